From an optimization exercise on the open Yosys and OpenROAD flow, aimed at small area and a short achievable clock period; shortcuts taken in it are not production practice. Only simulation tests tie the RTL to the original design; equivalence was not proved. The runs stand in the order in which they began. Some may have run side by side, so a run need not build on the results above it, and the first need not be the original design. The series may have gaps, and a smaller design here may also do less where the tests do not look.

### design/flow/run.sh
#!/bin/bash
# synth_recipe.tcl (not shown) runs the flow's synth.tcl, then flattens the netlist and writes it again
# the make line also repeats each setting of config.mk as NAME=value (left out here)
make -C /OpenROAD-flow-scripts/flow DESIGN_CONFIG=/design/flow/config.mk WORK_HOME=/design/flow/orfs CLKGATE_MAP_FILE= SYNTH_SCRIPT=/design/flow/synth_recipe.tcl finish
### design/flow/config.mk
export PLATFORM = sky130hd
export DESIGN_NAME = DYN_MMU
export DESIGN_NICKNAME = DYN_MMU
export VERILOG_FILES = /design/flow/design.v
export SDC_FILE = /design/flow/constraint.sdc
export NUM_CORES = 4
export LEC_CHECK = 0
export CAP_MARGIN = 20
export CORE_MARGIN = 2
export CORE_UTILIZATION = 40
export SLEW_MARGIN = 20
### design/flow/constraint.sdc
create_clock -name core_clock -period 6.5 [get_ports {clk}]
set_input_delay 1.3000 -clock core_clock [delete_from_list [all_inputs] [get_ports {clk}]]
set_output_delay 1.3000 -clock core_clock [all_outputs]
set_load 0.01 [all_outputs]
### design/flow/design.v
`timescale 1ns / 1ps
module MAC#(parameter size = 256, bit_width=8, acc_width_curr=32, acc_width_next=32)(
    clk,
	 control,
	 acc_in,		 
	 acc_out,	 
	 data_in,	 
	 wt_path_in,		 
	 data_out,	
	 wt_path_out		 
	 );
	input clk;
	input control;
	input signed [acc_width_curr-1:0] acc_in;
	input signed [bit_width-1:0] data_in;
	input signed [bit_width-1:0] wt_path_in;				
	output reg signed [acc_width_next-1:0] acc_out;
	output reg signed [bit_width-1:0] data_out;
	output reg signed [bit_width-1:0] wt_path_out;		
	reg signed [bit_width-1:0] wt_in;							
	wire signed [acc_width_next-1:0]acc_out_temp;
	wire signed [2*bit_width-1:0] multi_temp;
	multi  #(.bit_width(bit_width)) multipl(data_in, wt_in, multi_temp);
    assign acc_out_temp = acc_in + multi_temp;
	always@(posedge clk)begin
	if(control)begin
	wt_path_out<=wt_path_in;				
	end
	else if(~control) wt_in<=wt_path_out;
	end
	always@(posedge clk)
	begin
	if(~control) begin
	data_out <= data_in;
	acc_out <= acc_out_temp;
	end
	end
endmodule
module multi #(parameter bit_width=8) (input signed [bit_width-1: 0] a,
		input signed [bit_width-1: 0] b,
		output reg signed [2*bit_width-1:0] c);
always@ (*) begin
c = a*b;
end 
endmodule
`timescale 1ns / 1ps
module MAC_chain#(parameter size=4, bit_width=8 ,acc_width_curr=32, acc_width_next=32)(
	clk,
	control,
	data,
	weight,
	acc_in,
	data_out,
	weight_out,
    acc_out
    );
	input clk;
	input control;
	input signed [bit_width-1:0] data;
	input signed [bit_width-1:0] weight;
	input signed [acc_width_curr*size-1:0] acc_in;
	output reg signed [bit_width-1:0] data_out;
	output reg signed [bit_width-1:0] weight_out;
	output reg signed [acc_width_next*size-1:0] acc_out;
	integer m,n;
	wire [acc_width_next-1:0] acc_out_temp[0:size-1];
	always@* begin
	for(m=0;m<size;m=m+1)begin
	for(n=0;n<acc_width_next;n=n+1)begin
	acc_out[m*acc_width_next+n]=acc_out_temp[m][n];
	end
	end
	end
	reg [bit_width-1:0] temp_first_wt;
	wire [bit_width-1:0]temp_data[size+1:0];		 
	wire [bit_width-1:0]temp_wt[size+1:0];
	assign temp_data[0]=data;
	assign temp_wt[0]=temp_first_wt;
    always@(*)begin
	data_out=temp_data[size];
	end
    always@(*)begin
	weight_out=temp_wt[size];
	end
	always@(*)begin
	if(control) temp_first_wt=weight; 
	else temp_first_wt= 0;
	end
	generate 
	genvar i;
    for(i=0;i<size;i=i+1)
		begin:mac
		MAC #(.size(size), .bit_width(bit_width),.acc_width_curr(acc_width_curr),.acc_width_next(acc_width_next)) mac(
		.clk(clk),
		.control(control),
		.acc_in(acc_in[i*acc_width_curr+acc_width_curr-1:i*acc_width_curr]),
		.acc_out(acc_out_temp[i]),
		.data_in(temp_data[i]),
		.wt_path_in(temp_wt[i]),
		.data_out(temp_data[i+1]),
		.wt_path_out(temp_wt[i+1]));
		end
	endgenerate
endmodule
`timescale 1ns / 1ps
module MMU #(parameter depth=16, bit_width=16, acc_width=64, size=16)
(
	clk,
	control,
	data_arr,  
	wt_arr,
	acc_in, 
	data_arr_out,
	wt_arr_out,
	acc_out   
    );
input clk;
input control;
input  [(bit_width*depth)-1:0] data_arr;
input  [(bit_width*depth)-1:0] wt_arr;
input [acc_width*size-1 : 0] acc_in;  
output wire [(bit_width*depth)-1:0] data_arr_out;   
output wire [(bit_width*depth)-1:0] wt_arr_out;
output reg [acc_width*size-1 : 0] acc_out;
	generate 
	genvar i;
	for(i=0;i<depth+1;i=i+1)
	begin:temp_acc
	wire [acc_width*size-1:0] test;
	end
	endgenerate
	assign temp_acc[0].test=acc_in;
	always@(*)begin
	acc_out=temp_acc[depth].test;
	end
	generate 
	for(i=0;i<depth;i=i+1)
		begin:chain	
		MAC_chain #(.size(size),.bit_width(bit_width),.acc_width_curr(acc_width),.acc_width_next(acc_width)) chain(
			.clk(clk),
			.control(control),
			.data(data_arr[(depth-1-i)*bit_width+bit_width-1 : (depth-1-i)*bit_width]),
			.weight(wt_arr[(depth-1-i)*bit_width+bit_width-1 : (depth-1-i)*bit_width]),
			.acc_in(temp_acc[i].test),
			.data_out(data_arr_out[(depth-1-i)*bit_width+bit_width-1 : (depth-1-i)*bit_width]),
			.weight_out(wt_arr_out[(depth-1-i)*bit_width+bit_width-1 : (depth-1-i)*bit_width]),
			.acc_out(temp_acc[i+1].test));
		end
	endgenerate
endmodule
`timescale 1ns / 1ps
module MMU_chain #(parameter depth=128, bit_width=8, acc_width=24, size=128, mmu_block=16)
(
	clk,
	control,
	data_arr_alt,
	data_arr_sle_s,
	acc_arr_sle_d,
	wt_arr,
	acc_in,
	wt_arr_out,
	data_arr_out,
	acc_out
    );
localparam s_len = size / mmu_block;
input clk;
input  control;
input  [bit_width*mmu_block*s_len-1:0] data_arr_alt;
input  [s_len-1:0] data_arr_sle_s;
input  [s_len-1:0] acc_arr_sle_d;
input  [bit_width*mmu_block-1:0] wt_arr;
input [acc_width*mmu_block*s_len-1 : 0] acc_in;
output reg [bit_width*mmu_block-1:0] wt_arr_out;
output reg [bit_width*mmu_block-1:0] data_arr_out;
output reg [acc_width*mmu_block*s_len-1 : 0] acc_out;
wire [acc_width*mmu_block-1:0] acc_out_temp [0: s_len-1];
reg [bit_width*mmu_block-1:0] data_arr_temp [0: s_len-1];
integer m,n;
always@* begin
	for(m=0;m<s_len;m=m+1)begin
	for(n=0;n<acc_width*mmu_block;n=n+1)begin
		acc_out[m*acc_width*mmu_block+n]=acc_out_temp[m][n];
	end
	end
	end
always@* begin
	for(m=0;m<s_len;m=m+1)begin
	for(n=0;n<bit_width*mmu_block;n=n+1)begin
		data_arr_temp[m][n] = data_arr_alt[m*bit_width*mmu_block+n];
	end
	end
	end
	reg [bit_width*mmu_block-1:0] temp_first_wt;
	wire [bit_width*mmu_block-1:0] temp_data [s_len:0];		 
	wire [bit_width*mmu_block-1:0] temp_data2 [s_len:0];
	wire [bit_width*mmu_block-1:0] temp_wt[s_len:0];
	wire [acc_width*mmu_block-1:0] acc_in2 [s_len-1:0];
	assign temp_wt[0]=temp_first_wt;
	always@(*)begin
	if(control) temp_first_wt=wt_arr; 
	else temp_first_wt= 0;
	end
	assign temp_data[0]=0;
    always@(*)begin
	data_arr_out = temp_data[s_len];
	wt_arr_out = temp_wt[s_len];
	end
	generate 
	genvar i;
    for(i=0;i<s_len;i=i+1)
		begin:mmu
		assign temp_data2[i] = (data_arr_sle_s[i])? data_arr_temp[i]: temp_data[i];
		assign acc_in2[i] = (acc_arr_sle_d[i])? 0: acc_in[i*acc_width*mmu_block+acc_width*mmu_block-1:i*acc_width*mmu_block];
        MMU #(.depth(mmu_block), .bit_width(bit_width),.acc_width(acc_width),.size(mmu_block)) mmu (
		.clk(clk),
		.control(control),
		.data_arr(temp_data2[i]),   
		.wt_arr(temp_wt[i]),
		.acc_in(acc_in2[i]),
		.data_arr_out(temp_data[i+1]),
		.wt_arr_out(temp_wt[i+1]),
		.acc_out(acc_out_temp[i])
		);
		end
	endgenerate
endmodule
`timescale 1ns / 1ps
module DYN_MMU #(parameter depth=6, bit_width=8, acc_width=24, size=6, mmu_block=3)
(
	clk,
	control,
	wt_arr,
	data_arr_alt,  
	acc_sle_d,
	data_sle_s,
	wt_arr_out,
	data_arr_out,
	acc_in,
	acc_out   
    );
localparam d_len  = depth / mmu_block;
localparam s_len = size / mmu_block;
input clk;
input control;
input  [(bit_width*mmu_block*d_len)-1:0] wt_arr;
input  [bit_width*mmu_block*s_len*d_len-1:0] data_arr_alt;
input  [d_len*s_len-1:0] acc_sle_d;
input [s_len*d_len-1:0] data_sle_s;
input [acc_width*mmu_block*s_len-1:0] acc_in;
output wire [(bit_width*mmu_block*d_len)-1:0] wt_arr_out;
output wire [(bit_width*mmu_block*d_len)-1:0] data_arr_out;
output reg [acc_width*mmu_block*s_len-1 : 0] acc_out;	
	generate 
	genvar i;
	for(i=0;i<d_len+1;i=i+1)
	begin:temp_acc
	wire [acc_width*mmu_block*s_len-1:0] test;
	wire [acc_width*mmu_block*s_len-1:0] test2;
	end
	endgenerate
assign temp_acc[0].test=acc_in;
always@(*)begin
	acc_out=temp_acc[d_len].test;
	end
	generate 
	for(i=0;i<d_len;i=i+1)
		begin:mmu_chain	
		MMU_chain #(.depth(depth),.bit_width(bit_width),.acc_width(acc_width),.size(size), .mmu_block(mmu_block)) mmu_chain(
			.clk(clk),
			.control(control),
			.data_arr_alt(data_arr_alt[(d_len-1-i)*bit_width*mmu_block*s_len+bit_width*mmu_block*s_len-1 : (d_len-1-i)*bit_width*mmu_block*s_len]),
			.data_arr_sle_s (data_sle_s[(d_len-i)*s_len-1:(d_len-i-1)*s_len]),
			.acc_arr_sle_d (acc_sle_d[(d_len-i)*s_len-1:(d_len-i-1)*s_len]),
			.wt_arr(wt_arr[(d_len-1-i)*bit_width*mmu_block+bit_width*mmu_block-1 : (d_len-1-i)*bit_width*mmu_block]),
			.wt_arr_out(wt_arr_out[(d_len-1-i)*bit_width*mmu_block+bit_width*mmu_block-1 : (d_len-1-i)*bit_width*mmu_block]),
			.data_arr_out(data_arr_out[(d_len-1-i)*bit_width*mmu_block+bit_width*mmu_block-1 : (d_len-1-i)*bit_width*mmu_block]),
			.acc_in(temp_acc[i].test),
			.acc_out(temp_acc[i+1].test));
	end
	endgenerate
endmodule
==> reports/qor.yml, run 1 <==
crit_start: "data_arr_alt[95]"
cts-root-buf: "clkbuf_16"
synthCells: 17100
vias: 123000
fillCellCount: 46100
met3_length_um: 15700
clk_latency_ps: 930
die_y_um: 714
cts_tree: "built"
drtPass1Iterations: 5
clock_path_buffers: 4
drt_iter0_drc: 5778
fp.dieW_um: 714
worst_setup_path_start_kind: "primary input"
ys_warn_count: 8
synth_edf_count: 1728
setup_viol_count_final: 0
netlist.top_cell.by_area: "fa_1"
clock-sinks: 1728
wl_per_cell_um: 17.5
cts_inserted_buffers: 220
synth_fp_nets: 23100
grt_pass1_wl_um: 740000
slew_headroom: 0.377
drive_gt1_frac: 0.0889
drc: 0
run_status: "finished clean"
gr-total-overflow: 0
setup_tns_ps: 0
hold_path_class: "reg2reg"
skew_ps: 76.4
antenna_found_initial: 48
synth_area_leaders: "fa_1 37%, edfxtp_1 26%, ha_1 12%"
dp_cells: 25400
io_pins: 538
avgSynthCellArea_sq_um: 11.8
critPathKind: "in2reg"
critPathMaxFanout: 7
ys_seq_area_frac: 0.257
cts_hold_buf: 0
netlist_area_sq_um: 202000
cap_violations: 0
fin_util: 0.462
m1WireLength_um: 202000
routed.top_layer: "met5"
min_period_ps: 6330
max_freq_ghz: 0.158
critPathArrivalTime_ps: 6970
min_path_cells: 0
track_usage: 0.183
start_util: 0.402
maxSlewViolCount: 0
fin_crit_sh: 0.974
core_sq_um: 502000
yosys.area.top_type_share: 0.372
syn_to_final_growth_pct: 15.0
synth_ff_type: "edfxtp_1"
grt_pass1_vias: 135000
synth_cell_types: 84
r2r_cells: 16
wl_met2_um: 223000
dieArea_sq_um: 510000
row_count: 260
clkTransAtPathRegs_ps: 70
netlist_top_cells_count: "3744 x fa_1, 3428 x inv_1, 1944 x ha_1"
reg2reg_slack_ps: 350
final_area_sq_um: 232000
gp_congestion: 0.873
viasPerCell: 4.77
place_hpwl_um: 386000
synth_most_common_cell: "fa_1"
grt_max_degree: 153
ys_seq_elements: 1728
htree_num_levels: 4
routed_wl_um: 451000
async_reset_ff_frac: 0
cp.required_ps: 7140
fin_cells: 25800
crit_path_end_kind: "register"
antenna_left: 0
place_area_sq_um: 224000
nNetsFinal: 24900
rsz0062_at_grt: "false"
io_buffers: 537
tightestPinTransition_ps: 935
finalHoldViolCount: 0
## cell usage in the layout (no fill, tap or decap), types with 18 or more instances in the layout
cell type,n
o211ai_1,27
xor2_1,153
o21ai_0,187
buf_12,27
a211oi_1,55
clkinvlp_4,20
o21a_1,101
a21oi_1,414
nand2b_1,176
nand3_1,111
ha_1,1944
nand2_1,988
a21boi_0,18
nor3_1,139
a21o_1,137
inv_1,3427
and3_1,269
clkinv_4,24
or2_2,31
o21bai_1,64
clkinv_2,31
edfxtp_1,1728
bufinv_16,28
clkbuf_1,27
a31oi_1,32
nor2b_1,471
buf_4,1169
mux2_2,61
nor2_1,508
clkbuf_16,222
and2_1,1075
clkdlybuf4s50_1,528
xnor2_1,692
clkinv_1,47
fa_1,3744
or3_1,55
## stage by stage
| stage | hold WS [ps] | setup slack, ps |
|---|---|---|
| 6_report | 407 | 168 |
| 5_1_grt | 428 | 2.72 |
| 3_3_place_gp | 431 | -863 |
| 3_5_place_dp | 432 | -878 |
| 2_1_floorplan | 421 | -16660 |
| 4_1_cts | 400 | 134 |
## kinds of logic (layout without fill, tap and decap cells)
logic type | after synthesis | count (layout) | synth area share
DFF | 1728 | 1728 | 0.257
AOI/OAI and AO/OA | 1281 | 1281 | 0.0420
adders and majority gates | 5688 | 5688 | 0.492
buffers and inverters | 3565 | 5581 | 0.0664
xor gates and xnor gates | 845 | 845 | 0.0367
and+or+nand+nor | 3886 | 3886 | 0.101
muxes | 77 | 77 | 0.00421
other | 0 | 14 | 0
## final cells by class
cell class / count / area [sq um] / area share
tap: 6681 / 8360 / 0.0361
timing repair buffer: 1733 / 14700 / 0.0633
clock inverter: 160 / 1820 / 0.00783
clock buffer: 249 / 5660 / 0.0244
sequential: 1728 / 51900 / 0.224
inverter: 3439 / 12900 / 0.0557
antenna: 14 / 35.0 / 0.000151
multi-input combinational: 11800 / 136000 / 0.589
## critical path, cell delays in order
cell	delay [ps]
clkdlybuf4s50_1	470
mux2_4	350
and2_1	210
buf_12	150
fa_1	540
fa_1	450
fa_1	560
fa_1	420
ha_1	290
ha_1	290
a2111o_1	440
or3_1	300
and3_1	220
a2111oi_4	390
nor3_2	110
nor3_2	220
nor3_1	110
xor2_1	160
## worst min-delay path by stage
stage	startpoint	to	slack [ps]
after floorplan	register	register	420
after detailed placement	register	register	430
after CTS	register	register	400
after global routing	register	register	430
final	register	register	410
after global placement	register	register	430
## repair_timing
item | CTS | global route
gates resized for setup | 0 | 24
setup endpoints to repair | 0 | 21
setup buffers | 0 | 3
## registers in the layout, summed over array words and instances, names as in the netlist
signal                                                       count
mmu_chain.mmu_chain.mmu.mmu.chain.chain.mac.mac.wt_path_out    288
mmu_chain.mmu_chain.mmu.mmu.chain.chain.mac.mac.wt_in          288
mmu_chain.mmu_chain.mmu.mmu.chain.chain.mac.mac.acc_out        864
mmu_chain.mmu_chain.mmu.mmu.chain.chain.mac.mac.data_out       288
## metal layers
metal / track usage / vias up
li1: - / 57900
met1: 0.244 / 62800
met2: 0.321 / 1720
met3: 0.0188 / 453
met4: 0.0408 / 14
met5: 0 / -
Power of run 1 is not shown: default switching activity piles up to over one toggle a cycle in this logic, so the estimate is an artifact.
==> run 2, diff against run 1 <==
==> design/flow/design.v (replaced) <==
module macar_c(input [7:0] x, input [7:0] y, input [23:0] c, output [23:0] s);
wire p1;
wire p2;
wire p3;
wire p4;
wire p5;
wire p6;
wire p7;
wire p8;
wire p9;
wire p10;
wire p11;
wire p12;
wire p13;
wire p14;
wire p15;
wire p16;
wire p17;
wire p18;
wire p19;
wire p20;
wire p21;
wire p22;
wire p23;
wire p24;
wire p25;
wire p26;
wire p27;
wire p28;
wire p29;
wire p30;
wire p31;
wire p32;
wire p33;
wire p34;
wire p35;
wire p36;
wire p37;
wire p38;
wire p39;
wire p40;
wire p41;
wire p42;
wire p43;
wire p44;
wire p45;
wire p46;
wire p47;
wire p48;
wire p49;
wire p50;
wire p51;
wire p52;
wire p53;
wire p54;
wire p55;
wire p56;
wire p57;
wire p58;
wire p59;
wire p60;
wire p61;
wire p62;
wire p63;
wire p64;
wire s65;
wire k66;
wire s67;
wire k68;
wire s69;
wire k70;
wire s71;
wire k72;
wire s73;
wire k74;
wire s75;
wire k76;
wire s77;
wire k78;
wire s79;
wire k80;
wire s81;
wire k82;
wire s83;
wire k84;
wire s85;
wire k86;
wire s87;
wire k88;
wire s89;
wire k90;
wire s91;
wire k92;
wire s93;
wire k94;
wire s95;
wire k96;
wire s97;
wire k98;
wire s99;
wire k100;
wire s101;
wire k102;
wire s103;
wire k104;
wire s105;
wire k106;
wire s107;
wire k108;
wire s109;
wire k110;
wire s111;
wire k112;
wire s113;
wire k114;
wire s115;
wire k116;
wire s117;
wire k118;
wire s119;
wire k120;
wire s121;
wire k122;
wire s123;
wire k124;
wire s125;
wire k126;
wire s127;
wire k128;
wire s129;
wire k130;
wire s131;
wire k132;
wire s133;
wire k134;
wire s135;
wire k136;
wire s137;
wire k138;
wire s139;
wire k140;
wire s141;
wire k142;
wire s143;
wire k144;
wire s145;
wire k146;
wire s147;
wire k148;
wire s149;
wire k150;
wire s151;
wire k152;
wire s153;
wire k154;
wire s155;
wire k156;
wire s157;
wire k158;
wire s159;
wire k160;
wire s161;
wire k162;
wire s163;
wire k164;
wire s165;
wire k166;
wire s167;
wire k168;
wire s169;
wire k170;
wire s171;
wire k172;
wire s173;
wire k174;
wire s175;
wire k176;
wire s177;
wire k178;
wire s179;
wire k180;
wire s181;
wire k182;
wire s183;
wire k184;
wire s185;
wire k186;
wire s187;
wire k188;
wire s189;
wire k190;
wire s191;
wire k192;
wire s193;
wire k194;
assign p1 = x[0] & y[0];
assign p2 = x[0] & y[1];
assign p3 = x[0] & y[2];
assign p4 = x[0] & y[3];
assign p5 = x[0] & y[4];
assign p6 = x[0] & y[5];
assign p7 = x[0] & y[6];
assign p8 = ~(x[0] & y[7]);
assign p9 = x[1] & y[0];
assign p10 = x[1] & y[1];
assign p11 = x[1] & y[2];
assign p12 = x[1] & y[3];
assign p13 = x[1] & y[4];
assign p14 = x[1] & y[5];
assign p15 = x[1] & y[6];
assign p16 = ~(x[1] & y[7]);
assign p17 = x[2] & y[0];
assign p18 = x[2] & y[1];
assign p19 = x[2] & y[2];
assign p20 = x[2] & y[3];
assign p21 = x[2] & y[4];
assign p22 = x[2] & y[5];
assign p23 = x[2] & y[6];
assign p24 = ~(x[2] & y[7]);
assign p25 = x[3] & y[0];
assign p26 = x[3] & y[1];
assign p27 = x[3] & y[2];
assign p28 = x[3] & y[3];
assign p29 = x[3] & y[4];
assign p30 = x[3] & y[5];
assign p31 = x[3] & y[6];
assign p32 = ~(x[3] & y[7]);
assign p33 = x[4] & y[0];
assign p34 = x[4] & y[1];
assign p35 = x[4] & y[2];
assign p36 = x[4] & y[3];
assign p37 = x[4] & y[4];
assign p38 = x[4] & y[5];
assign p39 = x[4] & y[6];
assign p40 = ~(x[4] & y[7]);
assign p41 = x[5] & y[0];
assign p42 = x[5] & y[1];
assign p43 = x[5] & y[2];
assign p44 = x[5] & y[3];
assign p45 = x[5] & y[4];
assign p46 = x[5] & y[5];
assign p47 = x[5] & y[6];
assign p48 = ~(x[5] & y[7]);
assign p49 = x[6] & y[0];
assign p50 = x[6] & y[1];
assign p51 = x[6] & y[2];
assign p52 = x[6] & y[3];
assign p53 = x[6] & y[4];
assign p54 = x[6] & y[5];
assign p55 = x[6] & y[6];
assign p56 = ~(x[6] & y[7]);
assign p57 = ~(x[7] & y[0]);
assign p58 = ~(x[7] & y[1]);
assign p59 = ~(x[7] & y[2]);
assign p60 = ~(x[7] & y[3]);
assign p61 = ~(x[7] & y[4]);
assign p62 = ~(x[7] & y[5]);
assign p63 = ~(x[7] & y[6]);
assign p64 = x[7] & y[7];
assign s65 = p2 ^ p9 ^ c[1];
assign k66 = (p2 & p9) | (p2 & c[1]) | (p9 & c[1]);
assign s67 = p3 ^ p10 ^ p17;
assign k68 = (p3 & p10) | (p3 & p17) | (p10 & p17);
assign s69 = s67 ^ c[2] ^ k66;
assign k70 = (s67 & c[2]) | (s67 & k66) | (c[2] & k66);
assign s71 = p4 ^ p11 ^ p18;
assign k72 = (p4 & p11) | (p4 & p18) | (p11 & p18);
assign s73 = p25 ^ k68 ^ s71;
assign k74 = (p25 & k68) | (p25 & s71) | (k68 & s71);
assign s75 = s73 ^ c[3] ^ k70;
assign k76 = (s73 & c[3]) | (s73 & k70) | (c[3] & k70);
assign s77 = p5 ^ p12 ^ p19;
assign k78 = (p5 & p12) | (p5 & p19) | (p12 & p19);
assign s79 = p26 ^ p33 ^ k72;
assign k80 = (p26 & p33) | (p26 & k72) | (p33 & k72);
assign s81 = s77 ^ s79 ^ k74;
assign k82 = (s77 & s79) | (s77 & k74) | (s79 & k74);
assign s83 = c[4] ^ s81 ^ k76;
assign k84 = (c[4] & s81) | (c[4] & k76) | (s81 & k76);
assign s85 = p6 ^ p13 ^ p20;
assign k86 = (p6 & p13) | (p6 & p20) | (p13 & p20);
assign s87 = p27 ^ p34 ^ p41;
assign k88 = (p27 & p34) | (p27 & p41) | (p34 & p41);
assign s89 = k78 ^ s85 ^ s87;
assign k90 = (k78 & s85) | (k78 & s87) | (s85 & s87);
assign s91 = k80 ^ s89 ^ k82;
assign k92 = (k80 & s89) | (k80 & k82) | (s89 & k82);
assign s93 = c[5] ^ s91 ^ k84;
assign k94 = (c[5] & s91) | (c[5] & k84) | (s91 & k84);
assign s95 = p7 ^ p14 ^ p21;
assign k96 = (p7 & p14) | (p7 & p21) | (p14 & p21);
assign s97 = p28 ^ p35 ^ p42;
assign k98 = (p28 & p35) | (p28 & p42) | (p35 & p42);
assign s99 = p49 ^ k86 ^ k88;
assign k100 = (p49 & k86) | (p49 & k88) | (k86 & k88);
assign s101 = s95 ^ s97 ^ s99;
assign k102 = (s95 & s97) | (s95 & s99) | (s97 & s99);
assign s103 = k90 ^ c[6] ^ s101;
assign k104 = (k90 & c[6]) | (k90 & s101) | (c[6] & s101);
assign s105 = k92 ^ s103 ^ k94;
assign k106 = (k92 & s103) | (k92 & k94) | (s103 & k94);
assign s107 = p8 ^ p15 ^ p22;
assign k108 = (p8 & p15) | (p8 & p22) | (p15 & p22);
assign s109 = p29 ^ p36 ^ p43;
assign k110 = (p29 & p36) | (p29 & p43) | (p36 & p43);
assign s111 = p50 ^ p57 ^ k96;
assign k112 = (p50 & p57) | (p50 & k96) | (p57 & k96);
assign s113 = k98 ^ s107 ^ s109;
assign k114 = (k98 & s107) | (k98 & s109) | (s107 & s109);
assign s115 = k100 ^ s111 ^ s113;
assign k116 = (k100 & s111) | (k100 & s113) | (s111 & s113);
assign s117 = k102 ^ c[7] ^ s115;
assign k118 = (k102 & c[7]) | (k102 & s115) | (c[7] & s115);
assign s119 = k104 ^ s117 ^ k106;
assign k120 = (k104 & s117) | (k104 & k106) | (s117 & k106);
assign s121 = 1'b1 ^ p16 ^ p23;
assign k122 = (1'b1 & p16) | (1'b1 & p23) | (p16 & p23);
assign s123 = p30 ^ p37 ^ p44;
assign k124 = (p30 & p37) | (p30 & p44) | (p37 & p44);
assign s125 = p51 ^ p58 ^ k108;
assign k126 = (p51 & p58) | (p51 & k108) | (p58 & k108);
assign s127 = k110 ^ s121 ^ s123;
assign k128 = (k110 & s121) | (k110 & s123) | (s121 & s123);
assign s129 = k112 ^ s125 ^ k114;
assign k130 = (k112 & s125) | (k112 & k114) | (s125 & k114);
assign s131 = s127 ^ c[8] ^ k116;
assign k132 = (s127 & c[8]) | (s127 & k116) | (c[8] & k116);
assign s133 = s129 ^ k118 ^ s131;
assign k134 = (s129 & k118) | (s129 & s131) | (k118 & s131);
assign s135 = p24 ^ p31 ^ p38;
assign k136 = (p24 & p31) | (p24 & p38) | (p31 & p38);
assign s137 = p45 ^ p52 ^ p59;
assign k138 = (p45 & p52) | (p45 & p59) | (p52 & p59);
assign s139 = k122 ^ k124 ^ s135;
assign k140 = (k122 & k124) | (k122 & s135) | (k124 & s135);
assign s141 = s137 ^ k126 ^ k128;
assign k142 = (s137 & k126) | (s137 & k128) | (k126 & k128);
assign s143 = s139 ^ k130 ^ c[9];
assign k144 = (s139 & k130) | (s139 & c[9]) | (k130 & c[9]);
assign s145 = s141 ^ k132 ^ s143;
assign k146 = (s141 & k132) | (s141 & s143) | (k132 & s143);
assign s147 = p32 ^ p39 ^ p46;
assign k148 = (p32 & p39) | (p32 & p46) | (p39 & p46);
assign s149 = p53 ^ p60 ^ k136;
assign k150 = (p53 & p60) | (p53 & k136) | (p60 & k136);
assign s151 = k138 ^ s147 ^ s149;
assign k152 = (k138 & s147) | (k138 & s149) | (s147 & s149);
assign s153 = k140 ^ k142 ^ c[10];
assign k154 = (k140 & k142) | (k140 & c[10]) | (k142 & c[10]);
assign s155 = s151 ^ k144 ^ s153;
assign k156 = (s151 & k144) | (s151 & s153) | (k144 & s153);
assign s157 = p40 ^ p47 ^ p54;
assign k158 = (p40 & p47) | (p40 & p54) | (p47 & p54);
assign s159 = p61 ^ k148 ^ s157;
assign k160 = (p61 & k148) | (p61 & s157) | (k148 & s157);
assign s161 = k150 ^ s159 ^ k152;
assign k162 = (k150 & s159) | (k150 & k152) | (s159 & k152);
assign s163 = c[11] ^ k154 ^ s161;
assign k164 = (c[11] & k154) | (c[11] & s161) | (k154 & s161);
assign s165 = p48 ^ p55 ^ p62;
assign k166 = (p48 & p55) | (p48 & p62) | (p55 & p62);
assign s167 = k158 ^ s165 ^ k160;
assign k168 = (k158 & s165) | (k158 & k160) | (s165 & k160);
assign s169 = c[12] ^ s167 ^ k162;
assign k170 = (c[12] & s167) | (c[12] & k162) | (s167 & k162);
assign s171 = p56 ^ p63 ^ k166;
assign k172 = (p56 & p63) | (p56 & k166) | (p63 & k166);
assign s173 = s171 ^ k168 ^ c[13];
assign k174 = (s171 & k168) | (s171 & c[13]) | (k168 & c[13]);
assign s175 = p64 ^ k172 ^ c[14];
assign k176 = (p64 & k172) | (p64 & c[14]) | (k172 & c[14]);
assign s177 = 1'b1 ^ c[15] ^ k176;
assign k178 = (1'b1 & c[15]) | (1'b1 & k176) | (c[15] & k176);
assign s179 = 1'b1 ^ c[16] ^ k178;
assign k180 = (1'b1 & c[16]) | (1'b1 & k178) | (c[16] & k178);
assign s181 = 1'b1 ^ c[17] ^ k180;
assign k182 = (1'b1 & c[17]) | (1'b1 & k180) | (c[17] & k180);
assign s183 = 1'b1 ^ c[18] ^ k182;
assign k184 = (1'b1 & c[18]) | (1'b1 & k182) | (c[18] & k182);
assign s185 = 1'b1 ^ c[19] ^ k184;
assign k186 = (1'b1 & c[19]) | (1'b1 & k184) | (c[19] & k184);
assign s187 = 1'b1 ^ c[20] ^ k186;
assign k188 = (1'b1 & c[20]) | (1'b1 & k186) | (c[20] & k186);
assign s189 = 1'b1 ^ c[21] ^ k188;
assign k190 = (1'b1 & c[21]) | (1'b1 & k188) | (c[21] & k188);
assign s191 = 1'b1 ^ c[22] ^ k190;
assign k192 = (1'b1 & c[22]) | (1'b1 & k190) | (c[22] & k190);
assign s193 = 1'b1 ^ c[23] ^ k192;
assign k194 = (1'b1 & c[23]) | (1'b1 & k192) | (c[23] & k192);
wire [23:0] r0 = {s193, s191, s189, s187, s185, s183, s181, s179, s177, k174, k170, k164, k156, k146, k134, k120, s119, s105, s93, s83, s75, s69, s65, p1};
wire [23:0] r1 = {1'b0, 1'b0, 1'b0, 1'b0, 1'b0, 1'b0, 1'b0, 1'b0, 1'b0, s175, s173, s169, s163, s155, s145, s133, 1'b0, 1'b0, 1'b0, 1'b0, 1'b0, 1'b0, 1'b0, c[0]};
assign s = r0 + r1;
endmodule
module MAC_c (
  input clk,
  input control,
  input [23:0] ain,
  input [7:0] din,
  input [7:0] wpin,
  output reg [23:0] a,
  output reg [7:0] d,
  output reg [7:0] wpath
);
  reg [7:0] w;
  wire [23:0] s;
  macar_c u_ar (.x(din), .y(w), .c(ain), .s(s));
  always @(posedge clk) begin
    if (control) wpath <= wpin;
    else begin
      w <= wpath;
      d <= din;
      a <= s;
    end
  end
endmodule
module macar_n(input [7:0] x, input [7:0] y, input [23:0] c, output [23:0] s);
wire p1;
wire p2;
wire p3;
wire p4;
wire p5;
wire p6;
wire p7;
wire p8;
wire p9;
wire p10;
wire p11;
wire p12;
wire p13;
wire p14;
wire p15;
wire p16;
wire p17;
wire p18;
wire p19;
wire p20;
wire p21;
wire p22;
wire p23;
wire p24;
wire p25;
wire p26;
wire p27;
wire p28;
wire p29;
wire p30;
wire p31;
wire p32;
wire p33;
wire p34;
wire p35;
wire p36;
wire p37;
wire p38;
wire p39;
wire p40;
wire p41;
wire p42;
wire p43;
wire p44;
wire p45;
wire p46;
wire p47;
wire p48;
wire p49;
wire p50;
wire p51;
wire p52;
wire p53;
wire p54;
wire p55;
wire p56;
wire p57;
wire p58;
wire p59;
wire p60;
wire p61;
wire p62;
wire p63;
wire p64;
wire s65;
wire k66;
wire s67;
wire k68;
wire s69;
wire k70;
wire s71;
wire k72;
wire s73;
wire k74;
wire s75;
wire k76;
wire s77;
wire k78;
wire s79;
wire k80;
wire s81;
wire k82;
wire s83;
wire k84;
wire s85;
wire k86;
wire s87;
wire k88;
wire s89;
wire k90;
wire s91;
wire k92;
wire s93;
wire k94;
wire s95;
wire k96;
wire s97;
wire k98;
wire s99;
wire k100;
wire s101;
wire k102;
wire s103;
wire k104;
wire s105;
wire k106;
wire s107;
wire k108;
wire s109;
wire k110;
wire s111;
wire k112;
wire s113;
wire k114;
wire s115;
wire k116;
wire s117;
wire k118;
wire s119;
wire k120;
wire s121;
wire k122;
wire s123;
wire k124;
wire s125;
wire k126;
wire s127;
wire k128;
wire s129;
wire k130;
wire s131;
wire k132;
wire s133;
wire k134;
wire s135;
wire k136;
wire s137;
wire k138;
wire s139;
wire k140;
wire s141;
wire k142;
wire s143;
wire k144;
wire s145;
wire k146;
wire s147;
wire k148;
wire s149;
wire k150;
wire s151;
wire k152;
wire s153;
wire k154;
wire s155;
wire k156;
wire s157;
wire k158;
wire s159;
wire k160;
wire s161;
wire k162;
wire s163;
wire k164;
wire s165;
wire k166;
wire s167;
wire k168;
wire s169;
wire k170;
wire s171;
wire k172;
wire s173;
wire k174;
wire s175;
wire k176;
wire s177;
wire k178;
wire s179;
wire k180;
wire s181;
wire k182;
wire s183;
wire k184;
wire s185;
wire k186;
wire s187;
wire k188;
wire s189;
wire k190;
wire s191;
wire k192;
wire s193;
wire k194;
assign p1 = x[0] & y[0];
assign p2 = x[0] & y[1];
assign p3 = x[0] & y[2];
assign p4 = x[0] & y[3];
assign p5 = x[0] & y[4];
assign p6 = x[0] & y[5];
assign p7 = x[0] & y[6];
assign p8 = ~(x[0] & y[7]);
assign p9 = x[1] & y[0];
assign p10 = x[1] & y[1];
assign p11 = x[1] & y[2];
assign p12 = x[1] & y[3];
assign p13 = x[1] & y[4];
assign p14 = x[1] & y[5];
assign p15 = x[1] & y[6];
assign p16 = ~(x[1] & y[7]);
assign p17 = x[2] & y[0];
assign p18 = x[2] & y[1];
assign p19 = x[2] & y[2];
assign p20 = x[2] & y[3];
assign p21 = x[2] & y[4];
assign p22 = x[2] & y[5];
assign p23 = x[2] & y[6];
assign p24 = ~(x[2] & y[7]);
assign p25 = x[3] & y[0];
assign p26 = x[3] & y[1];
assign p27 = x[3] & y[2];
assign p28 = x[3] & y[3];
assign p29 = x[3] & y[4];
assign p30 = x[3] & y[5];
assign p31 = x[3] & y[6];
assign p32 = ~(x[3] & y[7]);
assign p33 = x[4] & y[0];
assign p34 = x[4] & y[1];
assign p35 = x[4] & y[2];
assign p36 = x[4] & y[3];
assign p37 = x[4] & y[4];
assign p38 = x[4] & y[5];
assign p39 = x[4] & y[6];
assign p40 = ~(x[4] & y[7]);
assign p41 = x[5] & y[0];
assign p42 = x[5] & y[1];
assign p43 = x[5] & y[2];
assign p44 = x[5] & y[3];
assign p45 = x[5] & y[4];
assign p46 = x[5] & y[5];
assign p47 = x[5] & y[6];
assign p48 = ~(x[5] & y[7]);
assign p49 = x[6] & y[0];
assign p50 = x[6] & y[1];
assign p51 = x[6] & y[2];
assign p52 = x[6] & y[3];
assign p53 = x[6] & y[4];
assign p54 = x[6] & y[5];
assign p55 = x[6] & y[6];
assign p56 = ~(x[6] & y[7]);
assign p57 = ~(x[7] & y[0]);
assign p58 = ~(x[7] & y[1]);
assign p59 = ~(x[7] & y[2]);
assign p60 = ~(x[7] & y[3]);
assign p61 = ~(x[7] & y[4]);
assign p62 = ~(x[7] & y[5]);
assign p63 = ~(x[7] & y[6]);
assign p64 = x[7] & y[7];
assign s65 = c[1] ^ p2 ^ p9;
assign k66 = (c[1] & p2) | (c[1] & p9) | (p2 & p9);
assign s67 = c[2] ^ p3 ^ p10;
assign k68 = (c[2] & p3) | (c[2] & p10) | (p3 & p10);
assign s69 = p17 ^ k66 ^ s67;
assign k70 = (p17 & k66) | (p17 & s67) | (k66 & s67);
assign s71 = c[3] ^ p4 ^ p11;
assign k72 = (c[3] & p4) | (c[3] & p11) | (p4 & p11);
assign s73 = p18 ^ p25 ^ k68;
assign k74 = (p18 & p25) | (p18 & k68) | (p25 & k68);
assign s75 = s71 ^ s73 ^ k70;
assign k76 = (s71 & s73) | (s71 & k70) | (s73 & k70);
assign s77 = c[4] ^ p5 ^ p12;
assign k78 = (c[4] & p5) | (c[4] & p12) | (p5 & p12);
assign s79 = p19 ^ p26 ^ p33;
assign k80 = (p19 & p26) | (p19 & p33) | (p26 & p33);
assign s81 = k72 ^ s77 ^ s79;
assign k82 = (k72 & s77) | (k72 & s79) | (s77 & s79);
assign s83 = k74 ^ s81 ^ k76;
assign k84 = (k74 & s81) | (k74 & k76) | (s81 & k76);
assign s85 = c[5] ^ p6 ^ p13;
assign k86 = (c[5] & p6) | (c[5] & p13) | (p6 & p13);
assign s87 = p20 ^ p27 ^ p34;
assign k88 = (p20 & p27) | (p20 & p34) | (p27 & p34);
assign s89 = p41 ^ k78 ^ k80;
assign k90 = (p41 & k78) | (p41 & k80) | (k78 & k80);
assign s91 = s85 ^ s87 ^ s89;
assign k92 = (s85 & s87) | (s85 & s89) | (s87 & s89);
assign s93 = k82 ^ s91 ^ k84;
assign k94 = (k82 & s91) | (k82 & k84) | (s91 & k84);
assign s95 = c[6] ^ p7 ^ p14;
assign k96 = (c[6] & p7) | (c[6] & p14) | (p7 & p14);
assign s97 = p21 ^ p28 ^ p35;
assign k98 = (p21 & p28) | (p21 & p35) | (p28 & p35);
assign s99 = p42 ^ p49 ^ k86;
assign k100 = (p42 & p49) | (p42 & k86) | (p49 & k86);
assign s101 = k88 ^ s95 ^ s97;
assign k102 = (k88 & s95) | (k88 & s97) | (s95 & s97);
assign s103 = k90 ^ s99 ^ s101;
assign k104 = (k90 & s99) | (k90 & s101) | (s99 & s101);
assign s105 = k92 ^ s103 ^ k94;
assign k106 = (k92 & s103) | (k92 & k94) | (s103 & k94);
assign s107 = c[7] ^ p8 ^ p15;
assign k108 = (c[7] & p8) | (c[7] & p15) | (p8 & p15);
assign s109 = p22 ^ p29 ^ p36;
assign k110 = (p22 & p29) | (p22 & p36) | (p29 & p36);
assign s111 = p43 ^ p50 ^ p57;
assign k112 = (p43 & p50) | (p43 & p57) | (p50 & p57);
assign s113 = k96 ^ k98 ^ s107;
assign k114 = (k96 & k98) | (k96 & s107) | (k98 & s107);
assign s115 = s109 ^ s111 ^ k100;
assign k116 = (s109 & s111) | (s109 & k100) | (s111 & k100);
assign s117 = k102 ^ s113 ^ s115;
assign k118 = (k102 & s113) | (k102 & s115) | (s113 & s115);
assign s119 = k104 ^ s117 ^ k106;
assign k120 = (k104 & s117) | (k104 & k106) | (s117 & k106);
assign s121 = 1'b1 ^ c[8] ^ p16;
assign k122 = (1'b1 & c[8]) | (1'b1 & p16) | (c[8] & p16);
assign s123 = p23 ^ p30 ^ p37;
assign k124 = (p23 & p30) | (p23 & p37) | (p30 & p37);
assign s125 = p44 ^ p51 ^ p58;
assign k126 = (p44 & p51) | (p44 & p58) | (p51 & p58);
assign s127 = k108 ^ k110 ^ k112;
assign k128 = (k108 & k110) | (k108 & k112) | (k110 & k112);
assign s129 = s121 ^ s123 ^ s125;
assign k130 = (s121 & s123) | (s121 & s125) | (s123 & s125);
assign s131 = s127 ^ k114 ^ s129;
assign k132 = (s127 & k114) | (s127 & s129) | (k114 & s129);
assign s133 = k116 ^ s131 ^ k118;
assign k134 = (k116 & s131) | (k116 & k118) | (s131 & k118);
assign s135 = c[9] ^ p24 ^ p31;
assign k136 = (c[9] & p24) | (c[9] & p31) | (p24 & p31);
assign s137 = p38 ^ p45 ^ p52;
assign k138 = (p38 & p45) | (p38 & p52) | (p45 & p52);
assign s139 = p59 ^ k122 ^ k124;
assign k140 = (p59 & k122) | (p59 & k124) | (k122 & k124);
assign s141 = k126 ^ s135 ^ s137;
assign k142 = (k126 & s135) | (k126 & s137) | (s135 & s137);
assign s143 = k128 ^ s139 ^ k130;
assign k144 = (k128 & s139) | (k128 & k130) | (s139 & k130);
assign s145 = s141 ^ k132 ^ s143;
assign k146 = (s141 & k132) | (s141 & s143) | (k132 & s143);
assign s147 = c[10] ^ p32 ^ p39;
assign k148 = (c[10] & p32) | (c[10] & p39) | (p32 & p39);
assign s149 = p46 ^ p53 ^ p60;
assign k150 = (p46 & p53) | (p46 & p60) | (p53 & p60);
assign s151 = k136 ^ k138 ^ s147;
assign k152 = (k136 & k138) | (k136 & s147) | (k138 & s147);
assign s153 = s149 ^ k140 ^ k142;
assign k154 = (s149 & k140) | (s149 & k142) | (k140 & k142);
assign s155 = s151 ^ k144 ^ s153;
assign k156 = (s151 & k144) | (s151 & s153) | (k144 & s153);
assign s157 = c[11] ^ p40 ^ p47;
assign k158 = (c[11] & p40) | (c[11] & p47) | (p40 & p47);
assign s159 = p54 ^ p61 ^ k148;
assign k160 = (p54 & p61) | (p54 & k148) | (p61 & k148);
assign s161 = k150 ^ s157 ^ s159;
assign k162 = (k150 & s157) | (k150 & s159) | (s157 & s159);
assign s163 = k152 ^ k154 ^ s161;
assign k164 = (k152 & k154) | (k152 & s161) | (k154 & s161);
assign s165 = c[12] ^ p48 ^ p55;
assign k166 = (c[12] & p48) | (c[12] & p55) | (p48 & p55);
assign s167 = p62 ^ k158 ^ s165;
assign k168 = (p62 & k158) | (p62 & s165) | (k158 & s165);
assign s169 = k160 ^ s167 ^ k162;
assign k170 = (k160 & s167) | (k160 & k162) | (s167 & k162);
assign s171 = c[13] ^ p56 ^ p63;
assign k172 = (c[13] & p56) | (c[13] & p63) | (p56 & p63);
assign s173 = k166 ^ s171 ^ k168;
assign k174 = (k166 & s171) | (k166 & k168) | (s171 & k168);
assign s175 = c[14] ^ p64 ^ k172;
assign k176 = (c[14] & p64) | (c[14] & k172) | (p64 & k172);
assign s177 = 1'b1 ^ c[15] ^ k176;
assign k178 = (1'b1 & c[15]) | (1'b1 & k176) | (c[15] & k176);
assign s179 = 1'b1 ^ c[16] ^ k178;
assign k180 = (1'b1 & c[16]) | (1'b1 & k178) | (c[16] & k178);
assign s181 = 1'b1 ^ c[17] ^ k180;
assign k182 = (1'b1 & c[17]) | (1'b1 & k180) | (c[17] & k180);
assign s183 = 1'b1 ^ c[18] ^ k182;
assign k184 = (1'b1 & c[18]) | (1'b1 & k182) | (c[18] & k182);
assign s185 = 1'b1 ^ c[19] ^ k184;
assign k186 = (1'b1 & c[19]) | (1'b1 & k184) | (c[19] & k184);
assign s187 = 1'b1 ^ c[20] ^ k186;
assign k188 = (1'b1 & c[20]) | (1'b1 & k186) | (c[20] & k186);
assign s189 = 1'b1 ^ c[21] ^ k188;
assign k190 = (1'b1 & c[21]) | (1'b1 & k188) | (c[21] & k188);
assign s191 = 1'b1 ^ c[22] ^ k190;
assign k192 = (1'b1 & c[22]) | (1'b1 & k190) | (c[22] & k190);
assign s193 = 1'b1 ^ c[23] ^ k192;
assign k194 = (1'b1 & c[23]) | (1'b1 & k192) | (c[23] & k192);
wire [23:0] r0 = {s193, s191, s189, s187, s185, s183, s181, s179, s177, k174, k170, k164, k156, k146, k134, k120, s119, s105, s93, s83, s75, s69, s65, p1};
wire [23:0] r1 = {1'b0, 1'b0, 1'b0, 1'b0, 1'b0, 1'b0, 1'b0, 1'b0, 1'b0, s175, s173, s169, s163, s155, s145, s133, 1'b0, 1'b0, 1'b0, 1'b0, 1'b0, 1'b0, 1'b0, c[0]};
assign s = r0 + r1;
endmodule
module MAC_n (
  input clk,
  input control,
  input [23:0] ain,
  input [7:0] din,
  input [7:0] wpin,
  output reg [23:0] a,
  output reg [7:0] d,
  output reg [7:0] wpath
);
  reg [7:0] w;
  wire [23:0] s;
  macar_n u_ar (.x(din), .y(w), .c(ain), .s(s));
  always @(posedge clk) begin
    if (control) wpath <= wpin;
    else begin
      w <= wpath;
      d <= din;
      a <= s;
    end
  end
endmodule
module macar_x(input [7:0] x, input [7:0] y, input [23:0] c, output [23:0] s);
wire p1;
wire p2;
wire p3;
wire p4;
wire p5;
wire p6;
wire p7;
wire p8;
wire p9;
wire p10;
wire p11;
wire p12;
wire p13;
wire p14;
wire p15;
wire p16;
wire p17;
wire p18;
wire p19;
wire p20;
wire p21;
wire p22;
wire p23;
wire p24;
wire p25;
wire p26;
wire p27;
wire p28;
wire p29;
wire p30;
wire p31;
wire p32;
wire p33;
wire p34;
wire p35;
wire p36;
wire p37;
wire p38;
wire p39;
wire p40;
wire p41;
wire p42;
wire p43;
wire p44;
wire p45;
wire p46;
wire p47;
wire p48;
wire p49;
wire p50;
wire p51;
wire p52;
wire p53;
wire p54;
wire p55;
wire p56;
wire p57;
wire p58;
wire p59;
wire p60;
wire p61;
wire p62;
wire p63;
wire p64;
wire s65;
wire k66;
wire s67;
wire k68;
wire s69;
wire k70;
wire s71;
wire k72;
wire s73;
wire k74;
wire s75;
wire k76;
wire s77;
wire k78;
wire s79;
wire k80;
wire s81;
wire k82;
wire s83;
wire k84;
wire s85;
wire k86;
wire s87;
wire k88;
wire s89;
wire k90;
wire s91;
wire k92;
wire s93;
wire k94;
wire s95;
wire k96;
wire s97;
wire k98;
wire s99;
wire k100;
wire s101;
wire k102;
wire s103;
wire k104;
wire s105;
wire k106;
wire s107;
wire k108;
wire s109;
wire k110;
wire s111;
wire k112;
wire s113;
wire k114;
wire s115;
wire k116;
wire s117;
wire k118;
wire s119;
wire k120;
wire s121;
wire k122;
wire s123;
wire k124;
wire s125;
wire k126;
wire s127;
wire k128;
wire s129;
wire k130;
wire s131;
wire k132;
wire s133;
wire k134;
wire s135;
wire k136;
wire s137;
wire k138;
wire s139;
wire k140;
wire s141;
wire k142;
wire s143;
wire k144;
wire s145;
wire k146;
wire s147;
wire k148;
wire s149;
wire k150;
wire s151;
wire k152;
wire s153;
wire k154;
wire s155;
wire k156;
wire s157;
wire k158;
wire s159;
wire k160;
wire s161;
wire k162;
wire s163;
wire k164;
wire s165;
wire k166;
wire s167;
wire k168;
wire s169;
wire k170;
wire s171;
wire k172;
wire s173;
wire k174;
wire s175;
wire k176;
wire s177;
wire k178;
wire s179;
wire k180;
wire s181;
wire k182;
wire s183;
wire k184;
wire s185;
wire k186;
wire s187;
wire k188;
wire s189;
wire k190;
wire s191;
wire k192;
wire s193;
wire k194;
assign p1 = x[0] & y[0];
assign p2 = x[0] & y[1];
assign p3 = x[0] & y[2];
assign p4 = x[0] & y[3];
assign p5 = x[0] & y[4];
assign p6 = x[0] & y[5];
assign p7 = x[0] & y[6];
assign p8 = ~(x[0] & y[7]);
assign p9 = x[1] & y[0];
assign p10 = x[1] & y[1];
assign p11 = x[1] & y[2];
assign p12 = x[1] & y[3];
assign p13 = x[1] & y[4];
assign p14 = x[1] & y[5];
assign p15 = x[1] & y[6];
assign p16 = ~(x[1] & y[7]);
assign p17 = x[2] & y[0];
assign p18 = x[2] & y[1];
assign p19 = x[2] & y[2];
assign p20 = x[2] & y[3];
assign p21 = x[2] & y[4];
assign p22 = x[2] & y[5];
assign p23 = x[2] & y[6];
assign p24 = ~(x[2] & y[7]);
assign p25 = x[3] & y[0];
assign p26 = x[3] & y[1];
assign p27 = x[3] & y[2];
assign p28 = x[3] & y[3];
assign p29 = x[3] & y[4];
assign p30 = x[3] & y[5];
assign p31 = x[3] & y[6];
assign p32 = ~(x[3] & y[7]);
assign p33 = x[4] & y[0];
assign p34 = x[4] & y[1];
assign p35 = x[4] & y[2];
assign p36 = x[4] & y[3];
assign p37 = x[4] & y[4];
assign p38 = x[4] & y[5];
assign p39 = x[4] & y[6];
assign p40 = ~(x[4] & y[7]);
assign p41 = x[5] & y[0];
assign p42 = x[5] & y[1];
assign p43 = x[5] & y[2];
assign p44 = x[5] & y[3];
assign p45 = x[5] & y[4];
assign p46 = x[5] & y[5];
assign p47 = x[5] & y[6];
assign p48 = ~(x[5] & y[7]);
assign p49 = x[6] & y[0];
assign p50 = x[6] & y[1];
assign p51 = x[6] & y[2];
assign p52 = x[6] & y[3];
assign p53 = x[6] & y[4];
assign p54 = x[6] & y[5];
assign p55 = x[6] & y[6];
assign p56 = ~(x[6] & y[7]);
assign p57 = ~(x[7] & y[0]);
assign p58 = ~(x[7] & y[1]);
assign p59 = ~(x[7] & y[2]);
assign p60 = ~(x[7] & y[3]);
assign p61 = ~(x[7] & y[4]);
assign p62 = ~(x[7] & y[5]);
assign p63 = ~(x[7] & y[6]);
assign p64 = x[7] & y[7];
assign s65 = c[1] ^ p2 ^ p9;
assign k66 = (c[1] & p2) | (c[1] & p9) | (p2 & p9);
assign s67 = c[2] ^ p3 ^ p10;
assign k68 = (c[2] & p3) | (c[2] & p10) | (p3 & p10);
assign s69 = p17 ^ k66 ^ s67;
assign k70 = (p17 & k66) | (p17 & s67) | (k66 & s67);
assign s71 = c[3] ^ p4 ^ p11;
assign k72 = (c[3] & p4) | (c[3] & p11) | (p4 & p11);
assign s73 = p18 ^ p25 ^ k68;
assign k74 = (p18 & p25) | (p18 & k68) | (p25 & k68);
assign s75 = s71 ^ k70 ^ s73;
assign k76 = (s71 & k70) | (s71 & s73) | (k70 & s73);
assign s77 = c[4] ^ p5 ^ p12;
assign k78 = (c[4] & p5) | (c[4] & p12) | (p5 & p12);
assign s79 = p19 ^ p26 ^ p33;
assign k80 = (p19 & p26) | (p19 & p33) | (p26 & p33);
assign s81 = k72 ^ s77 ^ s79;
assign k82 = (k72 & s77) | (k72 & s79) | (s77 & s79);
assign s83 = k74 ^ s81 ^ k76;
assign k84 = (k74 & s81) | (k74 & k76) | (s81 & k76);
assign s85 = c[5] ^ p6 ^ p13;
assign k86 = (c[5] & p6) | (c[5] & p13) | (p6 & p13);
assign s87 = p20 ^ p27 ^ p34;
assign k88 = (p20 & p27) | (p20 & p34) | (p27 & p34);
assign s89 = p41 ^ k78 ^ k80;
assign k90 = (p41 & k78) | (p41 & k80) | (k78 & k80);
assign s91 = s85 ^ s87 ^ k82;
assign k92 = (s85 & s87) | (s85 & k82) | (s87 & k82);
assign s93 = s89 ^ s91 ^ k84;
assign k94 = (s89 & s91) | (s89 & k84) | (s91 & k84);
assign s95 = c[6] ^ p7 ^ p14;
assign k96 = (c[6] & p7) | (c[6] & p14) | (p7 & p14);
assign s97 = p21 ^ p28 ^ p35;
assign k98 = (p21 & p28) | (p21 & p35) | (p28 & p35);
assign s99 = p42 ^ p49 ^ k86;
assign k100 = (p42 & p49) | (p42 & k86) | (p49 & k86);
assign s101 = k88 ^ s95 ^ s97;
assign k102 = (k88 & s95) | (k88 & s97) | (s95 & s97);
assign s103 = k90 ^ s99 ^ s101;
assign k104 = (k90 & s99) | (k90 & s101) | (s99 & s101);
assign s105 = k92 ^ s103 ^ k94;
assign k106 = (k92 & s103) | (k92 & k94) | (s103 & k94);
assign s107 = c[7] ^ p8 ^ p15;
assign k108 = (c[7] & p8) | (c[7] & p15) | (p8 & p15);
assign s109 = p22 ^ p29 ^ p36;
assign k110 = (p22 & p29) | (p22 & p36) | (p29 & p36);
assign s111 = p43 ^ p50 ^ p57;
assign k112 = (p43 & p50) | (p43 & p57) | (p50 & p57);
assign s113 = k96 ^ k98 ^ s107;
assign k114 = (k96 & k98) | (k96 & s107) | (k98 & s107);
assign s115 = s109 ^ s111 ^ k100;
assign k116 = (s109 & s111) | (s109 & k100) | (s111 & k100);
assign s117 = k102 ^ s113 ^ s115;
assign k118 = (k102 & s113) | (k102 & s115) | (s113 & s115);
assign s119 = k104 ^ s117 ^ k106;
assign k120 = (k104 & s117) | (k104 & k106) | (s117 & k106);
assign s121 = 1'b1 ^ c[8] ^ p16;
assign k122 = (1'b1 & c[8]) | (1'b1 & p16) | (c[8] & p16);
assign s123 = p23 ^ p30 ^ p37;
assign k124 = (p23 & p30) | (p23 & p37) | (p30 & p37);
assign s125 = p44 ^ p51 ^ p58;
assign k126 = (p44 & p51) | (p44 & p58) | (p51 & p58);
assign s127 = k108 ^ k110 ^ k112;
assign k128 = (k108 & k110) | (k108 & k112) | (k110 & k112);
assign s129 = s121 ^ s123 ^ s125;
assign k130 = (s121 & s123) | (s121 & s125) | (s123 & s125);
assign s131 = k114 ^ s127 ^ s129;
assign k132 = (k114 & s127) | (k114 & s129) | (s127 & s129);
assign s133 = k116 ^ s131 ^ k118;
assign k134 = (k116 & s131) | (k116 & k118) | (s131 & k118);
assign s135 = c[9] ^ p24 ^ p31;
assign k136 = (c[9] & p24) | (c[9] & p31) | (p24 & p31);
assign s137 = p38 ^ p45 ^ p52;
assign k138 = (p38 & p45) | (p38 & p52) | (p45 & p52);
assign s139 = p59 ^ k122 ^ k124;
assign k140 = (p59 & k122) | (p59 & k124) | (k122 & k124);
assign s141 = k126 ^ s135 ^ s137;
assign k142 = (k126 & s135) | (k126 & s137) | (s135 & s137);
assign s143 = k128 ^ k130 ^ s139;
assign k144 = (k128 & k130) | (k128 & s139) | (k130 & s139);
assign s145 = s141 ^ k132 ^ s143;
assign k146 = (s141 & k132) | (s141 & s143) | (k132 & s143);
assign s147 = c[10] ^ p32 ^ p39;
assign k148 = (c[10] & p32) | (c[10] & p39) | (p32 & p39);
assign s149 = p46 ^ p53 ^ p60;
assign k150 = (p46 & p53) | (p46 & p60) | (p53 & p60);
assign s151 = k136 ^ k138 ^ s147;
assign k152 = (k136 & k138) | (k136 & s147) | (k138 & s147);
assign s153 = s149 ^ k140 ^ k142;
assign k154 = (s149 & k140) | (s149 & k142) | (k140 & k142);
assign s155 = s151 ^ k144 ^ s153;
assign k156 = (s151 & k144) | (s151 & s153) | (k144 & s153);
assign s157 = c[11] ^ p40 ^ p47;
assign k158 = (c[11] & p40) | (c[11] & p47) | (p40 & p47);
assign s159 = p54 ^ p61 ^ k148;
assign k160 = (p54 & p61) | (p54 & k148) | (p61 & k148);
assign s161 = k150 ^ s157 ^ k152;
assign k162 = (k150 & s157) | (k150 & k152) | (s157 & k152);
assign s163 = s159 ^ k154 ^ s161;
assign k164 = (s159 & k154) | (s159 & s161) | (k154 & s161);
assign s165 = c[12] ^ p48 ^ p55;
assign k166 = (c[12] & p48) | (c[12] & p55) | (p48 & p55);
assign s167 = p62 ^ k158 ^ s165;
assign k168 = (p62 & k158) | (p62 & s165) | (k158 & s165);
assign s169 = k160 ^ s167 ^ k162;
assign k170 = (k160 & s167) | (k160 & k162) | (s167 & k162);
assign s171 = c[13] ^ p56 ^ p63;
assign k172 = (c[13] & p56) | (c[13] & p63) | (p56 & p63);
assign s173 = k166 ^ s171 ^ k168;
assign k174 = (k166 & s171) | (k166 & k168) | (s171 & k168);
assign s175 = c[14] ^ p64 ^ k172;
assign k176 = (c[14] & p64) | (c[14] & k172) | (p64 & k172);
assign s177 = 1'b1 ^ c[15] ^ k176;
assign k178 = (1'b1 & c[15]) | (1'b1 & k176) | (c[15] & k176);
assign s179 = 1'b1 ^ c[16] ^ k178;
assign k180 = (1'b1 & c[16]) | (1'b1 & k178) | (c[16] & k178);
assign s181 = 1'b1 ^ c[17] ^ k180;
assign k182 = (1'b1 & c[17]) | (1'b1 & k180) | (c[17] & k180);
assign s183 = 1'b1 ^ c[18] ^ k182;
assign k184 = (1'b1 & c[18]) | (1'b1 & k182) | (c[18] & k182);
assign s185 = 1'b1 ^ c[19] ^ k184;
assign k186 = (1'b1 & c[19]) | (1'b1 & k184) | (c[19] & k184);
assign s187 = 1'b1 ^ c[20] ^ k186;
assign k188 = (1'b1 & c[20]) | (1'b1 & k186) | (c[20] & k186);
assign s189 = 1'b1 ^ c[21] ^ k188;
assign k190 = (1'b1 & c[21]) | (1'b1 & k188) | (c[21] & k188);
assign s191 = 1'b1 ^ c[22] ^ k190;
assign k192 = (1'b1 & c[22]) | (1'b1 & k190) | (c[22] & k190);
assign s193 = 1'b1 ^ c[23] ^ k192;
assign k194 = (1'b1 & c[23]) | (1'b1 & k192) | (c[23] & k192);
wire [23:0] r0 = {s193, s191, s189, s187, s185, s183, s181, s179, s177, k174, k170, k164, k156, k146, k134, k120, s119, s105, s93, s83, s75, s69, s65, p1};
wire [23:0] r1 = {1'b0, 1'b0, 1'b0, 1'b0, 1'b0, 1'b0, 1'b0, 1'b0, 1'b0, s175, s173, s169, s163, s155, s145, s133, 1'b0, 1'b0, 1'b0, 1'b0, 1'b0, 1'b0, 1'b0, c[0]};
assign s = r0 + r1;
endmodule
module MAC_x (
  input clk,
  input control,
  input [23:0] ain,
  input [7:0] din,
  input [7:0] wpin,
  output reg [23:0] a,
  output reg [7:0] d,
  output reg [7:0] wpath
);
  reg [7:0] w;
  wire [23:0] s;
  macar_x u_ar (.x(din), .y(w), .c(ain), .s(s));
  always @(posedge clk) begin
    if (control) wpath <= wpin;
    else begin
      w <= wpath;
      d <= din;
      a <= s;
    end
  end
endmodule
module macar_xc(input [7:0] x, input [7:0] y, input [23:0] c, output [23:0] s);
wire p1;
wire p2;
wire p3;
wire p4;
wire p5;
wire p6;
wire p7;
wire p8;
wire p9;
wire p10;
wire p11;
wire p12;
wire p13;
wire p14;
wire p15;
wire p16;
wire p17;
wire p18;
wire p19;
wire p20;
wire p21;
wire p22;
wire p23;
wire p24;
wire p25;
wire p26;
wire p27;
wire p28;
wire p29;
wire p30;
wire p31;
wire p32;
wire p33;
wire p34;
wire p35;
wire p36;
wire p37;
wire p38;
wire p39;
wire p40;
wire p41;
wire p42;
wire p43;
wire p44;
wire p45;
wire p46;
wire p47;
wire p48;
wire p49;
wire p50;
wire p51;
wire p52;
wire p53;
wire p54;
wire p55;
wire p56;
wire p57;
wire p58;
wire p59;
wire p60;
wire p61;
wire p62;
wire p63;
wire p64;
wire s65;
wire k66;
wire s67;
wire k68;
wire s69;
wire k70;
wire s71;
wire k72;
wire s73;
wire k74;
wire s75;
wire k76;
wire s77;
wire k78;
wire s79;
wire k80;
wire s81;
wire k82;
wire s83;
wire k84;
wire s85;
wire k86;
wire s87;
wire k88;
wire s89;
wire k90;
wire s91;
wire k92;
wire s93;
wire k94;
wire s95;
wire k96;
wire s97;
wire k98;
wire s99;
wire k100;
wire s101;
wire k102;
wire s103;
wire k104;
wire s105;
wire k106;
wire s107;
wire k108;
wire s109;
wire k110;
wire s111;
wire k112;
wire s113;
wire k114;
wire s115;
wire k116;
wire s117;
wire k118;
wire s119;
wire k120;
wire s121;
wire k122;
wire s123;
wire k124;
wire s125;
wire k126;
wire s127;
wire k128;
wire s129;
wire k130;
wire s131;
wire k132;
wire s133;
wire k134;
wire s135;
wire k136;
wire s137;
wire k138;
wire s139;
wire k140;
wire s141;
wire k142;
wire s143;
wire k144;
wire s145;
wire k146;
wire s147;
wire k148;
wire s149;
wire k150;
wire s151;
wire k152;
wire s153;
wire k154;
wire s155;
wire k156;
wire s157;
wire k158;
wire s159;
wire k160;
wire s161;
wire k162;
wire s163;
wire k164;
wire s165;
wire k166;
wire s167;
wire k168;
wire s169;
wire k170;
wire s171;
wire k172;
wire s173;
wire k174;
wire s175;
wire k176;
wire s177;
wire k178;
wire s179;
wire k180;
wire s181;
wire k182;
wire s183;
wire k184;
wire s185;
wire k186;
wire s187;
wire k188;
wire s189;
wire k190;
wire s191;
wire k192;
wire s193;
wire k194;
assign p1 = x[0] & y[0];
assign p2 = x[0] & y[1];
assign p3 = x[0] & y[2];
assign p4 = x[0] & y[3];
assign p5 = x[0] & y[4];
assign p6 = x[0] & y[5];
assign p7 = x[0] & y[6];
assign p8 = ~(x[0] & y[7]);
assign p9 = x[1] & y[0];
assign p10 = x[1] & y[1];
assign p11 = x[1] & y[2];
assign p12 = x[1] & y[3];
assign p13 = x[1] & y[4];
assign p14 = x[1] & y[5];
assign p15 = x[1] & y[6];
assign p16 = ~(x[1] & y[7]);
assign p17 = x[2] & y[0];
assign p18 = x[2] & y[1];
assign p19 = x[2] & y[2];
assign p20 = x[2] & y[3];
assign p21 = x[2] & y[4];
assign p22 = x[2] & y[5];
assign p23 = x[2] & y[6];
assign p24 = ~(x[2] & y[7]);
assign p25 = x[3] & y[0];
assign p26 = x[3] & y[1];
assign p27 = x[3] & y[2];
assign p28 = x[3] & y[3];
assign p29 = x[3] & y[4];
assign p30 = x[3] & y[5];
assign p31 = x[3] & y[6];
assign p32 = ~(x[3] & y[7]);
assign p33 = x[4] & y[0];
assign p34 = x[4] & y[1];
assign p35 = x[4] & y[2];
assign p36 = x[4] & y[3];
assign p37 = x[4] & y[4];
assign p38 = x[4] & y[5];
assign p39 = x[4] & y[6];
assign p40 = ~(x[4] & y[7]);
assign p41 = x[5] & y[0];
assign p42 = x[5] & y[1];
assign p43 = x[5] & y[2];
assign p44 = x[5] & y[3];
assign p45 = x[5] & y[4];
assign p46 = x[5] & y[5];
assign p47 = x[5] & y[6];
assign p48 = ~(x[5] & y[7]);
assign p49 = x[6] & y[0];
assign p50 = x[6] & y[1];
assign p51 = x[6] & y[2];
assign p52 = x[6] & y[3];
assign p53 = x[6] & y[4];
assign p54 = x[6] & y[5];
assign p55 = x[6] & y[6];
assign p56 = ~(x[6] & y[7]);
assign p57 = ~(x[7] & y[0]);
assign p58 = ~(x[7] & y[1]);
assign p59 = ~(x[7] & y[2]);
assign p60 = ~(x[7] & y[3]);
assign p61 = ~(x[7] & y[4]);
assign p62 = ~(x[7] & y[5]);
assign p63 = ~(x[7] & y[6]);
assign p64 = x[7] & y[7];
assign s65 = c[1] ^ p2 ^ p9;
assign k66 = (c[1] & p2) | (c[1] & p9) | (p2 & p9);
assign s67 = c[2] ^ p3 ^ p10;
assign k68 = (c[2] & p3) | (c[2] & p10) | (p3 & p10);
assign s69 = p17 ^ k66 ^ s67;
assign k70 = (p17 & k66) | (p17 & s67) | (k66 & s67);
assign s71 = c[3] ^ p4 ^ p11;
assign k72 = (c[3] & p4) | (c[3] & p11) | (p4 & p11);
assign s73 = p18 ^ p25 ^ k68;
assign k74 = (p18 & p25) | (p18 & k68) | (p25 & k68);
assign s75 = s71 ^ k70 ^ s73;
assign k76 = (s71 & k70) | (s71 & s73) | (k70 & s73);
assign s77 = c[4] ^ p5 ^ p12;
assign k78 = (c[4] & p5) | (c[4] & p12) | (p5 & p12);
assign s79 = p19 ^ p26 ^ p33;
assign k80 = (p19 & p26) | (p19 & p33) | (p26 & p33);
assign s81 = k72 ^ s77 ^ s79;
assign k82 = (k72 & s77) | (k72 & s79) | (s77 & s79);
assign s83 = k74 ^ s81 ^ k76;
assign k84 = (k74 & s81) | (k74 & k76) | (s81 & k76);
assign s85 = c[5] ^ p6 ^ p13;
assign k86 = (c[5] & p6) | (c[5] & p13) | (p6 & p13);
assign s87 = p20 ^ p27 ^ p34;
assign k88 = (p20 & p27) | (p20 & p34) | (p27 & p34);
assign s89 = p41 ^ k78 ^ k80;
assign k90 = (p41 & k78) | (p41 & k80) | (k78 & k80);
assign s91 = s85 ^ s87 ^ k82;
assign k92 = (s85 & s87) | (s85 & k82) | (s87 & k82);
assign s93 = s89 ^ s91 ^ k84;
assign k94 = (s89 & s91) | (s89 & k84) | (s91 & k84);
assign s95 = c[6] ^ p7 ^ p14;
assign k96 = (c[6] & p7) | (c[6] & p14) | (p7 & p14);
assign s97 = p21 ^ p28 ^ p35;
assign k98 = (p21 & p28) | (p21 & p35) | (p28 & p35);
assign s99 = p42 ^ p49 ^ k86;
assign k100 = (p42 & p49) | (p42 & k86) | (p49 & k86);
assign s101 = k88 ^ s95 ^ s97;
assign k102 = (k88 & s95) | (k88 & s97) | (s95 & s97);
assign s103 = k90 ^ s99 ^ s101;
assign k104 = (k90 & s99) | (k90 & s101) | (s99 & s101);
assign s105 = k92 ^ s103 ^ k94;
assign k106 = (k92 & s103) | (k92 & k94) | (s103 & k94);
assign s107 = c[7] ^ p8 ^ p15;
assign k108 = (c[7] & p8) | (c[7] & p15) | (p8 & p15);
assign s109 = p22 ^ p29 ^ p36;
assign k110 = (p22 & p29) | (p22 & p36) | (p29 & p36);
assign s111 = p43 ^ p50 ^ p57;
assign k112 = (p43 & p50) | (p43 & p57) | (p50 & p57);
assign s113 = k96 ^ k98 ^ s107;
assign k114 = (k96 & k98) | (k96 & s107) | (k98 & s107);
assign s115 = s109 ^ s111 ^ k100;
assign k116 = (s109 & s111) | (s109 & k100) | (s111 & k100);
assign s117 = k102 ^ s113 ^ s115;
assign k118 = (k102 & s113) | (k102 & s115) | (s113 & s115);
assign s119 = k104 ^ s117 ^ k106;
assign k120 = (k104 & s117) | (k104 & k106) | (s117 & k106);
assign s121 = 1'b1 ^ c[8] ^ p16;
assign k122 = (1'b1 & c[8]) | (1'b1 & p16) | (c[8] & p16);
assign s123 = p23 ^ p30 ^ p37;
assign k124 = (p23 & p30) | (p23 & p37) | (p30 & p37);
assign s125 = p44 ^ p51 ^ p58;
assign k126 = (p44 & p51) | (p44 & p58) | (p51 & p58);
assign s127 = k108 ^ k110 ^ k112;
assign k128 = (k108 & k110) | (k108 & k112) | (k110 & k112);
assign s129 = s121 ^ s123 ^ s125;
assign k130 = (s121 & s123) | (s121 & s125) | (s123 & s125);
assign s131 = k114 ^ s127 ^ s129;
assign k132 = (k114 & s127) | (k114 & s129) | (s127 & s129);
assign s133 = k116 ^ s131 ^ k118;
assign k134 = (k116 & s131) | (k116 & k118) | (s131 & k118);
assign s135 = c[9] ^ p24 ^ p31;
assign k136 = (c[9] & p24) | (c[9] & p31) | (p24 & p31);
assign s137 = p38 ^ p45 ^ p52;
assign k138 = (p38 & p45) | (p38 & p52) | (p45 & p52);
assign s139 = p59 ^ k122 ^ k124;
assign k140 = (p59 & k122) | (p59 & k124) | (k122 & k124);
assign s141 = k126 ^ s135 ^ s137;
assign k142 = (k126 & s135) | (k126 & s137) | (s135 & s137);
assign s143 = k128 ^ k130 ^ s139;
assign k144 = (k128 & k130) | (k128 & s139) | (k130 & s139);
assign s145 = s141 ^ k132 ^ s143;
assign k146 = (s141 & k132) | (s141 & s143) | (k132 & s143);
assign s147 = c[10] ^ p32 ^ p39;
assign k148 = (c[10] & p32) | (c[10] & p39) | (p32 & p39);
assign s149 = p46 ^ p53 ^ p60;
assign k150 = (p46 & p53) | (p46 & p60) | (p53 & p60);
assign s151 = k136 ^ k138 ^ s147;
assign k152 = (k136 & k138) | (k136 & s147) | (k138 & s147);
assign s153 = s149 ^ k140 ^ k142;
assign k154 = (s149 & k140) | (s149 & k142) | (k140 & k142);
assign s155 = s151 ^ k144 ^ s153;
assign k156 = (s151 & k144) | (s151 & s153) | (k144 & s153);
assign s157 = c[11] ^ p40 ^ p47;
assign k158 = (c[11] & p40) | (c[11] & p47) | (p40 & p47);
assign s159 = p54 ^ p61 ^ k148;
assign k160 = (p54 & p61) | (p54 & k148) | (p61 & k148);
assign s161 = k150 ^ s157 ^ k152;
assign k162 = (k150 & s157) | (k150 & k152) | (s157 & k152);
assign s163 = s159 ^ k154 ^ s161;
assign k164 = (s159 & k154) | (s159 & s161) | (k154 & s161);
assign s165 = c[12] ^ p48 ^ p55;
assign k166 = (c[12] & p48) | (c[12] & p55) | (p48 & p55);
assign s167 = p62 ^ k158 ^ s165;
assign k168 = (p62 & k158) | (p62 & s165) | (k158 & s165);
assign s169 = k160 ^ s167 ^ k162;
assign k170 = (k160 & s167) | (k160 & k162) | (s167 & k162);
assign s171 = c[13] ^ p56 ^ p63;
assign k172 = (c[13] & p56) | (c[13] & p63) | (p56 & p63);
assign s173 = k166 ^ s171 ^ k168;
assign k174 = (k166 & s171) | (k166 & k168) | (s171 & k168);
assign s175 = c[14] ^ p64 ^ k172;
assign k176 = (c[14] & p64) | (c[14] & k172) | (p64 & k172);
assign s177 = 1'b1 ^ c[15] ^ k176;
assign k178 = (1'b1 & c[15]) | (1'b1 & k176) | (c[15] & k176);
assign s179 = 1'b1 ^ c[16] ^ k178;
assign k180 = (1'b1 & c[16]) | (1'b1 & k178) | (c[16] & k178);
assign s181 = 1'b1 ^ c[17] ^ k180;
assign k182 = (1'b1 & c[17]) | (1'b1 & k180) | (c[17] & k180);
assign s183 = 1'b1 ^ c[18] ^ k182;
assign k184 = (1'b1 & c[18]) | (1'b1 & k182) | (c[18] & k182);
assign s185 = 1'b1 ^ c[19] ^ k184;
assign k186 = (1'b1 & c[19]) | (1'b1 & k184) | (c[19] & k184);
assign s187 = 1'b1 ^ c[20] ^ k186;
assign k188 = (1'b1 & c[20]) | (1'b1 & k186) | (c[20] & k186);
assign s189 = 1'b1 ^ c[21] ^ k188;
assign k190 = (1'b1 & c[21]) | (1'b1 & k188) | (c[21] & k188);
assign s191 = 1'b1 ^ c[22] ^ k190;
assign k192 = (1'b1 & c[22]) | (1'b1 & k190) | (c[22] & k190);
assign s193 = 1'b1 ^ c[23] ^ k192;
assign k194 = (1'b1 & c[23]) | (1'b1 & k192) | (c[23] & k192);
wire [23:0] r0 = {s193, s191, s189, s187, s185, s183, s181, s179, s177, k174, k170, k164, k156, k146, k134, k120, s119, s105, s93, s83, s75, s69, s65, p1};
wire [23:0] r1 = {1'b0, 1'b0, 1'b0, 1'b0, 1'b0, 1'b0, 1'b0, 1'b0, 1'b0, s175, s173, s169, s163, s155, s145, s133, 1'b0, 1'b0, 1'b0, 1'b0, 1'b0, 1'b0, 1'b0, c[0]};
assign s = r0 + r1;
endmodule
module MAC_xc (
  input clk,
  input control,
  input [23:0] ain,
  input [7:0] din,
  input [7:0] wpin,
  output reg [23:0] a,
  output reg [7:0] d,
  output reg [7:0] wpath
);
  reg [7:0] w;
  wire [23:0] s;
  macar_xc u_ar (.x(din), .y(w), .c(ain), .s(s));
  always @(posedge clk) begin
    if (control) wpath <= wpin;
    else begin
      w <= wpath;
      d <= din;
      a <= s;
    end
  end
endmodule
module DYN_MMU #(parameter depth=6, bit_width=8, acc_width=24, size=6, mmu_block=3)
(
  input clk,
  input control,
  input [47:0] wt_arr,
  input [95:0] data_arr_alt,
  input [3:0] acc_sle_d,
  input [3:0] data_sle_s,
  output [47:0] wt_arr_out,
  output [47:0] data_arr_out,
  input [143:0] acc_in,
  output [143:0] acc_out
);
  wire [23:0] a_0_0;
  wire [7:0] d_0_0, wp_0_0, din_0_0, wpi_0_0;
  wire [23:0] ain_0_0;
  wire [23:0] a_0_1;
  wire [7:0] d_0_1, wp_0_1, din_0_1, wpi_0_1;
  wire [23:0] ain_0_1;
  wire [23:0] a_0_2;
  wire [7:0] d_0_2, wp_0_2, din_0_2, wpi_0_2;
  wire [23:0] ain_0_2;
  wire [23:0] a_0_3;
  wire [7:0] d_0_3, wp_0_3, din_0_3, wpi_0_3;
  wire [23:0] ain_0_3;
  wire [23:0] a_0_4;
  wire [7:0] d_0_4, wp_0_4, din_0_4, wpi_0_4;
  wire [23:0] ain_0_4;
  wire [23:0] a_0_5;
  wire [7:0] d_0_5, wp_0_5, din_0_5, wpi_0_5;
  wire [23:0] ain_0_5;
  wire [23:0] a_1_0;
  wire [7:0] d_1_0, wp_1_0, din_1_0, wpi_1_0;
  wire [23:0] ain_1_0;
  wire [23:0] a_1_1;
  wire [7:0] d_1_1, wp_1_1, din_1_1, wpi_1_1;
  wire [23:0] ain_1_1;
  wire [23:0] a_1_2;
  wire [7:0] d_1_2, wp_1_2, din_1_2, wpi_1_2;
  wire [23:0] ain_1_2;
  wire [23:0] a_1_3;
  wire [7:0] d_1_3, wp_1_3, din_1_3, wpi_1_3;
  wire [23:0] ain_1_3;
  wire [23:0] a_1_4;
  wire [7:0] d_1_4, wp_1_4, din_1_4, wpi_1_4;
  wire [23:0] ain_1_4;
  wire [23:0] a_1_5;
  wire [7:0] d_1_5, wp_1_5, din_1_5, wpi_1_5;
  wire [23:0] ain_1_5;
  wire [23:0] a_2_0;
  wire [7:0] d_2_0, wp_2_0, din_2_0, wpi_2_0;
  wire [23:0] ain_2_0;
  wire [23:0] a_2_1;
  wire [7:0] d_2_1, wp_2_1, din_2_1, wpi_2_1;
  wire [23:0] ain_2_1;
  wire [23:0] a_2_2;
  wire [7:0] d_2_2, wp_2_2, din_2_2, wpi_2_2;
  wire [23:0] ain_2_2;
  wire [23:0] a_2_3;
  wire [7:0] d_2_3, wp_2_3, din_2_3, wpi_2_3;
  wire [23:0] ain_2_3;
  wire [23:0] a_2_4;
  wire [7:0] d_2_4, wp_2_4, din_2_4, wpi_2_4;
  wire [23:0] ain_2_4;
  wire [23:0] a_2_5;
  wire [7:0] d_2_5, wp_2_5, din_2_5, wpi_2_5;
  wire [23:0] ain_2_5;
  wire [23:0] a_3_0;
  wire [7:0] d_3_0, wp_3_0, din_3_0, wpi_3_0;
  wire [23:0] ain_3_0;
  wire [23:0] a_3_1;
  wire [7:0] d_3_1, wp_3_1, din_3_1, wpi_3_1;
  wire [23:0] ain_3_1;
  wire [23:0] a_3_2;
  wire [7:0] d_3_2, wp_3_2, din_3_2, wpi_3_2;
  wire [23:0] ain_3_2;
  wire [23:0] a_3_3;
  wire [7:0] d_3_3, wp_3_3, din_3_3, wpi_3_3;
  wire [23:0] ain_3_3;
  wire [23:0] a_3_4;
  wire [7:0] d_3_4, wp_3_4, din_3_4, wpi_3_4;
  wire [23:0] ain_3_4;
  wire [23:0] a_3_5;
  wire [7:0] d_3_5, wp_3_5, din_3_5, wpi_3_5;
  wire [23:0] ain_3_5;
  wire [23:0] a_4_0;
  wire [7:0] d_4_0, wp_4_0, din_4_0, wpi_4_0;
  wire [23:0] ain_4_0;
  wire [23:0] a_4_1;
  wire [7:0] d_4_1, wp_4_1, din_4_1, wpi_4_1;
  wire [23:0] ain_4_1;
  wire [23:0] a_4_2;
  wire [7:0] d_4_2, wp_4_2, din_4_2, wpi_4_2;
  wire [23:0] ain_4_2;
  wire [23:0] a_4_3;
  wire [7:0] d_4_3, wp_4_3, din_4_3, wpi_4_3;
  wire [23:0] ain_4_3;
  wire [23:0] a_4_4;
  wire [7:0] d_4_4, wp_4_4, din_4_4, wpi_4_4;
  wire [23:0] ain_4_4;
  wire [23:0] a_4_5;
  wire [7:0] d_4_5, wp_4_5, din_4_5, wpi_4_5;
  wire [23:0] ain_4_5;
  wire [23:0] a_5_0;
  wire [7:0] d_5_0, wp_5_0, din_5_0, wpi_5_0;
  wire [23:0] ain_5_0;
  wire [23:0] a_5_1;
  wire [7:0] d_5_1, wp_5_1, din_5_1, wpi_5_1;
  wire [23:0] ain_5_1;
  wire [23:0] a_5_2;
  wire [7:0] d_5_2, wp_5_2, din_5_2, wpi_5_2;
  wire [23:0] ain_5_2;
  wire [23:0] a_5_3;
  wire [7:0] d_5_3, wp_5_3, din_5_3, wpi_5_3;
  wire [23:0] ain_5_3;
  wire [23:0] a_5_4;
  wire [7:0] d_5_4, wp_5_4, din_5_4, wpi_5_4;
  wire [23:0] ain_5_4;
  wire [23:0] a_5_5;
  wire [7:0] d_5_5, wp_5_5, din_5_5, wpi_5_5;
  wire [23:0] ain_5_5;
  assign din_0_0 = data_sle_s[2] ? data_arr_alt[64 +: 8] : 8'd0;
  assign ain_0_0 = acc_sle_d[2] ? 24'd0 : acc_in[0 +: 24];
  assign wpi_0_0 = wt_arr[40 +: 8];
  MAC_xc mac_0_0 (.clk(clk), .control(control), .ain(ain_0_0), .din(din_0_0), .wpin(wpi_0_0),
    .a(a_0_0), .d(d_0_0), .wpath(wp_0_0));
  assign din_0_1 = d_0_0;
  assign ain_0_1 = acc_sle_d[2] ? 24'd0 : acc_in[24 +: 24];
  assign wpi_0_1 = wp_0_0;
  MAC_c mac_0_1 (.clk(clk), .control(control), .ain(ain_0_1), .din(din_0_1), .wpin(wpi_0_1),
    .a(a_0_1), .d(d_0_1), .wpath(wp_0_1));
  assign din_0_2 = d_0_1;
  assign ain_0_2 = acc_sle_d[2] ? 24'd0 : acc_in[48 +: 24];
  assign wpi_0_2 = wp_0_1;
  MAC_c mac_0_2 (.clk(clk), .control(control), .ain(ain_0_2), .din(din_0_2), .wpin(wpi_0_2),
    .a(a_0_2), .d(d_0_2), .wpath(wp_0_2));
  assign din_0_3 = data_sle_s[3] ? data_arr_alt[88 +: 8] : d_0_2;
  assign ain_0_3 = acc_sle_d[3] ? 24'd0 : acc_in[72 +: 24];
  assign wpi_0_3 = wp_0_2;
  MAC_xc mac_0_3 (.clk(clk), .control(control), .ain(ain_0_3), .din(din_0_3), .wpin(wpi_0_3),
    .a(a_0_3), .d(d_0_3), .wpath(wp_0_3));
  assign din_0_4 = d_0_3;
  assign ain_0_4 = acc_sle_d[3] ? 24'd0 : acc_in[96 +: 24];
  assign wpi_0_4 = wp_0_3;
  MAC_c mac_0_4 (.clk(clk), .control(control), .ain(ain_0_4), .din(din_0_4), .wpin(wpi_0_4),
    .a(a_0_4), .d(d_0_4), .wpath(wp_0_4));
  assign din_0_5 = d_0_4;
  assign ain_0_5 = acc_sle_d[3] ? 24'd0 : acc_in[120 +: 24];
  assign wpi_0_5 = wp_0_4;
  MAC_c mac_0_5 (.clk(clk), .control(control), .ain(ain_0_5), .din(din_0_5), .wpin(wpi_0_5),
    .a(a_0_5), .d(d_0_5), .wpath(wp_0_5));
  assign din_1_0 = data_sle_s[2] ? data_arr_alt[56 +: 8] : 8'd0;
  assign ain_1_0 = a_0_0;
  assign wpi_1_0 = wt_arr[32 +: 8];
  MAC_x mac_1_0 (.clk(clk), .control(control), .ain(ain_1_0), .din(din_1_0), .wpin(wpi_1_0),
    .a(a_1_0), .d(d_1_0), .wpath(wp_1_0));
  assign din_1_1 = d_1_0;
  assign ain_1_1 = a_0_1;
  assign wpi_1_1 = wp_1_0;
  MAC_n mac_1_1 (.clk(clk), .control(control), .ain(ain_1_1), .din(din_1_1), .wpin(wpi_1_1),
    .a(a_1_1), .d(d_1_1), .wpath(wp_1_1));
  assign din_1_2 = d_1_1;
  assign ain_1_2 = a_0_2;
  assign wpi_1_2 = wp_1_1;
  MAC_n mac_1_2 (.clk(clk), .control(control), .ain(ain_1_2), .din(din_1_2), .wpin(wpi_1_2),
    .a(a_1_2), .d(d_1_2), .wpath(wp_1_2));
  assign din_1_3 = data_sle_s[3] ? data_arr_alt[80 +: 8] : d_1_2;
  assign ain_1_3 = a_0_3;
  assign wpi_1_3 = wp_1_2;
  MAC_x mac_1_3 (.clk(clk), .control(control), .ain(ain_1_3), .din(din_1_3), .wpin(wpi_1_3),
    .a(a_1_3), .d(d_1_3), .wpath(wp_1_3));
  assign din_1_4 = d_1_3;
  assign ain_1_4 = a_0_4;
  assign wpi_1_4 = wp_1_3;
  MAC_n mac_1_4 (.clk(clk), .control(control), .ain(ain_1_4), .din(din_1_4), .wpin(wpi_1_4),
    .a(a_1_4), .d(d_1_4), .wpath(wp_1_4));
  assign din_1_5 = d_1_4;
  assign ain_1_5 = a_0_5;
  assign wpi_1_5 = wp_1_4;
  MAC_n mac_1_5 (.clk(clk), .control(control), .ain(ain_1_5), .din(din_1_5), .wpin(wpi_1_5),
    .a(a_1_5), .d(d_1_5), .wpath(wp_1_5));
  assign din_2_0 = data_sle_s[2] ? data_arr_alt[48 +: 8] : 8'd0;
  assign ain_2_0 = a_1_0;
  assign wpi_2_0 = wt_arr[24 +: 8];
  MAC_x mac_2_0 (.clk(clk), .control(control), .ain(ain_2_0), .din(din_2_0), .wpin(wpi_2_0),
    .a(a_2_0), .d(d_2_0), .wpath(wp_2_0));
  assign din_2_1 = d_2_0;
  assign ain_2_1 = a_1_1;
  assign wpi_2_1 = wp_2_0;
  MAC_n mac_2_1 (.clk(clk), .control(control), .ain(ain_2_1), .din(din_2_1), .wpin(wpi_2_1),
    .a(a_2_1), .d(d_2_1), .wpath(wp_2_1));
  assign din_2_2 = d_2_1;
  assign ain_2_2 = a_1_2;
  assign wpi_2_2 = wp_2_1;
  MAC_n mac_2_2 (.clk(clk), .control(control), .ain(ain_2_2), .din(din_2_2), .wpin(wpi_2_2),
    .a(a_2_2), .d(d_2_2), .wpath(wp_2_2));
  assign din_2_3 = data_sle_s[3] ? data_arr_alt[72 +: 8] : d_2_2;
  assign ain_2_3 = a_1_3;
  assign wpi_2_3 = wp_2_2;
  MAC_x mac_2_3 (.clk(clk), .control(control), .ain(ain_2_3), .din(din_2_3), .wpin(wpi_2_3),
    .a(a_2_3), .d(d_2_3), .wpath(wp_2_3));
  assign din_2_4 = d_2_3;
  assign ain_2_4 = a_1_4;
  assign wpi_2_4 = wp_2_3;
  MAC_n mac_2_4 (.clk(clk), .control(control), .ain(ain_2_4), .din(din_2_4), .wpin(wpi_2_4),
    .a(a_2_4), .d(d_2_4), .wpath(wp_2_4));
  assign din_2_5 = d_2_4;
  assign ain_2_5 = a_1_5;
  assign wpi_2_5 = wp_2_4;
  MAC_n mac_2_5 (.clk(clk), .control(control), .ain(ain_2_5), .din(din_2_5), .wpin(wpi_2_5),
    .a(a_2_5), .d(d_2_5), .wpath(wp_2_5));
  assign din_3_0 = data_sle_s[0] ? data_arr_alt[16 +: 8] : 8'd0;
  assign ain_3_0 = acc_sle_d[0] ? 24'd0 : a_2_0;
  assign wpi_3_0 = wt_arr[16 +: 8];
  MAC_x mac_3_0 (.clk(clk), .control(control), .ain(ain_3_0), .din(din_3_0), .wpin(wpi_3_0),
    .a(a_3_0), .d(d_3_0), .wpath(wp_3_0));
  assign din_3_1 = d_3_0;
  assign ain_3_1 = acc_sle_d[0] ? 24'd0 : a_2_1;
  assign wpi_3_1 = wp_3_0;
  MAC_n mac_3_1 (.clk(clk), .control(control), .ain(ain_3_1), .din(din_3_1), .wpin(wpi_3_1),
    .a(a_3_1), .d(d_3_1), .wpath(wp_3_1));
  assign din_3_2 = d_3_1;
  assign ain_3_2 = acc_sle_d[0] ? 24'd0 : a_2_2;
  assign wpi_3_2 = wp_3_1;
  MAC_n mac_3_2 (.clk(clk), .control(control), .ain(ain_3_2), .din(din_3_2), .wpin(wpi_3_2),
    .a(a_3_2), .d(d_3_2), .wpath(wp_3_2));
  assign din_3_3 = data_sle_s[1] ? data_arr_alt[40 +: 8] : d_3_2;
  assign ain_3_3 = acc_sle_d[1] ? 24'd0 : a_2_3;
  assign wpi_3_3 = wp_3_2;
  MAC_x mac_3_3 (.clk(clk), .control(control), .ain(ain_3_3), .din(din_3_3), .wpin(wpi_3_3),
    .a(a_3_3), .d(d_3_3), .wpath(wp_3_3));
  assign din_3_4 = d_3_3;
  assign ain_3_4 = acc_sle_d[1] ? 24'd0 : a_2_4;
  assign wpi_3_4 = wp_3_3;
  MAC_n mac_3_4 (.clk(clk), .control(control), .ain(ain_3_4), .din(din_3_4), .wpin(wpi_3_4),
    .a(a_3_4), .d(d_3_4), .wpath(wp_3_4));
  assign din_3_5 = d_3_4;
  assign ain_3_5 = acc_sle_d[1] ? 24'd0 : a_2_5;
  assign wpi_3_5 = wp_3_4;
  MAC_n mac_3_5 (.clk(clk), .control(control), .ain(ain_3_5), .din(din_3_5), .wpin(wpi_3_5),
    .a(a_3_5), .d(d_3_5), .wpath(wp_3_5));
  assign din_4_0 = data_sle_s[0] ? data_arr_alt[8 +: 8] : 8'd0;
  assign ain_4_0 = a_3_0;
  assign wpi_4_0 = wt_arr[8 +: 8];
  MAC_x mac_4_0 (.clk(clk), .control(control), .ain(ain_4_0), .din(din_4_0), .wpin(wpi_4_0),
    .a(a_4_0), .d(d_4_0), .wpath(wp_4_0));
  assign din_4_1 = d_4_0;
  assign ain_4_1 = a_3_1;
  assign wpi_4_1 = wp_4_0;
  MAC_n mac_4_1 (.clk(clk), .control(control), .ain(ain_4_1), .din(din_4_1), .wpin(wpi_4_1),
    .a(a_4_1), .d(d_4_1), .wpath(wp_4_1));
  assign din_4_2 = d_4_1;
  assign ain_4_2 = a_3_2;
  assign wpi_4_2 = wp_4_1;
  MAC_n mac_4_2 (.clk(clk), .control(control), .ain(ain_4_2), .din(din_4_2), .wpin(wpi_4_2),
    .a(a_4_2), .d(d_4_2), .wpath(wp_4_2));
  assign din_4_3 = data_sle_s[1] ? data_arr_alt[32 +: 8] : d_4_2;
  assign ain_4_3 = a_3_3;
  assign wpi_4_3 = wp_4_2;
  MAC_x mac_4_3 (.clk(clk), .control(control), .ain(ain_4_3), .din(din_4_3), .wpin(wpi_4_3),
    .a(a_4_3), .d(d_4_3), .wpath(wp_4_3));
  assign din_4_4 = d_4_3;
  assign ain_4_4 = a_3_4;
  assign wpi_4_4 = wp_4_3;
  MAC_n mac_4_4 (.clk(clk), .control(control), .ain(ain_4_4), .din(din_4_4), .wpin(wpi_4_4),
    .a(a_4_4), .d(d_4_4), .wpath(wp_4_4));
  assign din_4_5 = d_4_4;
  assign ain_4_5 = a_3_5;
  assign wpi_4_5 = wp_4_4;
  MAC_n mac_4_5 (.clk(clk), .control(control), .ain(ain_4_5), .din(din_4_5), .wpin(wpi_4_5),
    .a(a_4_5), .d(d_4_5), .wpath(wp_4_5));
  assign din_5_0 = data_sle_s[0] ? data_arr_alt[0 +: 8] : 8'd0;
  assign ain_5_0 = a_4_0;
  assign wpi_5_0 = wt_arr[0 +: 8];
  MAC_x mac_5_0 (.clk(clk), .control(control), .ain(ain_5_0), .din(din_5_0), .wpin(wpi_5_0),
    .a(a_5_0), .d(d_5_0), .wpath(wp_5_0));
  assign din_5_1 = d_5_0;
  assign ain_5_1 = a_4_1;
  assign wpi_5_1 = wp_5_0;
  MAC_n mac_5_1 (.clk(clk), .control(control), .ain(ain_5_1), .din(din_5_1), .wpin(wpi_5_1),
    .a(a_5_1), .d(d_5_1), .wpath(wp_5_1));
  assign din_5_2 = d_5_1;
  assign ain_5_2 = a_4_2;
  assign wpi_5_2 = wp_5_1;
  MAC_n mac_5_2 (.clk(clk), .control(control), .ain(ain_5_2), .din(din_5_2), .wpin(wpi_5_2),
    .a(a_5_2), .d(d_5_2), .wpath(wp_5_2));
  assign din_5_3 = data_sle_s[1] ? data_arr_alt[24 +: 8] : d_5_2;
  assign ain_5_3 = a_4_3;
  assign wpi_5_3 = wp_5_2;
  MAC_x mac_5_3 (.clk(clk), .control(control), .ain(ain_5_3), .din(din_5_3), .wpin(wpi_5_3),
    .a(a_5_3), .d(d_5_3), .wpath(wp_5_3));
  assign din_5_4 = d_5_3;
  assign ain_5_4 = a_4_4;
  assign wpi_5_4 = wp_5_3;
  MAC_n mac_5_4 (.clk(clk), .control(control), .ain(ain_5_4), .din(din_5_4), .wpin(wpi_5_4),
    .a(a_5_4), .d(d_5_4), .wpath(wp_5_4));
  assign din_5_5 = d_5_4;
  assign ain_5_5 = a_4_5;
  assign wpi_5_5 = wp_5_4;
  MAC_n mac_5_5 (.clk(clk), .control(control), .ain(ain_5_5), .din(din_5_5), .wpin(wpi_5_5),
    .a(a_5_5), .d(d_5_5), .wpath(wp_5_5));
  assign acc_out[0 +: 24] = a_5_0;
  assign acc_out[24 +: 24] = a_5_1;
  assign acc_out[48 +: 24] = a_5_2;
  assign acc_out[72 +: 24] = a_5_3;
  assign acc_out[96 +: 24] = a_5_4;
  assign acc_out[120 +: 24] = a_5_5;
  assign data_arr_out[40 +: 8] = d_0_5;
  assign wt_arr_out[40 +: 8] = wp_0_5;
  assign data_arr_out[32 +: 8] = d_1_5;
  assign wt_arr_out[32 +: 8] = wp_1_5;
  assign data_arr_out[24 +: 8] = d_2_5;
  assign wt_arr_out[24 +: 8] = wp_2_5;
  assign data_arr_out[16 +: 8] = d_3_5;
  assign wt_arr_out[16 +: 8] = wp_3_5;
  assign data_arr_out[8 +: 8] = d_4_5;
  assign wt_arr_out[8 +: 8] = wp_4_5;
  assign data_arr_out[0 +: 8] = d_5_5;
  assign wt_arr_out[0 +: 8] = wp_5_5;
endmodule
==> run 2 against run 1 <==
Critical path depth is 4 higher. Critical path type unchanged. Clock skew is 22 ps lower. Cell area is 29% lower. Sequential share of layout area is 9.0 points higher. Highest routed layer unchanged. Still clean on timing, DRC and antenna. Synthesized cell count is 25% lower. Die area is 29% lower. Non-clock buffer count is 712 lower.
==> reports/qor.yml, run 2 <==
ys_warn_count: 4  # -4
vias: 89500  # -27%
drtPass1Iterations: 5  # unchanged
place_area_sq_um: 158000  # -29%
cts_resized: 0  # unchanged
fin_crit_sh: 0.961  # -0.0132
worst_setup_path_start_kind: "primary input"
dp_slack_ps: -732  # +145 ps
critPathKind: "in2reg"
r2r-start: "mac_2_4.d[1]$_DFFE_PN_"
layout_common_cells: "2918 x inv_1, 1979 x fa_1, 1728 x edfxtp_1"
min_period_ps: 6250  # -85.5 ps
antenna_left: 0  # unchanged
synth_ff_type: "edfxtp_1"
cp.required_ps: 7130  # about the same
cp_common_cell: "fa_1"
slew_headroom: 0.294  # -0.0827
tightestPinTransition_ps: 1060  # +122 ps
synth_mux_area_frac: 0.00391  # -0.000303
reg2reg_slack_ps: 410  # +60 ps
synth_xor_xnor_area_share: 0.0485  # +0.0117
track_usage: 0.192  # +0.00893
cap_violations: 0  # unchanged
yosys.area.top_type_share: 0.362  # -0.0103
nNetsFinal: 16800  # -32%
place_hpwl_um: 278000  # -28%
async_reset_ff_frac: 0  # unchanged
maxSlewViolCount: 0  # unchanged
synth_edf_count: 1728  # unchanged
syn_to_final_growth_pct: 15.1
r2r_cells: 20  # +4
io_buffers: 537  # unchanged
cts_inserted_buffers: 208  # -5.5%
max_stage_delay_ps: 520  # -40 ps
antenna_found_initial: 28  # -42%
r2r_end: "mac_2_5.a[23]$_DFFE_PN_"
routed_wl_um: 340000  # -25%
synth_fp_nets: 15700  # -32%
critPathArrivalTime_ps: 6870  # -100 ps
gr-total-overflow: 0  # unchanged
crit_slowest_cell: "clkdlybuf4s50_1"
setup_viol_count_final: 0  # unchanged
synth_cell_types: 70  # -17%
run_status: "finished clean"
clkTransAtPathRegs_ps: 60  # about the same
drive_gt1_frac: 0.0637  # -0.0253
core_sq_um: 356000  # -29%
synth_fa_ha_area_frac: 0.333  # -0.159
synth_area_leaders: "edfxtp_1 36%, fa_1 28%, inv_1 7.6%"
critical_path.cell_chain: "clkdlybuf4s50_1 -> buf_12 -> mux2_2 -> and2_1 -> fa_1 -> fa_1 -> fa_2 -> fa_1 -> inv_1 -> fa_1 -> inv_1 -> fa_1 -> inv_1 -> fa_1 -> inv_1 -> ha_1 -> nand3b_1 -> or2_2 -> o31ai_1 -> a21boi_0 -> nor4_1 -> xnor2_1"
clk_latency_ps: 920  # about the same
dieArea_sq_um: 364000  # -29%
cts_tree: "built"
clock-sinks: 1728  # unchanged
synth_compound_area_frac: 0.0318  # -0.0102
grt_pass1_wl_um: 546000  # -26%
hold_ws_ps: 435  # +27.4 ps
avgSynthCellArea_sq_um: 11.2  # -4.9%
whs_endpoint: "mac_3_5.wpath[6]$_DFFE_PP_"
cts-root-buf: "clkbuf_16"
path_buf_inv: 6  # +4
synth-simple-area-share: 0.141  # +0.0405
wl_per_cell_um: 18.1  # +3.3%
drt_iter0_drc: 5169  # -11%
io_pins: 538  # unchanged
row_count: 219  # -16%
viasPerCell: 4.75  # -0.30%
netlist_top_cells_count: "2919 x inv_1, 1980 x fa_1, 1728 x edfxtp_1"
synth_top_family_by_area: "adder cells"
cp_top_family: "adder cells"
post-cts-setup-buffers: 0  # unchanged
seq_area_sq_um: 51900  # unchanged
final_common_cell: "inv_1"
critPathMaxFanout: 10  # +3
min_path_cells: 0  # unchanged
ys_seq_elements: 1728  # unchanged
finalHoldViolCount: 0  # unchanged
ys_seq_area_frac: 0.362  # +0.104
crit_path_end_kind: "register"
grt_pass1_vias: 94500  # -30%
grt_max_degree: 137  # -10%
max_freq_ghz: 0.160  # +1.4%
clock_path_buffers: 4  # unchanged
cts_hold_buf: 0  # unchanged
fp.dieW_um: 603  # -16%
hold_path_class: "reg2reg"
start_util: 0.403  # +0.000744
fin_ws_ps: 254  # +85.5 ps
final_area_sq_um: 165000  # -29%
netlist.top_cell.by_area: "edfxtp_1"
gp_congestion: 0.888  # +1.7%
rsz0062_at_grt: "false"
netlist_area_sq_um: 144000  # -29%
synthCells: 12800  # -25%
die_y_um: 603  # -16%
min_from: "mac_3_4.wpath[6]$_DFFE_PP_"
drc: 0  # unchanged
synth_most_common_cell: "inv_1"
htree_num_levels: 4  # unchanged
fillCellCount: 32900  # -29%
multiInputGateArea_sq_um: 80200  # -41%
skew_ps: 54.9  # -21.5 ps
-- run 2: cell types whose count changed after synthesis, moves of 75 or more --
cell / change
fa_1: -1764
inv_1: -509
nand2_1: +279
ha_1: -1287
a21oi_1: -203
xnor2_1: -180
xor2_1: +129
a21o_1: -77
o21ai_0: -75
nor2_1: -269
nor2b_1: -290
-- run 2: worst max path at each step --
stage | to | depth (start not counted) | from | slack [ps]
floorplan | mac_0_0.a[0]$_DFFE_PN_ | 1 | control | -16660
finish | mac_3_3.a[22]$_DFFE_PN_ | 22 | data_sle_s[1] | 250
CTS | mac_3_3.a[18]$_DFFE_PN_ | 23 | data_sle_s[1] | 250
global placement | mac_3_3.a[17]$_DFFE_PN_ | 23 | data_sle_s[1] | -690
global route | mac_3_3.a[17]$_DFFE_PN_ | 23 | data_sle_s[1] | 60
detailed placement | mac_3_3.a[17]$_DFFE_PN_ | 23 | data_sle_s[1] | -730
-- run 2: cell families (layout without fill, tap and decap cells) --
family | Yosys count | in the layout
compound gates | 700 | 700
xor+xnor | 794 | 794
fa+ha+maj | 2637 | 2637
buf+inv | 3043 | 4323
flops | 1728 | 1728
mux | 50 | 50
other cells | 0 | 9
simple gates | 3827 | 3827
-- run 2: final cells by class --
| class | count | share of cell area |
|---|---|---|
| Clock buffer | 244 | 0.0327 |
| Sequential cell | 1728 | 0.314 |
| Tap cell | 4751 | 0.0360 |
| Antenna cell | 9 | 0.000136 |
| Inverter | 2919 | 0.0663 |
| Timing Repair Buffer | 1021 | 0.0561 |
| Clock inverter | 139 | 0.00909 |
| Multi-Input combinational cell | 8008 | 0.486 |
-- run 2: metrics by stage --
step                cells  utilization  TNS (ps)
floorplan           12800            -         -
global placement    18400        0.444    -38740
detailed placement  18400        0.444    -43450
CTS                 18800        0.463         0
global route        18800        0.463         0
finish              18800        0.463         0
-- run 2: worst register-to-register path, cell delays in order, from the launching register on --
cell	delay, ps
edfxtp_1	610
nand2_1	170
fa_1	540
inv_1	60
fa_1	410
inv_1	90
fa_1	170
inv_1	50
fa_1	450
fa_1	460
fa_1	430
inv_1	90
fa_1	190
inv_1	50
ha_1	310
and3b_1	200
a41oi_1	390
and4b_1	250
a211oi_1	580
nor4_1	140
xnor2_1	160
-- run 2: layer usage --
| metal | part of all wire | GRT usage | vias to the layer above |
|---|---|---|---|
| met3 | 0.043 | 0.0240 | 387 |
| met2 | 0.48 | 0.322 | 1781 |
| met1 | 0.46 | 0.266 | 44900 |
| met5 | 0.00021 | 0 | - |
| met4 | 0.023 | 0.0419 | 10 |
| li1 | - | - | 42400 |
Power of run 2 is not shown: the default activity estimate is doubtful for this run.
==> run 3, diff against run 2 <==
==> design/flow/design.v (replaced) <==
module macar_c0 (input [7:0] x, input [7:0] y, input [23:0] c, output [23:0] s);
  wire p1;
  wire p2;
  wire p3;
  wire p4;
  wire p5;
  wire p6;
  wire p7;
  wire p8;
  wire p9;
  wire p10;
  wire p11;
  wire p12;
  wire p13;
  wire p14;
  wire p15;
  wire p16;
  wire p17;
  wire p18;
  wire p19;
  wire p20;
  wire p21;
  wire p22;
  wire p23;
  wire p24;
  wire p25;
  wire p26;
  wire p27;
  wire p28;
  wire p29;
  wire p30;
  wire p31;
  wire p32;
  wire p33;
  wire p34;
  wire p35;
  wire p36;
  wire p37;
  wire p38;
  wire p39;
  wire p40;
  wire p41;
  wire p42;
  wire p43;
  wire p44;
  wire p45;
  wire p46;
  wire p47;
  wire p48;
  wire p49;
  wire p50;
  wire p51;
  wire p52;
  wire p53;
  wire p54;
  wire p55;
  wire p56;
  wire p57;
  wire p58;
  wire p59;
  wire p60;
  wire p61;
  wire p62;
  wire p63;
  wire p64;
  wire s65;
  wire k66;
  wire s67;
  wire k68;
  wire s69;
  wire k70;
  wire s71;
  wire k72;
  wire s73;
  wire k74;
  wire s75;
  wire k76;
  wire s77;
  wire k78;
  wire s79;
  wire k80;
  wire s81;
  wire k82;
  wire s83;
  wire k84;
  wire s85;
  wire k86;
  wire s87;
  wire k88;
  wire s89;
  wire k90;
  wire s91;
  wire k92;
  wire s93;
  wire k94;
  wire s95;
  wire k96;
  wire s97;
  wire k98;
  wire s99;
  wire k100;
  wire s101;
  wire k102;
  wire s103;
  wire k104;
  wire s105;
  wire k106;
  wire s107;
  wire k108;
  wire s109;
  wire k110;
  wire s111;
  wire k112;
  wire s113;
  wire k114;
  wire s115;
  wire k116;
  wire s117;
  wire k118;
  wire s119;
  wire k120;
  wire s121;
  wire k122;
  wire s123;
  wire k124;
  wire s125;
  wire k126;
  wire s127;
  wire k128;
  wire s129;
  wire k130;
  wire s131;
  wire k132;
  wire s133;
  wire k134;
  wire s135;
  wire k136;
  wire s137;
  wire k138;
  wire s139;
  wire k140;
  wire s141;
  wire k142;
  wire s143;
  wire k144;
  wire s145;
  wire k146;
  wire s147;
  wire k148;
  wire s149;
  wire k150;
  wire s151;
  wire k152;
  wire s153;
  wire k154;
  wire s155;
  wire k156;
  wire s157;
  wire k158;
  wire s159;
  wire k160;
  wire s161;
  wire k162;
  wire s163;
  wire k164;
  wire s165;
  wire k166;
  wire s167;
  wire k168;
  wire s169;
  wire k170;
  wire s171;
  wire k172;
  wire s173;
  wire k174;
  wire s175;
  wire k176;
  assign p1 = x[0] & y[0];
  assign p2 = x[0] & y[1];
  assign p3 = x[0] & y[2];
  assign p4 = x[0] & y[3];
  assign p5 = x[0] & y[4];
  assign p6 = x[0] & y[5];
  assign p7 = x[0] & y[6];
  assign p8 = ~(x[0] & y[7]);
  assign p9 = x[1] & y[0];
  assign p10 = x[1] & y[1];
  assign p11 = x[1] & y[2];
  assign p12 = x[1] & y[3];
  assign p13 = x[1] & y[4];
  assign p14 = x[1] & y[5];
  assign p15 = x[1] & y[6];
  assign p16 = ~(x[1] & y[7]);
  assign p17 = x[2] & y[0];
  assign p18 = x[2] & y[1];
  assign p19 = x[2] & y[2];
  assign p20 = x[2] & y[3];
  assign p21 = x[2] & y[4];
  assign p22 = x[2] & y[5];
  assign p23 = x[2] & y[6];
  assign p24 = ~(x[2] & y[7]);
  assign p25 = x[3] & y[0];
  assign p26 = x[3] & y[1];
  assign p27 = x[3] & y[2];
  assign p28 = x[3] & y[3];
  assign p29 = x[3] & y[4];
  assign p30 = x[3] & y[5];
  assign p31 = x[3] & y[6];
  assign p32 = ~(x[3] & y[7]);
  assign p33 = x[4] & y[0];
  assign p34 = x[4] & y[1];
  assign p35 = x[4] & y[2];
  assign p36 = x[4] & y[3];
  assign p37 = x[4] & y[4];
  assign p38 = x[4] & y[5];
  assign p39 = x[4] & y[6];
  assign p40 = ~(x[4] & y[7]);
  assign p41 = x[5] & y[0];
  assign p42 = x[5] & y[1];
  assign p43 = x[5] & y[2];
  assign p44 = x[5] & y[3];
  assign p45 = x[5] & y[4];
  assign p46 = x[5] & y[5];
  assign p47 = x[5] & y[6];
  assign p48 = ~(x[5] & y[7]);
  assign p49 = x[6] & y[0];
  assign p50 = x[6] & y[1];
  assign p51 = x[6] & y[2];
  assign p52 = x[6] & y[3];
  assign p53 = x[6] & y[4];
  assign p54 = x[6] & y[5];
  assign p55 = x[6] & y[6];
  assign p56 = ~(x[6] & y[7]);
  assign p57 = ~(x[7] & y[0]);
  assign p58 = ~(x[7] & y[1]);
  assign p59 = ~(x[7] & y[2]);
  assign p60 = ~(x[7] & y[3]);
  assign p61 = ~(x[7] & y[4]);
  assign p62 = ~(x[7] & y[5]);
  assign p63 = ~(x[7] & y[6]);
  assign p64 = x[7] & y[7];
  assign s65 = p2 ^ p9;
  assign k66 = p2 & p9;
  assign s67 = p3 ^ p10 ^ p17;
  assign k68 = (p3 & p10) | (p3 & p17) | (p10 & p17);
  assign s69 = k66 ^ s67;
  assign k70 = k66 & s67;
  assign s71 = p4 ^ p11 ^ p18;
  assign k72 = (p4 & p11) | (p4 & p18) | (p11 & p18);
  assign s73 = p25 ^ k68 ^ s71;
  assign k74 = (p25 & k68) | (p25 & s71) | (k68 & s71);
  assign s75 = k70 ^ s73;
  assign k76 = k70 & s73;
  assign s77 = p5 ^ p12 ^ p19;
  assign k78 = (p5 & p12) | (p5 & p19) | (p12 & p19);
  assign s79 = p26 ^ p33 ^ k72;
  assign k80 = (p26 & p33) | (p26 & k72) | (p33 & k72);
  assign s81 = s77 ^ s79 ^ k74;
  assign k82 = (s77 & s79) | (s77 & k74) | (s79 & k74);
  assign s83 = k76 ^ c[4] ^ s81;
  assign k84 = (k76 & c[4]) | (k76 & s81) | (c[4] & s81);
  assign s85 = p6 ^ p13 ^ p20;
  assign k86 = (p6 & p13) | (p6 & p20) | (p13 & p20);
  assign s87 = p27 ^ p34 ^ p41;
  assign k88 = (p27 & p34) | (p27 & p41) | (p34 & p41);
  assign s89 = k78 ^ s85 ^ s87;
  assign k90 = (k78 & s85) | (k78 & s87) | (s85 & s87);
  assign s91 = k80 ^ s89 ^ k82;
  assign k92 = (k80 & s89) | (k80 & k82) | (s89 & k82);
  assign s93 = c[5] ^ k84 ^ s91;
  assign k94 = (c[5] & k84) | (c[5] & s91) | (k84 & s91);
  assign s95 = p7 ^ p14 ^ p21;
  assign k96 = (p7 & p14) | (p7 & p21) | (p14 & p21);
  assign s97 = p28 ^ p35 ^ p42;
  assign k98 = (p28 & p35) | (p28 & p42) | (p35 & p42);
  assign s99 = p49 ^ k86 ^ k88;
  assign k100 = (p49 & k86) | (p49 & k88) | (k86 & k88);
  assign s101 = s95 ^ s97 ^ s99;
  assign k102 = (s95 & s97) | (s95 & s99) | (s97 & s99);
  assign s103 = k90 ^ c[6] ^ s101;
  assign k104 = (k90 & c[6]) | (k90 & s101) | (c[6] & s101);
  assign s105 = k92 ^ s103;
  assign k106 = k92 & s103;
  assign s107 = p8 ^ p15 ^ p22;
  assign k108 = (p8 & p15) | (p8 & p22) | (p15 & p22);
  assign s109 = p29 ^ p36 ^ p43;
  assign k110 = (p29 & p36) | (p29 & p43) | (p36 & p43);
  assign s111 = p50 ^ p57 ^ k96;
  assign k112 = (p50 & p57) | (p50 & k96) | (p57 & k96);
  assign s113 = k98 ^ s107 ^ s109;
  assign k114 = (k98 & s107) | (k98 & s109) | (s107 & s109);
  assign s115 = k100 ^ s111 ^ s113;
  assign k116 = (k100 & s111) | (k100 & s113) | (s111 & s113);
  assign s117 = k102 ^ c[7] ^ s115;
  assign k118 = (k102 & c[7]) | (k102 & s115) | (c[7] & s115);
  assign s119 = k104 ^ s117 ^ k106;
  assign k120 = (k104 & s117) | (k104 & k106) | (s117 & k106);
  assign s121 = p16 ^ p23 ^ p30;
  assign k122 = (p16 & p23) | (p16 & p30) | (p23 & p30);
  assign s123 = p37 ^ p44 ^ p51;
  assign k124 = (p37 & p44) | (p37 & p51) | (p44 & p51);
  assign s125 = p58 ^ k108 ^ k110;
  assign k126 = (p58 & k108) | (p58 & k110) | (k108 & k110);
  assign s127 = s121 ^ s123 ^ k112;
  assign k128 = (s121 & s123) | (s121 & k112) | (s123 & k112);
  assign s129 = s125 ^ k114 ^ s127;
  assign k130 = (s125 & k114) | (s125 & s127) | (k114 & s127);
  assign s131 = c[8] ^ k116 ^ s129;
  assign k132 = (c[8] & k116) | (c[8] & s129) | (k116 & s129);
  assign s133 = k118 ^ s131;
  assign k134 = k118 & s131;
  assign s135 = p24 ^ p31 ^ p38;
  assign k136 = (p24 & p31) | (p24 & p38) | (p31 & p38);
  assign s137 = p45 ^ p52 ^ p59;
  assign k138 = (p45 & p52) | (p45 & p59) | (p52 & p59);
  assign s139 = k122 ^ k124 ^ s135;
  assign k140 = (k122 & k124) | (k122 & s135) | (k124 & s135);
  assign s141 = s137 ^ k126 ^ s139;
  assign k142 = (s137 & k126) | (s137 & s139) | (k126 & s139);
  assign s143 = k128 ^ c[9] ^ s141;
  assign k144 = (k128 & c[9]) | (k128 & s141) | (c[9] & s141);
  assign s145 = k130 ^ s143 ^ k132;
  assign k146 = (k130 & s143) | (k130 & k132) | (s143 & k132);
  assign s147 = p32 ^ p39 ^ p46;
  assign k148 = (p32 & p39) | (p32 & p46) | (p39 & p46);
  assign s149 = p53 ^ p60 ^ k136;
  assign k150 = (p53 & p60) | (p53 & k136) | (p60 & k136);
  assign s151 = k138 ^ s147 ^ s149;
  assign k152 = (k138 & s147) | (k138 & s149) | (s147 & s149);
  assign s153 = k140 ^ c[10] ^ k142;
  assign k154 = (k140 & c[10]) | (k140 & k142) | (c[10] & k142);
  assign s155 = s151 ^ k144 ^ s153;
  assign k156 = (s151 & k144) | (s151 & s153) | (k144 & s153);
  assign s157 = p40 ^ p47 ^ p54;
  assign k158 = (p40 & p47) | (p40 & p54) | (p47 & p54);
  assign s159 = p61 ^ k148 ^ s157;
  assign k160 = (p61 & k148) | (p61 & s157) | (k148 & s157);
  assign s161 = k150 ^ s159 ^ k152;
  assign k162 = (k150 & s159) | (k150 & k152) | (s159 & k152);
  assign s163 = c[11] ^ k154 ^ s161;
  assign k164 = (c[11] & k154) | (c[11] & s161) | (k154 & s161);
  assign s165 = p48 ^ p55 ^ p62;
  assign k166 = (p48 & p55) | (p48 & p62) | (p55 & p62);
  assign s167 = k158 ^ s165 ^ k160;
  assign k168 = (k158 & s165) | (k158 & k160) | (s165 & k160);
  assign s169 = c[12] ^ s167 ^ k162;
  assign k170 = (c[12] & s167) | (c[12] & k162) | (s167 & k162);
  assign s171 = p56 ^ p63 ^ k166;
  assign k172 = (p56 & p63) | (p56 & k166) | (p63 & k166);
  assign s173 = s171 ^ k168 ^ c[13];
  assign k174 = (s171 & k168) | (s171 & c[13]) | (k168 & c[13]);
  assign s175 = p64 ^ k172 ^ c[14];
  assign k176 = (p64 & k172) | (p64 & c[14]) | (k172 & c[14]);
  wire [23:0] r0 = {c[23], c[22], c[21], c[20], c[19], c[18], c[17], c[16], c[15], k174, s173, k164, k156, s155, k134, k120, s119, s105, s93, s83, s75, s69, s65, p1};
  wire [23:0] r1 = {1'b0, 1'b0, 1'b0, 1'b0, 1'b0, 1'b0, 1'b0, 1'b0, k176, s175, k170, s169, s163, k146, s145, s133, 1'b0, k94, 1'b0, 1'b0, c[3], c[2], c[1], c[0]};
  assign s = r0 + r1;
endmodule
module MAC_c0 (
  input clk,
  input control,
  input [23:0] ain,
  input [7:0] din,
  input [7:0] wpin,
  output reg [23:0] a,
  output reg [7:0] d,
  output reg [7:0] wpath
);
  reg [7:0] w;
  wire [23:0] s;
  macar_c0 u_ar (.x(din), .y(w), .c(ain), .s(s));
  always @(posedge clk) begin
    if (control) wpath <= wpin;
    else begin
      w <= wpath;
      d <= din;
      a <= s;
    end
  end
endmodule
module macar_n0 (input [7:0] x, input [7:0] y, input [23:0] c, output [23:0] s);
  wire p1;
  wire p2;
  wire p3;
  wire p4;
  wire p5;
  wire p6;
  wire p7;
  wire p8;
  wire p9;
  wire p10;
  wire p11;
  wire p12;
  wire p13;
  wire p14;
  wire p15;
  wire p16;
  wire p17;
  wire p18;
  wire p19;
  wire p20;
  wire p21;
  wire p22;
  wire p23;
  wire p24;
  wire p25;
  wire p26;
  wire p27;
  wire p28;
  wire p29;
  wire p30;
  wire p31;
  wire p32;
  wire p33;
  wire p34;
  wire p35;
  wire p36;
  wire p37;
  wire p38;
  wire p39;
  wire p40;
  wire p41;
  wire p42;
  wire p43;
  wire p44;
  wire p45;
  wire p46;
  wire p47;
  wire p48;
  wire p49;
  wire p50;
  wire p51;
  wire p52;
  wire p53;
  wire p54;
  wire p55;
  wire p56;
  wire p57;
  wire p58;
  wire p59;
  wire p60;
  wire p61;
  wire p62;
  wire p63;
  wire p64;
  wire s65;
  wire k66;
  wire s67;
  wire k68;
  wire s69;
  wire k70;
  wire s71;
  wire k72;
  wire s73;
  wire k74;
  wire s75;
  wire k76;
  wire s77;
  wire k78;
  wire s79;
  wire k80;
  wire s81;
  wire k82;
  wire s83;
  wire k84;
  wire s85;
  wire k86;
  wire s87;
  wire k88;
  wire s89;
  wire k90;
  wire s91;
  wire k92;
  wire s93;
  wire k94;
  wire s95;
  wire k96;
  wire s97;
  wire k98;
  wire s99;
  wire k100;
  wire s101;
  wire k102;
  wire s103;
  wire k104;
  wire s105;
  wire k106;
  wire s107;
  wire k108;
  wire s109;
  wire k110;
  wire s111;
  wire k112;
  wire s113;
  wire k114;
  wire s115;
  wire k116;
  wire s117;
  wire k118;
  wire s119;
  wire k120;
  wire s121;
  wire k122;
  wire s123;
  wire k124;
  wire s125;
  wire k126;
  wire s127;
  wire k128;
  wire s129;
  wire k130;
  wire s131;
  wire k132;
  wire s133;
  wire k134;
  wire s135;
  wire k136;
  wire s137;
  wire k138;
  wire s139;
  wire k140;
  wire s141;
  wire k142;
  wire s143;
  wire k144;
  wire s145;
  wire k146;
  wire s147;
  wire k148;
  wire s149;
  wire k150;
  wire s151;
  wire k152;
  wire s153;
  wire k154;
  wire s155;
  wire k156;
  wire s157;
  wire k158;
  wire s159;
  wire k160;
  wire s161;
  wire k162;
  wire s163;
  wire k164;
  wire s165;
  wire k166;
  wire s167;
  wire k168;
  wire s169;
  wire k170;
  wire s171;
  wire k172;
  wire s173;
  wire k174;
  wire s175;
  wire k176;
  assign p1 = x[0] & y[0];
  assign p2 = x[0] & y[1];
  assign p3 = x[0] & y[2];
  assign p4 = x[0] & y[3];
  assign p5 = x[0] & y[4];
  assign p6 = x[0] & y[5];
  assign p7 = x[0] & y[6];
  assign p8 = ~(x[0] & y[7]);
  assign p9 = x[1] & y[0];
  assign p10 = x[1] & y[1];
  assign p11 = x[1] & y[2];
  assign p12 = x[1] & y[3];
  assign p13 = x[1] & y[4];
  assign p14 = x[1] & y[5];
  assign p15 = x[1] & y[6];
  assign p16 = ~(x[1] & y[7]);
  assign p17 = x[2] & y[0];
  assign p18 = x[2] & y[1];
  assign p19 = x[2] & y[2];
  assign p20 = x[2] & y[3];
  assign p21 = x[2] & y[4];
  assign p22 = x[2] & y[5];
  assign p23 = x[2] & y[6];
  assign p24 = ~(x[2] & y[7]);
  assign p25 = x[3] & y[0];
  assign p26 = x[3] & y[1];
  assign p27 = x[3] & y[2];
  assign p28 = x[3] & y[3];
  assign p29 = x[3] & y[4];
  assign p30 = x[3] & y[5];
  assign p31 = x[3] & y[6];
  assign p32 = ~(x[3] & y[7]);
  assign p33 = x[4] & y[0];
  assign p34 = x[4] & y[1];
  assign p35 = x[4] & y[2];
  assign p36 = x[4] & y[3];
  assign p37 = x[4] & y[4];
  assign p38 = x[4] & y[5];
  assign p39 = x[4] & y[6];
  assign p40 = ~(x[4] & y[7]);
  assign p41 = x[5] & y[0];
  assign p42 = x[5] & y[1];
  assign p43 = x[5] & y[2];
  assign p44 = x[5] & y[3];
  assign p45 = x[5] & y[4];
  assign p46 = x[5] & y[5];
  assign p47 = x[5] & y[6];
  assign p48 = ~(x[5] & y[7]);
  assign p49 = x[6] & y[0];
  assign p50 = x[6] & y[1];
  assign p51 = x[6] & y[2];
  assign p52 = x[6] & y[3];
  assign p53 = x[6] & y[4];
  assign p54 = x[6] & y[5];
  assign p55 = x[6] & y[6];
  assign p56 = ~(x[6] & y[7]);
  assign p57 = ~(x[7] & y[0]);
  assign p58 = ~(x[7] & y[1]);
  assign p59 = ~(x[7] & y[2]);
  assign p60 = ~(x[7] & y[3]);
  assign p61 = ~(x[7] & y[4]);
  assign p62 = ~(x[7] & y[5]);
  assign p63 = ~(x[7] & y[6]);
  assign p64 = x[7] & y[7];
  assign s65 = c[1] ^ p2 ^ p9;
  assign k66 = (c[1] & p2) | (c[1] & p9) | (p2 & p9);
  assign s67 = c[2] ^ p3 ^ p10;
  assign k68 = (c[2] & p3) | (c[2] & p10) | (p3 & p10);
  assign s69 = p17 ^ k66 ^ s67;
  assign k70 = (p17 & k66) | (p17 & s67) | (k66 & s67);
  assign s71 = c[3] ^ p4 ^ p11;
  assign k72 = (c[3] & p4) | (c[3] & p11) | (p4 & p11);
  assign s73 = p18 ^ p25 ^ k68;
  assign k74 = (p18 & p25) | (p18 & k68) | (p25 & k68);
  assign s75 = s71 ^ s73 ^ k70;
  assign k76 = (s71 & s73) | (s71 & k70) | (s73 & k70);
  assign s77 = c[4] ^ p5 ^ p12;
  assign k78 = (c[4] & p5) | (c[4] & p12) | (p5 & p12);
  assign s79 = p19 ^ p26 ^ p33;
  assign k80 = (p19 & p26) | (p19 & p33) | (p26 & p33);
  assign s81 = k72 ^ s77 ^ s79;
  assign k82 = (k72 & s77) | (k72 & s79) | (s77 & s79);
  assign s83 = k74 ^ s81;
  assign k84 = k74 & s81;
  assign s85 = c[5] ^ p6 ^ p13;
  assign k86 = (c[5] & p6) | (c[5] & p13) | (p6 & p13);
  assign s87 = p20 ^ p27 ^ p34;
  assign k88 = (p20 & p27) | (p20 & p34) | (p27 & p34);
  assign s89 = p41 ^ k78 ^ k80;
  assign k90 = (p41 & k78) | (p41 & k80) | (k78 & k80);
  assign s91 = s85 ^ s87 ^ s89;
  assign k92 = (s85 & s87) | (s85 & s89) | (s87 & s89);
  assign s93 = k82 ^ k84 ^ s91;
  assign k94 = (k82 & k84) | (k82 & s91) | (k84 & s91);
  assign s95 = c[6] ^ p7 ^ p14;
  assign k96 = (c[6] & p7) | (c[6] & p14) | (p7 & p14);
  assign s97 = p21 ^ p28 ^ p35;
  assign k98 = (p21 & p28) | (p21 & p35) | (p28 & p35);
  assign s99 = p42 ^ p49 ^ k86;
  assign k100 = (p42 & p49) | (p42 & k86) | (p49 & k86);
  assign s101 = k88 ^ s95 ^ s97;
  assign k102 = (k88 & s95) | (k88 & s97) | (s95 & s97);
  assign s103 = k90 ^ s99 ^ s101;
  assign k104 = (k90 & s99) | (k90 & s101) | (s99 & s101);
  assign s105 = k92 ^ s103;
  assign k106 = k92 & s103;
  assign s107 = c[7] ^ p8 ^ p15;
  assign k108 = (c[7] & p8) | (c[7] & p15) | (p8 & p15);
  assign s109 = p22 ^ p29 ^ p36;
  assign k110 = (p22 & p29) | (p22 & p36) | (p29 & p36);
  assign s111 = p43 ^ p50 ^ p57;
  assign k112 = (p43 & p50) | (p43 & p57) | (p50 & p57);
  assign s113 = k96 ^ k98 ^ s107;
  assign k114 = (k96 & k98) | (k96 & s107) | (k98 & s107);
  assign s115 = s109 ^ s111 ^ k100;
  assign k116 = (s109 & s111) | (s109 & k100) | (s111 & k100);
  assign s117 = k102 ^ s113 ^ s115;
  assign k118 = (k102 & s113) | (k102 & s115) | (s113 & s115);
  assign s119 = k104 ^ k106 ^ s117;
  assign k120 = (k104 & k106) | (k104 & s117) | (k106 & s117);
  assign s121 = c[8] ^ p16 ^ p23;
  assign k122 = (c[8] & p16) | (c[8] & p23) | (p16 & p23);
  assign s123 = p30 ^ p37 ^ p44;
  assign k124 = (p30 & p37) | (p30 & p44) | (p37 & p44);
  assign s125 = p51 ^ p58 ^ k108;
  assign k126 = (p51 & p58) | (p51 & k108) | (p58 & k108);
  assign s127 = k110 ^ k112 ^ s121;
  assign k128 = (k110 & k112) | (k110 & s121) | (k112 & s121);
  assign s129 = s123 ^ s125 ^ k114;
  assign k130 = (s123 & s125) | (s123 & k114) | (s125 & k114);
  assign s131 = s127 ^ k116 ^ s129;
  assign k132 = (s127 & k116) | (s127 & s129) | (k116 & s129);
  assign s133 = k118 ^ s131;
  assign k134 = k118 & s131;
  assign s135 = c[9] ^ p24 ^ p31;
  assign k136 = (c[9] & p24) | (c[9] & p31) | (p24 & p31);
  assign s137 = p38 ^ p45 ^ p52;
  assign k138 = (p38 & p45) | (p38 & p52) | (p45 & p52);
  assign s139 = p59 ^ k122 ^ k124;
  assign k140 = (p59 & k122) | (p59 & k124) | (k122 & k124);
  assign s141 = s135 ^ s137 ^ k126;
  assign k142 = (s135 & s137) | (s135 & k126) | (s137 & k126);
  assign s143 = s139 ^ k128 ^ k130;
  assign k144 = (s139 & k128) | (s139 & k130) | (k128 & k130);
  assign s145 = s141 ^ k132 ^ s143;
  assign k146 = (s141 & k132) | (s141 & s143) | (k132 & s143);
  assign s147 = c[10] ^ p32 ^ p39;
  assign k148 = (c[10] & p32) | (c[10] & p39) | (p32 & p39);
  assign s149 = p46 ^ p53 ^ p60;
  assign k150 = (p46 & p53) | (p46 & p60) | (p53 & p60);
  assign s151 = k136 ^ k138 ^ s147;
  assign k152 = (k136 & k138) | (k136 & s147) | (k138 & s147);
  assign s153 = s149 ^ k140 ^ s151;
  assign k154 = (s149 & k140) | (s149 & s151) | (k140 & s151);
  assign s155 = k142 ^ s153 ^ k144;
  assign k156 = (k142 & s153) | (k142 & k144) | (s153 & k144);
  assign s157 = c[11] ^ p40 ^ p47;
  assign k158 = (c[11] & p40) | (c[11] & p47) | (p40 & p47);
  assign s159 = p54 ^ p61 ^ k148;
  assign k160 = (p54 & p61) | (p54 & k148) | (p61 & k148);
  assign s161 = k150 ^ s157 ^ s159;
  assign k162 = (k150 & s157) | (k150 & s159) | (s157 & s159);
  assign s163 = k152 ^ k154 ^ s161;
  assign k164 = (k152 & k154) | (k152 & s161) | (k154 & s161);
  assign s165 = c[12] ^ p48 ^ p55;
  assign k166 = (c[12] & p48) | (c[12] & p55) | (p48 & p55);
  assign s167 = p62 ^ k158 ^ s165;
  assign k168 = (p62 & k158) | (p62 & s165) | (k158 & s165);
  assign s169 = k160 ^ s167 ^ k162;
  assign k170 = (k160 & s167) | (k160 & k162) | (s167 & k162);
  assign s171 = c[13] ^ p56 ^ p63;
  assign k172 = (c[13] & p56) | (c[13] & p63) | (p56 & p63);
  assign s173 = k166 ^ s171 ^ k168;
  assign k174 = (k166 & s171) | (k166 & k168) | (s171 & k168);
  assign s175 = c[14] ^ p64 ^ k172;
  assign k176 = (c[14] & p64) | (c[14] & k172) | (p64 & k172);
  wire [23:0] r0 = {c[23], c[22], c[21], c[20], c[19], c[18], c[17], c[16], c[15], s175, s173, k164, s163, k146, k134, s133, s119, s105, s93, s83, s75, s69, s65, c[0]};
  wire [23:0] r1 = {1'b0, 1'b0, 1'b0, 1'b0, 1'b0, 1'b0, 1'b0, 1'b0, k176, k174, k170, s169, k156, s155, s145, k120, 1'b0, k94, 1'b0, k76, 1'b0, 1'b0, 1'b0, p1};
  assign s = r0 + r1;
endmodule
module MAC_n0 (
  input clk,
  input control,
  input [23:0] ain,
  input [7:0] din,
  input [7:0] wpin,
  output reg [23:0] a,
  output reg [7:0] d,
  output reg [7:0] wpath
);
  reg [7:0] w;
  wire [23:0] s;
  macar_n0 u_ar (.x(din), .y(w), .c(ain), .s(s));
  always @(posedge clk) begin
    if (control) wpath <= wpin;
    else begin
      w <= wpath;
      d <= din;
      a <= s;
    end
  end
endmodule
module macar_n3 (input [7:0] x, input [7:0] y, input [23:0] c, output [23:0] s);
  wire p1;
  wire p2;
  wire p3;
  wire p4;
  wire p5;
  wire p6;
  wire p7;
  wire p8;
  wire p9;
  wire p10;
  wire p11;
  wire p12;
  wire p13;
  wire p14;
  wire p15;
  wire p16;
  wire p17;
  wire p18;
  wire p19;
  wire p20;
  wire p21;
  wire p22;
  wire p23;
  wire p24;
  wire p25;
  wire p26;
  wire p27;
  wire p28;
  wire p29;
  wire p30;
  wire p31;
  wire p32;
  wire p33;
  wire p34;
  wire p35;
  wire p36;
  wire p37;
  wire p38;
  wire p39;
  wire p40;
  wire p41;
  wire p42;
  wire p43;
  wire p44;
  wire p45;
  wire p46;
  wire p47;
  wire p48;
  wire p49;
  wire p50;
  wire p51;
  wire p52;
  wire p53;
  wire p54;
  wire p55;
  wire p56;
  wire p57;
  wire p58;
  wire p59;
  wire p60;
  wire p61;
  wire p62;
  wire p63;
  wire p64;
  wire nc65;
  wire nc66;
  wire nc67;
  wire nc68;
  wire nc69;
  wire nc70;
  wire nc71;
  wire nc72;
  wire nc73;
  wire nc74;
  wire s75;
  wire k76;
  wire s77;
  wire k78;
  wire s79;
  wire k80;
  wire s81;
  wire k82;
  wire s83;
  wire k84;
  wire s85;
  wire k86;
  wire s87;
  wire k88;
  wire s89;
  wire k90;
  wire s91;
  wire k92;
  wire s93;
  wire k94;
  wire s95;
  wire k96;
  wire s97;
  wire k98;
  wire s99;
  wire k100;
  wire s101;
  wire k102;
  wire s103;
  wire k104;
  wire s105;
  wire k106;
  wire s107;
  wire k108;
  wire s109;
  wire k110;
  wire s111;
  wire k112;
  wire s113;
  wire k114;
  wire s115;
  wire k116;
  wire s117;
  wire k118;
  wire s119;
  wire k120;
  wire s121;
  wire k122;
  wire s123;
  wire k124;
  wire s125;
  wire k126;
  wire s127;
  wire k128;
  wire s129;
  wire k130;
  wire s131;
  wire k132;
  wire s133;
  wire k134;
  wire s135;
  wire k136;
  wire s137;
  wire k138;
  wire s139;
  wire k140;
  wire s141;
  wire k142;
  wire s143;
  wire k144;
  wire s145;
  wire k146;
  wire s147;
  wire k148;
  wire s149;
  wire k150;
  wire s151;
  wire k152;
  wire s153;
  wire k154;
  wire s155;
  wire k156;
  wire s157;
  wire k158;
  wire s159;
  wire k160;
  wire s161;
  wire k162;
  wire s163;
  wire k164;
  wire s165;
  wire k166;
  wire s167;
  wire k168;
  wire s169;
  wire k170;
  wire s171;
  wire k172;
  wire s173;
  wire k174;
  wire s175;
  wire k176;
  wire s177;
  wire k178;
  wire s179;
  wire k180;
  wire s181;
  wire k182;
  wire s183;
  wire k184;
  wire s185;
  wire k186;
  wire s187;
  wire k188;
  wire s189;
  wire k190;
  wire s191;
  wire k192;
  wire s193;
  wire k194;
  wire s195;
  wire k196;
  wire s197;
  wire k198;
  wire s199;
  wire k200;
  wire s201;
  wire k202;
  assign p1 = x[0] & y[0];
  assign p2 = x[0] & y[1];
  assign p3 = x[0] & y[2];
  assign p4 = x[0] & y[3];
  assign p5 = x[0] & y[4];
  assign p6 = x[0] & y[5];
  assign p7 = x[0] & y[6];
  assign p8 = ~(x[0] & y[7]);
  assign p9 = x[1] & y[0];
  assign p10 = x[1] & y[1];
  assign p11 = x[1] & y[2];
  assign p12 = x[1] & y[3];
  assign p13 = x[1] & y[4];
  assign p14 = x[1] & y[5];
  assign p15 = x[1] & y[6];
  assign p16 = ~(x[1] & y[7]);
  assign p17 = x[2] & y[0];
  assign p18 = x[2] & y[1];
  assign p19 = x[2] & y[2];
  assign p20 = x[2] & y[3];
  assign p21 = x[2] & y[4];
  assign p22 = x[2] & y[5];
  assign p23 = x[2] & y[6];
  assign p24 = ~(x[2] & y[7]);
  assign p25 = x[3] & y[0];
  assign p26 = x[3] & y[1];
  assign p27 = x[3] & y[2];
  assign p28 = x[3] & y[3];
  assign p29 = x[3] & y[4];
  assign p30 = x[3] & y[5];
  assign p31 = x[3] & y[6];
  assign p32 = ~(x[3] & y[7]);
  assign p33 = x[4] & y[0];
  assign p34 = x[4] & y[1];
  assign p35 = x[4] & y[2];
  assign p36 = x[4] & y[3];
  assign p37 = x[4] & y[4];
  assign p38 = x[4] & y[5];
  assign p39 = x[4] & y[6];
  assign p40 = ~(x[4] & y[7]);
  assign p41 = x[5] & y[0];
  assign p42 = x[5] & y[1];
  assign p43 = x[5] & y[2];
  assign p44 = x[5] & y[3];
  assign p45 = x[5] & y[4];
  assign p46 = x[5] & y[5];
  assign p47 = x[5] & y[6];
  assign p48 = ~(x[5] & y[7]);
  assign p49 = x[6] & y[0];
  assign p50 = x[6] & y[1];
  assign p51 = x[6] & y[2];
  assign p52 = x[6] & y[3];
  assign p53 = x[6] & y[4];
  assign p54 = x[6] & y[5];
  assign p55 = x[6] & y[6];
  assign p56 = ~(x[6] & y[7]);
  assign p57 = ~(x[7] & y[0]);
  assign p58 = ~(x[7] & y[1]);
  assign p59 = ~(x[7] & y[2]);
  assign p60 = ~(x[7] & y[3]);
  assign p61 = ~(x[7] & y[4]);
  assign p62 = ~(x[7] & y[5]);
  assign p63 = ~(x[7] & y[6]);
  assign p64 = x[7] & y[7];
  assign nc65 = ~c[8];
  assign nc66 = ~c[9];
  assign nc67 = ~c[15];
  assign nc68 = ~c[17];
  assign nc69 = ~c[18];
  assign nc70 = ~c[19];
  assign nc71 = ~c[20];
  assign nc72 = ~c[21];
  assign nc73 = ~c[22];
  assign nc74 = ~c[23];
  assign s75 = c[1] ^ p2 ^ p9;
  assign k76 = (c[1] & p2) | (c[1] & p9) | (p2 & p9);
  assign s77 = c[2] ^ p3 ^ p10;
  assign k78 = (c[2] & p3) | (c[2] & p10) | (p3 & p10);
  assign s79 = p17 ^ k76 ^ s77;
  assign k80 = (p17 & k76) | (p17 & s77) | (k76 & s77);
  assign s81 = c[3] ^ p4 ^ p11;
  assign k82 = (c[3] & p4) | (c[3] & p11) | (p4 & p11);
  assign s83 = p18 ^ p25 ^ k78;
  assign k84 = (p18 & p25) | (p18 & k78) | (p25 & k78);
  assign s85 = s81 ^ s83 ^ k80;
  assign k86 = (s81 & s83) | (s81 & k80) | (s83 & k80);
  assign s87 = c[4] ^ p5 ^ p12;
  assign k88 = (c[4] & p5) | (c[4] & p12) | (p5 & p12);
  assign s89 = p19 ^ p26 ^ p33;
  assign k90 = (p19 & p26) | (p19 & p33) | (p26 & p33);
  assign s91 = k82 ^ s87 ^ s89;
  assign k92 = (k82 & s87) | (k82 & s89) | (s87 & s89);
  assign s93 = k84 ^ s91;
  assign k94 = k84 & s91;
  assign s95 = c[5] ^ p6 ^ p13;
  assign k96 = (c[5] & p6) | (c[5] & p13) | (p6 & p13);
  assign s97 = p20 ^ p27 ^ p34;
  assign k98 = (p20 & p27) | (p20 & p34) | (p27 & p34);
  assign s99 = p41 ^ k88 ^ k90;
  assign k100 = (p41 & k88) | (p41 & k90) | (k88 & k90);
  assign s101 = s95 ^ s97 ^ s99;
  assign k102 = (s95 & s97) | (s95 & s99) | (s97 & s99);
  assign s103 = k92 ^ k94 ^ s101;
  assign k104 = (k92 & k94) | (k92 & s101) | (k94 & s101);
  assign s105 = c[6] ^ p7 ^ p14;
  assign k106 = (c[6] & p7) | (c[6] & p14) | (p7 & p14);
  assign s107 = p21 ^ p28 ^ p35;
  assign k108 = (p21 & p28) | (p21 & p35) | (p28 & p35);
  assign s109 = p42 ^ p49 ^ k96;
  assign k110 = (p42 & p49) | (p42 & k96) | (p49 & k96);
  assign s111 = k98 ^ s105 ^ s107;
  assign k112 = (k98 & s105) | (k98 & s107) | (s105 & s107);
  assign s113 = k100 ^ s109 ^ s111;
  assign k114 = (k100 & s109) | (k100 & s111) | (s109 & s111);
  assign s115 = k102 ^ s113;
  assign k116 = k102 & s113;
  assign s117 = c[7] ^ p8 ^ p15;
  assign k118 = (c[7] & p8) | (c[7] & p15) | (p8 & p15);
  assign s119 = p22 ^ p29 ^ p36;
  assign k120 = (p22 & p29) | (p22 & p36) | (p29 & p36);
  assign s121 = p43 ^ p50 ^ p57;
  assign k122 = (p43 & p50) | (p43 & p57) | (p50 & p57);
  assign s123 = k106 ^ k108 ^ s117;
  assign k124 = (k106 & k108) | (k106 & s117) | (k108 & s117);
  assign s125 = s119 ^ s121 ^ k110;
  assign k126 = (s119 & s121) | (s119 & k110) | (s121 & k110);
  assign s127 = k112 ^ s123 ^ s125;
  assign k128 = (k112 & s123) | (k112 & s125) | (s123 & s125);
  assign s129 = k114 ^ k116 ^ s127;
  assign k130 = (k114 & k116) | (k114 & s127) | (k116 & s127);
  assign s131 = nc65 ^ p16 ^ p23;
  assign k132 = (nc65 & p16) | (nc65 & p23) | (p16 & p23);
  assign s133 = p30 ^ p37 ^ p44;
  assign k134 = (p30 & p37) | (p30 & p44) | (p37 & p44);
  assign s135 = p51 ^ p58 ^ k118;
  assign k136 = (p51 & p58) | (p51 & k118) | (p58 & k118);
  assign s137 = k120 ^ k122 ^ s131;
  assign k138 = (k120 & k122) | (k120 & s131) | (k122 & s131);
  assign s139 = s133 ^ s135 ^ k124;
  assign k140 = (s133 & s135) | (s133 & k124) | (s135 & k124);
  assign s141 = s137 ^ k126 ^ s139;
  assign k142 = (s137 & k126) | (s137 & s139) | (k126 & s139);
  assign s143 = k128 ^ s141;
  assign k144 = k128 & s141;
  assign s145 = c[8] ^ nc66 ^ p24;
  assign k146 = (c[8] & nc66) | (c[8] & p24) | (nc66 & p24);
  assign s147 = p31 ^ p38 ^ p45;
  assign k148 = (p31 & p38) | (p31 & p45) | (p38 & p45);
  assign s149 = p52 ^ p59 ^ k132;
  assign k150 = (p52 & p59) | (p52 & k132) | (p59 & k132);
  assign s151 = k134 ^ s145 ^ s147;
  assign k152 = (k134 & s145) | (k134 & s147) | (s145 & s147);
  assign s153 = k136 ^ s149 ^ k138;
  assign k154 = (k136 & s149) | (k136 & k138) | (s149 & k138);
  assign s155 = s151 ^ k140 ^ s153;
  assign k156 = (s151 & k140) | (s151 & s153) | (k140 & s153);
  assign s157 = k142 ^ s155;
  assign k158 = k142 & s155;
  assign s159 = c[10] ^ c[9] ^ p32;
  assign k160 = (c[10] & c[9]) | (c[10] & p32) | (c[9] & p32);
  assign s161 = p39 ^ p46 ^ p53;
  assign k162 = (p39 & p46) | (p39 & p53) | (p46 & p53);
  assign s163 = p60 ^ k146 ^ k148;
  assign k164 = (p60 & k146) | (p60 & k148) | (k146 & k148);
  assign s165 = s159 ^ s161 ^ k150;
  assign k166 = (s159 & s161) | (s159 & k150) | (s161 & k150);
  assign s167 = s163 ^ k152 ^ k154;
  assign k168 = (s163 & k152) | (s163 & k154) | (k152 & k154);
  assign s169 = s165 ^ k156 ^ s167;
  assign k170 = (s165 & k156) | (s165 & s167) | (k156 & s167);
  assign s171 = c[11] ^ p40 ^ p47;
  assign k172 = (c[11] & p40) | (c[11] & p47) | (p40 & p47);
  assign s173 = p54 ^ p61 ^ k160;
  assign k174 = (p54 & p61) | (p54 & k160) | (p61 & k160);
  assign s175 = k162 ^ s171 ^ k164;
  assign k176 = (k162 & s171) | (k162 & k164) | (s171 & k164);
  assign s177 = s173 ^ k166 ^ s175;
  assign k178 = (s173 & k166) | (s173 & s175) | (k166 & s175);
  assign s179 = k168 ^ s177;
  assign k180 = k168 & s177;
  assign s181 = c[12] ^ p48 ^ p55;
  assign k182 = (c[12] & p48) | (c[12] & p55) | (p48 & p55);
  assign s183 = p62 ^ k172 ^ s181;
  assign k184 = (p62 & k172) | (p62 & s181) | (k172 & s181);
  assign s185 = k174 ^ s183 ^ k176;
  assign k186 = (k174 & s183) | (k174 & k176) | (s183 & k176);
  assign s187 = k178 ^ s185;
  assign k188 = k178 & s185;
  assign s189 = c[13] ^ p56 ^ p63;
  assign k190 = (c[13] & p56) | (c[13] & p63) | (p56 & p63);
  assign s191 = k182 ^ s189 ^ k184;
  assign k192 = (k182 & s189) | (k182 & k184) | (s189 & k184);
  assign s193 = s191 ^ k186;
  assign k194 = s191 & k186;
  assign s195 = c[14] ^ p64 ^ k190;
  assign k196 = (c[14] & p64) | (c[14] & k190) | (p64 & k190);
  assign s197 = s195 ^ k192;
  assign k198 = s195 & k192;
  assign s199 = nc67 ^ k196;
  assign k200 = nc67 & k196;
  assign s201 = c[16] ^ c[15];
  assign k202 = c[16] & c[15];
  wire [23:0] r0 = {c[22], c[21], c[20], c[19], c[18], c[17], nc68, s201, s199, s197, s193, s187, s179, k158, k144, s143, s129, s115, s103, s93, s85, s79, s75, c[0]};
  wire [23:0] r1 = {nc74, nc73, nc72, nc71, nc70, nc69, k202, k200, k198, k194, k188, k180, k170, s169, s157, k130, 1'b0, k104, 1'b0, k86, 1'b0, 1'b0, 1'b0, p1};
  assign s = r0 + r1;
endmodule
module MAC_n3 (
  input clk,
  input control,
  input [23:0] ain,
  input [7:0] din,
  input [7:0] wpin,
  output reg [23:0] a,
  output reg [7:0] d,
  output reg [7:0] wpath
);
  reg [7:0] w;
  wire [23:0] s;
  macar_n3 u_ar (.x(din), .y(w), .c(ain), .s(s));
  always @(posedge clk) begin
    if (control) wpath <= wpin;
    else begin
      w <= wpath;
      d <= din;
      a <= s;
    end
  end
endmodule
module macar_x0 (input [7:0] x, input [7:0] y, input [23:0] c, output [23:0] s);
  wire p1;
  wire p2;
  wire p3;
  wire p4;
  wire p5;
  wire p6;
  wire p7;
  wire p8;
  wire p9;
  wire p10;
  wire p11;
  wire p12;
  wire p13;
  wire p14;
  wire p15;
  wire p16;
  wire p17;
  wire p18;
  wire p19;
  wire p20;
  wire p21;
  wire p22;
  wire p23;
  wire p24;
  wire p25;
  wire p26;
  wire p27;
  wire p28;
  wire p29;
  wire p30;
  wire p31;
  wire p32;
  wire p33;
  wire p34;
  wire p35;
  wire p36;
  wire p37;
  wire p38;
  wire p39;
  wire p40;
  wire p41;
  wire p42;
  wire p43;
  wire p44;
  wire p45;
  wire p46;
  wire p47;
  wire p48;
  wire p49;
  wire p50;
  wire p51;
  wire p52;
  wire p53;
  wire p54;
  wire p55;
  wire p56;
  wire p57;
  wire p58;
  wire p59;
  wire p60;
  wire p61;
  wire p62;
  wire p63;
  wire p64;
  wire s65;
  wire k66;
  wire s67;
  wire k68;
  wire s69;
  wire k70;
  wire s71;
  wire k72;
  wire s73;
  wire k74;
  wire s75;
  wire k76;
  wire s77;
  wire k78;
  wire s79;
  wire k80;
  wire s81;
  wire k82;
  wire s83;
  wire k84;
  wire s85;
  wire k86;
  wire s87;
  wire k88;
  wire s89;
  wire k90;
  wire s91;
  wire k92;
  wire s93;
  wire k94;
  wire s95;
  wire k96;
  wire s97;
  wire k98;
  wire s99;
  wire k100;
  wire s101;
  wire k102;
  wire s103;
  wire k104;
  wire s105;
  wire k106;
  wire s107;
  wire k108;
  wire s109;
  wire k110;
  wire s111;
  wire k112;
  wire s113;
  wire k114;
  wire s115;
  wire k116;
  wire s117;
  wire k118;
  wire s119;
  wire k120;
  wire s121;
  wire k122;
  wire s123;
  wire k124;
  wire s125;
  wire k126;
  wire s127;
  wire k128;
  wire s129;
  wire k130;
  wire s131;
  wire k132;
  wire s133;
  wire k134;
  wire s135;
  wire k136;
  wire s137;
  wire k138;
  wire s139;
  wire k140;
  wire s141;
  wire k142;
  wire s143;
  wire k144;
  wire s145;
  wire k146;
  wire s147;
  wire k148;
  wire s149;
  wire k150;
  wire s151;
  wire k152;
  wire s153;
  wire k154;
  wire s155;
  wire k156;
  wire s157;
  wire k158;
  wire s159;
  wire k160;
  wire s161;
  wire k162;
  wire s163;
  wire k164;
  wire s165;
  wire k166;
  wire s167;
  wire k168;
  wire s169;
  wire k170;
  wire s171;
  wire k172;
  wire s173;
  wire k174;
  wire s175;
  wire k176;
  assign p1 = x[0] & y[0];
  assign p2 = x[0] & y[1];
  assign p3 = x[0] & y[2];
  assign p4 = x[0] & y[3];
  assign p5 = x[0] & y[4];
  assign p6 = x[0] & y[5];
  assign p7 = x[0] & y[6];
  assign p8 = ~(x[0] & y[7]);
  assign p9 = x[1] & y[0];
  assign p10 = x[1] & y[1];
  assign p11 = x[1] & y[2];
  assign p12 = x[1] & y[3];
  assign p13 = x[1] & y[4];
  assign p14 = x[1] & y[5];
  assign p15 = x[1] & y[6];
  assign p16 = ~(x[1] & y[7]);
  assign p17 = x[2] & y[0];
  assign p18 = x[2] & y[1];
  assign p19 = x[2] & y[2];
  assign p20 = x[2] & y[3];
  assign p21 = x[2] & y[4];
  assign p22 = x[2] & y[5];
  assign p23 = x[2] & y[6];
  assign p24 = ~(x[2] & y[7]);
  assign p25 = x[3] & y[0];
  assign p26 = x[3] & y[1];
  assign p27 = x[3] & y[2];
  assign p28 = x[3] & y[3];
  assign p29 = x[3] & y[4];
  assign p30 = x[3] & y[5];
  assign p31 = x[3] & y[6];
  assign p32 = ~(x[3] & y[7]);
  assign p33 = x[4] & y[0];
  assign p34 = x[4] & y[1];
  assign p35 = x[4] & y[2];
  assign p36 = x[4] & y[3];
  assign p37 = x[4] & y[4];
  assign p38 = x[4] & y[5];
  assign p39 = x[4] & y[6];
  assign p40 = ~(x[4] & y[7]);
  assign p41 = x[5] & y[0];
  assign p42 = x[5] & y[1];
  assign p43 = x[5] & y[2];
  assign p44 = x[5] & y[3];
  assign p45 = x[5] & y[4];
  assign p46 = x[5] & y[5];
  assign p47 = x[5] & y[6];
  assign p48 = ~(x[5] & y[7]);
  assign p49 = x[6] & y[0];
  assign p50 = x[6] & y[1];
  assign p51 = x[6] & y[2];
  assign p52 = x[6] & y[3];
  assign p53 = x[6] & y[4];
  assign p54 = x[6] & y[5];
  assign p55 = x[6] & y[6];
  assign p56 = ~(x[6] & y[7]);
  assign p57 = ~(x[7] & y[0]);
  assign p58 = ~(x[7] & y[1]);
  assign p59 = ~(x[7] & y[2]);
  assign p60 = ~(x[7] & y[3]);
  assign p61 = ~(x[7] & y[4]);
  assign p62 = ~(x[7] & y[5]);
  assign p63 = ~(x[7] & y[6]);
  assign p64 = x[7] & y[7];
  assign s65 = c[1] ^ p2 ^ p9;
  assign k66 = (c[1] & p2) | (c[1] & p9) | (p2 & p9);
  assign s67 = c[2] ^ p3 ^ p10;
  assign k68 = (c[2] & p3) | (c[2] & p10) | (p3 & p10);
  assign s69 = p17 ^ k66 ^ s67;
  assign k70 = (p17 & k66) | (p17 & s67) | (k66 & s67);
  assign s71 = c[3] ^ p4 ^ p11;
  assign k72 = (c[3] & p4) | (c[3] & p11) | (p4 & p11);
  assign s73 = p18 ^ p25 ^ k68;
  assign k74 = (p18 & p25) | (p18 & k68) | (p25 & k68);
  assign s75 = s71 ^ k70 ^ s73;
  assign k76 = (s71 & k70) | (s71 & s73) | (k70 & s73);
  assign s77 = c[4] ^ p5 ^ p12;
  assign k78 = (c[4] & p5) | (c[4] & p12) | (p5 & p12);
  assign s79 = p19 ^ p26 ^ p33;
  assign k80 = (p19 & p26) | (p19 & p33) | (p26 & p33);
  assign s81 = k72 ^ s77 ^ s79;
  assign k82 = (k72 & s77) | (k72 & s79) | (s77 & s79);
  assign s83 = k74 ^ s81;
  assign k84 = k74 & s81;
  assign s85 = c[5] ^ p6 ^ p13;
  assign k86 = (c[5] & p6) | (c[5] & p13) | (p6 & p13);
  assign s87 = p20 ^ p27 ^ p34;
  assign k88 = (p20 & p27) | (p20 & p34) | (p27 & p34);
  assign s89 = p41 ^ k78 ^ k80;
  assign k90 = (p41 & k78) | (p41 & k80) | (k78 & k80);
  assign s91 = s85 ^ s87 ^ k82;
  assign k92 = (s85 & s87) | (s85 & k82) | (s87 & k82);
  assign s93 = s89 ^ k84 ^ s91;
  assign k94 = (s89 & k84) | (s89 & s91) | (k84 & s91);
  assign s95 = c[6] ^ p7 ^ p14;
  assign k96 = (c[6] & p7) | (c[6] & p14) | (p7 & p14);
  assign s97 = p21 ^ p28 ^ p35;
  assign k98 = (p21 & p28) | (p21 & p35) | (p28 & p35);
  assign s99 = p42 ^ p49 ^ k86;
  assign k100 = (p42 & p49) | (p42 & k86) | (p49 & k86);
  assign s101 = k88 ^ s95 ^ s97;
  assign k102 = (k88 & s95) | (k88 & s97) | (s95 & s97);
  assign s103 = k90 ^ s99 ^ s101;
  assign k104 = (k90 & s99) | (k90 & s101) | (s99 & s101);
  assign s105 = k92 ^ s103;
  assign k106 = k92 & s103;
  assign s107 = c[7] ^ p8 ^ p15;
  assign k108 = (c[7] & p8) | (c[7] & p15) | (p8 & p15);
  assign s109 = p22 ^ p29 ^ p36;
  assign k110 = (p22 & p29) | (p22 & p36) | (p29 & p36);
  assign s111 = p43 ^ p50 ^ p57;
  assign k112 = (p43 & p50) | (p43 & p57) | (p50 & p57);
  assign s113 = k96 ^ k98 ^ s107;
  assign k114 = (k96 & k98) | (k96 & s107) | (k98 & s107);
  assign s115 = s109 ^ s111 ^ k100;
  assign k116 = (s109 & s111) | (s109 & k100) | (s111 & k100);
  assign s117 = k102 ^ s113 ^ s115;
  assign k118 = (k102 & s113) | (k102 & s115) | (s113 & s115);
  assign s119 = k104 ^ k106 ^ s117;
  assign k120 = (k104 & k106) | (k104 & s117) | (k106 & s117);
  assign s121 = c[8] ^ p16 ^ p23;
  assign k122 = (c[8] & p16) | (c[8] & p23) | (p16 & p23);
  assign s123 = p30 ^ p37 ^ p44;
  assign k124 = (p30 & p37) | (p30 & p44) | (p37 & p44);
  assign s125 = p51 ^ p58 ^ k108;
  assign k126 = (p51 & p58) | (p51 & k108) | (p58 & k108);
  assign s127 = k110 ^ k112 ^ s121;
  assign k128 = (k110 & k112) | (k110 & s121) | (k112 & s121);
  assign s129 = s123 ^ k114 ^ s125;
  assign k130 = (s123 & k114) | (s123 & s125) | (k114 & s125);
  assign s131 = s127 ^ k116 ^ s129;
  assign k132 = (s127 & k116) | (s127 & s129) | (k116 & s129);
  assign s133 = k118 ^ s131;
  assign k134 = k118 & s131;
  assign s135 = c[9] ^ p24 ^ p31;
  assign k136 = (c[9] & p24) | (c[9] & p31) | (p24 & p31);
  assign s137 = p38 ^ p45 ^ p52;
  assign k138 = (p38 & p45) | (p38 & p52) | (p45 & p52);
  assign s139 = p59 ^ k122 ^ k124;
  assign k140 = (p59 & k122) | (p59 & k124) | (k122 & k124);
  assign s141 = s135 ^ s137 ^ k126;
  assign k142 = (s135 & s137) | (s135 & k126) | (s137 & k126);
  assign s143 = k128 ^ s139 ^ k130;
  assign k144 = (k128 & s139) | (k128 & k130) | (s139 & k130);
  assign s145 = s141 ^ k132 ^ s143;
  assign k146 = (s141 & k132) | (s141 & s143) | (k132 & s143);
  assign s147 = c[10] ^ p32 ^ p39;
  assign k148 = (c[10] & p32) | (c[10] & p39) | (p32 & p39);
  assign s149 = p46 ^ p53 ^ p60;
  assign k150 = (p46 & p53) | (p46 & p60) | (p53 & p60);
  assign s151 = k136 ^ k138 ^ s147;
  assign k152 = (k136 & k138) | (k136 & s147) | (k138 & s147);
  assign s153 = s149 ^ k140 ^ s151;
  assign k154 = (s149 & k140) | (s149 & s151) | (k140 & s151);
  assign s155 = k142 ^ s153 ^ k144;
  assign k156 = (k142 & s153) | (k142 & k144) | (s153 & k144);
  assign s157 = c[11] ^ p40 ^ p47;
  assign k158 = (c[11] & p40) | (c[11] & p47) | (p40 & p47);
  assign s159 = p54 ^ p61 ^ k148;
  assign k160 = (p54 & p61) | (p54 & k148) | (p61 & k148);
  assign s161 = k150 ^ s157 ^ k152;
  assign k162 = (k150 & s157) | (k150 & k152) | (s157 & k152);
  assign s163 = s159 ^ k154 ^ s161;
  assign k164 = (s159 & k154) | (s159 & s161) | (k154 & s161);
  assign s165 = c[12] ^ p48 ^ p55;
  assign k166 = (c[12] & p48) | (c[12] & p55) | (p48 & p55);
  assign s167 = p62 ^ k158 ^ s165;
  assign k168 = (p62 & k158) | (p62 & s165) | (k158 & s165);
  assign s169 = k160 ^ s167 ^ k162;
  assign k170 = (k160 & s167) | (k160 & k162) | (s167 & k162);
  assign s171 = c[13] ^ p56 ^ p63;
  assign k172 = (c[13] & p56) | (c[13] & p63) | (p56 & p63);
  assign s173 = k166 ^ s171 ^ k168;
  assign k174 = (k166 & s171) | (k166 & k168) | (s171 & k168);
  assign s175 = c[14] ^ p64 ^ k172;
  assign k176 = (c[14] & p64) | (c[14] & k172) | (p64 & k172);
  wire [23:0] r0 = {c[23], c[22], c[21], c[20], c[19], c[18], c[17], c[16], c[15], s175, s173, k164, s163, k146, k134, s133, s119, s105, s93, s83, s75, s69, s65, c[0]};
  wire [23:0] r1 = {1'b0, 1'b0, 1'b0, 1'b0, 1'b0, 1'b0, 1'b0, 1'b0, k176, k174, k170, s169, k156, s155, s145, k120, 1'b0, k94, 1'b0, k76, 1'b0, 1'b0, 1'b0, p1};
  assign s = r0 + r1;
endmodule
module MAC_x0 (
  input clk,
  input control,
  input [23:0] ain,
  input [7:0] din,
  input [7:0] wpin,
  output reg [23:0] a,
  output reg [7:0] d,
  output reg [7:0] wpath
);
  reg [7:0] w;
  wire [23:0] s;
  macar_x0 u_ar (.x(din), .y(w), .c(ain), .s(s));
  always @(posedge clk) begin
    if (control) wpath <= wpin;
    else begin
      w <= wpath;
      d <= din;
      a <= s;
    end
  end
endmodule
module macar_x3 (input [7:0] x, input [7:0] y, input [23:0] c, output [23:0] s);
  wire p1;
  wire p2;
  wire p3;
  wire p4;
  wire p5;
  wire p6;
  wire p7;
  wire p8;
  wire p9;
  wire p10;
  wire p11;
  wire p12;
  wire p13;
  wire p14;
  wire p15;
  wire p16;
  wire p17;
  wire p18;
  wire p19;
  wire p20;
  wire p21;
  wire p22;
  wire p23;
  wire p24;
  wire p25;
  wire p26;
  wire p27;
  wire p28;
  wire p29;
  wire p30;
  wire p31;
  wire p32;
  wire p33;
  wire p34;
  wire p35;
  wire p36;
  wire p37;
  wire p38;
  wire p39;
  wire p40;
  wire p41;
  wire p42;
  wire p43;
  wire p44;
  wire p45;
  wire p46;
  wire p47;
  wire p48;
  wire p49;
  wire p50;
  wire p51;
  wire p52;
  wire p53;
  wire p54;
  wire p55;
  wire p56;
  wire p57;
  wire p58;
  wire p59;
  wire p60;
  wire p61;
  wire p62;
  wire p63;
  wire p64;
  wire nc65;
  wire nc66;
  wire nc67;
  wire nc68;
  wire nc69;
  wire nc70;
  wire nc71;
  wire nc72;
  wire nc73;
  wire nc74;
  wire s75;
  wire k76;
  wire s77;
  wire k78;
  wire s79;
  wire k80;
  wire s81;
  wire k82;
  wire s83;
  wire k84;
  wire s85;
  wire k86;
  wire s87;
  wire k88;
  wire s89;
  wire k90;
  wire s91;
  wire k92;
  wire s93;
  wire k94;
  wire s95;
  wire k96;
  wire s97;
  wire k98;
  wire s99;
  wire k100;
  wire s101;
  wire k102;
  wire s103;
  wire k104;
  wire s105;
  wire k106;
  wire s107;
  wire k108;
  wire s109;
  wire k110;
  wire s111;
  wire k112;
  wire s113;
  wire k114;
  wire s115;
  wire k116;
  wire s117;
  wire k118;
  wire s119;
  wire k120;
  wire s121;
  wire k122;
  wire s123;
  wire k124;
  wire s125;
  wire k126;
  wire s127;
  wire k128;
  wire s129;
  wire k130;
  wire s131;
  wire k132;
  wire s133;
  wire k134;
  wire s135;
  wire k136;
  wire s137;
  wire k138;
  wire s139;
  wire k140;
  wire s141;
  wire k142;
  wire s143;
  wire k144;
  wire s145;
  wire k146;
  wire s147;
  wire k148;
  wire s149;
  wire k150;
  wire s151;
  wire k152;
  wire s153;
  wire k154;
  wire s155;
  wire k156;
  wire s157;
  wire k158;
  wire s159;
  wire k160;
  wire s161;
  wire k162;
  wire s163;
  wire k164;
  wire s165;
  wire k166;
  wire s167;
  wire k168;
  wire s169;
  wire k170;
  wire s171;
  wire k172;
  wire s173;
  wire k174;
  wire s175;
  wire k176;
  wire s177;
  wire k178;
  wire s179;
  wire k180;
  wire s181;
  wire k182;
  wire s183;
  wire k184;
  wire s185;
  wire k186;
  wire s187;
  wire k188;
  wire s189;
  wire k190;
  wire s191;
  wire k192;
  wire s193;
  wire k194;
  wire s195;
  wire k196;
  wire s197;
  wire k198;
  wire s199;
  wire k200;
  wire s201;
  wire k202;
  assign p1 = x[0] & y[0];
  assign p2 = x[0] & y[1];
  assign p3 = x[0] & y[2];
  assign p4 = x[0] & y[3];
  assign p5 = x[0] & y[4];
  assign p6 = x[0] & y[5];
  assign p7 = x[0] & y[6];
  assign p8 = ~(x[0] & y[7]);
  assign p9 = x[1] & y[0];
  assign p10 = x[1] & y[1];
  assign p11 = x[1] & y[2];
  assign p12 = x[1] & y[3];
  assign p13 = x[1] & y[4];
  assign p14 = x[1] & y[5];
  assign p15 = x[1] & y[6];
  assign p16 = ~(x[1] & y[7]);
  assign p17 = x[2] & y[0];
  assign p18 = x[2] & y[1];
  assign p19 = x[2] & y[2];
  assign p20 = x[2] & y[3];
  assign p21 = x[2] & y[4];
  assign p22 = x[2] & y[5];
  assign p23 = x[2] & y[6];
  assign p24 = ~(x[2] & y[7]);
  assign p25 = x[3] & y[0];
  assign p26 = x[3] & y[1];
  assign p27 = x[3] & y[2];
  assign p28 = x[3] & y[3];
  assign p29 = x[3] & y[4];
  assign p30 = x[3] & y[5];
  assign p31 = x[3] & y[6];
  assign p32 = ~(x[3] & y[7]);
  assign p33 = x[4] & y[0];
  assign p34 = x[4] & y[1];
  assign p35 = x[4] & y[2];
  assign p36 = x[4] & y[3];
  assign p37 = x[4] & y[4];
  assign p38 = x[4] & y[5];
  assign p39 = x[4] & y[6];
  assign p40 = ~(x[4] & y[7]);
  assign p41 = x[5] & y[0];
  assign p42 = x[5] & y[1];
  assign p43 = x[5] & y[2];
  assign p44 = x[5] & y[3];
  assign p45 = x[5] & y[4];
  assign p46 = x[5] & y[5];
  assign p47 = x[5] & y[6];
  assign p48 = ~(x[5] & y[7]);
  assign p49 = x[6] & y[0];
  assign p50 = x[6] & y[1];
  assign p51 = x[6] & y[2];
  assign p52 = x[6] & y[3];
  assign p53 = x[6] & y[4];
  assign p54 = x[6] & y[5];
  assign p55 = x[6] & y[6];
  assign p56 = ~(x[6] & y[7]);
  assign p57 = ~(x[7] & y[0]);
  assign p58 = ~(x[7] & y[1]);
  assign p59 = ~(x[7] & y[2]);
  assign p60 = ~(x[7] & y[3]);
  assign p61 = ~(x[7] & y[4]);
  assign p62 = ~(x[7] & y[5]);
  assign p63 = ~(x[7] & y[6]);
  assign p64 = x[7] & y[7];
  assign nc65 = ~c[8];
  assign nc66 = ~c[9];
  assign nc67 = ~c[15];
  assign nc68 = ~c[17];
  assign nc69 = ~c[18];
  assign nc70 = ~c[19];
  assign nc71 = ~c[20];
  assign nc72 = ~c[21];
  assign nc73 = ~c[22];
  assign nc74 = ~c[23];
  assign s75 = c[1] ^ p2 ^ p9;
  assign k76 = (c[1] & p2) | (c[1] & p9) | (p2 & p9);
  assign s77 = c[2] ^ p3 ^ p10;
  assign k78 = (c[2] & p3) | (c[2] & p10) | (p3 & p10);
  assign s79 = p17 ^ k76 ^ s77;
  assign k80 = (p17 & k76) | (p17 & s77) | (k76 & s77);
  assign s81 = c[3] ^ p4 ^ p11;
  assign k82 = (c[3] & p4) | (c[3] & p11) | (p4 & p11);
  assign s83 = p18 ^ p25 ^ k78;
  assign k84 = (p18 & p25) | (p18 & k78) | (p25 & k78);
  assign s85 = s81 ^ k80 ^ s83;
  assign k86 = (s81 & k80) | (s81 & s83) | (k80 & s83);
  assign s87 = c[4] ^ p5 ^ p12;
  assign k88 = (c[4] & p5) | (c[4] & p12) | (p5 & p12);
  assign s89 = p19 ^ p26 ^ p33;
  assign k90 = (p19 & p26) | (p19 & p33) | (p26 & p33);
  assign s91 = k82 ^ s87 ^ s89;
  assign k92 = (k82 & s87) | (k82 & s89) | (s87 & s89);
  assign s93 = k84 ^ s91;
  assign k94 = k84 & s91;
  assign s95 = c[5] ^ p6 ^ p13;
  assign k96 = (c[5] & p6) | (c[5] & p13) | (p6 & p13);
  assign s97 = p20 ^ p27 ^ p34;
  assign k98 = (p20 & p27) | (p20 & p34) | (p27 & p34);
  assign s99 = p41 ^ k88 ^ k90;
  assign k100 = (p41 & k88) | (p41 & k90) | (k88 & k90);
  assign s101 = s95 ^ s97 ^ k92;
  assign k102 = (s95 & s97) | (s95 & k92) | (s97 & k92);
  assign s103 = s99 ^ k94 ^ s101;
  assign k104 = (s99 & k94) | (s99 & s101) | (k94 & s101);
  assign s105 = c[6] ^ p7 ^ p14;
  assign k106 = (c[6] & p7) | (c[6] & p14) | (p7 & p14);
  assign s107 = p21 ^ p28 ^ p35;
  assign k108 = (p21 & p28) | (p21 & p35) | (p28 & p35);
  assign s109 = p42 ^ p49 ^ k96;
  assign k110 = (p42 & p49) | (p42 & k96) | (p49 & k96);
  assign s111 = k98 ^ s105 ^ s107;
  assign k112 = (k98 & s105) | (k98 & s107) | (s105 & s107);
  assign s113 = k100 ^ s109 ^ s111;
  assign k114 = (k100 & s109) | (k100 & s111) | (s109 & s111);
  assign s115 = k102 ^ s113;
  assign k116 = k102 & s113;
  assign s117 = c[7] ^ p8 ^ p15;
  assign k118 = (c[7] & p8) | (c[7] & p15) | (p8 & p15);
  assign s119 = p22 ^ p29 ^ p36;
  assign k120 = (p22 & p29) | (p22 & p36) | (p29 & p36);
  assign s121 = p43 ^ p50 ^ p57;
  assign k122 = (p43 & p50) | (p43 & p57) | (p50 & p57);
  assign s123 = k106 ^ k108 ^ s117;
  assign k124 = (k106 & k108) | (k106 & s117) | (k108 & s117);
  assign s125 = s119 ^ s121 ^ k110;
  assign k126 = (s119 & s121) | (s119 & k110) | (s121 & k110);
  assign s127 = k112 ^ s123 ^ s125;
  assign k128 = (k112 & s123) | (k112 & s125) | (s123 & s125);
  assign s129 = k114 ^ k116 ^ s127;
  assign k130 = (k114 & k116) | (k114 & s127) | (k116 & s127);
  assign s131 = nc65 ^ p16 ^ p23;
  assign k132 = (nc65 & p16) | (nc65 & p23) | (p16 & p23);
  assign s133 = p30 ^ p37 ^ p44;
  assign k134 = (p30 & p37) | (p30 & p44) | (p37 & p44);
  assign s135 = p51 ^ p58 ^ k118;
  assign k136 = (p51 & p58) | (p51 & k118) | (p58 & k118);
  assign s137 = k120 ^ k122 ^ s131;
  assign k138 = (k120 & k122) | (k120 & s131) | (k122 & s131);
  assign s139 = s133 ^ k124 ^ s135;
  assign k140 = (s133 & k124) | (s133 & s135) | (k124 & s135);
  assign s141 = s137 ^ k126 ^ s139;
  assign k142 = (s137 & k126) | (s137 & s139) | (k126 & s139);
  assign s143 = k128 ^ s141;
  assign k144 = k128 & s141;
  assign s145 = c[8] ^ nc66 ^ p24;
  assign k146 = (c[8] & nc66) | (c[8] & p24) | (nc66 & p24);
  assign s147 = p31 ^ p38 ^ p45;
  assign k148 = (p31 & p38) | (p31 & p45) | (p38 & p45);
  assign s149 = p52 ^ p59 ^ k132;
  assign k150 = (p52 & p59) | (p52 & k132) | (p59 & k132);
  assign s151 = k134 ^ s145 ^ s147;
  assign k152 = (k134 & s145) | (k134 & s147) | (s145 & s147);
  assign s153 = k136 ^ k138 ^ s149;
  assign k154 = (k136 & k138) | (k136 & s149) | (k138 & s149);
  assign s155 = s151 ^ k140 ^ s153;
  assign k156 = (s151 & k140) | (s151 & s153) | (k140 & s153);
  assign s157 = k142 ^ s155;
  assign k158 = k142 & s155;
  assign s159 = c[10] ^ c[9] ^ p32;
  assign k160 = (c[10] & c[9]) | (c[10] & p32) | (c[9] & p32);
  assign s161 = p39 ^ p46 ^ p53;
  assign k162 = (p39 & p46) | (p39 & p53) | (p46 & p53);
  assign s163 = p60 ^ k146 ^ k148;
  assign k164 = (p60 & k146) | (p60 & k148) | (k146 & k148);
  assign s165 = s159 ^ s161 ^ k150;
  assign k166 = (s159 & s161) | (s159 & k150) | (s161 & k150);
  assign s167 = k152 ^ s163 ^ k154;
  assign k168 = (k152 & s163) | (k152 & k154) | (s163 & k154);
  assign s169 = s165 ^ k156 ^ s167;
  assign k170 = (s165 & k156) | (s165 & s167) | (k156 & s167);
  assign s171 = c[11] ^ p40 ^ p47;
  assign k172 = (c[11] & p40) | (c[11] & p47) | (p40 & p47);
  assign s173 = p54 ^ p61 ^ k160;
  assign k174 = (p54 & p61) | (p54 & k160) | (p61 & k160);
  assign s175 = k162 ^ s171 ^ k164;
  assign k176 = (k162 & s171) | (k162 & k164) | (s171 & k164);
  assign s177 = s173 ^ k166 ^ s175;
  assign k178 = (s173 & k166) | (s173 & s175) | (k166 & s175);
  assign s179 = k168 ^ s177;
  assign k180 = k168 & s177;
  assign s181 = c[12] ^ p48 ^ p55;
  assign k182 = (c[12] & p48) | (c[12] & p55) | (p48 & p55);
  assign s183 = p62 ^ k172 ^ s181;
  assign k184 = (p62 & k172) | (p62 & s181) | (k172 & s181);
  assign s185 = k174 ^ s183 ^ k176;
  assign k186 = (k174 & s183) | (k174 & k176) | (s183 & k176);
  assign s187 = k178 ^ s185;
  assign k188 = k178 & s185;
  assign s189 = c[13] ^ p56 ^ p63;
  assign k190 = (c[13] & p56) | (c[13] & p63) | (p56 & p63);
  assign s191 = k182 ^ s189 ^ k184;
  assign k192 = (k182 & s189) | (k182 & k184) | (s189 & k184);
  assign s193 = s191 ^ k186;
  assign k194 = s191 & k186;
  assign s195 = c[14] ^ p64 ^ k190;
  assign k196 = (c[14] & p64) | (c[14] & k190) | (p64 & k190);
  assign s197 = s195 ^ k192;
  assign k198 = s195 & k192;
  assign s199 = nc67 ^ k196;
  assign k200 = nc67 & k196;
  assign s201 = c[16] ^ c[15];
  assign k202 = c[16] & c[15];
  wire [23:0] r0 = {c[22], c[21], c[20], c[19], c[18], c[17], nc68, s201, s199, s197, s193, s187, s179, k158, k144, s143, s129, s115, s103, s93, s85, s79, s75, c[0]};
  wire [23:0] r1 = {nc74, nc73, nc72, nc71, nc70, nc69, k202, k200, k198, k194, k188, k180, k170, s169, s157, k130, 1'b0, k104, 1'b0, k86, 1'b0, 1'b0, 1'b0, p1};
  assign s = r0 + r1;
endmodule
module MAC_x3 (
  input clk,
  input control,
  input [23:0] ain,
  input [7:0] din,
  input [7:0] wpin,
  output reg [23:0] a,
  output reg [7:0] d,
  output reg [7:0] wpath
);
  reg [7:0] w;
  wire [23:0] s;
  macar_x3 u_ar (.x(din), .y(w), .c(ain), .s(s));
  always @(posedge clk) begin
    if (control) wpath <= wpin;
    else begin
      w <= wpath;
      d <= din;
      a <= s;
    end
  end
endmodule
module macar_xc0 (input [7:0] x, input [7:0] y, input [23:0] c, output [23:0] s);
  wire p1;
  wire p2;
  wire p3;
  wire p4;
  wire p5;
  wire p6;
  wire p7;
  wire p8;
  wire p9;
  wire p10;
  wire p11;
  wire p12;
  wire p13;
  wire p14;
  wire p15;
  wire p16;
  wire p17;
  wire p18;
  wire p19;
  wire p20;
  wire p21;
  wire p22;
  wire p23;
  wire p24;
  wire p25;
  wire p26;
  wire p27;
  wire p28;
  wire p29;
  wire p30;
  wire p31;
  wire p32;
  wire p33;
  wire p34;
  wire p35;
  wire p36;
  wire p37;
  wire p38;
  wire p39;
  wire p40;
  wire p41;
  wire p42;
  wire p43;
  wire p44;
  wire p45;
  wire p46;
  wire p47;
  wire p48;
  wire p49;
  wire p50;
  wire p51;
  wire p52;
  wire p53;
  wire p54;
  wire p55;
  wire p56;
  wire p57;
  wire p58;
  wire p59;
  wire p60;
  wire p61;
  wire p62;
  wire p63;
  wire p64;
  wire s65;
  wire k66;
  wire s67;
  wire k68;
  wire s69;
  wire k70;
  wire s71;
  wire k72;
  wire s73;
  wire k74;
  wire s75;
  wire k76;
  wire s77;
  wire k78;
  wire s79;
  wire k80;
  wire s81;
  wire k82;
  wire s83;
  wire k84;
  wire s85;
  wire k86;
  wire s87;
  wire k88;
  wire s89;
  wire k90;
  wire s91;
  wire k92;
  wire s93;
  wire k94;
  wire s95;
  wire k96;
  wire s97;
  wire k98;
  wire s99;
  wire k100;
  wire s101;
  wire k102;
  wire s103;
  wire k104;
  wire s105;
  wire k106;
  wire s107;
  wire k108;
  wire s109;
  wire k110;
  wire s111;
  wire k112;
  wire s113;
  wire k114;
  wire s115;
  wire k116;
  wire s117;
  wire k118;
  wire s119;
  wire k120;
  wire s121;
  wire k122;
  wire s123;
  wire k124;
  wire s125;
  wire k126;
  wire s127;
  wire k128;
  wire s129;
  wire k130;
  wire s131;
  wire k132;
  wire s133;
  wire k134;
  wire s135;
  wire k136;
  wire s137;
  wire k138;
  wire s139;
  wire k140;
  wire s141;
  wire k142;
  wire s143;
  wire k144;
  wire s145;
  wire k146;
  wire s147;
  wire k148;
  wire s149;
  wire k150;
  wire s151;
  wire k152;
  wire s153;
  wire k154;
  wire s155;
  wire k156;
  wire s157;
  wire k158;
  wire s159;
  wire k160;
  wire s161;
  wire k162;
  wire s163;
  wire k164;
  wire s165;
  wire k166;
  wire s167;
  wire k168;
  wire s169;
  wire k170;
  wire s171;
  wire k172;
  wire s173;
  wire k174;
  wire s175;
  wire k176;
  assign p1 = x[0] & y[0];
  assign p2 = x[0] & y[1];
  assign p3 = x[0] & y[2];
  assign p4 = x[0] & y[3];
  assign p5 = x[0] & y[4];
  assign p6 = x[0] & y[5];
  assign p7 = x[0] & y[6];
  assign p8 = ~(x[0] & y[7]);
  assign p9 = x[1] & y[0];
  assign p10 = x[1] & y[1];
  assign p11 = x[1] & y[2];
  assign p12 = x[1] & y[3];
  assign p13 = x[1] & y[4];
  assign p14 = x[1] & y[5];
  assign p15 = x[1] & y[6];
  assign p16 = ~(x[1] & y[7]);
  assign p17 = x[2] & y[0];
  assign p18 = x[2] & y[1];
  assign p19 = x[2] & y[2];
  assign p20 = x[2] & y[3];
  assign p21 = x[2] & y[4];
  assign p22 = x[2] & y[5];
  assign p23 = x[2] & y[6];
  assign p24 = ~(x[2] & y[7]);
  assign p25 = x[3] & y[0];
  assign p26 = x[3] & y[1];
  assign p27 = x[3] & y[2];
  assign p28 = x[3] & y[3];
  assign p29 = x[3] & y[4];
  assign p30 = x[3] & y[5];
  assign p31 = x[3] & y[6];
  assign p32 = ~(x[3] & y[7]);
  assign p33 = x[4] & y[0];
  assign p34 = x[4] & y[1];
  assign p35 = x[4] & y[2];
  assign p36 = x[4] & y[3];
  assign p37 = x[4] & y[4];
  assign p38 = x[4] & y[5];
  assign p39 = x[4] & y[6];
  assign p40 = ~(x[4] & y[7]);
  assign p41 = x[5] & y[0];
  assign p42 = x[5] & y[1];
  assign p43 = x[5] & y[2];
  assign p44 = x[5] & y[3];
  assign p45 = x[5] & y[4];
  assign p46 = x[5] & y[5];
  assign p47 = x[5] & y[6];
  assign p48 = ~(x[5] & y[7]);
  assign p49 = x[6] & y[0];
  assign p50 = x[6] & y[1];
  assign p51 = x[6] & y[2];
  assign p52 = x[6] & y[3];
  assign p53 = x[6] & y[4];
  assign p54 = x[6] & y[5];
  assign p55 = x[6] & y[6];
  assign p56 = ~(x[6] & y[7]);
  assign p57 = ~(x[7] & y[0]);
  assign p58 = ~(x[7] & y[1]);
  assign p59 = ~(x[7] & y[2]);
  assign p60 = ~(x[7] & y[3]);
  assign p61 = ~(x[7] & y[4]);
  assign p62 = ~(x[7] & y[5]);
  assign p63 = ~(x[7] & y[6]);
  assign p64 = x[7] & y[7];
  assign s65 = c[1] ^ p2 ^ p9;
  assign k66 = (c[1] & p2) | (c[1] & p9) | (p2 & p9);
  assign s67 = c[2] ^ p3 ^ p10;
  assign k68 = (c[2] & p3) | (c[2] & p10) | (p3 & p10);
  assign s69 = p17 ^ k66 ^ s67;
  assign k70 = (p17 & k66) | (p17 & s67) | (k66 & s67);
  assign s71 = c[3] ^ p4 ^ p11;
  assign k72 = (c[3] & p4) | (c[3] & p11) | (p4 & p11);
  assign s73 = p18 ^ p25 ^ k68;
  assign k74 = (p18 & p25) | (p18 & k68) | (p25 & k68);
  assign s75 = s71 ^ k70 ^ s73;
  assign k76 = (s71 & k70) | (s71 & s73) | (k70 & s73);
  assign s77 = c[4] ^ p5 ^ p12;
  assign k78 = (c[4] & p5) | (c[4] & p12) | (p5 & p12);
  assign s79 = p19 ^ p26 ^ p33;
  assign k80 = (p19 & p26) | (p19 & p33) | (p26 & p33);
  assign s81 = k72 ^ s77 ^ s79;
  assign k82 = (k72 & s77) | (k72 & s79) | (s77 & s79);
  assign s83 = k74 ^ s81;
  assign k84 = k74 & s81;
  assign s85 = c[5] ^ p6 ^ p13;
  assign k86 = (c[5] & p6) | (c[5] & p13) | (p6 & p13);
  assign s87 = p20 ^ p27 ^ p34;
  assign k88 = (p20 & p27) | (p20 & p34) | (p27 & p34);
  assign s89 = p41 ^ k78 ^ k80;
  assign k90 = (p41 & k78) | (p41 & k80) | (k78 & k80);
  assign s91 = s85 ^ s87 ^ k82;
  assign k92 = (s85 & s87) | (s85 & k82) | (s87 & k82);
  assign s93 = s89 ^ k84 ^ s91;
  assign k94 = (s89 & k84) | (s89 & s91) | (k84 & s91);
  assign s95 = c[6] ^ p7 ^ p14;
  assign k96 = (c[6] & p7) | (c[6] & p14) | (p7 & p14);
  assign s97 = p21 ^ p28 ^ p35;
  assign k98 = (p21 & p28) | (p21 & p35) | (p28 & p35);
  assign s99 = p42 ^ p49 ^ k86;
  assign k100 = (p42 & p49) | (p42 & k86) | (p49 & k86);
  assign s101 = k88 ^ s95 ^ s97;
  assign k102 = (k88 & s95) | (k88 & s97) | (s95 & s97);
  assign s103 = k90 ^ s99 ^ s101;
  assign k104 = (k90 & s99) | (k90 & s101) | (s99 & s101);
  assign s105 = k92 ^ s103;
  assign k106 = k92 & s103;
  assign s107 = c[7] ^ p8 ^ p15;
  assign k108 = (c[7] & p8) | (c[7] & p15) | (p8 & p15);
  assign s109 = p22 ^ p29 ^ p36;
  assign k110 = (p22 & p29) | (p22 & p36) | (p29 & p36);
  assign s111 = p43 ^ p50 ^ p57;
  assign k112 = (p43 & p50) | (p43 & p57) | (p50 & p57);
  assign s113 = k96 ^ k98 ^ s107;
  assign k114 = (k96 & k98) | (k96 & s107) | (k98 & s107);
  assign s115 = s109 ^ s111 ^ k100;
  assign k116 = (s109 & s111) | (s109 & k100) | (s111 & k100);
  assign s117 = k102 ^ s113 ^ s115;
  assign k118 = (k102 & s113) | (k102 & s115) | (s113 & s115);
  assign s119 = k104 ^ k106 ^ s117;
  assign k120 = (k104 & k106) | (k104 & s117) | (k106 & s117);
  assign s121 = c[8] ^ p16 ^ p23;
  assign k122 = (c[8] & p16) | (c[8] & p23) | (p16 & p23);
  assign s123 = p30 ^ p37 ^ p44;
  assign k124 = (p30 & p37) | (p30 & p44) | (p37 & p44);
  assign s125 = p51 ^ p58 ^ k108;
  assign k126 = (p51 & p58) | (p51 & k108) | (p58 & k108);
  assign s127 = k110 ^ k112 ^ s121;
  assign k128 = (k110 & k112) | (k110 & s121) | (k112 & s121);
  assign s129 = s123 ^ k114 ^ s125;
  assign k130 = (s123 & k114) | (s123 & s125) | (k114 & s125);
  assign s131 = s127 ^ k116 ^ s129;
  assign k132 = (s127 & k116) | (s127 & s129) | (k116 & s129);
  assign s133 = k118 ^ s131;
  assign k134 = k118 & s131;
  assign s135 = c[9] ^ p24 ^ p31;
  assign k136 = (c[9] & p24) | (c[9] & p31) | (p24 & p31);
  assign s137 = p38 ^ p45 ^ p52;
  assign k138 = (p38 & p45) | (p38 & p52) | (p45 & p52);
  assign s139 = p59 ^ k122 ^ k124;
  assign k140 = (p59 & k122) | (p59 & k124) | (k122 & k124);
  assign s141 = s135 ^ s137 ^ k126;
  assign k142 = (s135 & s137) | (s135 & k126) | (s137 & k126);
  assign s143 = k128 ^ s139 ^ k130;
  assign k144 = (k128 & s139) | (k128 & k130) | (s139 & k130);
  assign s145 = s141 ^ k132 ^ s143;
  assign k146 = (s141 & k132) | (s141 & s143) | (k132 & s143);
  assign s147 = c[10] ^ p32 ^ p39;
  assign k148 = (c[10] & p32) | (c[10] & p39) | (p32 & p39);
  assign s149 = p46 ^ p53 ^ p60;
  assign k150 = (p46 & p53) | (p46 & p60) | (p53 & p60);
  assign s151 = k136 ^ k138 ^ s147;
  assign k152 = (k136 & k138) | (k136 & s147) | (k138 & s147);
  assign s153 = s149 ^ k140 ^ s151;
  assign k154 = (s149 & k140) | (s149 & s151) | (k140 & s151);
  assign s155 = k142 ^ s153 ^ k144;
  assign k156 = (k142 & s153) | (k142 & k144) | (s153 & k144);
  assign s157 = c[11] ^ p40 ^ p47;
  assign k158 = (c[11] & p40) | (c[11] & p47) | (p40 & p47);
  assign s159 = p54 ^ p61 ^ k148;
  assign k160 = (p54 & p61) | (p54 & k148) | (p61 & k148);
  assign s161 = k150 ^ s157 ^ k152;
  assign k162 = (k150 & s157) | (k150 & k152) | (s157 & k152);
  assign s163 = s159 ^ k154 ^ s161;
  assign k164 = (s159 & k154) | (s159 & s161) | (k154 & s161);
  assign s165 = c[12] ^ p48 ^ p55;
  assign k166 = (c[12] & p48) | (c[12] & p55) | (p48 & p55);
  assign s167 = p62 ^ k158 ^ s165;
  assign k168 = (p62 & k158) | (p62 & s165) | (k158 & s165);
  assign s169 = k160 ^ s167 ^ k162;
  assign k170 = (k160 & s167) | (k160 & k162) | (s167 & k162);
  assign s171 = c[13] ^ p56 ^ p63;
  assign k172 = (c[13] & p56) | (c[13] & p63) | (p56 & p63);
  assign s173 = k166 ^ s171 ^ k168;
  assign k174 = (k166 & s171) | (k166 & k168) | (s171 & k168);
  assign s175 = c[14] ^ p64 ^ k172;
  assign k176 = (c[14] & p64) | (c[14] & k172) | (p64 & k172);
  wire [23:0] r0 = {c[23], c[22], c[21], c[20], c[19], c[18], c[17], c[16], c[15], s175, s173, k164, s163, k146, k134, s133, s119, s105, s93, s83, s75, s69, s65, c[0]};
  wire [23:0] r1 = {1'b0, 1'b0, 1'b0, 1'b0, 1'b0, 1'b0, 1'b0, 1'b0, k176, k174, k170, s169, k156, s155, s145, k120, 1'b0, k94, 1'b0, k76, 1'b0, 1'b0, 1'b0, p1};
  assign s = r0 + r1;
endmodule
module MAC_xc0 (
  input clk,
  input control,
  input [23:0] ain,
  input [7:0] din,
  input [7:0] wpin,
  output reg [23:0] a,
  output reg [7:0] d,
  output reg [7:0] wpath
);
  reg [7:0] w;
  wire [23:0] s;
  macar_xc0 u_ar (.x(din), .y(w), .c(ain), .s(s));
  always @(posedge clk) begin
    if (control) wpath <= wpin;
    else begin
      w <= wpath;
      d <= din;
      a <= s;
    end
  end
endmodule
module DYN_MMU #(parameter depth=6, bit_width=8, acc_width=24, size=6, mmu_block=3)
(
  input clk,
  input control,
  input [47:0] wt_arr,
  input [95:0] data_arr_alt,
  input [3:0] acc_sle_d,
  input [3:0] data_sle_s,
  output [47:0] wt_arr_out,
  output [47:0] data_arr_out,
  input [143:0] acc_in,
  output [143:0] acc_out
);
  wire [23:0] a_0_0;
  wire [7:0] d_0_0, wp_0_0, din_0_0, wpi_0_0;
  wire [23:0] ain_0_0;
  wire [23:0] a_0_1;
  wire [7:0] d_0_1, wp_0_1, din_0_1, wpi_0_1;
  wire [23:0] ain_0_1;
  wire [23:0] a_0_2;
  wire [7:0] d_0_2, wp_0_2, din_0_2, wpi_0_2;
  wire [23:0] ain_0_2;
  wire [23:0] a_0_3;
  wire [7:0] d_0_3, wp_0_3, din_0_3, wpi_0_3;
  wire [23:0] ain_0_3;
  wire [23:0] a_0_4;
  wire [7:0] d_0_4, wp_0_4, din_0_4, wpi_0_4;
  wire [23:0] ain_0_4;
  wire [23:0] a_0_5;
  wire [7:0] d_0_5, wp_0_5, din_0_5, wpi_0_5;
  wire [23:0] ain_0_5;
  wire [23:0] a_1_0;
  wire [7:0] d_1_0, wp_1_0, din_1_0, wpi_1_0;
  wire [23:0] ain_1_0;
  wire [23:0] a_1_1;
  wire [7:0] d_1_1, wp_1_1, din_1_1, wpi_1_1;
  wire [23:0] ain_1_1;
  wire [23:0] a_1_2;
  wire [7:0] d_1_2, wp_1_2, din_1_2, wpi_1_2;
  wire [23:0] ain_1_2;
  wire [23:0] a_1_3;
  wire [7:0] d_1_3, wp_1_3, din_1_3, wpi_1_3;
  wire [23:0] ain_1_3;
  wire [23:0] a_1_4;
  wire [7:0] d_1_4, wp_1_4, din_1_4, wpi_1_4;
  wire [23:0] ain_1_4;
  wire [23:0] a_1_5;
  wire [7:0] d_1_5, wp_1_5, din_1_5, wpi_1_5;
  wire [23:0] ain_1_5;
  wire [23:0] a_2_0;
  wire [7:0] d_2_0, wp_2_0, din_2_0, wpi_2_0;
  wire [23:0] ain_2_0;
  wire [23:0] a_2_1;
  wire [7:0] d_2_1, wp_2_1, din_2_1, wpi_2_1;
  wire [23:0] ain_2_1;
  wire [23:0] a_2_2;
  wire [7:0] d_2_2, wp_2_2, din_2_2, wpi_2_2;
  wire [23:0] ain_2_2;
  wire [23:0] a_2_3;
  wire [7:0] d_2_3, wp_2_3, din_2_3, wpi_2_3;
  wire [23:0] ain_2_3;
  wire [23:0] a_2_4;
  wire [7:0] d_2_4, wp_2_4, din_2_4, wpi_2_4;
  wire [23:0] ain_2_4;
  wire [23:0] a_2_5;
  wire [7:0] d_2_5, wp_2_5, din_2_5, wpi_2_5;
  wire [23:0] ain_2_5;
  wire [23:0] a_3_0;
  wire [7:0] d_3_0, wp_3_0, din_3_0, wpi_3_0;
  wire [23:0] ain_3_0;
  wire [23:0] a_3_1;
  wire [7:0] d_3_1, wp_3_1, din_3_1, wpi_3_1;
  wire [23:0] ain_3_1;
  wire [23:0] a_3_2;
  wire [7:0] d_3_2, wp_3_2, din_3_2, wpi_3_2;
  wire [23:0] ain_3_2;
  wire [23:0] a_3_3;
  wire [7:0] d_3_3, wp_3_3, din_3_3, wpi_3_3;
  wire [23:0] ain_3_3;
  wire [23:0] a_3_4;
  wire [7:0] d_3_4, wp_3_4, din_3_4, wpi_3_4;
  wire [23:0] ain_3_4;
  wire [23:0] a_3_5;
  wire [7:0] d_3_5, wp_3_5, din_3_5, wpi_3_5;
  wire [23:0] ain_3_5;
  wire [23:0] a_4_0;
  wire [7:0] d_4_0, wp_4_0, din_4_0, wpi_4_0;
  wire [23:0] ain_4_0;
  wire [23:0] a_4_1;
  wire [7:0] d_4_1, wp_4_1, din_4_1, wpi_4_1;
  wire [23:0] ain_4_1;
  wire [23:0] a_4_2;
  wire [7:0] d_4_2, wp_4_2, din_4_2, wpi_4_2;
  wire [23:0] ain_4_2;
  wire [23:0] a_4_3;
  wire [7:0] d_4_3, wp_4_3, din_4_3, wpi_4_3;
  wire [23:0] ain_4_3;
  wire [23:0] a_4_4;
  wire [7:0] d_4_4, wp_4_4, din_4_4, wpi_4_4;
  wire [23:0] ain_4_4;
  wire [23:0] a_4_5;
  wire [7:0] d_4_5, wp_4_5, din_4_5, wpi_4_5;
  wire [23:0] ain_4_5;
  wire [23:0] a_5_0;
  wire [7:0] d_5_0, wp_5_0, din_5_0, wpi_5_0;
  wire [23:0] ain_5_0;
  wire [23:0] a_5_1;
  wire [7:0] d_5_1, wp_5_1, din_5_1, wpi_5_1;
  wire [23:0] ain_5_1;
  wire [23:0] a_5_2;
  wire [7:0] d_5_2, wp_5_2, din_5_2, wpi_5_2;
  wire [23:0] ain_5_2;
  wire [23:0] a_5_3;
  wire [7:0] d_5_3, wp_5_3, din_5_3, wpi_5_3;
  wire [23:0] ain_5_3;
  wire [23:0] a_5_4;
  wire [7:0] d_5_4, wp_5_4, din_5_4, wpi_5_4;
  wire [23:0] ain_5_4;
  wire [23:0] a_5_5;
  wire [7:0] d_5_5, wp_5_5, din_5_5, wpi_5_5;
  wire [23:0] ain_5_5;
  assign din_0_0 = data_sle_s[2] ? data_arr_alt[64 +: 8] : 8'd0;
  assign ain_0_0 = acc_sle_d[2] ? 24'd0 : acc_in[0 +: 24];
  assign wpi_0_0 = wt_arr[40 +: 8];
  MAC_xc0 mac_0_0 (.clk(clk), .control(control), .ain(ain_0_0), .din(din_0_0), .wpin(wpi_0_0),
    .a(a_0_0), .d(d_0_0), .wpath(wp_0_0));
  assign din_0_1 = d_0_0;
  assign ain_0_1 = acc_sle_d[2] ? 24'd0 : acc_in[24 +: 24];
  assign wpi_0_1 = wp_0_0;
  MAC_c0 mac_0_1 (.clk(clk), .control(control), .ain(ain_0_1), .din(din_0_1), .wpin(wpi_0_1),
    .a(a_0_1), .d(d_0_1), .wpath(wp_0_1));
  assign din_0_2 = d_0_1;
  assign ain_0_2 = acc_sle_d[2] ? 24'd0 : acc_in[48 +: 24];
  assign wpi_0_2 = wp_0_1;
  MAC_c0 mac_0_2 (.clk(clk), .control(control), .ain(ain_0_2), .din(din_0_2), .wpin(wpi_0_2),
    .a(a_0_2), .d(d_0_2), .wpath(wp_0_2));
  assign din_0_3 = data_sle_s[3] ? data_arr_alt[88 +: 8] : d_0_2;
  assign ain_0_3 = acc_sle_d[3] ? 24'd0 : acc_in[72 +: 24];
  assign wpi_0_3 = wp_0_2;
  MAC_xc0 mac_0_3 (.clk(clk), .control(control), .ain(ain_0_3), .din(din_0_3), .wpin(wpi_0_3),
    .a(a_0_3), .d(d_0_3), .wpath(wp_0_3));
  assign din_0_4 = d_0_3;
  assign ain_0_4 = acc_sle_d[3] ? 24'd0 : acc_in[96 +: 24];
  assign wpi_0_4 = wp_0_3;
  MAC_c0 mac_0_4 (.clk(clk), .control(control), .ain(ain_0_4), .din(din_0_4), .wpin(wpi_0_4),
    .a(a_0_4), .d(d_0_4), .wpath(wp_0_4));
  assign din_0_5 = d_0_4;
  assign ain_0_5 = acc_sle_d[3] ? 24'd0 : acc_in[120 +: 24];
  assign wpi_0_5 = wp_0_4;
  MAC_c0 mac_0_5 (.clk(clk), .control(control), .ain(ain_0_5), .din(din_0_5), .wpin(wpi_0_5),
    .a(a_0_5), .d(d_0_5), .wpath(wp_0_5));
  assign din_1_0 = data_sle_s[2] ? data_arr_alt[56 +: 8] : 8'd0;
  assign ain_1_0 = a_0_0;
  assign wpi_1_0 = wt_arr[32 +: 8];
  MAC_x0 mac_1_0 (.clk(clk), .control(control), .ain(ain_1_0), .din(din_1_0), .wpin(wpi_1_0),
    .a(a_1_0), .d(d_1_0), .wpath(wp_1_0));
  assign din_1_1 = d_1_0;
  assign ain_1_1 = a_0_1;
  assign wpi_1_1 = wp_1_0;
  MAC_n0 mac_1_1 (.clk(clk), .control(control), .ain(ain_1_1), .din(din_1_1), .wpin(wpi_1_1),
    .a(a_1_1), .d(d_1_1), .wpath(wp_1_1));
  assign din_1_2 = d_1_1;
  assign ain_1_2 = a_0_2;
  assign wpi_1_2 = wp_1_1;
  MAC_n0 mac_1_2 (.clk(clk), .control(control), .ain(ain_1_2), .din(din_1_2), .wpin(wpi_1_2),
    .a(a_1_2), .d(d_1_2), .wpath(wp_1_2));
  assign din_1_3 = data_sle_s[3] ? data_arr_alt[80 +: 8] : d_1_2;
  assign ain_1_3 = a_0_3;
  assign wpi_1_3 = wp_1_2;
  MAC_x0 mac_1_3 (.clk(clk), .control(control), .ain(ain_1_3), .din(din_1_3), .wpin(wpi_1_3),
    .a(a_1_3), .d(d_1_3), .wpath(wp_1_3));
  assign din_1_4 = d_1_3;
  assign ain_1_4 = a_0_4;
  assign wpi_1_4 = wp_1_3;
  MAC_n0 mac_1_4 (.clk(clk), .control(control), .ain(ain_1_4), .din(din_1_4), .wpin(wpi_1_4),
    .a(a_1_4), .d(d_1_4), .wpath(wp_1_4));
  assign din_1_5 = d_1_4;
  assign ain_1_5 = a_0_5;
  assign wpi_1_5 = wp_1_4;
  MAC_n0 mac_1_5 (.clk(clk), .control(control), .ain(ain_1_5), .din(din_1_5), .wpin(wpi_1_5),
    .a(a_1_5), .d(d_1_5), .wpath(wp_1_5));
  assign din_2_0 = data_sle_s[2] ? data_arr_alt[48 +: 8] : 8'd0;
  assign ain_2_0 = a_1_0;
  assign wpi_2_0 = wt_arr[24 +: 8];
  MAC_x3 mac_2_0 (.clk(clk), .control(control), .ain(ain_2_0), .din(din_2_0), .wpin(wpi_2_0),
    .a(a_2_0), .d(d_2_0), .wpath(wp_2_0));
  assign din_2_1 = d_2_0;
  assign ain_2_1 = a_1_1;
  assign wpi_2_1 = wp_2_0;
  MAC_n3 mac_2_1 (.clk(clk), .control(control), .ain(ain_2_1), .din(din_2_1), .wpin(wpi_2_1),
    .a(a_2_1), .d(d_2_1), .wpath(wp_2_1));
  assign din_2_2 = d_2_1;
  assign ain_2_2 = a_1_2;
  assign wpi_2_2 = wp_2_1;
  MAC_n3 mac_2_2 (.clk(clk), .control(control), .ain(ain_2_2), .din(din_2_2), .wpin(wpi_2_2),
    .a(a_2_2), .d(d_2_2), .wpath(wp_2_2));
  assign din_2_3 = data_sle_s[3] ? data_arr_alt[72 +: 8] : d_2_2;
  assign ain_2_3 = a_1_3;
  assign wpi_2_3 = wp_2_2;
  MAC_x3 mac_2_3 (.clk(clk), .control(control), .ain(ain_2_3), .din(din_2_3), .wpin(wpi_2_3),
    .a(a_2_3), .d(d_2_3), .wpath(wp_2_3));
  assign din_2_4 = d_2_3;
  assign ain_2_4 = a_1_4;
  assign wpi_2_4 = wp_2_3;
  MAC_n3 mac_2_4 (.clk(clk), .control(control), .ain(ain_2_4), .din(din_2_4), .wpin(wpi_2_4),
    .a(a_2_4), .d(d_2_4), .wpath(wp_2_4));
  assign din_2_5 = d_2_4;
  assign ain_2_5 = a_1_5;
  assign wpi_2_5 = wp_2_4;
  MAC_n3 mac_2_5 (.clk(clk), .control(control), .ain(ain_2_5), .din(din_2_5), .wpin(wpi_2_5),
    .a(a_2_5), .d(d_2_5), .wpath(wp_2_5));
  assign din_3_0 = data_sle_s[0] ? data_arr_alt[16 +: 8] : 8'd0;
  assign ain_3_0 = acc_sle_d[0] ? 24'd0 : a_2_0;
  assign wpi_3_0 = wt_arr[16 +: 8];
  MAC_x0 mac_3_0 (.clk(clk), .control(control), .ain(ain_3_0), .din(din_3_0), .wpin(wpi_3_0),
    .a(a_3_0), .d(d_3_0), .wpath(wp_3_0));
  assign din_3_1 = d_3_0;
  assign ain_3_1 = acc_sle_d[0] ? 24'd0 : a_2_1;
  assign wpi_3_1 = wp_3_0;
  MAC_n0 mac_3_1 (.clk(clk), .control(control), .ain(ain_3_1), .din(din_3_1), .wpin(wpi_3_1),
    .a(a_3_1), .d(d_3_1), .wpath(wp_3_1));
  assign din_3_2 = d_3_1;
  assign ain_3_2 = acc_sle_d[0] ? 24'd0 : a_2_2;
  assign wpi_3_2 = wp_3_1;
  MAC_n0 mac_3_2 (.clk(clk), .control(control), .ain(ain_3_2), .din(din_3_2), .wpin(wpi_3_2),
    .a(a_3_2), .d(d_3_2), .wpath(wp_3_2));
  assign din_3_3 = data_sle_s[1] ? data_arr_alt[40 +: 8] : d_3_2;
  assign ain_3_3 = acc_sle_d[1] ? 24'd0 : a_2_3;
  assign wpi_3_3 = wp_3_2;
  MAC_x0 mac_3_3 (.clk(clk), .control(control), .ain(ain_3_3), .din(din_3_3), .wpin(wpi_3_3),
    .a(a_3_3), .d(d_3_3), .wpath(wp_3_3));
  assign din_3_4 = d_3_3;
  assign ain_3_4 = acc_sle_d[1] ? 24'd0 : a_2_4;
  assign wpi_3_4 = wp_3_3;
  MAC_n0 mac_3_4 (.clk(clk), .control(control), .ain(ain_3_4), .din(din_3_4), .wpin(wpi_3_4),
    .a(a_3_4), .d(d_3_4), .wpath(wp_3_4));
  assign din_3_5 = d_3_4;
  assign ain_3_5 = acc_sle_d[1] ? 24'd0 : a_2_5;
  assign wpi_3_5 = wp_3_4;
  MAC_n0 mac_3_5 (.clk(clk), .control(control), .ain(ain_3_5), .din(din_3_5), .wpin(wpi_3_5),
    .a(a_3_5), .d(d_3_5), .wpath(wp_3_5));
  assign din_4_0 = data_sle_s[0] ? data_arr_alt[8 +: 8] : 8'd0;
  assign ain_4_0 = a_3_0;
  assign wpi_4_0 = wt_arr[8 +: 8];
  MAC_x0 mac_4_0 (.clk(clk), .control(control), .ain(ain_4_0), .din(din_4_0), .wpin(wpi_4_0),
    .a(a_4_0), .d(d_4_0), .wpath(wp_4_0));
  assign din_4_1 = d_4_0;
  assign ain_4_1 = a_3_1;
  assign wpi_4_1 = wp_4_0;
  MAC_n0 mac_4_1 (.clk(clk), .control(control), .ain(ain_4_1), .din(din_4_1), .wpin(wpi_4_1),
    .a(a_4_1), .d(d_4_1), .wpath(wp_4_1));
  assign din_4_2 = d_4_1;
  assign ain_4_2 = a_3_2;
  assign wpi_4_2 = wp_4_1;
  MAC_n0 mac_4_2 (.clk(clk), .control(control), .ain(ain_4_2), .din(din_4_2), .wpin(wpi_4_2),
    .a(a_4_2), .d(d_4_2), .wpath(wp_4_2));
  assign din_4_3 = data_sle_s[1] ? data_arr_alt[32 +: 8] : d_4_2;
  assign ain_4_3 = a_3_3;
  assign wpi_4_3 = wp_4_2;
  MAC_x0 mac_4_3 (.clk(clk), .control(control), .ain(ain_4_3), .din(din_4_3), .wpin(wpi_4_3),
    .a(a_4_3), .d(d_4_3), .wpath(wp_4_3));
  assign din_4_4 = d_4_3;
  assign ain_4_4 = a_3_4;
  assign wpi_4_4 = wp_4_3;
  MAC_n0 mac_4_4 (.clk(clk), .control(control), .ain(ain_4_4), .din(din_4_4), .wpin(wpi_4_4),
    .a(a_4_4), .d(d_4_4), .wpath(wp_4_4));
  assign din_4_5 = d_4_4;
  assign ain_4_5 = a_3_5;
  assign wpi_4_5 = wp_4_4;
  MAC_n0 mac_4_5 (.clk(clk), .control(control), .ain(ain_4_5), .din(din_4_5), .wpin(wpi_4_5),
    .a(a_4_5), .d(d_4_5), .wpath(wp_4_5));
  assign din_5_0 = data_sle_s[0] ? data_arr_alt[0 +: 8] : 8'd0;
  assign ain_5_0 = a_4_0;
  assign wpi_5_0 = wt_arr[0 +: 8];
  MAC_x3 mac_5_0 (.clk(clk), .control(control), .ain(ain_5_0), .din(din_5_0), .wpin(wpi_5_0),
    .a(a_5_0), .d(d_5_0), .wpath(wp_5_0));
  assign din_5_1 = d_5_0;
  assign ain_5_1 = a_4_1;
  assign wpi_5_1 = wp_5_0;
  MAC_n3 mac_5_1 (.clk(clk), .control(control), .ain(ain_5_1), .din(din_5_1), .wpin(wpi_5_1),
    .a(a_5_1), .d(d_5_1), .wpath(wp_5_1));
  assign din_5_2 = d_5_1;
  assign ain_5_2 = a_4_2;
  assign wpi_5_2 = wp_5_1;
  MAC_n3 mac_5_2 (.clk(clk), .control(control), .ain(ain_5_2), .din(din_5_2), .wpin(wpi_5_2),
    .a(a_5_2), .d(d_5_2), .wpath(wp_5_2));
  assign din_5_3 = data_sle_s[1] ? data_arr_alt[24 +: 8] : d_5_2;
  assign ain_5_3 = a_4_3;
  assign wpi_5_3 = wp_5_2;
  MAC_x3 mac_5_3 (.clk(clk), .control(control), .ain(ain_5_3), .din(din_5_3), .wpin(wpi_5_3),
    .a(a_5_3), .d(d_5_3), .wpath(wp_5_3));
  assign din_5_4 = d_5_3;
  assign ain_5_4 = a_4_4;
  assign wpi_5_4 = wp_5_3;
  MAC_n3 mac_5_4 (.clk(clk), .control(control), .ain(ain_5_4), .din(din_5_4), .wpin(wpi_5_4),
    .a(a_5_4), .d(d_5_4), .wpath(wp_5_4));
  assign din_5_5 = d_5_4;
  assign ain_5_5 = a_4_5;
  assign wpi_5_5 = wp_5_4;
  MAC_n3 mac_5_5 (.clk(clk), .control(control), .ain(ain_5_5), .din(din_5_5), .wpin(wpi_5_5),
    .a(a_5_5), .d(d_5_5), .wpath(wp_5_5));
  assign acc_out[0 +: 24] = a_5_0;
  assign acc_out[24 +: 24] = a_5_1;
  assign acc_out[48 +: 24] = a_5_2;
  assign acc_out[72 +: 24] = a_5_3;
  assign acc_out[96 +: 24] = a_5_4;
  assign acc_out[120 +: 24] = a_5_5;
  assign data_arr_out[40 +: 8] = d_0_5;
  assign wt_arr_out[40 +: 8] = wp_0_5;
  assign data_arr_out[32 +: 8] = d_1_5;
  assign wt_arr_out[32 +: 8] = wp_1_5;
  assign data_arr_out[24 +: 8] = d_2_5;
  assign wt_arr_out[24 +: 8] = wp_2_5;
  assign data_arr_out[16 +: 8] = d_3_5;
  assign wt_arr_out[16 +: 8] = wp_3_5;
  assign data_arr_out[8 +: 8] = d_4_5;
  assign wt_arr_out[8 +: 8] = wp_4_5;
  assign data_arr_out[0 +: 8] = d_5_5;
  assign wt_arr_out[0 +: 8] = wp_5_5;
endmodule
==> run 3 against run 2 <==
Utilization hardly changed. Cell count decreased by 1.9%. Synthesized area fell by 1.1%. Highest routed layer unchanged.
==> reports/qor.yml, run 3 <==
run_status: "finished clean"
crit_slowest_cell: "fa_1"
yosys.area.top_type_share: 0.365  # +0.00389
syn_to_final_growth_pct: 15.1  # about the same
critPathKind: "in2reg"
max_stage_delay_ps: 530  # about the same
crit_path_end_kind: "register"
final_area_sq_um: 164000  # -1.0%
tightestPinTransition_ps: 920  # -137 ps
wl_per_cell_um: 18.7  # +3.2%
dieArea_sq_um: 360000  # -1.1%
ys_seq_area_frac: 0.365  # +0.00389
grt_pass1_wl_um: 544000  # -0.45%
io_buffers: 537  # unchanged
hold_path_class: "reg2reg"
dp_slack_ps: -708  # +24.2 ps
viasPerCell: 4.87  # +2.4%
antenna_found_initial: 35  # +25%
fin_ws_ps: 205  # -48.4 ps
grt_max_degree: 127  # -7.3%
cts_tree: "built"
io_pins: 538  # unchanged
synth_fp_nets: 15400  # -2.1%
netlist_area_sq_um: 142000  # -1.1%
start_util: 0.402  # about the same
cts_hold_buf: 0  # unchanged
worst_setup_path_start_kind: "primary input"
clk_latency_ps: 930  # about the same
max_freq_ghz: 0.159  # -0.77%
critPathArrivalTime_ps: 6970  # +100 ps
die_y_um: 600  # -0.53%
antenna_left: 0  # unchanged
clkTransAtPathRegs_ps: 60  # about the same
final_common_cell: "inv_1"
cap_violations: 0  # unchanged
clock-sinks: 1728  # unchanged
fp.dieW_um: 600  # -0.53%
fillCellCount: 32700  # -0.59%
drc: 0  # unchanged
routed_wl_um: 345000  # +1.3%
critPathMaxFanout: 10  # unchanged
place_hpwl_um: 279000  # +0.46%
netlist_top_cells_count: "2242 x inv_1, 1916 x fa_1, 1728 x edfxtp_1"
gr-total-overflow: 0  # unchanged
skew_ps: 64.0  # +9.11 ps
vias: 89900  # +0.43%
reg2reg_slack_ps: 290  # -120 ps
synth_ff_type: "edfxtp_1"
synth_area_leaders: "edfxtp_1 37%, fa_1 27%, ha_1 6.3%"
htree_num_levels: 4  # unchanged
min_period_ps: 6290  # +48.4 ps
ys_warn_count: 6  # +2
maxSlewViolCount: 0  # unchanged
post-cts-setup-buffers: 0  # unchanged
critical_path.cell_chain: "clkdlybuf4s50_1 -> buf_12 -> buf_4 -> mux2_2 -> and2_1 -> fa_1 -> inv_1 -> fa_1 -> fa_1 -> inv_1 -> fa_1 -> inv_1 -> ha_1 -> ha_1 -> and3_1 -> a2111oi_0 -> buf_4 -> o31ai_1 -> a221o_1 -> a21o_1 -> a21oi_1 -> xnor2_1"
cts-root-buf: "clkbuf_16"
ys_seq_elements: 1728  # unchanged
cts_inserted_buffers: 209  # +0.48%
place_area_sq_um: 157000  # -1.1%
netlist.top_cell.by_area: "edfxtp_1"
row_count: 218  # -0.46%
avgSynthCellArea_sq_um: 11.4  # +1.5%
layout_common_cells: "2241 x inv_1, 1916 x fa_1, 1728 x edfxtp_1"
core_sq_um: 353000  # -0.99%
drt_iter0_drc: 5465  # +5.7%
finalHoldViolCount: 0  # unchanged
synth_most_common_cell: "inv_1"
clock_path_buffers: 4  # unchanged
seq_area_sq_um: 51900  # unchanged
synth_edf_count: 1728  # unchanged
track_usage: 0.195  # +0.00291
cp_common_cell: "fa_1"
gp_congestion: 0.885  # -0.41%
fin_crit_sh: 0.968  # +0.00745
setup_viol_count_final: 0  # unchanged
synth_cell_types: 81  # +16%
cp.required_ps: 7170  # +40 ps
nNetsFinal: 16500  # -2.1%
drtPass1Iterations: 5  # unchanged
slew_headroom: 0.387  # +0.0930
async_reset_ff_frac: 0  # unchanged
grt_pass1_vias: 94200  # -0.34%
multiInputGateArea_sq_um: 81200  # +1.3%
synthCells: 12500  # -2.5%
drive_gt1_frac: 0.0660  # +0.00238
rsz0062_at_grt: "true"
-- run 3: cell count changes after synthesis, sizes merged, moves of 45 or more --
cell    delta
inv      -677
nand2    +168
nor2     +110
nand2b   -105
and2     -102
a21oi     +93
a21o      +90
xnor2     -79
nor3      -66
fa        -64
ha        +63
o21ai     +57
a31oi     +48
nand3     +45
-- run 3: cell type report --
cell class / count / area share
antenna: 14 / 0.000214
clock buffer: 234 / 0.0327
clock inverter: 155 / 0.00928
inverter: 2242 / 0.0515
multi-input combinational: 8364 / 0.497
sequential: 1728 / 0.317
tap: 4730 / 0.0362
timing repair buffer: 996 / 0.0559
-- run 3: per-layer routing --
layer  wire length (um)  vias up  GRT usage  share of wire
li1                   -    42600          -              -
met1             155000    44900      0.267           0.45
met2             161000     1889      0.319           0.47
met3              18600      451     0.0313          0.054
met4              10200       20     0.0549          0.030
met5                126        -          0        0.00037
-- run 3: final timing paths --
check	cells past startpoint	from	end
worst min register to register	0	mac_1_4.wpath[1]$_DFFE_PP_	mac_1_4.w[1]$_DFFE_PN_
worst max-delay path	22	data_sle_s[1]	mac_5_3.a[22]$_DFFE_PN_
worst max register to register	18	mac_0_2.w[4]$_DFFE_PN_	mac_0_2.a[20]$_DFFE_PN_
worst min-delay path	0	mac_1_4.wpath[1]$_DFFE_PP_	mac_1_4.w[1]$_DFFE_PN_
-- run 3: cells by family (layout without fill, tap and decap cells) --
family | after synthesis | count (layout) | synth area share
buf+inv | 2362 | 3627 | 0.0625
simple gates | 3811 | 3811 | 0.136
mux | 52 | 52 | 0.00411
flops | 1728 | 1728 | 0.365
compound gates | 1127 | 1127 | 0.0527
xor+xnor | 738 | 738 | 0.0455
fa+ha+maj | 2636 | 2636 | 0.334
other cells | 0 | 14 | 0
-- run 3: timing repair --
item                       CTS  global route
hold endpoints to repair     0             0
setup endpoints to repair    0             6
gates resized for setup      0             2
-- run 3: critical path, delay by kind of cell --
family,cells,cell delay [ps]
AOI/OAI and AO/OA,5,1220
xor gates and xnor gates,1,90
adders and majority gates,6,2520
buffers and inverters,7,1130
muxes,1,350
and+or+nand+nor,2,340
-- run 3: stage by stage --
stage / std cells / hold slack (ps) / TNS [ps] / util
finish: 18500 / 417 / 0 / 0.463
global route: 18500 / 447 / -90.6 / 0.463
CTS: 18400 / 413 / 0 / 0.463
detailed placement: 18100 / 429 / -30500 / 0.444
global placement: 18100 / 426 / -25750 / 0.444
floorplan: 12500 / 421 / - / -
Power of run 3 is not shown: the default activity estimate is doubtful for this run.
==> run 4, diff against run 3 <==
--- a/design/flow/config.mk
+++ b/design/flow/config.mk
@@ -5,7 +5,9 @@
 export SDC_FILE = /design/flow/constraint.sdc
 export NUM_CORES = 4
 export LEC_CHECK = 0
+export ABC_CLOCK_PERIOD_IN_PS = 4000
 export CAP_MARGIN = 20
 export CORE_MARGIN = 2
 export CORE_UTILIZATION = 40
+export SETUP_SLACK_MARGIN = 1.5
 export SLEW_MARGIN = 20
==> run 4 against run 3 <==
Still clean. Synthesized cell count did not move. Critical path depth down 4. Maximum frequency rose by 14%. Sequential cell count did not move. Clock skew barely moved. Highest routed layer unchanged.
==> reports/qor.yml, run 4 <==
hold_ws_ps: 424  # +6.52 ps
skew_ps: 63.9  # -0.0912 ps
wl_per_cell_um: 19.1  # +2.2%
netlist.top_cell.by_area: "edfxtp_1"
ys_seq_area_frac: 0.365  # unchanged
fillCellCount: 31500  # -3.7%
reg2reg_slack_ps: 960  # +670 ps
min_path_cells: 0  # unchanged
clkTransAtPathRegs_ps: 60  # about the same
netlist_area_sq_um: 142000  # unchanged
hold_path_class: "reg2reg"
row_count: 218  # unchanged
clock_path_buffers: 4  # unchanged
drtPass1Iterations: 6  # +1
synth_cell_types: 81  # unchanged
vias: 94100  # +4.7%
synth_fp_nets: 15400  # unchanged
maxSlewViolCount: 0  # unchanged
viasPerCell: 4.91  # +0.88%
setup_viol_count_final: 0  # unchanged
critical_path.cell_chain: "and2_4 -> fa_2 -> fa_2 -> fa_1 -> inv_1 -> fa_1 -> inv_1 -> fa_1 -> ha_4 -> ha_4 -> and3b_1 -> o21ai_2 -> or4b_4 -> o221ai_4 -> o21ai_4 -> o311ai_2 -> xor2_1 -> nor2_2"
seq_area_sq_um: 51900  # unchanged
start_util: 0.402  # unchanged
grt_pass1_wl_um: 568000  # +4.5%
netlist_top_cells_count: "2242 x inv_1, 1916 x fa_1, 1728 x edfxtp_1"
crit_path_end_kind: "register"
multiInputGateArea_sq_um: 87800  # +8.0%
nNetsFinal: 17200  # +4.3%
cts_inserted_buffers: 209  # unchanged
worst_setup_path_start_kind: "register"
min_period_ps: 5540  # -760 ps
max_stage_delay_ps: 560  # +30 ps
gp_congestion: 0.885  # unchanged
routed_wl_um: 365000  # +6.0%
synth_edf_count: 1728  # unchanged
antenna_found_initial: 39  # +11%
critPathArrivalTime_ps: 6130  # -840 ps
drc: 0  # unchanged
cts_hold_buf: 0  # unchanged
cp.required_ps: 7100  # -70 ps
clock-sinks: 1728  # unchanged
die_y_um: 600  # unchanged
ys_seq_elements: 1728  # unchanged
place_hpwl_um: 279000  # unchanged
dieArea_sq_um: 360000  # unchanged
core_sq_um: 353000  # unchanged
cts-root-buf: "clkbuf_16"
drt_iter0_drc: 5660  # +3.6%
critPathKind: "reg2reg"
whs_endpoint: "mac_1_4.w[1]$_DFFE_PN_"
async_reset_ff_frac: 0  # unchanged
synth_most_common_cell: "inv_1"
fin_util: 0.500  # +0.0366
crit_slowest_cell: "fa_1"
antenna_left: 0  # unchanged
cts_tree: "built"
r2r-start: "mac_0_2.w[6]$_DFFE_PN_"
yosys.area.top_type_share: 0.365  # unchanged
syn_to_final_growth_pct: 24.2
clk_latency_ps: 930  # about the same
critPathMaxFanout: 5  # -5
r2r_end: "mac_0_2.a[20]$_DFFE_PN_"
fp.dieW_um: 600  # unchanged
grt_max_degree: 127  # unchanged
cp_common_cell: "fa_1"
max_freq_ghz: 0.181  # +14%
final_common_cell: "inv_1"
run_status: "finished clean"
fin_crit_sh: 0.852  # -0.117
track_usage: 0.202  # +0.00795
ys_warn_count: 6  # unchanged
gr-total-overflow: 0  # unchanged
synth_ff_type: "edfxtp_1"
io_buffers: 537  # unchanged
layout_common_cells: "2052 x inv_1, 1728 x edfxtp_1, 1658 x fa_1"
cap_violations: 0  # unchanged
synth_area_leaders: "edfxtp_1 37%, fa_1 27%, ha_1 6.3%"
min_from: "mac_1_4.wpath[1]$_DFFE_PP_"
synthCells: 12500  # unchanged
tightestPinTransition_ps: 982  # +62.9 ps
finalHoldViolCount: 0  # unchanged
drive_gt1_frac: 0.203  # +0.137
slew_headroom: 0.345  # -0.0420
grt_pass1_vias: 98100  # +4.1%
rsz0062_at_grt: "true"
r2r_cells: 18  # unchanged
io_pins: 538  # unchanged
htree_num_levels: 4  # unchanged
avgSynthCellArea_sq_um: 11.4  # unchanged
run 4: cell counts after synthesis:
Identical to the previous run, type by type.
run 4: worst max-delay path, delay by kind of cell (launching register included):
kind / cells / cell delay (ps)
adders and majority gates: 7 / 2760
and+or+nand+nor: 4 / 910
AOI/OAI and AO/OA: 4 / 750
DFF: 1 / 410
xor gates and xnor gates: 1 / 280
buffers and inverters: 2 / 110
run 4: per-layer routing:
metal | wire length, um | vias up | share of wire | global-route usage
li1 | - | 44000 | - | -
met1 | 163000 | 47500 | 0.45 | 0.279
met2 | 175000 | 2051 | 0.48 | 0.339
met3 | 16800 | 476 | 0.046 | 0.0252
met4 | 10100 | 16 | 0.028 | 0.0509
met5 | 99 | - | 0.00027 | 0
run 4: worst max-delay path by stage:
stage                      startpoint                 endpoint  slack, ps  depth (start not counted)
2_1_floorplan                 control   mac_0_0.a[0]$_DFFE_PN_     -16660                          1
3_3_place_gp            data_sle_s[1]  mac_5_3.a[22]$_DFFE_PN_       -650                         22
3_5_place_dp            data_sle_s[1]  mac_5_3.a[22]$_DFFE_PN_       -710                         22
4_1_cts        mac_0_2.w[4]$_DFFE_PN_  mac_0_2.a[20]$_DFFE_PN_       1030                         18
5_1_grt        mac_0_2.w[4]$_DFFE_PN_  mac_0_2.a[20]$_DFFE_PN_        800                         21
6_report       mac_0_2.w[6]$_DFFE_PN_  mac_0_2.a[20]$_DFFE_PN_        960                         18
run 4: layout make-up:
type / instances / share of cell area
inverter: 2242 / 0.0477
clock inverter: 155 / 0.00860
antenna: 10 / 0.000142
timing repair buffer: 1701 / 0.0880
multi-input combinational: 8365 / 0.498
sequential: 1728 / 0.294
clock buffer: 234 / 0.0303
tap: 4730 / 0.0335
run 4: kinds of logic (layout without fill, tap and decap cells):
logic type,count (synthesis),after routing,synth area share
simple gates,3811,3811,0.136
fa+ha+maj,2636,2636,0.334
buf+inv,2362,4332,0.0625
flops,1728,1728,0.365
compound gates,1127,1128,0.0527
xor+xnor,738,738,0.0455
mux,52,52,0.00411
other cells,0,10,0
run 4: repair_timing:
| item | in CTS | in global routing |
|---|---|---|
| pin swaps | 608 | 601 |
| setup buffers | 461 | 232 |
| resized for setup | 1129 | 802 |
| setup endpoints to repair | 372 | 335 |
| cloned | 10 | 3 |
run 4: metrics by stage:
step	area [sq um]	instances	TNS, ps	worst slack [ps]
6_report	176000	19200	0	965
5_1_grt	176000	19200	0	801
4_1_cts	171000	18900	0	1030
3_5_place_dp	157000	18100	-30500	-708
3_3_place_gp	157000	18100	-25750	-652
2_1_floorplan	142000	12500	-	-16660
Power of run 4 is not shown: the default activity estimate is doubtful for this run.
==> run 5, diff against run 4 <==
==> design/flow/flow/run.sh (new file) <==
#!/bin/bash
# Layout flow: the standard ORFS flow, with one change to synthesis: Yosys's
# generic "abc -fast" pre-mapping inside "synth" is skipped (-noabc), so that
# extract_fa sees the design's own full-adder equations and maps them to adder
# cells without the inverters that the pre-mapping's arbitrary polarities cause.
# Everything else (ORFS synthesis script, flattening, renaming, floorplan to
# finish) is the standard flow. Each tool's output goes to a log file here.
set -euo pipefail
here=$(pwd)
sed "s|^proc synth {args} { yosys synth -nofsm -noshare {\*}\$args }|proc synth {args} { yosys synth -nofsm -noshare -noabc {*}\$args }|" \
  synth_recipe.tcl > my_synth.tcl
grep -q -- "-noabc" my_synth.tcl
sed "s|SYNTH_SCRIPT=[^ ]*|SYNTH_SCRIPT=$here/my_synth.tcl|" standard.sh > my_standard.sh
grep -q "my_synth.tcl" my_standard.sh
bash my_standard.sh synth > synth.log 2>&1
python3 flow/polarity.py orfs/results/$FLOW_PLATFORM/DYN_MMU/base/1_2_yosys.v > polarity.log 2>&1 || true
bash standard.sh > layout.log 2>&1
==> design/flow/flow/polarity.py (new file) <==
#!/usr/bin/env python3
"""Inverter clean-up on the synthesized gate netlist (flat, as Yosys writes it).

Yosys maps the adder trees to full-adder cells with arbitrary polarities and puts inverters
between them. A full adder is self-dual: FA(~a, ~b, ~c) = (~sum, ~cout). This script
removes every inverter, then chooses for each full adder whether it works on true or
complemented signals (and for some simple gates whether to use the inverting twin, e.g.
nand2 for and2), so that as few inverters as possible have to be put back. The logic
function of every register input and output port is unchanged; registers are not touched.

usage: polarity.py NETLIST.v   (rewrites the file in place, keeps NETLIST.v.orig)
"""
import re
import sys
import shutil
import random
import math

P = 'sky130_fd_sc_hd__'
INV = re.compile(r'^' + P + r'(clk)?inv_\d+$')
OUTPINS = {'X', 'Y', 'Q', 'Q_N', 'SUM', 'COUT', 'HI', 'LO', 'GCLK'}
# cell -> (twin cell, old output pin, new output pin, area change)
TWIN = {
    'and2_1': ('nand2_1', 'X', 'Y', 3.7536 - 6.256),
    'nand2_1': ('and2_1', 'Y', 'X', 6.256 - 3.7536),
    'or2_1': ('nor2_1', 'X', 'Y', 3.7536 - 6.256),
    'nor2_1': ('or2_1', 'Y', 'X', 6.256 - 3.7536),
    'xor2_1': ('xnor2_1', 'X', 'Y', 0.0),
    'xnor2_1': ('xor2_1', 'Y', 'X', 0.0),
    'and3_1': ('nand3_1', 'X', 'Y', 5.0048 - 6.256),
    'nand3_1': ('and3_1', 'Y', 'X', 6.256 - 5.0048),
}
INV_AREA = 3.7536


def main(path):
    text = open(path).read()
    m = re.search(r'^module\s+(\S+)\s*\((.*?)\);', text, re.M | re.S)
    ports = set(x.strip() for x in m.group(2).split(','))
    if re.search(r'^\s*assign\s', text, re.M):
        aliased = set()
        for a in re.findall(r'^\s*assign\s+(.*?);', text, re.M | re.S):
            for n in re.findall(r'\\\S+|[A-Za-z_][\w$]*(?:\s*\[\d+\])?', a):
                aliased.add(n.strip())
    else:
        aliased = set()
    cellre = re.compile(r'^(\s*)(' + P + r'\w+)\s+(\S+)\s*\((.*?)\);\n', re.M | re.S)
    cells = []
    spans = []
    for cm in cellre.finditer(text):
        pins = [(p, n.strip()) for p, n in re.findall(r'\.(\w+)\(([^()]*)\)', cm.group(4))]
        cells.append({'type': cm.group(2)[len(P):], 'name': cm.group(3), 'pins': pins})
        spans.append((cm.start(), cm.end()))
    head = text[:spans[0][0]]
    tail = text[spans[-1][1]:]
    between = ''.join(text[spans[i][1]:spans[i + 1][0]] for i in range(len(spans) - 1))
    if between.strip():
        print('unexpected text between cells; netlist left unchanged')
        return

    def base(n):
        return n.lstrip('\\').split('[')[0].strip()

    def fixed_net(n):
        return base(n) in ports or n in aliased or n.startswith("1'") or n.startswith("0'")

    driver = {}
    for ci, c in enumerate(cells):
        for p, n in c['pins']:
            if p in OUTPINS:
                driver[n] = (ci, p)
    # collapse inverters: root(net) = (root net, parity)
    inv_of = {}
    for ci, c in enumerate(cells):
        if INV.match(P + c['type']):
            d = dict(c['pins'])
            if not fixed_net(d['Y']):
                inv_of[d['Y']] = (ci, d['A'])

    def root(n):
        par = 0
        seen = 0
        while n in inv_of and seen < 100:
            n = inv_of[n][1]
            par ^= 1
            seen += 1
        return n, par

    removed = set(ci for ci, _ in inv_of.values())
    # flippable cells
    flippable = {}
    for ci, c in enumerate(cells):
        if ci in removed:
            continue
        if c['type'].startswith('fa_'):
            outs = [n for p, n in c['pins'] if p in OUTPINS]
            if not any(fixed_net(n) for n in outs):
                flippable[ci] = 'fa'
        elif c['type'] in TWIN:
            outs = [n for p, n in c['pins'] if p in OUTPINS]
            if not any(fixed_net(n) for n in outs):
                flippable[ci] = 'twin'
    flip = {ci: 0 for ci in flippable}
    # consumers: list of (cell index, pin, root net, parity)
    uses = []
    for ci, c in enumerate(cells):
        if ci in removed:
            continue
        for p, n in c['pins']:
            if p in OUTPINS:
                continue
            r, par = root(n)
            uses.append((ci, p, r, par))
    # inverters that drive fixed nets (ports) stay as consumers of their input
    # (they are not in inv_of, so they are ordinary cells above)
    want = {}  # root -> [count wanting polarity 0, count wanting 1] (relative to true signal)
    uses_of_cell = {}
    for ui, (ci, p, r, par) in enumerate(uses):
        uses_of_cell.setdefault(ci, []).append(ui)
    roots_of_cell_out = {}
    for ci in flippable:
        roots_of_cell_out[ci] = [n for p, n in cells[ci]['pins'] if p in OUTPINS]

    def provided(r):
        d = driver.get(r)
        if d is None:
            return 0
        ci = d[0]
        return flip.get(ci, 0) if ci in flippable else 0

    def wanted(ui):
        ci, p, r, par = uses[ui]
        if flippable.get(ci) == 'fa':
            return par ^ flip[ci]
        return par

    for ui in range(len(uses)):
        r = uses[ui][2]
        want.setdefault(r, [0, 0])[wanted(ui)] += 1

    def rcost(r):
        w = want.get(r)
        if not w:
            return 0.0
        return INV_AREA if w[provided(r) ^ 1] > 0 else 0.0

    def cell_cost(ci):
        if flippable[ci] == 'twin' and flip[ci]:
            return TWIN[cells[ci]['type']][3]
        return 0.0

    def affected(ci):
        rs = set(roots_of_cell_out[ci])
        if flippable[ci] == 'fa':
            rs.update(uses[ui][2] for ui in uses_of_cell.get(ci, []))
        return rs

    def toggle(ci):
        if flippable[ci] == 'fa':
            for ui in uses_of_cell.get(ci, []):
                want[uses[ui][2]][wanted(ui)] -= 1
            flip[ci] ^= 1
            for ui in uses_of_cell.get(ci, []):
                want[uses[ui][2]][wanted(ui)] += 1
        else:
            flip[ci] ^= 1

    start = sum(rcost(r) for r in want) + sum(cell_cost(ci) for ci in flippable)
    # simulated annealing over the flip choices, then a greedy clean-up
    rng = random.Random(1)
    keys = list(flippable)
    cur = start
    best = cur
    best_flip = dict(flip)
    steps = 60 * len(keys)
    t0, t1 = 4.0, 0.05
    for s in range(steps):
        temp = t0 * (t1 / t0) ** (s / steps)
        ci = keys[rng.randrange(len(keys))]
        rs = affected(ci)
        before = sum(rcost(r) for r in rs) + cell_cost(ci)
        toggle(ci)
        after = sum(rcost(r) for r in rs) + cell_cost(ci)
        d = after - before
        if d <= 0 or rng.random() < math.exp(-d / temp):
            cur += d
            if cur < best - 1e-9:
                best = cur
                best_flip = dict(flip)
        else:
            toggle(ci)
    for ci in keys:
        if flip[ci] != best_flip[ci]:
            toggle(ci)
    for it in range(20):
        improved = 0
        for ci in keys:
            rs = affected(ci)
            before = sum(rcost(r) for r in rs) + cell_cost(ci)
            toggle(ci)
            after = sum(rcost(r) for r in rs) + cell_cost(ci)
            if after < before - 1e-9:
                improved += 1
            else:
                toggle(ci)
        if not improved:
            break
    end = sum(rcost(r) for r in want) + sum(cell_cost(ci) for ci in flippable)
    # rebuild
    used_names = set(re.findall(r'\b_pol\d+_\b', text))
    k = [0]

    def fresh():
        while True:
            k[0] += 1
            n = f'_pol{k[0]}_'
            if n not in used_names:
                return n
    comp = {}
    new_wires = []
    # output nets of flipped cells keep their names but now carry the complement
    pin_net = {}
    for ui, (ci, p, r, par) in enumerate(uses):
        w = wanted(ui)
        if w == provided(r):
            pin_net[(ci, p)] = r
        else:
            if r not in comp:
                comp[r] = fresh()
                new_wires.append(comp[r])
            pin_net[(ci, p)] = comp[r]
    out = [head]
    n_inv = 0
    for ci, c in enumerate(cells):
        if ci in removed:
            continue
        typ = c['type']
        pins = []
        for p, n in c['pins']:
            if p in OUTPINS:
                if flippable.get(ci) == 'twin' and flip[ci]:
                    p = TWIN[typ][2]
                pins.append((p, n))
            else:
                pins.append((p, pin_net[(ci, p)]))
        if flippable.get(ci) == 'twin' and flip[ci]:
            typ = TWIN[typ][0]
        body = ',\n'.join(f'    .{p}({n}{" " if n.startswith(chr(92)) else ""})' for p, n in pins)
        out.append(f'  {P}{typ} {c["name"]} (\n{body}\n  );\n')
    for r, cn in comp.items():
        n_inv += 1
        sp = ' ' if r.startswith('\\') else ''
        out.append(f'  {P}inv_1 _polinv{n_inv}_ (\n    .A({r}{sp}),\n    .Y({cn})\n  );\n')
    decl = ''.join(f'  wire {w};\n' for w in new_wires)
    tail2 = tail
    res = ''.join(out)
    # declare new wires right after the module's existing declarations (before first cell)
    res = head + decl + res[len(head):] + tail2
    shutil.copy(path, path + '.orig')
    open(path, 'w').write(res)
    flipped = sum(flip.values())
    print(f'inverters: {len(removed)} removed, {n_inv} added; flipped cells {flipped} of {len(flippable)};'
          f' cost {start:.1f} -> {end:.1f}')


if __name__ == '__main__':
    main(sys.argv[1])
==> design/flow/standard.sh (new file) <==
#!/bin/bash
# synth_recipe.tcl (not shown) runs the flow's synth.tcl, then flattens the netlist and writes it again
# the make line also repeats each setting of config.mk as NAME=value (left out here)
make -C /OpenROAD-flow-scripts/flow DESIGN_CONFIG=/design/flow/config.mk WORK_HOME=/design/flow/orfs CLKGATE_MAP_FILE= SYNTH_SCRIPT=/design/flow/synth_recipe.tcl "${@:-finish}"
removed: design/flow/run.sh
==> run 5 against run 4 <==
Non-clock buffer count fell by 236. Utilization fell by 0.79 points. First-iteration DRC count fell by 4.0%. Worst hold slack improved by 18 ps. Register-to-register slack improved by 270 ps. Synthesized area fell by 2.9%. Setup slack improved by 150 ps. Synthesized cell count fell by 13%. Die area fell by 2.9%. Maximum frequency rose by 2.8%. Via count fell by 4.3%. Clock-buffer cell count fell by 2.
==> reports/qor.yml, run 5 <==
run_status: "finished clean"
reg2reg_slack_ps: 1230  # +270 ps
viasPerCell: 5.24  # +6.8%
min_path_cells: 0  # unchanged
min_period_ps: 5380  # -152 ps
crit_cells: 21  # +3
cts_hold_buf: 0  # unchanged
final_common_cell: "edfxtp_1"
clk_latency_ps: 930  # about the same
drtPass1Iterations: 5  # -1
finalHoldViolCount: 0  # unchanged
seq_area_sq_um: 51900  # unchanged
crit_slowest_cell: "fa_2"
gr-total-overflow: 0  # unchanged
max_stage_delay_ps: 600  # +40 ps
start_util: 0.402  # about the same
grt_pass1_wl_um: 571000  # +0.63%
row_count: 215  # -1.4%
r2r_end: "mac_0_4.a[17]$_DFFE_PN_"
maxSlewViolCount: 0  # unchanged
cp_top_family: "adder cells"
fillCellCount: 29700  # -5.7%
r2r-start: "mac_0_3.d[2]$_DFFE_PN_"
tightestPinTransition_ps: 1190  # +206 ps
multiInputGateArea_sq_um: 89000  # +1.4%
clkTransAtPathRegs_ps: 60  # about the same
antenna_left: 0  # unchanged
clock_path_buffers: 4  # unchanged
io_pins: 538  # unchanged
grt_pass1_vias: 96000  # -2.1%
fp.dieW_um: 591  # -1.4%
wl_per_cell_um: 21.7  # +14%
skew_ps: 59.7  # -4.14 ps
track_usage: 0.211  # +0.00814
cap_violations: 0  # unchanged
gp_congestion: 0.879  # -0.63%
clock-sinks: 1728  # unchanged
avgSynthCellArea_sq_um: 12.7  # +11%
ys_warn_count: 6  # unchanged
slew_headroom: 0.208  # -0.137
nNetsFinal: 15400  # -11%
fin_crit_sh: 0.828  # -0.0233
max_freq_ghz: 0.186  # +2.8%
fin_cells: 17200  # -10%
setup_tns_ps: 0  # unchanged
critPathArrivalTime_ps: 6010  # -120 ps
htree_num_levels: 4  # unchanged
fin_ws_ps: 1120  # +152 ps
drc: 0  # unchanged
setup_viol_count_final: 0  # unchanged
io_buffers: 537  # unchanged
dp_slack_ps: -430  # +278 ps
crit_start: "data_sle_s[3]"
critical_path.cell_chain: "buf_8 -> buf_16 -> buf_6 -> mux2i_2 -> buf_4 -> nor2b_4 -> fa_2 -> inv_2 -> fa_2 -> fa_2 -> fa_2 -> fa_2 -> ha_4 -> a21o_1 -> a221oi_2 -> buf_4 -> a211oi_4 -> buf_6 -> o311ai_4 -> xor2_1 -> nor2_1"
grt_max_degree: 203  # +60%
layout_common_cells: "1728 x edfxtp_1, 1613 x fa_1, 1207 x and2_1"
place_hpwl_um: 286000  # +2.5%
synthCells: 10900  # -13%
routed_wl_um: 373000  # +2.0%
path_buf_inv: 7  # +5
cp.required_ps: 7120  # +20 ps
r2r_cells: 16  # -2
cp_common_cell: "fa_2"
crit_path_end_kind: "register"
worst_setup_path_start_kind: "primary input"
critPathMaxFanout: 7  # +2
hold_path_class: "reg2reg"
core_sq_um: 343000  # -2.8%
cts_tree: "built"
antenna_found_initial: 66  # +69%
vias: 90100  # -4.3%
dieArea_sq_um: 350000  # -2.9%
crit_end: "mac_0_3.a[23]$_DFFE_PN_"
drt_iter0_drc: 5431  # -4.0%
rsz0062_at_grt: "true"
netlist_area_sq_um: 138000  # -2.9%
drive_gt1_frac: 0.184  # -0.0188
syn_to_final_growth_pct: 22.3
critPathKind: "in2reg"
dp_cells: 16200  # -11%
cts-root-buf: "clkbuf_16"
synth_fp_nets: 13800  # -10%
cts_inserted_buffers: 210  # +0.48%
die_y_um: 591  # -1.4%
==> run 5: layer usage <==
layer	up-vias	global-route usage	share of wire
met4	46	0.0569	0.027
met2	2181	0.352	0.48
li1	41000	-	-
met1	46300	0.286	0.44
met5	-	0	0.00075
met3	529	0.0320	0.050
==> run 5: what timing repair did <==
item / CTS / global route
cloned: 2 / 4
pin swaps: 330 / 459
setup buffers: 380 / 226
endpoints found under the setup margin: 325 / 308
gates resized for setup: 722 / 699
==> run 5: through the flow <==
stage / cell area, sq um / hold slack [ps] / util
floorplan: 138000 / 421 / -
global placement: 151000 / 429 / 0.441
detailed placement: 151000 / 432 / 0.441
CTS: 164000 / 440 / 0.478
global route: 169000 / 453 / 0.492
finish: 169000 / 441 / 0.492
==> run 5: final cells by class <==
class | count | share of cell area
Antenna cell | 22 | 0.000326
Clock buffer | 232 | 0.0321
Clock inverter | 151 | 0.00996
Inverter | 437 | 0.00977
Multi-Input combinational cell | 8584 | 0.528
Sequential cell | 1728 | 0.308
Tap cell | 4557 | 0.0338
Timing Repair Buffer | 1465 | 0.0788
==> run 5: how the worst min path moves through the flow <==
stage,start,to,slack [ps]
after global routing,mac_3_0.wpath[2]$_DFFE_PP_,mac_3_0.w[2]$_DFFE_PN_,450
after CTS,mac_2_0.wpath[0]$_DFFE_PP_,mac_2_1.wpath[0]$_DFFE_PP_,440
after detailed placement,mac_0_0.wpath[6]$_DFFE_PP_,mac_0_1.wpath[6]$_DFFE_PP_,430
final,mac_2_0.wpath[0]$_DFFE_PP_,mac_2_1.wpath[0]$_DFFE_PP_,440
after global placement,mac_5_4.wpath[3]$_DFFE_PP_,mac_5_4.w[3]$_DFFE_PN_,430
after floorplan,mac_0_0.wpath[0]$_DFFE_PP_,mac_0_0.w[0]$_DFFE_PN_,420
==> run 5: worst reg2reg max path, stage by stage, from the launching register on <==
cell and delay (ps):
edfxtp_1 490, buf_6 190, and2_4 160, fa_1 480, inv_1 50, fa_1 500, fa_1 430, fa_1 520
fa_1 460, ha_4 300, buf_6 80, nand4_1 180, nor2_2 170, a22oi_2 150, a21o_2 310, a21boi_2 160
mux2_2 350
Power of run 5 is not shown: the default activity estimate is doubtful for this run.

[what the ideal ports hide]
In the flow no input, the clock included, has a driving cell. The finished layouts below were timed again as built, in two steps. Step 1 sets driving cells, clkbuf_16 on the clock port and buf_2 on the other inputs (assumed; they add their load-dependent delay and slew). Step 2 moves the port delays by t, midway between the first and last clock arrival at a register: inputs arrive t later, outputs are due t later. That takes back most of the time a late clock gives input paths. a / b / c = no drivers / after step 1 / after step 2; a / b = the first two.
| run | t, ns | setup WS [ns] | worst data-port slew with drivers (ns) |
|---|---|---|---|
| run 1 | 1.023 | 0.168 / 0.258 / -0.765 | 0.22 |
| run 2 | 1.006 | 0.254 / 0.335 / -0.670 | 0.23 |
| run 3 | 1.010 | 0.205 / 0.286 / -0.724 | 0.17 |
| run 4 | 1.010 | 0.965 / 0.965 / 0.132 | 0.29 |
| run 5 | 1.004 | 1.117 / 1.174 / 0.169 | 0.22 |
With both steps, setup timing fails in run 1, run 2 and run 3, where it was met with ideal ports. For run 5, which loses most, drivers alone change the setup slack by +0.057 ns; drivers and shift together by -0.948 ns.
